This design comes from an exercise in tuning for small area, a short achievable clock period and few clock cycles per item on the open sky130 flow, not from production work. RTL that was checked went through simulation tests only; none was proved equivalent to the original. Runs are listed by start time; runs that overlapped did not see each other's results, and the first one shown may already differ from the original design. The series may have gaps, and a smaller design here may also do less where the tests do not look. Only the layout flow was run in runs 2 to 19, 22, 23 and 26; the RTL was not checked for function there. Power is estimated from default activity; no workload was simulated.

File: design/flow/design.v
module gift128(input  wire clk,
               input  wire [127:0] P,
               input  wire [127:0] K,
	           input  wire ld, 
               output wire [127:0] C,
               output wire done);
	localparam [0:40*6-1] GIFT_RC = {
     6'h01,6'h03,6'h07,6'h0F,6'h1F,6'h3E,6'h3D,6'h3B,6'h37,6'h2F,
     6'h1E,6'h3C,6'h39,6'h33,6'h27,6'h0E,6'h1D,6'h3A,6'h35,6'h2B,
     6'h16,6'h2C,6'h18,6'h30,6'h21,6'h02,6'h05,6'h0B,6'h17,6'h2E,
     6'h1C,6'h38,6'h31,6'h23,6'h06,6'h0D,6'h1B,6'h36,6'h2D,6'h1A};
	reg  [127:0] state;
	reg  [127:0] roundkey;
    reg  [5:0]   round;
    wire [127:0] round_out;
    wire [127:0] roundkey_out;
    wire  [127:0] next_state;
    wire  [127:0] next_roundkey;
    wire  [5:0]   next_round;
    wire [127:0] sub_1, sub_2, sub_3;
    assign sub_1[(128- 32)-1 -: 32] =  state[(128- 32)-1 -: 32] ^ (state[(128    )-1 -: 32] & state[(128- 64)-1 -: 32]);
    assign sub_1[(128    )-1 -: 32] =  state[(128    )-1 -: 32] ^ (sub_1[(128- 32)-1 -: 32] & state[(128- 96)-1 -: 32]);
    assign sub_1[(128- 64)-1 -: 32] =  state[(128- 64)-1 -: 32] ^ (sub_1[(128    )-1 -: 32] | sub_1[(128- 32)-1 -: 32]);
    assign sub_1[(128- 96)-1 -: 32] =  state[(128- 96)-1 -: 32] ^ sub_1[(128- 64)-1 -: 32];
    assign sub_2[(128- 32)-1 -: 32] =  sub_1[(128- 32)-1 -: 32] ^ sub_1[(128- 96)-1 -: 32];
    assign sub_2[(128- 96)-1 -: 32] = ~sub_1[(128- 96)-1 -: 32];
    assign sub_2[(128- 64)-1 -: 32] =  sub_1[(128- 64)-1 -: 32] ^ (sub_1[(128    )-1 -: 32] & sub_2[(128- 32)-1 -: 32]);
    assign sub_2[(128    )-1 -: 32] =  sub_1[(128    )-1 -: 32];
    assign sub_3[(128    )-1 -: 32] =  sub_2[(128- 96)-1 -: 32];
    assign sub_3[(128- 32)-1 -: 32] =  sub_2[(128- 32)-1 -: 32];
    assign sub_3[(128- 64)-1 -: 32] =  sub_2[(128- 64)-1 -: 32];
    assign sub_3[(128- 96)-1 -: 32] =  sub_2[(128    )-1 -: 32];
    wire [31:0] pq0, pq1, pq2, pq3;
    wire [31:0] pi0, pi1, pi2, pi3;
    assign pi0 = sub_3[(128    )-1 -: 32];
    assign pi1 = sub_3[(128- 32)-1 -: 32];
    assign pi2 = sub_3[(128- 64)-1 -: 32];
    assign pi3 = sub_3[(128- 96)-1 -: 32];
    assign {pq0[15], pq0[23], pq0[31], pq0[ 7], pq0[14], pq0[22], pq0[30], pq0[ 6], 
            pq0[13], pq0[21], pq0[29], pq0[ 5], pq0[12], pq0[20], pq0[28], pq0[ 4], 
            pq0[11], pq0[19], pq0[27], pq0[ 3], pq0[10], pq0[18], pq0[26], pq0[ 2], 
            pq0[ 9], pq0[17], pq0[25], pq0[ 1], pq0[ 8], pq0[16], pq0[24], pq0[ 0]} = pi0;
    assign {pq1[23], pq1[31], pq1[ 7], pq1[15], pq1[22], pq1[30], pq1[ 6], pq1[14], 
            pq1[21], pq1[29], pq1[ 5], pq1[13], pq1[20], pq1[28], pq1[ 4], pq1[12], 
            pq1[19], pq1[27], pq1[ 3], pq1[11], pq1[18], pq1[26], pq1[ 2], pq1[10], 
            pq1[17], pq1[25], pq1[ 1], pq1[ 9], pq1[16], pq1[24], pq1[ 0], pq1[ 8]} = pi1;
    assign {pq2[31], pq2[ 7], pq2[15], pq2[23], pq2[30], pq2[ 6], pq2[14], pq2[22], 
            pq2[29], pq2[ 5], pq2[13], pq2[21], pq2[28], pq2[ 4], pq2[12], pq2[20], 
            pq2[27], pq2[ 3], pq2[11], pq2[19], pq2[26], pq2[ 2], pq2[10], pq2[18], 
            pq2[25], pq2[ 1], pq2[ 9], pq2[17], pq2[24], pq2[ 0], pq2[ 8], pq2[16]} = pi2;
    assign {pq3[ 7], pq3[15], pq3[23], pq3[31], pq3[ 6], pq3[14], pq3[22], pq3[30], 
            pq3[ 5], pq3[13], pq3[21], pq3[29], pq3[ 4], pq3[12], pq3[20], pq3[28], 
            pq3[ 3], pq3[11], pq3[19], pq3[27], pq3[ 2], pq3[10], pq3[18], pq3[26], 
            pq3[ 1], pq3[ 9], pq3[17], pq3[25], pq3[ 0], pq3[ 8], pq3[16], pq3[24]} = pi3;
	wire [31:0] ark0, ark1, ark2, ark3;
	assign ark0 = pq0;
	assign ark1 = {roundkey[(128- 96)-1 -: 16], roundkey[(128-112)-1 -: 16]} ^ pq1;
	assign ark2 = {roundkey[(128- 32)-1 -: 16], roundkey[(128- 48)-1 -: 16]} ^ pq2;
	assign ark3 = ((round < 6'd40) ? GIFT_RC[6*round +: 6] : 6'h00) ^ pq3 ^ 32'h80000000;
    wire [127:0] ark_out;
	assign ark_out = {ark0, ark1, ark2, ark3};
	wire [15:0] rw0, rw1, rw2, rw3, rw4, rw5, rw6, rw7;
	assign {rw0, rw1, rw2, rw3, rw4, rw5, rw6, rw7} = roundkey;
	assign roundkey_out = {{rw6[2-1:0], rw6[15:2]}, {rw7[12-1:0], rw7[15:12]},
							rw0, rw1, rw2, rw3, rw4, rw5};
    assign round_out = ark_out;
    assign next_state = (ld) ? P : round_out;
    assign next_roundkey = (ld)   ? K : roundkey_out;
    assign next_round    = (ld)   ? 4'h0 : 
                           (done) ? 4'h0 : round + 4'h1;
    always @(posedge clk)
    begin
      state    <= next_state;
      roundkey <= next_roundkey; 
      round    <= next_round;
    end
    assign C = ark_out;
    assign done = (round == 6'd39);
endmodule
File: design/flow/run.sh
#!/bin/bash
# synth_recipe.tcl (not shown) runs the flow's synth.tcl, then flattens the netlist and writes it again
# the make line also repeats each setting of config.mk as NAME=value (left out here)
make -C /OpenROAD-flow-scripts/flow DESIGN_CONFIG=/design/flow/config.mk WORK_HOME=/design/flow/orfs CLKGATE_MAP_FILE= SYNTH_SCRIPT=/design/flow/synth_recipe.tcl finish
File: design/flow/config.mk
export PLATFORM = sky130hd
export DESIGN_NAME = gift128
export DESIGN_NICKNAME = gift128
export VERILOG_FILES = /design/flow/design.v
export SDC_FILE = /design/flow/constraint.sdc
export NUM_CORES = 4
export LEC_CHECK = 0
export CAP_MARGIN = 20
export CORE_MARGIN = 2
export CORE_UTILIZATION = 40
export SLEW_MARGIN = 20
File: design/flow/constraint.sdc
create_clock -name core_clock -period 10.0 [get_ports {clk}]
set_input_delay 2.0000 -clock core_clock [delete_from_list [all_inputs] [get_ports {clk}]]
set_output_delay 2.0000 -clock core_clock [all_outputs]
set_load 0.01 [all_outputs]
==> results.json, run 1 <==
{
  "synth_warnings": 1,
  "route.antenna.remaining_nets": 0,
  "ys_types": 75,
  "core.rowCount": 68,
  "cts_tree": "built",
  "yosysTopAreaCell": "dfxtp_1",
  "die_width_um": 190,
  "cts_max_path_buffers": 3,
  "initial_core_util_pct": 40.3,
  "area_growth_pct": 38.4,
  "clkPwrFrac_pct": 14.8,
  "tns_ns": 0,
  "syn_inst": 1424,
  "synth_area_um2": 13800,
  "die_h_um": 190,
  "root_buffer": "clkbuf_16",
  "utilization_pct": 55.8,
  "tightest_slew_ns": 1.06,
  "min_path_type": "flip-flop to flip-flop",
  "finalWirelength_um": 50900,
  "yosysTopAreaCellShare_pct": 37.9,
  "grt-ovfl-total": 0,
  "hold_viol_final": 0,
  "drive_above_1_share_pct": 18.5,
  "crit_path_frequent_cell": "ha_1",
  "first_pass_iters": 5,
  "first_iter_violations": 823,
  "insertion_delay_ns": 0.57,
  "num_vias": 11750,
  "dp_hpwl_um": 39700,
  "cts_buffers": 30,
  "antenna_found_initial": 10,
  "finalWorstSetupSlack_ns": 2.67,
  "portBuffers": 386,
  "comb_power_share_pct": 59.8,
  "power.switching_mw": 3.10,
  "wire_per_inst_um": 22.3,
  "cellInternalPower_mw": 4.35,
  "core_um2": 34300,
  "drc": 0,
  "syn_avg_cell_area_um2": 9.71,
  "powerDensity_nw_per_um2": 389,
  "max_freq_ghz": 0.136,
  "cts-resized-gates": 0,
  "clock_sinks": 262,
  "vdd_drop_max_v": 0.000249,
  "rsz0062_at_grt": "no",
  "postCtsSetupBuffers": 0,
  "crit_fanout": 19,
  "fin_nets": 2058,
  "synth_edf_count": 0,
  "crit_arrival_ns": 5.33,
  "htreeDepth": 1,
  "max_slew_margin_pct": 29.3,
  "p_leak_nw": 7.17,
  "grt_max_degree": 87,
  "fin_skew_ns": 0.00943,
  "fin_crit_ns": 7.33,
  "grt.total_usage_pct": 27.2,
  "ys_seq_area_share_pct": 37.9,
  "ys_ff_latch": 262,
  "dpl_worst_slack_ns": 3.19,
  "startpoint_type": "flip-flop",
  "synth_area_leaders": "dfxtp_1 38%, mux2_2 21%, xnor2_1 11%",
  "finalMaxSlewViolations": 0,
  "pin_count": 387,
  "end_kind": "primary output",
  "async_flop_share_pct": 0,
  "gp_congestion": 0.909,
  "clk_pin_slew_ns": 0.06,
  "path_cells": "ha_1, fa_1, ha_1, xor3_1, nor2_1, a21oi_1, o211ai_1, o2111ai_1, a221oi_1, a211oi_1, o31ai_1, xor2_1, clkdlybuf4s50_1",
  "placed_area_um2": 18100,
  "crit_type": "flip-flop to primary output",
  "holdBufCountCts": 0,
  "outcome": "timing/DRC/antenna clean",
  "switching_share_pct": 41.6,
  "finalCritPeriodShare_pct": 73.3,
  "setup_viol": 0,
  "grt_pass1_vias": 11467,
  "synth_top_flop_cell": "dfxtp_1",
  "syn_nets": 1691,
  "p_seq_share_pct": 25.3,
  "required_ns": 8.00,
  "cp_slowest_stage_delay_ns": 0.65,
  "die-area_um2": 36100,
  "grt_pass1_wl_um": 72800,
  "cpMaxStageDelayCell": "clkdlybuf4s50_1",
  "max_cap_violations": 0,
  "design_area_um2": 19100,
  "viasPerCell": 5.16
}
registers in the layout, summed over array words and instances, names as in the netlist:
register	cells
roundkey	128
state	128
round	6
worst max-delay path, delay by kind of cell (launching register included):
kind	cells	cell delay, ns
buf+inv	1	0.65
flops	1	0.34
fa+ha+maj	3	1.10
simple gates	1	0.49
xor+xnor	2	0.92
compound gates	6	1.24
cells in the mapped netlist (8+ instances only):
library cell and instances:
xnor2_1 172, nand2b_1 38, clkbuf_1 47, xor2_1 38
nor2_1 74, a31oi_1 10, a21oi_1 122, mux2_2 254
nand2_1 97, nand3b_1 28, dfxtp_1 262, ha_1 8
inv_1 9, o21ai_0 90, nand3_1 40
per-layer routing:
layer | GRT usage [%] | routed length (um)
met5 | 0 | 23
met4 | 11.2 | 2000
met3 | 6.51 | 3730
met2 | 45.8 | 23800
met1 | 33.3 | 21300
per-stage QoR:
stage	std cells	hold WS, ns	total power, mW
floorplan	1424	0.434	4.05
global placement	2214	0.437	6.33
detailed placement	2214	0.441	6.34
CTS	2269	0.455	7.49
global route	2276	0.461	7.88
finish	2277	0.454	7.45
worst paths after layout:
| kind | from | to | slack [ns] | depth (start not counted) |
|---|---|---|---|---|
| worst max-delay path | round[1]$_SDFF_PP0_ | C[5] | 2.67 | 13 |
| worst max register to register | round[1]$_SDFF_PP0_ | state[2]$_DFF_P_ | 5.46 | 12 |
| worst min register to register | roundkey[48]$_DFF_P_ | roundkey[16]$_DFF_P_ | 0.45 | 1 |
| worst min-delay path | roundkey[48]$_DFF_P_ | roundkey[16]$_DFF_P_ | 0.45 | 1 |
layout make-up:
cell class | instances | area [um^2]
inverters | 10 | 42.5
clock buffers | 44 | 903
repair buffers | 394 | 3930
multi-input cells | 1093 | 8340
flip-flops and latches | 262 | 5250
clock inverters | 11 | 100
diodes | 8 | 20.0
fillers | 3082 | 15100
well taps | 455 | 569
cell families (layout without fill, tap and decap cells):
| kind of cell | count (synthesis) | after routing | synth area share (%) |
|---|---|---|---|
| mux | 261 | 261 | 21.2 |
| xor+xnor | 216 | 216 | 14.1 |
| simple gates | 310 | 310 | 11.0 |
| compound gates | 297 | 297 | 12.9 |
| flops | 262 | 262 | 37.9 |
| buf+inv | 69 | 459 | 1.96 |
| other cells | 0 | 8 | 0 |
| fa+ha+maj | 9 | 9 | 0.868 |
cell usage in the layout (no fill, tap or decap), drive strengths merged, types with 5 or more instances in the layout:
cell type        n
o21ai           93
nand2           98
a31oi           10
clkdlybuf4s50  385
a211oi           7
nand2b          38
a21o             6
ha               8
dfxtp          262
buf              9
mux2i            5
mux2           256
a22oi            5
nand3b          28
clkinv           8
clkbuf          44
nand3           41
o211ai           6
nor3             5
nor2            75
o32ai            5
diode            8
inv             10
or3              7
a21oi          123
xnor2          174
xor2            39
power by group through the flow:
stage	combinational (mW)	clock, mW	sequential [mW]
6_report	4.46	1.11	1.89
5_1_grt	4.77	1.17	1.95
4_1_cts	4.48	1.13	1.88
3_5_place_dp	4.45	0	1.90
3_3_place_gp	4.45	0	1.88
2_1_floorplan	2.30	0	1.75
Testbench counts, summed over its fixed seeds: cycles 15,368, items 384.
==> run 2, diff against run 1 <==
==> design/flow/design.v (replaced) <==
module gift128(input  wire clk,
               input  wire [127:0] P,
               input  wire [127:0] K,
               input  wire ld,
               output wire [127:0] C,
               output wire done);
    localparam R = 5;
    reg  [127:0] state;
    reg  [127:0] roundkey;
    reg  [5:0]   rc;       
    function [127:0] gift_round(input [127:0] s, input [127:0] w, input [5:0] c);
        reg [31:0] s0, s1, s2, s3, t, p0, p1, p2, p3;
        integer b;
        begin
            {s0, s1, s2, s3} = s;
            s1 = s1 ^ (s0 & s2);
            s0 = s0 ^ (s1 & s3);
            s2 = s2 ^ (s0 | s1);
            s3 = s3 ^ s2;
            s1 = s1 ^ s3;
            s3 = ~s3;
            s2 = s2 ^ (s0 & s1);
            t = s0; s0 = s3; s3 = t;
            for (b = 0; b < 8; b = b + 1) begin
                p0[b +  0] = s0[4*b+0]; p0[b + 24] = s0[4*b+1]; p0[b + 16] = s0[4*b+2]; p0[b +  8] = s0[4*b+3];
                p1[b +  8] = s1[4*b+0]; p1[b +  0] = s1[4*b+1]; p1[b + 24] = s1[4*b+2]; p1[b + 16] = s1[4*b+3];
                p2[b + 16] = s2[4*b+0]; p2[b +  8] = s2[4*b+1]; p2[b +  0] = s2[4*b+2]; p2[b + 24] = s2[4*b+3];
                p3[b + 24] = s3[4*b+0]; p3[b + 16] = s3[4*b+1]; p3[b +  8] = s3[4*b+2]; p3[b +  0] = s3[4*b+3];
            end
            p2 = p2 ^ w[95:64];
            p1 = p1 ^ w[31:0];
            p3 = p3 ^ {1'b1, 25'h0, c};
            gift_round = {p0, p1, p2, p3};
        end
    endfunction
    function [127:0] key_update(input [127:0] w);
        begin
            key_update = {w[17:16], w[31:18], w[11:0], w[15:12], w[127:32]};
        end
    endfunction
    function [5:0] rc_update(input [5:0] c);
        begin
            rc_update = {c[4:0], ~(c[5] ^ c[4])};
        end
    endfunction
    wire [127:0] st [0:R];
    wire [127:0] kw [0:R];
    wire [5:0]   cw [0:R];
    assign st[0] = state;
    assign kw[0] = roundkey;
    assign cw[0] = rc;
    genvar j;
    generate
        for (j = 0; j < R; j = j + 1) begin : rnd
            assign st[j+1] = gift_round(st[j], kw[j], cw[j]);
            assign kw[j+1] = key_update(kw[j]);
            assign cw[j+1] = rc_update(cw[j]);
        end
    endgenerate
    always @(posedge clk) begin
        state    <= ld ? P : st[R];
        roundkey <= ld ? K : kw[R];
        rc       <= ld ? 6'h01 : cw[R];
    end
    assign C    = state;
    assign done = (rc == 6'h34);    
endmodule
==> run 2 against run 1 <==
  * First-iteration DRC count rose to 4.9 times the previous value
  * Non-clock buffer count grew 27
  * Design area grew 100%
  * Utilization decreased by 7.9 points
  * Clock skew up 0.019 ns
  * Global-route usage grew 11 points
  * Final cell count up 140%
  * Critical path depth stayed put
  * Synthesized area grew 140%
  * Critical path type is now flip-flop to flip-flop
  * Critical endpoint is now state[28]$_DFF_P_
  * Highest routed layer unchanged
==> results.json, run 2 <==
{
  "max_slew_margin_pct": 11.1,
  "core.rowCount": 104,
  "crit_type": "flip-flop to flip-flop",
  "synth_most_common_cell": "xnor2_1",
  "fillers": 8046,
  "portBuffers": 386,
  "max_freq_ghz": 0.157,
  "drive_above_1_share_pct": 8.98,
  "first_pass_iters": 7,
  "regToRegEndpoint": "state[28]$_DFF_P_",
  "ys_ff_latch": 262,
  "setup_viol": 0,
  "initial_core_util_pct": 40.4,
  "synth_area_leaders": "dfxtp_1 16%, xnor2_1 15%, xor2_1 5.3%",
  "required_ns": 10.36,
  "final_cell_mix": "546 x xnor2_1, 385 x clkdlybuf4s50_1, 370 x nand2_1",
  "outcome": "timing/DRC/antenna clean",
  "fin_nets": 4719,
  "pin_count": 387,
  "async_flop_share_pct": 0,
  "tightest_slew_ns": 1.33,
  "ys_types": 125,
  "multi_input_area_um2": 26400,
  "hold_viol_final": 0,
  "syn_inst": 4167,
  "grt-ovfl-total": 0,
  "area_growth_pct": 18.7,
  "startpoint_type": "flip-flop",
  "cts-resized-gates": 0,
  "wire_per_inst_um": 30.2,
  "cp.buffers_inverters": 0,
  "dp_hpwl_um": 140000,
  "hold_start": "roundkey[119]$_DFF_P_",
  "crit_fanout": 8,
  "cts_buffers": 38,
  "grt_max_degree": 90,
  "holdPathStages": 1,
  "route.antenna.remaining_nets": 0,
  "cts_max_path_buffers": 3,
  "path_cells": "nand2b_1, a21oi_1, o31ai_2, nand2_1, or4_1, o211ai_1, a32oi_1, xnor2_1, mux2_2, a211oi_2, xor2_2, o311ai_0, o21ai_0",
  "cts_tree": "built",
  "grt_pass1_wl_um": 226000,
  "cpMaxStageDelayCell": "o21ai_0",
  "grt_pass1_vias": 30293,
  "crit_arrival_ns": 6.74,
  "yosysTopAreaCell": "dfxtp_1",
  "synth_warnings": 1,
  "cp_slowest_stage_delay_ns": 1.00,
  "reg2reg_depth": 13,
  "insertion_delay_ns": 0.58,
  "finalCritPeriodShare_pct": 63.8,
  "reg2reg_from": "state[93]$_DFF_P_",
  "core_um2": 80500,
  "rsz0062_at_grt": "no",
  "final_common_cell": "xnor2_1",
  "min_path_type": "flip-flop to flip-flop",
  "fin_crit_ns": 6.38,
  "holdBufCountCts": 0,
  "synth_top_flop_cell": "dfxtp_1",
  "fin_skew_ns": 0.0280,
  "syn_nets": 4428,
  "end_kind": "flip-flop",
  "ys_seq_area_share_pct": 16.1,
  "viasPerCell": 6.27,
  "synth_area_um2": 32500,
  "num_vias": 34761,
  "tns_ns": 0,
  "die_width_um": 289,
  "crit_family": "compound AO/OA/AOI/OAI gates",
  "die-area_um2": 83600,
  "finalWirelength_um": 167000,
  "finalMaxSlewViolations": 0,
  "synth_edf_count": 0,
  "min_delay_worst_endpoint": "roundkey[85]$_DFF_P_",
  "die_h_um": 289,
  "drc": 0,
  "clock_sinks": 262,
  "max_cap_violations": 0,
  "yosysTopAreaCellShare_pct": 16.1,
  "reg2reg_slack_ns": 3.62,
  "root_buffer": "clkbuf_16",
  "seqCellArea_um2": 5250,
  "yosys-top-cells-count": "547 x xnor2_1, 370 x nand2_1, 296 x nor2_1",
  "htreeDepth": 2,
  "antenna_found_initial": 15,
  "gp_congestion": 1.05,
  "clk_pin_slew_ns": 0.06,
  "syn_avg_cell_area_um2": 7.81,
  "postCtsSetupBuffers": 0,
  "first_iter_violations": 4032,
  "reg_top3": "roundkey (128), state (128), rc (6)",
  "grt.total_usage_pct": 38.5
}
run 2: cell count changes after synthesis, sizes merged, moves of 60 or more:
cell | before | now
o21ai | 93 | 279
nor3 | 5 | 103
a211oi | 7 | 67
a21oi | 123 | 210
xor2 | 39 | 208
nor2 | 75 | 296
and2 | 2 | 114
xnor2 | 174 | 563
nand3 | 41 | 129
nand2 | 98 | 374
mux2 | 256 | 154
and3 | 3 | 68
mux2i | 5 | 89
run 2: stage by stage:
stage                     setup slack, ns  utilization [%]  instances  hold WS, ns  area [um^2]
after floorplan                      5.69                -       4167        0.493        32500
after global placement               3.95             46.3       5477        0.617        37300
after detailed placement             4.08             46.3       5478        0.621        37300
after CTS                            4.03             47.9       5546        0.641        38600
after global routing                 3.67             47.9       5546        0.666        38600
final                                3.62             47.9       5548        0.665        38600
run 2: worst max-delay path by stage:
stage                            start           endpoint  cells past startpoint
floorplan             state[0]$_DFF_P_   state[3]$_DFF_P_                     16
global placement     state[89]$_DFF_P_  state[29]$_DFF_P_                     12
detailed placement   state[47]$_DFF_P_   state[1]$_DFF_P_                     15
CTS                  state[47]$_DFF_P_   state[1]$_DFF_P_                     15
global route        state[117]$_DFF_P_  state[92]$_DFF_P_                     14
finish               state[93]$_DFF_P_  state[28]$_DFF_P_                     13
run 2: layout make-up:
cell class | count | share of cell area (%)
diodes | 2 | 0.0130
clock buffers | 48 | 2.72
clock inverters | 20 | 0.674
inverters | 54 | 0.525
multi-input cells | 3681 | 68.3
flip-flops and latches | 262 | 13.6
well taps | 1060 | 3.44
repair buffers | 421 | 10.7
run 2: metal layers:
metal | part of all wire [%] | wire length [um] | GRT usage (%)
met1 | 40 | 67400 | 50.2
met2 | 42 | 70300 | 58.0
met3 | 9.8 | 16500 | 6.87
met4 | 7.9 | 13200 | 25.5
met5 | 0.023 | 38 | 0
run 2: cells by family after synthesis:
| kind of cell | synth area share [%] |
|---|---|
| buffers and inverters | 2.85 |
| XOR/XNOR | 24.3 |
| multiplexers | 8.08 |
| flip-flops | 16.1 |
| adder cells (fa/ha/maj) | 0.115 |
| AND/OR/NAND/NOR | 23.9 |
| AO/OA/AOI/OAI | 24.6 |
Power of run 2 is not shown: default switching activity piles up to over one toggle a cycle in this logic, so the estimate is an artifact.
==> run 3, diff against run 2 <==
--- a/design/flow/design.v
+++ b/design/flow/design.v
@@ -4,7 +4,7 @@
                input  wire ld,
                output wire [127:0] C,
                output wire done);
-    localparam R = 5;
+    localparam R = 4;
     reg  [127:0] state;
     reg  [127:0] roundkey;
     reg  [5:0]   rc;       
==> run 3 against run 2 <==
  * Still clean
  * Sequential share of layout area increased by 2.8 points
  * Final cell count is 20% lower
  * Routed wire length shrank 29%
  * Clock skew shrank 0.0093 ns
  * Utilization is 1.6 points higher
  * Hold slack worse by 0.15 ns
  * Count of clock-buffer cells in the layout decreased by 1
  * Critical path type unchanged
  * Critical endpoint is now state[50]$_DFF_P_
  * Highest routed layer unchanged
==> results.json, run 3 <==
{
  "grt_pass1_vias": 23353,
  "startpoint_type": "flip-flop",
  "setup_viol": 0,
  "reg_top3": "roundkey (128), state (128), rc (6)",
  "grt-ovfl-total": 0,
  "synth_most_common_cell": "xnor2_1",
  "htreeDepth": 2,
  "max_slew_margin_pct": 21.8,
  "crit_type": "flip-flop to flip-flop",
  "tightest_slew_ns": 1.16,
  "ys_types": 111,
  "max_freq_ghz": 0.195,
  "cts_max_path_buffers": 3,
  "yosysTopAreaCellShare_pct": 20.1,
  "async_flop_share_pct": 0,
  "yosys-top-cells-count": "457 x xnor2_1, 294 x nand2_1, 262 x dfxtp_1",
  "tns_ns": 0,
  "area_growth_pct": 22.3,
  "finalWorstSetupSlack_ns": 4.88,
  "drc": 0,
  "dpl_worst_slack_ns": 4.99,
  "synth_edf_count": 0,
  "synth_top_flop_cell": "dfxtp_1",
  "first_pass_iters": 6,
  "postCtsSetupBuffers": 0,
  "fin_skew_ns": 0.0187,
  "root_buffer": "clkbuf_16",
  "syn_inst": 3222,
  "clock_sinks": 262,
  "fillers": 6394,
  "first_iter_violations": 2963,
  "top_layer": "met5",
  "finalWirelength_um": 118000,
  "die-area_um2": 67300,
  "required_ns": 10.40,
  "final_cell_mix": "457 x xnor2_1, 385 x clkdlybuf4s50_1, 294 x nand2_1",
  "route.antenna.remaining_nets": 0,
  "dp_hpwl_um": 97500,
  "drive_above_1_share_pct": 9.07,
  "reg2reg_depth": 12,
  "final_common_cell": "xnor2_1",
  "path_cells": "nand2b_1, and3_1, or4_1, a31o_2, a211oi_1, xnor2_1, mux2_2, a211oi_1, xnor2_1, mux2i_1, a21boi_0, o31ai_1",
  "cts-resized-gates": 0,
  "core.rowCount": 93,
  "viasPerCell": 5.98,
  "end_kind": "flip-flop",
  "ys_seq_area_share_pct": 20.1,
  "finalMaxSlewViolations": 0,
  "clk_pin_slew_ns": 0.06,
  "cp_slowest_stage_delay_ns": 0.76,
  "synth_warnings": 1,
  "outcome": "timing/DRC/antenna clean",
  "insertion_delay_ns": 0.57,
  "cpMaxStageDelayCell": "a211oi_1",
  "ys_ff_latch": 262,
  "grt_max_degree": 96,
  "grt_pass1_wl_um": 164000,
  "synth_area_um2": 26100,
  "crit_end": "state[50]$_DFF_P_",
  "crit_fanout": 7,
  "syn_nets": 3482,
  "crit_arrival_ns": 5.51,
  "num_vias": 26539,
  "dr_wl_met2_um": 50900,
  "antenna_found_initial": 8,
  "regToRegEndpoint": "state[50]$_DFF_P_",
  "min_path_type": "flip-flop to flip-flop",
  "yosysTopAreaCell": "dfxtp_1",
  "holdBufCountCts": 0,
  "core_um2": 64500,
  "cp-startpoint": "state[62]$_DFF_P_",
  "max_cap_violations": 0,
  "met1Wirelength_um": 50100,
  "hold_viol_final": 0,
  "fin_nets": 3822,
  "fin_crit_ns": 5.12,
  "gp_congestion": 1.01,
  "rsz0062_at_grt": "no",
  "cts_tree": "built",
  "reg2reg_from": "state[62]$_DFF_P_",
  "pin_count": 387,
  "die_h_um": 259,
  "synth_area_leaders": "dfxtp_1 20%, xnor2_1 15%, mux2_2 7.0%",
  "wire_per_inst_um": 26.7,
  "die_width_um": 259,
  "initial_core_util_pct": 40.5,
  "syn_avg_cell_area_um2": 8.10,
  "finalCritPeriodShare_pct": 51.2,
  "grt.total_usage_pct": 33.8,
  "reg2reg_slack_ns": 4.88,
  "cts_buffers": 35,
  "portBuffers": 386,
  "wl_met3_um": 10600
}
## run 3: changes by cell type after synthesis, sizes merged, moves of 30 or more
cell	change
xnor2	-97
nand2	-79
nor2	-70
o21ai	-66
nor3	-61
a21oi	-53
xor2	-52
nand3	-50
buf	-39
and3	-33
and2	-32
clkbuf	-31
nand4	-30
## run 3: cells by family after synthesis
logic type	count (synthesis)	synth area share [%]
buf+inv	141	2.13
flops	262	20.1
fa+ha+maj	2	0.0959
compound gates	854	22.7
simple gates	1076	21.3
mux	236	9.84
xor+xnor	651	23.8
## run 3: layout make-up
type | count | area, um^2 | area share (%)
Antenna cell | 2 | 5.00 | 0.0157
Clock buffer | 47 | 1000 | 3.14
Clock inverter | 12 | 145 | 0.455
Inverter | 41 | 154 | 0.482
Multi-Input combinational cell | 2819 | 20300 | 63.6
Sequential cell | 262 | 5250 | 16.4
Tap cell | 855 | 1070 | 3.35
Timing Repair Buffer | 403 | 4000 | 12.5
## run 3: how the worst min path moves through the flow
stage	slack [ns]	endpoint	depth (start not counted)	start
after floorplan	0.48	roundkey[126]$_DFF_P_	2	roundkey[112]$_DFF_P_
after global placement	0.50	roundkey[58]$_DFF_P_	2	roundkey[60]$_DFF_P_
after detailed placement	0.51	roundkey[58]$_DFF_P_	2	roundkey[60]$_DFF_P_
after CTS	0.52	roundkey[58]$_DFF_P_	2	roundkey[60]$_DFF_P_
after global routing	0.56	roundkey[58]$_DFF_P_	2	roundkey[60]$_DFF_P_
final	0.51	roundkey[58]$_DFF_P_	2	roundkey[60]$_DFF_P_
## run 3: worst max-delay path: cells and delay by family, from the launching register on
family                    cells  cell delay (ns)
AOI/OAI and AO/OA             5             1.97
DFF                           1             0.67
xor gates and xnor gates      2             0.70
and+or+nand+nor               3             0.90
muxes                         2             0.69
## run 3: metal layers
metal	vias to the layer above	GRT usage, %
met3	214	5.80
met1	12683	45.6
met2	1162	51.6
met4	6	17.5
li1	12474	-
met5	-	0
## run 3: through the flow
stage | std cells | utilization [%] | instance area, um^2 | hold WS (ns)
2_1_floorplan | 3222 | - | 26100 | 0.476
3_3_place_gp | 4380 | 47.7 | 30800 | 0.500
4_1_cts | 4439 | 49.5 | 31900 | 0.516
6_report | 4441 | 49.5 | 31900 | 0.514
3_5_place_dp | 4380 | 47.7 | 30800 | 0.507
5_1_grt | 4439 | 49.5 | 31900 | 0.562
Power of run 3 is left out for the same reason.
==> run 4, diff against run 3 <==
--- a/design/flow/design.v
+++ b/design/flow/design.v
@@ -4,13 +4,13 @@
                input  wire ld,
                output wire [127:0] C,
                output wire done);
-    localparam R = 4;
+    localparam R = 4;     
+    localparam M = 4;     
     reg  [127:0] state;
     reg  [127:0] roundkey;
-    reg  [5:0]   rc;       
-    function [127:0] gift_round(input [127:0] s, input [127:0] w, input [5:0] c);
-        reg [31:0] s0, s1, s2, s3, t, p0, p1, p2, p3;
-        integer b;
+    reg  [5:0]   rc;        
+    function [127:0] sub_cells(input [127:0] s);
+        reg [31:0] s0, s1, s2, s3;
         begin
             {s0, s1, s2, s3} = s;
             s1 = s1 ^ (s0 & s2);
@@ -20,7 +20,14 @@
             s1 = s1 ^ s3;
             s3 = ~s3;
             s2 = s2 ^ (s0 & s1);
-            t = s0; s0 = s3; s3 = t;
+            sub_cells = {s3, s1, s2, s0};
+        end
+    endfunction
+    function [127:0] perm_ark(input [127:0] s, input [127:0] w, input [5:0] c);
+        reg [31:0] s0, s1, s2, s3, p0, p1, p2, p3;
+        integer b;
+        begin
+            {s0, s1, s2, s3} = s;
             for (b = 0; b < 8; b = b + 1) begin
                 p0[b +  0] = s0[4*b+0]; p0[b + 24] = s0[4*b+1]; p0[b + 16] = s0[4*b+2]; p0[b +  8] = s0[4*b+3];
                 p1[b +  8] = s1[4*b+0]; p1[b +  0] = s1[4*b+1]; p1[b + 24] = s1[4*b+2]; p1[b + 16] = s1[4*b+3];
@@ -30,7 +37,7 @@
             p2 = p2 ^ w[95:64];
             p1 = p1 ^ w[31:0];
             p3 = p3 ^ {1'b1, 25'h0, c};
-            gift_round = {p0, p1, p2, p3};
+            perm_ark = {p0, p1, p2, p3};
         end
     endfunction
     function [127:0] key_update(input [127:0] w);
@@ -46,15 +53,27 @@
     wire [127:0] st [0:R];
     wire [127:0] kw [0:R];
     wire [5:0]   cw [0:R];
+    wire [127:0] st_in [0:R-1];
+    wire [127:0] kw_in [0:R-1];
+    wire [5:0]   cw_in [0:R-1];
     assign st[0] = state;
     assign kw[0] = roundkey;
     assign cw[0] = rc;
     genvar j;
     generate
         for (j = 0; j < R; j = j + 1) begin : rnd
-            assign st[j+1] = gift_round(st[j], kw[j], cw[j]);
-            assign kw[j+1] = key_update(kw[j]);
-            assign cw[j+1] = rc_update(cw[j]);
+            if (j == M) begin : mx
+                assign st_in[j] = ld ? P : st[j];
+                assign kw_in[j] = ld ? K : kw[j];
+                assign cw_in[j] = ld ? 6'h01 : cw[j];
+            end else begin : nomx
+                assign st_in[j] = st[j];
+                assign kw_in[j] = kw[j];
+                assign cw_in[j] = cw[j];
+            end
+            assign st[j+1] = perm_ark(sub_cells(st_in[j]), kw_in[j], cw_in[j]);
+            assign kw[j+1] = key_update(kw_in[j]);
+            assign cw[j+1] = rc_update(cw_in[j]);
         end
     endgenerate
     always @(posedge clk) begin
--- a/design/flow/config.mk
+++ b/design/flow/config.mk
@@ -8,4 +8,5 @@
 export CAP_MARGIN = 20
 export CORE_MARGIN = 2
 export CORE_UTILIZATION = 40
+export SETUP_SLACK_MARGIN = 5
 export SLEW_MARGIN = 20
==> run 4 against run 3 <==
  * Die area unchanged
  * Synthesized area unchanged
  * Global-route usage increased by 0.11 points
  * Routed wire length increased by 0.43%
  * Critical path type unchanged
  * Critical endpoint is now state[13]$_DFF_P_
==> results.json, run 4 <==
{
  "max_slew_margin_pct": 24.8,
  "reg_top3": "roundkey (128), state (128), rc (6)",
  "fin_crit_ns": 4.99,
  "pin_count": 387,
  "die_width_um": 259,
  "yosysTopAreaCell": "dfxtp_1",
  "synth_area_um2": 26100,
  "synth_edf_count": 0,
  "path_cells": "and3b_1, or4_1, a21o_1, and4_1, o31ai_1, and2_4, o211ai_2, xor2_1, and3_1, o21bai_1, xnor2_1, o21ai_0",
  "grt_pass1_wl_um": 165000,
  "grt.total_usage_pct": 33.9,
  "initial_core_util_pct": 40.5,
  "required_ns": 10.37,
  "max_freq_ghz": 0.200,
  "fin_skew_ns": 0.0244,
  "insertion_delay_ns": 0.58,
  "crit_arrival_ns": 5.37,
  "route.antenna.remaining_nets": 0,
  "viasPerCell": 6.01,
  "rsz0062_at_grt": "yes",
  "syn_nets": 3482,
  "die_h_um": 259,
  "crit_type": "flip-flop to flip-flop",
  "grt-ovfl-total": 0,
  "cts_max_path_buffers": 3,
  "finalCritPeriodShare_pct": 49.9,
  "multi_input_area_um2": 20300,
  "die-area_um2": 67300,
  "cts_buffers": 36,
  "final_cell_mix": "455 x xnor2_1, 385 x clkdlybuf4s50_1, 294 x nand2_1",
  "synth_warnings": 1,
  "end_kind": "flip-flop",
  "root_buffer": "clkbuf_16",
  "core.rowCount": 93,
  "synth_top_flop_cell": "dfxtp_1",
  "grt_pass1_vias": 23026,
  "hold_viol_final": 0,
  "first_pass_iters": 8,
  "fillers": 6293,
  "tns_ns": 0,
  "crit_fanout": 10,
  "htreeDepth": 2,
  "dp_hpwl_um": 97600,
  "first_iter_violations": 2967,
  "num_vias": 26703,
  "fin_nets": 3817,
  "core_um2": 64500,
  "postCtsSetupBuffers": 0,
  "outcome": "timing/DRC/antenna clean",
  "utilization_pct": 49.6,
  "gp_congestion": 1.02,
  "finalWirelength_um": 119000,
  "portBuffers": 386,
  "final_common_cell": "xnor2_1",
  "finalMaxSlewViolations": 0,
  "synth_most_common_cell": "xnor2_1",
  "max_cap_violations": 0,
  "min_path_type": "flip-flop to flip-flop",
  "setup_viol": 0,
  "ys_seq_area_share_pct": 20.1,
  "clock_sinks": 262,
  "area_growth_pct": 22.5,
  "cts_tree": "built",
  "seqCellArea_um2": 5250,
  "drive_above_1_share_pct": 9.24,
  "syn_avg_cell_area_um2": 8.10,
  "drc": 0,
  "async_flop_share_pct": 0,
  "ys_types": 111,
  "yosysTopAreaCellShare_pct": 20.1,
  "tightest_slew_ns": 1.12,
  "cpMaxStageDelayCell": "o31ai_1",
  "cp_slowest_stage_delay_ns": 0.79,
  "startpoint_type": "flip-flop",
  "syn_inst": 3222,
  "wire_per_inst_um": 26.8,
  "clk_pin_slew_ns": 0.06,
  "grt_max_degree": 181,
  "antenna_found_initial": 4,
  "yosys-top-cells-count": "457 x xnor2_1, 294 x nand2_1, 262 x dfxtp_1",
  "ys_ff_latch": 262,
  "synth_area_leaders": "dfxtp_1 20%, xnor2_1 15%, mux2_2 7.0%"
}
-- run 4: layout make-up --
class | instances | area share, %
clock inverters | 19 | 0.657
flip-flops and latches | 262 | 16.4
multi-input cells | 2819 | 63.6
inverters | 41 | 0.481
well taps | 855 | 3.34
repair buffers | 397 | 12.4
diodes | 4 | 0.0313
clock buffers | 46 | 3.13
-- run 4: worst paths after layout --
path / startpoint / endpoint / slack [ns] / depth (start not counted)
worst min-delay path: roundkey[48]$_DFF_P_ / roundkey[62]$_DFF_P_ / 0.54 / 2
worst max register to register: state[79]$_DFF_P_ / state[13]$_DFF_P_ / 5.01 / 12
worst min register to register: roundkey[48]$_DFF_P_ / roundkey[62]$_DFF_P_ / 0.54 / 2
worst max-delay path: state[79]$_DFF_P_ / state[13]$_DFF_P_ / 5.01 / 12
-- run 4: timing repair --
action,4_1_cts,5_1_grt
gates cloned,0,0
gates resized for setup,2,3
hold buffers,0,0
setup endpoints to repair,1,3
-- run 4: logic make-up (layout without fill, tap and decap cells) --
group / count (synthesis) / count (layout) / synth area share (%)
buffers and inverters: 141 / 503 / 2.13
other: 0 / 4 / 0
muxes: 236 / 236 / 9.84
AOI/OAI and AO/OA: 854 / 854 / 22.7
and+or+nand+nor: 1076 / 1076 / 21.3
adders and majority gates: 2 / 2 / 0.0959
DFF: 262 / 262 / 20.1
xor gates and xnor gates: 651 / 651 / 23.8
-- run 4: routing by layer --
layer | wire length [um] | track usage [%]
met5 | 13 | 0
met4 | 6470 | 15.6
met3 | 12400 | 6.63
met2 | 50800 | 51.3
met1 | 49300 | 46.3
-- run 4: critical path, delay by kind of cell, from the launching register on --
kind            cells  cell delay [ns]
flops               1             0.51
xor+xnor            2             0.66
simple gates        5             1.63
compound gates      5             1.99
-- run 4: metrics by stage --
| step | worst slack [ns] | hold WS, ns | std cells | instance area, um^2 |
|---|---|---|---|---|
| 2_1_floorplan | 6.27 | 0.476 | 3222 | 26100 |
| 3_3_place_gp | 4.65 | 0.539 | 4374 | 30700 |
| 3_5_place_dp | 4.65 | 0.547 | 4374 | 30700 |
| 4_1_cts | 5.16 | 0.550 | 4439 | 32000 |
| 5_1_grt | 4.97 | 0.589 | 4439 | 32000 |
| 6_report | 5.01 | 0.542 | 4443 | 32000 |
Power of run 4 is left out for the same reason.
==> run 5, diff against run 4 <==
--- a/design/flow/design.v
+++ b/design/flow/design.v
@@ -4,8 +4,8 @@
                input  wire ld,
                output wire [127:0] C,
                output wire done);
-    localparam R = 4;     
-    localparam M = 4;     
+    localparam R = 3;     
+    localparam M = 2;     
     reg  [127:0] state;
     reg  [127:0] roundkey;
     reg  [5:0]   rc;        
@@ -77,9 +77,9 @@
         end
     endgenerate
     always @(posedge clk) begin
-        state    <= ld ? P : st[R];
-        roundkey <= ld ? K : kw[R];
-        rc       <= ld ? 6'h01 : cw[R];
+        state    <= st[R];
+        roundkey <= kw[R];
+        rc       <= cw[R];
     end
     assign C    = state;
     assign done = (rc == 6'h34);    
==> design/flow/flow/run.sh (new file) <==
#!/bin/bash
# Standard ORFS layout, with timing repair aimed at a tighter period than the
# constraint (setup margin) and small port buffers. Logs: flow_std.log here,
# ORFS's own per-step logs under orfs/logs.
set -euo pipefail
MARGIN=$(cat flow/margin.txt 2>/dev/null || echo 7)
bash standard.sh SETUP_SLACK_MARGIN=$MARGIN "BUFFER_PORTS_ARGS=-buffer_cell sky130_fd_sc_hd__buf_1" finish > flow_std.log 2>&1
==> design/flow/flow/margin.txt (new file) <==
7
==> design/flow/standard.sh (new file) <==
#!/bin/bash
# synth_recipe.tcl (not shown) runs the flow's synth.tcl, then flattens the netlist and writes it again
# the make line also repeats each setting of config.mk as NAME=value (left out here)
make -C /OpenROAD-flow-scripts/flow DESIGN_CONFIG=/design/flow/config.mk WORK_HOME=/design/flow/orfs CLKGATE_MAP_FILE= SYNTH_SCRIPT=/design/flow/synth_recipe.tcl "${@:-finish}"
--- a/design/flow/config.mk
+++ b/design/flow/config.mk
@@ -8,5 +8,4 @@
 export CAP_MARGIN = 20
 export CORE_MARGIN = 2
 export CORE_UTILIZATION = 40
-export SETUP_SLACK_MARGIN = 5
 export SLEW_MARGIN = 20
removed: design/flow/run.sh
==> run 5 against run 4 <==
  * Still clean on timing, DRC and antenna
  * Utilization up 14 points
  * Count of clock-buffer cells in the layout down 3
  * Die area is 17% lower
  * First-iteration DRC count decreased by 9.5%
  * Sequential cell count is the same
  * Via count down 7.4%
  * Synthesized cell count decreased by 22%
==> results.json, run 5 <==
{
  "outcome": "timing/DRC/antenna clean",
  "min_delay_worst_endpoint": "roundkey[2]$_DFF_P_",
  "tns_ns": 0,
  "gp_congestion": 0.940,
  "ys_types": 119,
  "htreeDepth": 2,
  "grt.total_usage_pct": 39.0,
  "synth_most_common_cell": "xnor2_1",
  "min_path_type": "flip-flop to flip-flop",
  "max_cap_violations": 0,
  "drc": 0,
  "syn_inst": 2512,
  "pin_count": 387,
  "wire_per_inst_um": 29.3,
  "finalWirelength_um": 117000,
  "cts_tree": "built",
  "finalCritPeriodShare_pct": 34.9,
  "final_common_cell": "buf_4",
  "reg_top3": "roundkey (128), state (128), rc (6)",
  "async_flop_share_pct": 0,
  "worst_hold_slack_ns": 0.508,
  "ys_seq_area_share_pct": 24.3,
  "area_growth_pct": 57.2,
  "portBuffers": 386,
  "seqCellArea_um2": 5740,
  "core.rowCount": 85,
  "clk_pin_slew_ns": 0.06,
  "cts_max_path_buffers": 3,
  "first_pass_iters": 8,
  "final_cell_mix": "276 x buf_4, 261 x xnor2_1, 256 x buf_1",
  "reg2reg_from": "state[65]$_DFF_P_",
  "synth_top_flop_cell": "dfxtp_1",
  "rsz0062_at_grt": "yes",
  "fin_crit_ns": 3.49,
  "core_um2": 53600,
  "synth_edf_count": 0,
  "multi_input_area_um2": 18900,
  "required_ns": 10.47,
  "yosysTopAreaCellShare_pct": 24.3,
  "hold_viol_final": 0,
  "fin_nets": 3534,
  "die_width_um": 236,
  "finalWorstSetupSlack_ns": 6.51,
  "hold_start": "roundkey[98]$_DFF_P_",
  "drive_above_1_share_pct": 42.3,
  "holdPathStages": 1,
  "syn_avg_cell_area_um2": 8.58,
  "reg2reg_depth": 11,
  "antenna_found_initial": 4,
  "setup_viol": 0,
  "placed_area_um2": 24400,
  "crit_type": "input pin to flip-flop",
  "root_buffer": "clkbuf_16",
  "startpoint_type": "input pin",
  "crit_fanout": 17,
  "tightest_slew_ns": 1.01,
  "clock_sinks": 262,
  "cts_buffers": 34,
  "dp_hpwl_um": 76500,
  "grt-ovfl-total": 0,
  "design_area_um2": 33900,
  "insertion_delay_ns": 0.58,
  "yosys-top-cells-count": "325 x xnor2_1, 262 x dfxtp_1, 214 x nand2_1",
  "grt_pass1_wl_um": 157000,
  "max_freq_ghz": 0.287,
  "viasPerCell": 6.19,
  "synth_area_leaders": "dfxtp_1 24%, xnor2_1 13%, mux2_2 8.3%",
  "crit_arrival_ns": 3.95,
  "fin_skew_ns": 0.0296,
  "num_vias": 24715,
  "grt_max_degree": 38,
  "regToRegEndpoint": "state[38]$_DFF_P_",
  "synth_warnings": 1,
  "finalMaxSlewViolations": 0,
  "end_kind": "flip-flop",
  "ys_ff_latch": 262,
  "initial_core_util_pct": 40.2,
  "max_slew_margin_pct": 31.9,
  "first_iter_violations": 2684,
  "syn_nets": 2771,
  "fillers": 4252,
  "reg2reg_slack_ns": 6.63,
  "die-area_um2": 55800,
  "route.antenna.remaining_nets": 0,
  "synth_area_um2": 21600,
  "cp-startpoint": "ld",
  "grt_pass1_vias": 22588,
  "dpl_worst_slack_ns": 4.66,
  "yosysTopAreaCell": "dfxtp_1",
  "die_h_um": 236
}
[run 5: worst max-delay path: stages]
cell,delay [ns]
clkbuf_16,0.13
buf_16,0.14
buf_12,0.14
buf_16,0.17
o41ai_4,0.60
inv_1,0.10
o31ai_1,0.42
xor2_1,0.22
[run 5: logic make-up (layout without fill, tap and decap cells)]
logic type	count (synthesis)	after routing	synth area share, %
AND/OR/NAND/NOR	810	810	19.3
AO/OA/AOI/OAI	628	628	21.0
XOR/XNOR	475	475	21.7
flip-flops	262	262	24.3
multiplexers	225	225	11.5
buffers and inverters	111	896	2.08
adder cells (fa/ha/maj)	1	1	0.0580
other	0	1	0
[run 5: stage by stage]
| stage | utilization (%) | std cells |
|---|---|---|
| global route | 63.2 | 3993 |
| global placement | 45.4 | 3519 |
| CTS | 59.3 | 3899 |
| detailed placement | 45.4 | 3519 |
| finish | 63.2 | 3994 |
| floorplan | - | 2512 |
[run 5: final cells by class]
cell class | instances | share of cell area [%]
flip-flops and latches | 262 | 16.9
repair buffers | 800 | 20.3
multi-input cells | 2139 | 55.9
clock buffers | 43 | 2.79
diodes | 1 | 0.00738
repair inverters | 8 | 0.613
inverters | 30 | 0.417
clock inverters | 15 | 0.450
well taps | 696 | 2.57
[run 5: routing by layer]
metal,share of wire [%],global-route usage [%]
met3,10,8.75
met1,38,49.6
met2,43,58.5
met5,0.010,0
met4,8.6,27.4
[run 5: worst max path at each step]
stage	cells after the start	slack, ns	end
2_1_floorplan	8	6.46	state[57]$_DFF_P_
3_3_place_gp	9	4.72	state[32]$_DFF_P_
3_5_place_dp	11	4.66	state[38]$_DFF_P_
4_1_cts	3	6.58	done
5_1_grt	8	6.46	state[38]$_DFF_P_
6_report	8	6.51	state[38]$_DFF_P_
[run 5: repair_timing]
item,in CTS,in global routing
pin swaps,137,168
setup endpoints to repair,374,255
setup buffers,293,91
resized for setup,884,272
hold buffers,0,0
cloned,29,3
Power of run 5 is left out for the same reason.
==> run 6, diff against run 5 <==
--- a/design/flow/design.v
+++ b/design/flow/design.v
@@ -9,6 +9,7 @@
     reg  [127:0] state;
     reg  [127:0] roundkey;
     reg  [5:0]   rc;        
+    reg          done_r;    
     function [127:0] sub_cells(input [127:0] s);
         reg [31:0] s0, s1, s2, s3;
         begin
@@ -76,11 +77,13 @@
             assign cw[j+1] = rc_update(cw_in[j]);
         end
     endgenerate
+    wire [5:0] rc_next = cw[R];
     always @(posedge clk) begin
+        done_r <= (rc_next == 6'h34);    
         state    <= st[R];
         roundkey <= kw[R];
-        rc       <= cw[R];
+        rc       <= rc_next;
     end
     assign C    = state;
-    assign done = (rc == 6'h34);    
+    assign done = done_r;
 endmodule
==> design/flow/flow/run.sh (replaced) <==
#!/bin/bash
# The standard ORFS layout, with 1x port buffers instead of the default
# (clkdlybuf4s50_1) and, if flow/margin.txt exists, timing repair aimed that
# many ns below the clock period (setup margin). The make output goes to
# flow_std.log here; ORFS's per-step logs are under orfs/logs.
set -euo pipefail
ARGS=("BUFFER_PORTS_ARGS=-buffer_cell sky130_fd_sc_hd__buf_1")
if [[ -f flow/margin.txt ]]; then ARGS+=("SETUP_SLACK_MARGIN=$(cat flow/margin.txt)"); fi
bash standard.sh "${ARGS[@]}" finish > flow_std.log 2>&1
removed: design/flow/flow/margin.txt
==> run 6 against run 5 <==
  * Final cell count down 11%
  * Hold slack worse by 0.0023 ns
  * Routed wire length down 22%
  * Synthesized cell count down 0.92%
  * Non-clock buffer count down 407
  * Design area down 27%
  * Register-to-register slack worse by 0.47 ns
  * Clock skew down 0.012 ns
  * Fmax down 27%
==> results.json, run 6 <==
{
  "portBuffers": 386,
  "finalWirelength_um": 91000,
  "syn_avg_cell_area_um2": 8.58,
  "syn_nets": 2747,
  "end_kind": "flip-flop",
  "clk_pin_slew_ns": 0.06,
  "synth_top_flop_cell": "dfxtp_1",
  "final_common_cell": "buf_1",
  "fin_crit_ns": 4.79,
  "tightest_slew_ns": 1.18,
  "area_growth_pct": 15.3,
  "synth_warnings": 1,
  "max_slew_margin_pct": 20.9,
  "pin_count": 387,
  "gp_congestion": 0.937,
  "hold_viol_final": 0,
  "die_h_um": 235,
  "initial_core_util_pct": 40.5,
  "grt_pass1_vias": 19038,
  "grt_pass1_wl_um": 128000,
  "rsz0062_at_grt": "no",
  "synth_edf_count": 0,
  "reg_top3": "roundkey (128), state (128), rc (6)",
  "core.rowCount": 84,
  "yosysTopAreaCell": "dfxtp_1",
  "first_iter_violations": 1861,
  "setup_viol": 0,
  "drive_above_1_share_pct": 10.5,
  "dpl_worst_slack_ns": 4.72,
  "core_um2": 52700,
  "grt_max_degree": 166,
  "finalMaxSlewViolations": 0,
  "cp_slowest_stage_delay_ns": 0.69,
  "dp_hpwl_um": 74400,
  "max_cap_violations": 0,
  "synth_area_um2": 21300,
  "finalWorstSetupSlack_ns": 5.21,
  "synth_most_common_cell": "xnor2_1",
  "postCtsSetupBuffers": 0,
  "route.antenna.remaining_nets": 0,
  "fin_nets": 3108,
  "first_pass_iters": 5,
  "yosys-top-cells-count": "324 x xnor2_1, 263 x dfxtp_1, 219 x nand2_1",
  "ys_seq_area_share_pct": 24.7,
  "cpMaxStageDelayCell": "buf_4",
  "insertion_delay_ns": 0.55,
  "root_buffer": "clkbuf_16",
  "cts-resized-gates": 0,
  "required_ns": 10.44,
  "die-area_um2": 55200,
  "min_path_type": "flip-flop to flip-flop",
  "crit_arrival_ns": 5.23,
  "grt-ovfl-total": 0,
  "ys_types": 115,
  "synth_area_leaders": "dfxtp_1 25%, xnor2_1 13%, mux2_2 8.2%",
  "finalCritPeriodShare_pct": 47.9,
  "outcome": "timing/DRC/antenna clean",
  "cts_buffers": 35,
  "grt.total_usage_pct": 31.4,
  "ys_ff_latch": 263,
  "antenna_found_initial": 0,
  "path_cells": "clkbuf_4, buf_4, buf_12, nor2_1, nand2_1, mux2i_1, a311o_1, or3_1, and3_1, xnor2_1",
  "crit_fanout": 165,
  "syn_inst": 2489,
  "yosysTopAreaCellShare_pct": 24.7,
  "htreeDepth": 2,
  "fillers": 5196,
  "fin_skew_ns": 0.0173,
  "cts_max_path_buffers": 3,
  "cts_tree": "built",
  "startpoint_type": "input pin",
  "tns_ns": 0,
  "final_cell_mix": "385 x buf_1, 324 x xnor2_1, 263 x dfxtp_1",
  "crit_type": "input pin to flip-flop",
  "holdBufCountCts": 0,
  "viasPerCell": 5.80,
  "die_width_um": 235,
  "max_freq_ghz": 0.209,
  "drc": 0,
  "async_flop_share_pct": 0,
  "num_vias": 20666,
  "wire_per_inst_um": 25.5,
  "clock_sinks": 263
}
[run 6: changes by cell type after synthesis, moves of 7 or more]
cell      delta
a211oi_1     -9
o21ai_1     -15
and2_1       +7
nand2b_1    +10
o31a_1       -9
nor3_1      -16
o211ai_1     -7
o21ai_0     +13
clkbuf_1    -18
nor2b_1      +8
mux2i_1     +14
[run 6: worst paths after layout]
path / slack (ns) / endpoint / cells after the start / startpoint
max: 5.21 / state[50]$_DFF_P_ / 10 / ld
min reg2reg: 0.51 / roundkey[10]$_DFF_P_ / 1 / roundkey[106]$_DFF_P_
max reg2reg: 6.16 / state[35]$_DFF_P_ / 10 / state[7]$_DFF_P_
min: 0.51 / roundkey[10]$_DFF_P_ / 1 / roundkey[106]$_DFF_P_
[run 6: worst max-delay path, delay by kind of cell]
| family | cells | cell delay (ns) |
|---|---|---|
| and+or+nand+nor | 4 | 0.86 |
| xor gates and xnor gates | 1 | 0.11 |
| muxes | 1 | 0.07 |
| AOI/OAI and AO/OA | 1 | 0.48 |
| buffers and inverters | 3 | 1.34 |
[run 6: cell families after synthesis]
group | count (synthesis) | share of synthesized area, %
and+or+nand+nor | 819 | 19.7
AOI/OAI and AO/OA | 586 | 19.1
xor gates and xnor gates | 478 | 22.1
DFF | 263 | 24.7
muxes | 238 | 12.4
buffers and inverters | 105 | 2.09
[run 6: metrics by stage]
stage               instance area, um^2  hold slack (ns)  instances  util [%]
detailed placement                23400            0.492       3501      44.5
floorplan                         21300            0.449       2489         -
CTS                               24600            0.504       3563      46.7
global placement                  23400            0.489       3501      44.5
finish                            24600            0.506       3565      46.7
global route                      24600            0.523       3563      46.7
[run 6: area by class of cell]
cell class | instances | area [um^2] | share of cell area, %
sequential | 263 | 5270 | 21.4
inverter | 36 | 138 | 0.559
timing repair buffer | 393 | 1520 | 6.17
clock inverter | 15 | 189 | 0.768
multi-input combinational | 2121 | 15600 | 63.5
antenna | 2 | 5.00 | 0.0203
clock buffer | 47 | 993 | 4.04
tap | 688 | 861 | 3.50
[run 6: routing by layer]
layer  GRT usage, %  share of wire, %  wire (um)
met1           44.2                46      41400
met2           49.0                44      39900
met3           4.26               6.9       6290
met4           11.1               3.6       3310
met5              0                 0          0
Power of run 6 is left out for the same reason.
==> run 7, diff against run 6 <==
--- a/design/flow/design.v
+++ b/design/flow/design.v
@@ -4,7 +4,7 @@
                input  wire ld,
                output wire [127:0] C,
                output wire done);
-    localparam R = 3;     
+    localparam R = 2;     
     localparam M = 2;     
     reg  [127:0] state;
     reg  [127:0] roundkey;
@@ -77,11 +77,11 @@
             assign cw[j+1] = rc_update(cw_in[j]);
         end
     endgenerate
-    wire [5:0] rc_next = cw[R];
+    wire [5:0] rc_next = ld ? 6'h01 : cw[R];
     always @(posedge clk) begin
         done_r <= (rc_next == 6'h34);    
-        state    <= st[R];
-        roundkey <= kw[R];
+        state    <= ld ? P : st[R];
+        roundkey <= ld ? K : kw[R];
         rc       <= rc_next;
     end
     assign C    = state;
==> run 7 against run 6 <==
  * Highest routed layer is now met5
  * Non-clock buffer count is 3 lower
  * Critical path depth shrank 7
  * Synthesized cell count fell by 27%
  * Via count fell by 29%
  * Largest cell class unchanged
  * Routed wire length fell by 35%
  * Clock skew decreased by 0.0056 ns
  * Register-to-register slack better by 0.95 ns
  * Die area is 24% lower
  * Synthesized area is 24% lower
  * Still clean
==> results.json, run 7 <==
{
  "htreeDepth": 1,
  "synth_compound_area_share_pct": 16.8,
  "synth_area_um2": 16200,
  "antenna_found_initial": 3,
  "path_cells": "clkbuf_4, buf_4, mux2_2",
  "cts-resized-gates": 0,
  "fin_crit_ns": 3.80,
  "portBuffers": 386,
  "die-area_um2": 42000,
  "dp_hpwl_um": 48100,
  "hold_viol_final": 0,
  "rsz0062_at_grt": "no",
  "setup_viol": 0,
  "synth_top_flop_cell": "dfxtp_1",
  "crit_arrival_ns": 4.25,
  "yosysTopAreaCell": "dfxtp_1",
  "first_iter_violations": 944,
  "crit_family": "buffers and inverters",
  "yosys-top-cells-count": "263 x dfxtp_1, 259 x xnor2_1, 179 x nand2_1",
  "wire_per_inst_um": 21.6,
  "fin_skew_ns": 0.0117,
  "critical_path_depth": 3,
  "grt_max_degree": 97,
  "num_vias": 14678,
  "postCtsSetupBuffers": 0,
  "clock_sinks": 263,
  "max_freq_ghz": 0.263,
  "synthMuxAreaShare_pct": 13.7,
  "crit_end": "roundkey[91]$_DFF_P_",
  "syn_avg_cell_area_um2": 8.90,
  "drc": 0,
  "cp-startpoint": "ld",
  "ys_types": 71,
  "cpMaxStageDelayCell": "buf_4",
  "route.antenna.remaining_nets": 0,
  "core.rowCount": 73,
  "area_growth_pct": 18.1,
  "final_common_cell": "buf_1",
  "max_slew_margin_pct": 29.3,
  "finalCritPeriodShare_pct": 38.0,
  "reg_top3": "roundkey (128), state (128), rc (6)",
  "regToRegEndpoint": "state[32]$_DFF_P_",
  "drive_above_1_share_pct": 10.7,
  "async_flop_share_pct": 0,
  "synth_area_leaders": "dfxtp_1 33%, xnor2_1 14%, mux2_2 11%",
  "cts_buffers": 30,
  "tns_ns": 0,
  "synth-xor-area-share_pct": 18.0,
  "root_buffer": "clkbuf_16",
  "ys_ff_latch": 263,
  "finalWirelength_um": 59000,
  "max_cap_violations": 0,
  "ys_seq_area_share_pct": 32.6,
  "grt_pass1_vias": 13620,
  "cp_slowest_stage_delay_ns": 0.87,
  "syn_nets": 2074,
  "syn_inst": 1816,
  "placed_area_um2": 18100,
  "clk_pin_slew_ns": 0.06,
  "grt-ovfl-total": 0,
  "insertion_delay_ns": 0.57,
  "crit_fanout": 96,
  "cp.buffers_inverters": 2,
  "finalMaxSlewViolations": 0,
  "final_cell_mix": "385 x buf_1, 263 x dfxtp_1, 259 x xnor2_1",
  "crit_type": "input pin to flip-flop",
  "synth_edf_count": 0,
  "die_h_um": 205,
  "synth_fa_ha_area_share_pct": 0,
  "outcome": "timing/DRC/antenna clean",
  "startpoint_type": "input pin",
  "first_pass_iters": 5,
  "reg2reg_depth": 7,
  "min_path_type": "flip-flop to flip-flop",
  "required_ns": 10.46,
  "yosysTopAreaCellShare_pct": 32.6,
  "tightest_slew_ns": 1.06,
  "synth_most_common_cell": "dfxtp_1",
  "cts_tree": "built",
  "viasPerCell": 5.37,
  "synth_warnings": 1,
  "design_area_um2": 19100,
  "grt_pass1_wl_um": 85200,
  "synth_top_family_by_area": "XOR/XNOR gates",
  "grt.total_usage_pct": 27.4,
  "pin_count": 387,
  "synthSimpleGateAreaFrac_pct": 17.1,
  "reg2reg_from": "state[43]$_DFF_P_",
  "fin_nets": 2441,
  "holdBufCountCts": 0,
  "end_kind": "flip-flop",
  "core_um2": 39800,
  "initial_core_util_pct": 40.6,
  "die_width_um": 205,
  "fillers": 3942,
  "gp_congestion": 0.883,
  "reg2reg_slack_ns": 7.11,
  "cts_max_path_buffers": 3
}
[run 7: cell type report]
class	count	area, um^2	area share [%]
tap	525	657	3.44
inverter	16	60.1	0.315
multi-input combinational	1482	10600	55.5
timing repair buffer	390	1480	7.77
clock inverter	10	109	0.570
sequential	263	5270	27.6
antenna	1	2.50	0.0131
clock buffer	44	915	4.79
[run 7: worst register-to-register path, stage by stage, from the launching register on]
cell      delay, ns
dfxtp_1        0.52
and4b_1        0.25
a211oi_2       0.25
xor2_2         0.35
mux2_1         0.37
a211oi_1       0.74
xor2_1         0.20
o21ai_1        0.07
[run 7: cell families after synthesis]
kind of cell    after synthesis
compound gates              413
xor+xnor                    322
buf+inv                      71
flops                       263
mux                         201
simple gates                546
[run 7: routing by layer]
metal / vias up / share of wire, % / track usage, %
met1: 6968 / 45 / 37.8
met4: 4 / 1.5 / 4.34
li1: 7154 / - / -
met5: - / 0.053 / 0
met3: 51 / 7.0 / 3.88
met2: 501 / 47 / 46.0
[run 7: metrics by stage]
step	hold WS (ns)	utilization [%]	setup WS (ns)	instances
floorplan	0.473	-	6.55	1816
global placement	0.485	45.4	5.75	2676
detailed placement	0.494	45.4	5.68	2676
CTS	0.507	47.9	6.26	2730
global route	0.526	47.9	6.09	2730
finish	0.503	47.9	6.20	2731
[run 7: worst min path at each step]
| stage | start | depth (start not counted) | to |
|---|---|---|---|
| final | roundkey[80]$_DFF_P_ | 1 | roundkey[16]$_DFF_P_ |
| after global routing | roundkey[80]$_DFF_P_ | 1 | roundkey[16]$_DFF_P_ |
| after CTS | roundkey[80]$_DFF_P_ | 1 | roundkey[16]$_DFF_P_ |
| after detailed placement | roundkey[80]$_DFF_P_ | 1 | roundkey[16]$_DFF_P_ |
| after global placement | roundkey[101]$_DFF_P_ | 1 | roundkey[37]$_DFF_P_ |
| after floorplan | roundkey[74]$_DFF_P_ | 1 | roundkey[10]$_DFF_P_ |
Power of run 7 is not shown: the default activity estimate is doubtful for this run.
==> run 8, diff against run 7 <==
==> design/flow/flow/margin.txt (new file) <==
6.5
==> run 8 against run 7 <==
  * Setup slack gained 0.33 ns
  * Sequential cell count is the same
  * Via count grew 0.50%
  * Clock skew grew 0.0022 ns
  * Sequential share of layout area is essentially flat
  * Global-route usage is essentially flat
  * Critical endpoint is now C[30]
==> results.json, run 8 <==
{
  "finalMaxSlewViolations": 0,
  "core_um2": 39800,
  "reg_top3": "roundkey (128), state (128), rc (6)",
  "syn_nets": 2074,
  "tns_ns": 0,
  "yosysTopAreaCellShare_pct": 32.6,
  "finalWirelength_um": 59100,
  "dp_hpwl_um": 48100,
  "portBuffers": 386,
  "grt_pass1_wl_um": 85300,
  "synthSimpleGateAreaFrac_pct": 17.1,
  "first_pass_iters": 5,
  "finalCritPeriodShare_pct": 34.7,
  "antenna_found_initial": 3,
  "die_width_um": 205,
  "synth_area_leaders": "dfxtp_1 33%, xnor2_1 14%, mux2_2 11%",
  "async_flop_share_pct": 0,
  "die-area_um2": 42000,
  "max_cap_violations": 0,
  "synth_warnings": 1,
  "rsz0062_at_grt": "no",
  "synth_fa_ha_area_share_pct": 0,
  "area_growth_pct": 18.2,
  "ys_types": 71,
  "ys_seq_area_share_pct": 32.6,
  "yosysTopAreaCell": "dfxtp_1",
  "synth_top_family_by_area": "XOR/XNOR gates",
  "drc": 0,
  "postCtsSetupBuffers": 0,
  "yosys-top-cells-count": "263 x dfxtp_1, 259 x xnor2_1, 179 x nand2_1",
  "setup_viol": 0,
  "end_kind": "primary output",
  "max_slew_margin_pct": 39.7,
  "initial_core_util_pct": 40.6,
  "grt_max_degree": 97,
  "grt-ovfl-total": 0,
  "hold_viol_final": 0,
  "crit_fanout": 9,
  "gp_congestion": 0.883,
  "fin_skew_ns": 0.0139,
  "min_path_type": "flip-flop to flip-flop",
  "viasPerCell": 5.40,
  "synth_most_common_cell": "dfxtp_1",
  "wire_per_inst_um": 21.7,
  "root_buffer": "clkbuf_16",
  "fin_nets": 2441,
  "clk_pin_slew_ns": 0.06,
  "synth_area_um2": 16200,
  "final_cell_mix": "385 x buf_1, 262 x dfxtp_1, 259 x xnor2_1",
  "synth-xor-area-share_pct": 18.0,
  "holdPathStages": 1,
  "cts_max_path_buffers": 3,
  "grt.total_usage_pct": 27.4,
  "cp_slowest_stage_delay_ns": 0.65,
  "pin_count": 387,
  "fin_crit_ns": 3.47,
  "route.antenna.remaining_nets": 0,
  "startpoint_type": "flip-flop",
  "crit_type": "flip-flop to primary output",
  "syn_avg_cell_area_um2": 8.90,
  "num_vias": 14752,
  "required_ns": 8.00,
  "htreeDepth": 1,
  "holdBufCountCts": 0,
  "cts_buffers": 30,
  "insertion_delay_ns": 0.58,
  "drive_above_1_share_pct": 10.8,
  "cts_tree": "built",
  "reg2reg_depth": 7,
  "synth_top_flop_cell": "dfxtp_1",
  "crit_family": "flip-flops",
  "cpMaxStageDelayCell": "dfxtp_1",
  "synth_edf_count": 0,
  "tightest_slew_ns": 0.898,
  "core.rowCount": 73,
  "outcome": "timing/DRC/antenna clean",
  "max_freq_ghz": 0.288,
  "synthMuxAreaShare_pct": 13.7,
  "grt_pass1_vias": 13610,
  "cp.buffers_inverters": 1,
  "synth_compound_area_share_pct": 16.8,
  "die_h_um": 205,
  "final_common_cell": "buf_1",
  "cts-resized-gates": 4,
  "fillers": 3936,
  "crit_arrival_ns": 1.47,
  "critical_path_depth": 1,
  "path_cells": "buf_1",
  "ys_ff_latch": 263,
  "first_iter_violations": 932,
  "clock_sinks": 263,
  "syn_inst": 1816
}
[run 8: cell count changes in the layout (fill, tap and decap cells not counted)]
cell      previous run  this run
clkbuf_4             1         0
buf_6                0         2
dfxtp_1            263       262
dfxtp_2              0         1
clkbuf_8             9        10
buf_4                4         2
[run 8: path summary, 6_finish.rpt]
path / slack (ns) / endpoint / startpoint
worst min-delay path: 0.50 / roundkey[16]$_DFF_P_ / roundkey[80]$_DFF_P_
worst max-delay path: 6.53 / C[30] / state[30]$_DFF_P_
worst min register to register: 0.50 / roundkey[16]$_DFF_P_ / roundkey[80]$_DFF_P_
worst max register to register: 7.09 / state[32]$_DFF_P_ / state[43]$_DFF_P_
[run 8: logic make-up (layout without fill, tap and decap cells)]
| kind of cell | count (synthesis) | in the layout |
|---|---|---|
| buf+inv | 71 | 460 |
| mux | 201 | 201 |
| xor+xnor | 322 | 322 |
| compound gates | 413 | 413 |
| other cells | 0 | 1 |
| simple gates | 546 | 546 |
| flops | 263 | 263 |
[run 8: per-layer routing]
layer / up-vias / GRT usage (%) / part of all wire [%]
met2: 496 / 46.0 / 47
met5: - / 0 / 0.052
li1: 7163 / - / -
met4: 4 / 4.32 / 1.5
met3: 55 / 3.90 / 6.3
met1: 7034 / 37.8 / 45
[run 8: layout make-up]
cell class                 count  area [um^2]  area share (%)
antenna                        1         2.50          0.0131
clock buffer                  44          915            4.79
clock inverter                10          109           0.570
inverter                      16         60.1           0.314
multi-input combinational   1482        10600            55.5
sequential                   263         5270            27.6
tap                          525          657            3.44
timing repair buffer         390         1500            7.83
[run 8: per-stage QoR]
step | hold WS, ns | utilization (%) | instance area, um^2 | setup slack [ns] | cells
6_report | 0.501 | 48.0 | 19100 | 6.53 | 2731
5_1_grt | 0.526 | 48.0 | 19100 | 6.51 | 2730
4_1_cts | 0.507 | 48.0 | 19100 | 6.52 | 2730
3_5_place_dp | 0.494 | 45.4 | 18100 | 5.68 | 2676
3_3_place_gp | 0.485 | 45.4 | 18100 | 5.75 | 2676
2_1_floorplan | 0.473 | - | 16200 | 6.55 | 1816
Power of run 8 is not shown: the default activity estimate is doubtful for this run.
==> run 9, diff against run 8 <==
==> design/flow/flow/margin.txt (replaced) <==
6.8
==> run 9 against run 8 <==
  * Still clean
  * Register-to-register slack improved by 0.02 ns
  * Via count rose by 0.93%
  * Sequential cell count stayed put
  * Utilization rose by 1.9 points
  * Non-clock buffer count grew 16
  * Critical path type unchanged
  * Critical endpoint is now C[27]
==> results.json, run 9 <==
{
  "syn_inst": 1816,
  "max_cap_violations": 0,
  "cts_tree": "built",
  "hold_viol_final": 0,
  "finalMaxSlewViolations": 0,
  "clock_sinks": 263,
  "route.antenna.remaining_nets": 0,
  "finalCritPeriodShare_pct": 31.7,
  "drc": 0,
  "required_ns": 8.00,
  "portBuffers": 386,
  "first_pass_iters": 6,
  "yosysTopAreaCell": "dfxtp_1",
  "hold_start": "roundkey[101]$_DFF_P_",
  "final_cell_mix": "319 x buf_1, 259 x xnor2_1, 179 x nand2_1",
  "synth_most_common_cell": "dfxtp_1",
  "clk_pin_slew_ns": 0.06,
  "grt-ovfl-total": 0,
  "grt.total_usage_pct": 28.0,
  "yosys-top-cells-count": "263 x dfxtp_1, 259 x xnor2_1, 179 x nand2_1",
  "crit_fanout": 7,
  "path_cells": "buf_1",
  "yosysTopAreaCellShare_pct": 32.6,
  "insertion_delay_ns": 0.58,
  "initial_core_util_pct": 40.6,
  "fillers": 3934,
  "cts_buffers": 31,
  "grt_max_degree": 110,
  "pin_count": 387,
  "tns_ns": 0,
  "cts_max_path_buffers": 3,
  "critical_path_depth": 1,
  "diodes": 0,
  "reg2reg_from": "state[11]$_DFF_P_",
  "crit_type": "flip-flop to primary output",
  "max_slew_margin_pct": 37.0,
  "reg_top3": "roundkey (128), state (128), rc (6)",
  "cp-startpoint": "state[27]$_DFF_P_",
  "crit_arrival_ns": 1.17,
  "utilization_pct": 49.8,
  "ys_ff_latch": 263,
  "finalWirelength_um": 60700,
  "rsz0062_at_grt": "yes",
  "root_buffer": "clkbuf_16",
  "final_common_cell": "buf_1",
  "max_freq_ghz": 0.315,
  "startpoint_type": "flip-flop",
  "drive_above_1_share_pct": 20.3,
  "area_growth_pct": 22.8,
  "gp_congestion": 0.891,
  "syn_avg_cell_area_um2": 8.90,
  "cp_slowest_stage_delay_ns": 0.43,
  "outcome": "timing/DRC/antenna clean",
  "synth_warnings": 1,
  "async_flop_share_pct": 0,
  "end_kind": "primary output",
  "num_vias": 14889,
  "grt_pass1_wl_um": 86400,
  "antenna_found_initial": 4,
  "synth_area_leaders": "dfxtp_1 33%, xnor2_1 14%, mux2_2 11%",
  "dp_hpwl_um": 47700,
  "tightest_slew_ns": 0.939,
  "cp.buffers_inverters": 1,
  "grt_pass1_vias": 13824,
  "core.rowCount": 73,
  "syn_nets": 2074,
  "setup_viol": 0,
  "core_um2": 39800,
  "viasPerCell": 5.42,
  "min_path_type": "flip-flop to flip-flop",
  "synth_edf_count": 0,
  "wire_per_inst_um": 22.1,
  "fin_skew_ns": 0.0136,
  "htreeDepth": 1,
  "synth_area_um2": 16200,
  "ys_seq_area_share_pct": 32.6,
  "fin_crit_ns": 3.17,
  "reg2reg_depth": 8,
  "cpMaxStageDelayCell": "dfxtp_4",
  "die_width_um": 205,
  "die-area_um2": 42000,
  "synth_top_flop_cell": "dfxtp_1",
  "fin_nets": 2458,
  "crit_family": "flip-flops",
  "ys_types": 71,
  "holdPathStages": 1,
  "first_iter_violations": 1079,
  "die_h_um": 205
}
-- run 9: cell counts after synthesis --
Identical to the previous run, type by type.
-- run 9: kinds of logic after synthesis --
family	Yosys count	synth area share [%]
buffers and inverters	71	1.87
muxes	201	13.7
AOI/OAI and AO/OA	413	16.8
DFF	263	32.6
and+or+nand+nor	546	17.1
xor gates and xnor gates	322	18.0
-- run 9: final timing paths --
| check | to | slack [ns] |
|---|---|---|
| worst max-delay path | C[27] | 6.83 |
| worst min-delay path | roundkey[37]$_DFF_P_ | 0.51 |
| worst max register to register | state[32]$_DFF_P_ | 7.11 |
| worst min register to register | roundkey[37]$_DFF_P_ | 0.51 |
-- run 9: area by class of cell --
cell class              instances  area (um^2)  share of cell area [%]
clock buffers                  39          856                    4.31
well taps                     525          657                    3.31
flip-flops and latches        263         5630                    28.4
clock inverters                18          282                    1.42
repair buffers                406         1770                    8.93
multi-input cells            1482        10600                    53.4
inverters                      16         60.1                   0.303
-- run 9: timing repair --
| item | in CTS | in global routing |
|---|---|---|
| gates cloned | 2 | 0 |
| hold buffers | 0 | 0 |
| endpoints found under the setup margin | 340 | 85 |
| buffers inserted | 6 | 10 |
| resized for setup | 216 | 64 |
-- run 9: metal layers --
metal	global-route usage (%)	vias to the layer above	wire [um]
li1	-	7197	-
met4	6.96	4	1560
met5	0.357	-	27
met3	5.90	83	4470
met1	37.2	7073	26700
met2	46.2	532	28000
-- run 9: per-stage QoR --
stage | worst slack [ns] | hold WS (ns) | cells | cell area, um^2
after CTS | 6.80 | 0.508 | 2739 | 19700
after floorplan | 6.71 | 0.473 | 1816 | 16200
after detailed placement | 5.46 | 0.495 | 2674 | 18100
final | 6.83 | 0.507 | 2749 | 19900
after global placement | 5.45 | 0.484 | 2674 | 18100
after global routing | 6.79 | 0.514 | 2749 | 19900
Power of run 9 is not shown: the default activity estimate is doubtful for this run.
==> run 10, diff against run 9 <==
==> design/flow/flow/margin.txt (replaced) <==
7.1
==> run 10 against run 9 <==
  * Sequential cell count unchanged
  * Critical path depth unchanged
  * Utilization up 4.8 points
  * Routed wire length up 4.5%
  * Design area up 9.6%
  * Synthesized area unchanged
  * Count of clock-buffer cells in the layout up 7
  * Synthesized cell count unchanged
  * Non-clock buffer count up 126
  * Clock skew down 0.0041 ns
  * Hold slack better by 0.0034 ns
  * Critical endpoint is now C[28]
  * Largest cell class unchanged
  * Highest routed layer unchanged
==> results.json, run 10 <==
{
  "die-area_um2": 42000,
  "cts_max_path_buffers": 3,
  "fin_crit_ns": 3.12,
  "crit_arrival_ns": 1.12,
  "finalMaxSlewViolations": 0,
  "synth_edf_count": 0,
  "synth_area_leaders": "dfxtp_1 33%, xnor2_1 14%, mux2_2 11%",
  "fillers": 3704,
  "htreeDepth": 1,
  "gp_congestion": 0.898,
  "finalWirelength_um": 63500,
  "cts_tree": "built",
  "ys_seq_area_share_pct": 32.6,
  "tns_ns": 0,
  "viasPerCell": 5.43,
  "yosys-top-cells-count": "263 x dfxtp_1, 259 x xnor2_1, 179 x nand2_1",
  "final_cell_mix": "259 x xnor2_1, 256 x buf_1, 179 x nand2_1",
  "die_width_um": 205,
  "cp_slowest_stage_delay_ns": 0.41,
  "wl_met3_um": 4460,
  "yosysTopAreaCell": "dfxtp_1",
  "grt_max_degree": 114,
  "syn_inst": 1816,
  "dp_hpwl_um": 47600,
  "pin_count": 387,
  "first_iter_violations": 1005,
  "first_pass_iters": 5,
  "reg2reg_depth": 9,
  "initial_core_util_pct": 40.6,
  "crit_type": "flip-flop to primary output",
  "synth_area_um2": 16200,
  "finalCritPeriodShare_pct": 31.2,
  "required_ns": 8.00,
  "max_freq_ghz": 0.321,
  "insertion_delay_ns": 0.58,
  "route.antenna.remaining_nets": 0,
  "reg2reg_from": "state[46]$_DFF_P_",
  "drc": 0,
  "final_common_cell": "xnor2_1",
  "holdPathStages": 1,
  "synth_top_flop_cell": "dfxtp_1",
  "max_slew_margin_pct": 42.3,
  "fin_nets": 2583,
  "rsz0062_at_grt": "yes",
  "grt_pass1_wl_um": 91300,
  "wire_per_inst_um": 22.1,
  "grt_pass1_vias": 14824,
  "syn_avg_cell_area_um2": 8.90,
  "cts_buffers": 30,
  "syn_nets": 2074,
  "cp.buffers_inverters": 1,
  "reg2reg_slack_ns": 7.23,
  "grt-ovfl-total": 0,
  "portBuffers": 386,
  "yosysTopAreaCellShare_pct": 32.6,
  "hold_start": "roundkey[103]$_DFF_P_",
  "holdBufCountCts": 0,
  "drive_above_1_share_pct": 27.3,
  "async_flop_share_pct": 0,
  "die_h_um": 205,
  "outcome": "timing/DRC/antenna clean",
  "dr_wl_met2_um": 29700,
  "top_layer": "met5",
  "synth_most_common_cell": "dfxtp_1",
  "ys_ff_latch": 263,
  "crit_family": "flip-flops",
  "regToRegEndpoint": "state[0]$_DFF_P_",
  "num_vias": 15609,
  "ys_types": 71,
  "clock_sinks": 263,
  "root_buffer": "clkbuf_16",
  "synth_warnings": 1,
  "fin_skew_ns": 0.00948,
  "hold_viol_final": 0,
  "met1Wirelength_um": 27300,
  "reg_top3": "roundkey (128), state (128), rc (6)",
  "startpoint_type": "flip-flop",
  "core.rowCount": 73,
  "min_delay_worst_endpoint": "roundkey[39]$_DFF_P_",
  "min_path_type": "flip-flop to flip-flop",
  "max_cap_violations": 0,
  "core_um2": 39800,
  "path_cells": "buf_6",
  "clk_pin_slew_ns": 0.06,
  "crit_fanout": 2,
  "antenna_found_initial": 3,
  "setup_viol": 0,
  "end_kind": "primary output",
  "area_growth_pct": 34.6,
  "cpMaxStageDelayCell": "dfxtp_4",
  "tightest_slew_ns": 0.866,
  "grt.total_usage_pct": 29.4
}
[run 10: cell families (layout without fill, tap and decap cells)]
family	Yosys count	count (layout)	share of synthesized area (%)
mux	201	201	13.7
buf+inv	71	604	1.87
flops	263	263	32.6
compound gates	413	413	16.8
simple gates	546	546	17.1
other cells	0	2	0
xor+xnor	322	322	18.0
[run 10: final cells by class]
cell class              instances  area (um^2)  area share [%]
clock inverters                10          128           0.587
inverters                      16         60.1           0.276
flip-flops and latches        263         5750            26.4
repair buffers                532         3600            16.6
clock buffers                  46          942            4.33
multi-input cells            1482        10600            48.8
diodes                          2         5.00          0.0230
well taps                     525          657            3.02
[run 10: how the worst max path moves through the flow]
stage / startpoint / to / slack (ns) / depth (start not counted)
floorplan: ld / state[1]$_DFF_P_ / 7.06 / 4
global placement: ld / roundkey[44]$_DFF_P_ / 5.93 / 3
detailed placement: ld / roundkey[108]$_DFF_P_ / 5.88 / 3
CTS: state[28]$_DFF_P_ / C[28] / 6.85 / 1
global route: state[28]$_DFF_P_ / C[28] / 6.87 / 1
finish: state[28]$_DFF_P_ / C[28] / 6.88 / 1
[run 10: timing repair]
| item | 4_1_cts | 5_1_grt |
|---|---|---|
| setup buffers | 137 | 5 |
| gates cloned | 2 | 0 |
| setup endpoints to repair | 352 | 159 |
| resized for setup | 538 | 5 |
[run 10: metal layers]
layer  global-route usage, %  up-vias
li1                        -     7458
met1                    38.7     7488
met2                    49.4      561
met3                    4.60      100
met4                    8.94        2
met5                       0        -
[run 10: per-stage QoR]
step | worst slack (ns) | area, um^2 | hold slack (ns) | utilization [%] | instances
after floorplan | 7.06 | 16300 | 0.472 | - | 1816
after global placement | 5.93 | 18100 | 0.489 | 45.4 | 2674
after detailed placement | 5.88 | 18100 | 0.490 | 45.4 | 2674
after CTS | 6.85 | 21700 | 0.509 | 54.5 | 2869
after global routing | 6.87 | 21700 | 0.530 | 54.6 | 2875
final | 6.88 | 21800 | 0.511 | 54.6 | 2876
Power of run 10 is not shown: the default activity estimate is doubtful for this run.
==> run 11, diff against run 10 <==
--- a/design/flow/design.v
+++ b/design/flow/design.v
@@ -4,7 +4,7 @@
                input  wire ld,
                output wire [127:0] C,
                output wire done);
-    localparam R = 2;     
+    localparam R = 3;     
     localparam M = 2;     
     reg  [127:0] state;
     reg  [127:0] roundkey;
@@ -77,11 +77,11 @@
             assign cw[j+1] = rc_update(cw_in[j]);
         end
     endgenerate
-    wire [5:0] rc_next = ld ? 6'h01 : cw[R];
+    wire [5:0] rc_next = cw[R];
     always @(posedge clk) begin
         done_r <= (rc_next == 6'h34);    
-        state    <= ld ? P : st[R];
-        roundkey <= ld ? K : kw[R];
+        state    <= st[R];
+        roundkey <= kw[R];
         rc       <= rc_next;
     end
     assign C    = state;
==> design/flow/flow/margin.txt (replaced) <==
6.4
==> run 11 against run 10 <==
  * Still clean on timing, DRC and antenna
  * Fmax decreased by 13%
  * Sequential share of layout area decreased by 5.5 points
  * Utilization decreased by 6.8 points
  * Routed wire length increased by 48%
  * Critical path depth increased by 7
  * Via count increased by 34%
  * Clock skew increased by 0.013 ns
  * First-iteration DRC count increased by 110%
  * Setup slack got worse by 0.45 ns
  * Final cell count increased by 24%
  * Hold slack improved by 0.00051 ns
  * Design area increased by 16%
  * Critical path type is now input pin to flip-flop
  * Critical endpoint is now state[37]$_DFF_P_
==> results.json, run 11 <==
{
  "crit_fanout": 56,
  "fin_skew_ns": 0.0225,
  "gp_congestion": 0.942,
  "max_freq_ghz": 0.280,
  "wire_per_inst_um": 26.2,
  "syn_nets": 2747,
  "ys_types": 115,
  "outcome": "timing/DRC/antenna clean",
  "grt-ovfl-total": 0,
  "clock_sinks": 263,
  "ys_seq_area_share_pct": 24.7,
  "initial_core_util_pct": 40.5,
  "first_pass_iters": 6,
  "route.antenna.remaining_nets": 0,
  "crit_family": "buffers and inverters",
  "tns_ns": 0,
  "fin_nets": 3115,
  "root_buffer": "clkbuf_16",
  "grt.total_usage_pct": 32.1,
  "pin_count": 387,
  "cts_max_path_buffers": 3,
  "dp_hpwl_um": 74000,
  "async_flop_share_pct": 0,
  "insertion_delay_ns": 0.57,
  "finalMaxSlewViolations": 0,
  "yosys-top-cells-count": "324 x xnor2_1, 263 x dfxtp_1, 219 x nand2_1",
  "area_growth_pct": 18.0,
  "fin_crit_ns": 3.57,
  "path_cells": "clkbuf_16, buf_12, buf_16, nor3_1, a221o_2, xnor2_1, a211oi_1, xnor2_1",
  "die_width_um": 235,
  "finalCritPeriodShare_pct": 35.7,
  "ys_ff_latch": 263,
  "final_cell_mix": "385 x buf_1, 321 x xnor2_1, 262 x dfxtp_1",
  "syn_avg_cell_area_um2": 8.58,
  "synth_warnings": 1,
  "min_path_type": "flip-flop to flip-flop",
  "num_vias": 20859,
  "die_h_um": 235,
  "viasPerCell": 5.84,
  "startpoint_type": "input pin",
  "drive_above_1_share_pct": 12.0,
  "synth_top_flop_cell": "dfxtp_1",
  "portBuffers": 386,
  "max_slew_margin_pct": 35.6,
  "worst_hold_slack_ns": 0.511,
  "syn_inst": 2489,
  "setup_viol": 0,
  "design_area_um2": 25200,
  "yosysTopAreaCell": "dfxtp_1",
  "cp_slowest_stage_delay_ns": 0.51,
  "max_cap_violations": 0,
  "crit_arrival_ns": 4.05,
  "antenna_found_initial": 5,
  "grt_max_degree": 72,
  "tightest_slew_ns": 0.957,
  "reg_top3": "roundkey (128), state (128), rc (6)",
  "synth_most_common_cell": "xnor2_1",
  "cts_tree": "built",
  "crit_path_frequent_cell": "xnor2_1",
  "grt_pass1_wl_um": 131000,
  "required_ns": 10.48,
  "finalWirelength_um": 93700,
  "yosysTopAreaCellShare_pct": 24.7,
  "crit_type": "input pin to flip-flop",
  "grt_pass1_vias": 19351,
  "die-area_um2": 55200,
  "first_iter_violations": 2152,
  "synth_area_um2": 21300,
  "synth_edf_count": 0,
  "placed_area_um2": 23500,
  "cpMaxStageDelayCell": "a221o_2",
  "clk_pin_slew_ns": 0.06,
  "drc": 0,
  "synth_area_leaders": "dfxtp_1 25%, xnor2_1 13%, mux2_2 8.2%",
  "htreeDepth": 2,
  "end_kind": "flip-flop",
  "cp.buffers_inverters": 3,
  "core_um2": 52700,
  "holdBufCountCts": 0,
  "cts_buffers": 35,
  "hold_viol_final": 0,
  "final_common_cell": "buf_1",
  "core.rowCount": 84,
  "rsz0062_at_grt": "yes"
}
-- run 11: cell families (layout without fill, tap and decap cells) --
| logic type | after synthesis | count (layout) | synth area share (%) |
|---|---|---|---|
| AOI/OAI and AO/OA | 586 | 586 | 19.1 |
| xor gates and xnor gates | 478 | 478 | 22.1 |
| buffers and inverters | 105 | 499 | 2.09 |
| DFF | 263 | 263 | 24.7 |
| muxes | 238 | 238 | 12.4 |
| other | 0 | 1 | 0 |
| and+or+nand+nor | 819 | 819 | 19.7 |
-- run 11: area by class of cell --
class                      count  area (um^2)
fill                        5132        27500
multi-input combinational   2121        15900
sequential                   263         5270
timing repair buffer         399         1750
clock buffer                  48          996
tap                          688          861
clock inverter                15          240
inverter                      36          151
timing repair inverter         1         8.76
antenna                        1         2.50
-- run 11: worst register-to-register path: cells and delay by family, from the launching register on --
kind | cells | cell delay, ns
AO/OA/AOI/OAI | 4 | 1.44
XOR/XNOR | 2 | 0.79
flip-flops | 1 | 0.61
multiplexers | 1 | 0.39
AND/OR/NAND/NOR | 1 | 0.15
-- run 11: layer usage --
layer  up-vias  track usage, %  part of all wire, %
met5         -               0                0.027
met4         4            14.3                  4.8
met3       181            5.73                  8.1
met2       924            50.2                   44
met1     10060            43.1                   43
li1       9690               -                    -
-- run 11: path summary, 6_finish.rpt --
| check | slack [ns] | from | to | cells past startpoint |
|---|---|---|---|---|
| worst min register to register | 0.51 | roundkey[103]$_DFF_P_ | roundkey[7]$_DFF_P_ | 1 |
| worst min-delay path | 0.51 | roundkey[103]$_DFF_P_ | roundkey[7]$_DFF_P_ | 1 |
| worst max-delay path | 6.43 | ld | state[37]$_DFF_P_ | 8 |
| worst max register to register | 6.46 | state[120]$_DFF_P_ | state[7]$_DFF_P_ | 8 |
-- run 11: stage by stage --
stage                     worst slack [ns]  cells  util (%)
after global placement                4.77   3498      44.6
final                                 6.43   3572      47.9
after global routing                  6.36   3571      47.8
after floorplan                       6.34   2489         -
after CTS                             6.38   3565      47.5
after detailed placement              4.71   3498      44.6
-- run 11: timing repair --
item | in CTS | in global routing
gates resized for setup | 35 | 14
buffers inserted | 0 | 3
pin swaps | 1 | 2
setup endpoints to repair | 156 | 34
endpoints found under the hold margin | 0 | 0
gates cloned | 4 | 3
Power of run 11 is not shown: default switching activity piles up to over one toggle a cycle in this logic, so the estimate is an artifact.
==> run 12, diff against run 11 <==
--- a/design/flow/design.v
+++ b/design/flow/design.v
@@ -4,7 +4,7 @@
                input  wire ld,
                output wire [127:0] C,
                output wire done);
-    localparam R = 3;     
+    localparam R = 2;     
     localparam M = 2;     
     reg  [127:0] state;
     reg  [127:0] roundkey;
@@ -77,11 +77,11 @@
             assign cw[j+1] = rc_update(cw_in[j]);
         end
     endgenerate
-    wire [5:0] rc_next = cw[R];
+    wire [5:0] rc_next = ld ? 6'h01 : cw[R];
     always @(posedge clk) begin
         done_r <= (rc_next == 6'h34);    
-        state    <= st[R];
-        roundkey <= kw[R];
+        state    <= ld ? P : st[R];
+        roundkey <= ld ? K : kw[R];
         rc       <= rc_next;
     end
     assign C    = state;
==> design/flow/flow/margin.txt (replaced) <==
6.8
--- a/design/flow/config.mk
+++ b/design/flow/config.mk
@@ -8,4 +8,6 @@
 export CAP_MARGIN = 20
 export CORE_MARGIN = 2
 export CORE_UTILIZATION = 40
+export CTS_CLUSTER_DIAMETER = 120
+export CTS_CLUSTER_SIZE = 24
 export SLEW_MARGIN = 20
==> run 12 against run 11 <==
  * Non-clock buffer count down 3
  * Die area decreased by 24%
  * Count of clock-buffer cells in the layout decreased by 32
  * Synthesized cell count fell by 27%
  * Critical path depth shrank 7
  * Setup slack improved by 0.40 ns
==> results.json, run 12 <==
{
  "finalMaxSlewViolations": 0,
  "cpMaxStageDelayCell": "dfxtp_4",
  "reg_top3": "roundkey (128), state (128), rc (6)",
  "ys_seq_area_share_pct": 32.6,
  "synth_area_um2": 16200,
  "crit_family": "flip-flops",
  "insertion_delay_ns": 0.52,
  "antenna_found_initial": 5,
  "max_slew_margin_pct": 35.6,
  "finalWirelength_um": 60100,
  "crit_type": "flip-flop to primary output",
  "cts_max_path_buffers": 3,
  "pin_count": 387,
  "htreeDepth": 1,
  "drc": 0,
  "holdBufCountCts": 0,
  "route.antenna.remaining_nets": 0,
  "core.rowCount": 73,
  "wire_per_inst_um": 22.3,
  "rsz0062_at_grt": "no",
  "outcome": "timing/DRC/antenna clean",
  "first_pass_iters": 5,
  "required_ns": 8.00,
  "root_buffer": "clkbuf_16",
  "grt.total_usage_pct": 27.7,
  "synth_area_leaders": "dfxtp_1 33%, xnor2_1 14%, mux2_2 11%",
  "fin_nets": 2431,
  "core_um2": 39800,
  "grt_max_degree": 110,
  "syn_avg_cell_area_um2": 8.90,
  "synth_top_flop_cell": "dfxtp_1",
  "yosysTopAreaCellShare_pct": 32.6,
  "yosys-top-cells-count": "263 x dfxtp_1, 259 x xnor2_1, 179 x nand2_1",
  "crit_arrival_ns": 1.17,
  "drive_above_1_share_pct": 15.9,
  "cp_slowest_stage_delay_ns": 0.46,
  "tightest_slew_ns": 0.960,
  "initial_core_util_pct": 40.6,
  "setup_viol": 0,
  "gp_congestion": 0.891,
  "clk_pin_slew_ns": 0.10,
  "yosysTopAreaCell": "dfxtp_1",
  "portBuffers": 386,
  "die_h_um": 205,
  "async_flop_share_pct": 0,
  "diodes": 0,
  "area_growth_pct": 16.5,
  "path_cells": "buf_2",
  "final_cell_mix": "375 x buf_1, 259 x xnor2_1, 179 x nand2_1",
  "crit_fanout": 7,
  "finalCritPeriodShare_pct": 31.7,
  "dp_hpwl_um": 47700,
  "ys_ff_latch": 263,
  "num_vias": 14589,
  "die-area_um2": 42000,
  "syn_inst": 1816,
  "cts_buffers": 14,
  "ys_types": 71,
  "grt-ovfl-total": 0,
  "die_width_um": 205,
  "cts_tree": "built",
  "synth_most_common_cell": "dfxtp_1",
  "final_common_cell": "buf_1",
  "max_cap_violations": 0,
  "cp.buffers_inverters": 1,
  "first_iter_violations": 1000,
  "syn_nets": 2074,
  "min_path_type": "flip-flop to flip-flop",
  "fin_crit_ns": 3.17,
  "startpoint_type": "flip-flop",
  "viasPerCell": 5.41,
  "clock_sinks": 263,
  "reg2reg_slack_ns": 7.15,
  "grt_pass1_vias": 13560,
  "fin_skew_ns": 0.0141,
  "max_freq_ghz": 0.316,
  "hold_viol_final": 0,
  "grt_pass1_wl_um": 85300,
  "synth_edf_count": 0,
  "tns_ns": 0,
  "fillers": 4037,
  "synth_warnings": 1,
  "end_kind": "primary output"
}
-- run 12: cell families (layout without fill, tap and decap cells) --
kind of cell,Yosys count,after routing,share of synthesized area [%]
DFF,263,263,32.6
buffers and inverters,71,428,1.87
and+or+nand+nor,546,546,17.1
AOI/OAI and AO/OA,413,413,16.8
xor gates and xnor gates,322,322,18.0
muxes,201,201,13.7
-- run 12: path summary, 6_finish.rpt --
| kind | depth (start not counted) | startpoint | to |
|---|---|---|---|
| hold / removal | 1 | roundkey[102]$_DFF_P_ | roundkey[38]$_DFF_P_ |
| setup / recovery | 1 | state[28]$_DFF_P_ | C[28] |
| hold reg to reg | 1 | roundkey[102]$_DFF_P_ | roundkey[38]$_DFF_P_ |
| setup reg to reg | 7 | state[43]$_DFF_P_ | state[32]$_DFF_P_ |
-- run 12: area by class of cell --
cell class              count  area [um^2]  share of cell area, %
multi-input cells        1482        10600                   56.3
flip-flops and latches    263         5500                   29.2
repair buffers            396         1630                   8.64
well taps                 525          657                   3.49
clock buffers              16          379                   2.01
inverters                  16         60.1                  0.319
-- run 12: stage by stage --
stage	cells	area (um^2)	util, %	worst slack [ns]	hold slack (ns)
6_report	2698	18800	47.3	6.83	0.511
5_1_grt	2698	18800	47.3	6.80	0.519
4_1_cts	2692	18700	47.0	6.77	0.505
2_1_floorplan	1816	16200	-	6.71	0.473
3_5_place_dp	2674	18100	45.3	5.46	0.495
3_3_place_gp	2674	18100	45.3	5.45	0.484
-- run 12: repair_timing --
action                     4_1_cts  5_1_grt
gates cloned                     2        0
resized for setup              135       39
buffers inserted                 0        6
setup endpoints to repair      321       83
-- run 12: routing by layer --
layer  vias to the layer above  GRT usage, %  part of all wire (%)
li1                       7110             -                     -
met2                       435          45.7                    46
met5                         -             0                 0.067
met3                        61          6.19                   7.0
met1                      6977          36.7                    45
met4                         6          6.29                   2.2
Power of run 12 is not shown: the default activity estimate is doubtful for this run.
==> run 13, diff against run 12 <==
--- a/design/flow/design.v
+++ b/design/flow/design.v
@@ -4,7 +4,7 @@
                input  wire ld,
                output wire [127:0] C,
                output wire done);
-    localparam R = 2;     
+    localparam R = 3;     
     localparam M = 2;     
     reg  [127:0] state;
     reg  [127:0] roundkey;
@@ -77,11 +77,11 @@
             assign cw[j+1] = rc_update(cw_in[j]);
         end
     endgenerate
-    wire [5:0] rc_next = ld ? 6'h01 : cw[R];
+    wire [5:0] rc_next = cw[R];
     always @(posedge clk) begin
         done_r <= (rc_next == 6'h34);    
-        state    <= ld ? P : st[R];
-        roundkey <= ld ? K : kw[R];
+        state    <= st[R];
+        roundkey <= kw[R];
         rc       <= rc_next;
     end
     assign C    = state;
==> design/flow/flow/margin.txt (replaced) <==
6.7
--- a/design/flow/config.mk
+++ b/design/flow/config.mk
@@ -8,6 +8,4 @@
 export CAP_MARGIN = 20
 export CORE_MARGIN = 2
 export CORE_UTILIZATION = 40
-export CTS_CLUSTER_DIAMETER = 120
-export CTS_CLUSTER_SIZE = 24
 export SLEW_MARGIN = 20
==> run 13 against run 12 <==
  * Clock skew is 0.0056 ns higher
  * Register-to-register slack worse by 0.45 ns
  * Via count is 46% higher
  * Hold slack worse by 0.0043 ns
  * Utilization is 2.9 points higher
  * Fmax is 8.1% lower
  * Critical endpoint is now state[62]$_DFF_P_
==> results.json, run 13 <==
{
  "outcome": "timing/DRC/antenna clean",
  "portBuffers": 386,
  "synthMuxAreaShare_pct": 12.4,
  "clk_pin_slew_ns": 0.07,
  "grt_pass1_vias": 19625,
  "clock_sinks": 263,
  "hold_viol_final": 0,
  "first_pass_iters": 5,
  "syn_nets": 2747,
  "reg2reg_slack_ns": 6.70,
  "num_vias": 21315,
  "route.antenna.remaining_nets": 0,
  "async_flop_share_pct": 0,
  "pin_count": 387,
  "rsz0062_at_grt": "yes",
  "antenna_found_initial": 6,
  "startpoint_type": "input pin",
  "synth_compound_area_share_pct": 19.1,
  "gp_congestion": 0.949,
  "tns_ns": 0,
  "end_kind": "flip-flop",
  "syn_inst": 2489,
  "ys_ff_latch": 263,
  "grt_pass1_wl_um": 132000,
  "crit_family": "buffers and inverters",
  "grt.total_usage_pct": 32.4,
  "yosysTopAreaCell": "dfxtp_1",
  "cts_tree": "built",
  "synth_warnings": 1,
  "max_cap_violations": 0,
  "cp_slowest_stage_delay_ns": 0.47,
  "synth_edf_count": 0,
  "drc": 0,
  "crit_type": "input pin to flip-flop",
  "viasPerCell": 5.91,
  "yosysTopAreaCellShare_pct": 24.7,
  "dp_hpwl_um": 73600,
  "grt-ovfl-total": 0,
  "tightest_slew_ns": 1.02,
  "synth_area_leaders": "dfxtp_1 25%, xnor2_1 13%, mux2_2 8.2%",
  "fin_skew_ns": 0.0197,
  "wire_per_inst_um": 26.5,
  "core.rowCount": 84,
  "die-area_um2": 55200,
  "final_common_cell": "buf_1",
  "finalCritPeriodShare_pct": 34.4,
  "cp.buffers_inverters": 2,
  "die_width_um": 235,
  "reg_top3": "roundkey (128), state (128), rc (6)",
  "required_ns": 10.44,
  "initial_core_util_pct": 40.5,
  "synth_fa_ha_area_share_pct": 0,
  "path_cells": "clkbuf_16, inv_8, mux2i_4, nor2_1, a21oi_1, o221ai_2, xor2_1",
  "die_h_um": 235,
  "cts_max_path_buffers": 3,
  "synth_area_um2": 21300,
  "fin_nets": 3144,
  "root_buffer": "clkbuf_16",
  "max_slew_margin_pct": 29.9,
  "core_um2": 52700,
  "syn_avg_cell_area_um2": 8.58,
  "drive_above_1_share_pct": 19.3,
  "htreeDepth": 2,
  "min_path_type": "flip-flop to flip-flop",
  "ys_seq_area_share_pct": 24.7,
  "insertion_delay_ns": 0.56,
  "synth_top_family_by_area": "XOR/XNOR gates",
  "ys_types": 115,
  "fin_crit_ns": 3.44,
  "synth-xor-area-share_pct": 22.1,
  "setup_viol": 0,
  "synth_top_flop_cell": "dfxtp_1",
  "finalMaxSlewViolations": 0,
  "yosys-top-cells-count": "324 x xnor2_1, 263 x dfxtp_1, 219 x nand2_1",
  "cts_buffers": 35,
  "cpMaxStageDelayCell": "inv_8",
  "crit_arrival_ns": 3.88,
  "synth_most_common_cell": "xnor2_1",
  "first_iter_violations": 2204,
  "finalWirelength_um": 95400,
  "max_freq_ghz": 0.290,
  "crit_fanout": 54,
  "grt_max_degree": 55,
  "synthSimpleGateAreaFrac_pct": 19.7,
  "area_growth_pct": 23.7,
  "final_cell_mix": "376 x buf_1, 308 x xnor2_1, 217 x nand2_1"
}
-- run 13: cell families after synthesis --
family / after synthesis
AO/OA/AOI/OAI: 586
XOR/XNOR: 478
buffers and inverters: 105
flip-flops: 263
multiplexers: 238
AND/OR/NAND/NOR: 819
-- run 13: path summary, 6_finish.rpt --
check | from | endpoint | depth (start not counted)
hold reg to reg | roundkey[98]$_DFF_P_ | roundkey[2]$_DFF_P_ | 1
hold / removal | roundkey[98]$_DFF_P_ | roundkey[2]$_DFF_P_ | 1
setup / recovery | ld | state[62]$_DFF_P_ | 7
setup reg to reg | state[54]$_DFF_P_ | state[42]$_DFF_P_ | 10
-- run 13: through the flow --
stage | util, % | instances | hold slack (ns) | area, um^2 | setup slack (ns)
final | 50.1 | 3604 | 0.507 | 26400 | 6.56
after global routing | 50.1 | 3600 | 0.535 | 26400 | 6.54
after CTS | 48.9 | 3575 | 0.505 | 25800 | 6.57
after detailed placement | 45.2 | 3499 | 0.492 | 23800 | 4.82
after global placement | 45.2 | 3499 | 0.489 | 23800 | 4.86
after floorplan | - | 2489 | 0.449 | 22100 | 6.34
-- run 13: worst register-to-register path: stages (launching register included) --
cell      delay (ns)
dfxtp_1         0.57
nor2b_1         0.12
o21ba_2         0.22
or4_1           0.51
and2_1          0.25
o211ai_2        0.19
xnor2_1         0.23
o21ai_2         0.35
and3b_1         0.21
a221o_1         0.30
xor2_1          0.25
-- run 13: repair_timing --
item / in CTS / in global routing
buffers inserted: 5 / 20
pin swaps: 6 / 9
setup endpoints to repair: 210 / 85
hold buffers: 0 / 0
resized for setup: 138 / 83
cloned: 8 / 5
-- run 13: final cells by class --
cell class,count,area (um^2)
clock inverter,16,253
clock buffer,47,1030
inverter,36,161
tap,688,861
timing repair buffer,426,2100
multi-input combinational,2121,16600
antenna,4,10.0
timing repair inverter,3,33.8
fill,5019,26300
sequential,263,5380
-- run 13: layer usage --
metal	share of wire, %	GRT usage [%]	up-vias
met1	42	42.9	10285
met3	8.2	6.16	224
met2	44	51.1	1041
li1	-	-	9759
met5	0.042	0	-
met4	5.3	14.6	6
Power of run 13 is not shown: default switching activity piles up to over one toggle a cycle in this logic, so the estimate is an artifact.
==> run 14, diff against run 13 <==
==> design/flow/flow/margin.txt (replaced) <==
6.4
--- a/design/flow/config.mk
+++ b/design/flow/config.mk
@@ -8,4 +8,6 @@
 export CAP_MARGIN = 20
 export CORE_MARGIN = 2
 export CORE_UTILIZATION = 40
+export CTS_CLUSTER_DIAMETER = 120
+export CTS_CLUSTER_SIZE = 24
 export SLEW_MARGIN = 20
==> run 14 against run 13 <==
  * Fmax shrank 5.2%
  * Die area is the same
  * First-iteration DRC count shrank 8.6%
==> results.json, run 14 <==
{
  "outcome": "timing/DRC/antenna clean",
  "fin_crit_ns": 3.63,
  "drive_above_1_share_pct": 10.9,
  "synth_edf_count": 0,
  "initial_core_util_pct": 40.5,
  "drc": 0,
  "end_kind": "flip-flop",
  "ys_types": 115,
  "yosysTopAreaCellShare_pct": 24.7,
  "finalWirelength_um": 92300,
  "crit_arrival_ns": 4.03,
  "core_um2": 52700,
  "worst_hold_slack_ns": 0.512,
  "min_path_type": "flip-flop to flip-flop",
  "num_vias": 20806,
  "startpoint_type": "flip-flop",
  "fin_skew_ns": 0.0559,
  "finalMaxSlewViolations": 0,
  "max_slew_margin_pct": 37.4,
  "viasPerCell": 5.89,
  "grt_pass1_wl_um": 130000,
  "syn_inst": 2489,
  "setup_viol": 0,
  "die_h_um": 235,
  "cp_slowest_stage_delay_ns": 0.69,
  "path_cells": "mux2_2, a22oi_1, xor2_1, xnor2_1, o21ai_0, nand2_1, o21ai_0, a21oi_1",
  "grt.total_usage_pct": 31.7,
  "reg_top3": "roundkey (128), state (128), rc (6)",
  "gp_congestion": 0.942,
  "cts_buffers": 16,
  "clk_pin_slew_ns": 0.11,
  "area_growth_pct": 14.3,
  "required_ns": 10.39,
  "cpMaxStageDelayCell": "xnor2_1",
  "grt-ovfl-total": 0,
  "finalCritPeriodShare_pct": 36.3,
  "grt_pass1_vias": 19077,
  "die_width_um": 235,
  "synth_area_um2": 21300,
  "crit_fanout": 8,
  "tightest_slew_ns": 0.932,
  "ys_ff_latch": 263,
  "die-area_um2": 55200,
  "crit_family": "compound AO/OA/AOI/OAI gates",
  "portBuffers": 386,
  "syn_nets": 2747,
  "tns_ns": 0,
  "cts_max_path_buffers": 3,
  "antenna_found_initial": 3,
  "route.antenna.remaining_nets": 0,
  "grt_max_degree": 72,
  "yosysTopAreaCell": "dfxtp_1",
  "root_buffer": "clkbuf_16",
  "synth_top_flop_cell": "dfxtp_1",
  "synth_area_leaders": "dfxtp_1 25%, xnor2_1 13%, mux2_2 8.2%",
  "final_cell_mix": "385 x buf_1, 323 x xnor2_1, 261 x dfxtp_1",
  "core.rowCount": 84,
  "cts_tree": "built",
  "yosys-top-cells-count": "324 x xnor2_1, 263 x dfxtp_1, 219 x nand2_1",
  "ys_seq_area_share_pct": 24.7,
  "wire_per_inst_um": 26.1,
  "max_cap_violations": 0,
  "synth_most_common_cell": "xnor2_1",
  "dp_hpwl_um": 74000,
  "pin_count": 387,
  "insertion_delay_ns": 0.58,
  "fin_nets": 3093,
  "synth_warnings": 1,
  "htreeDepth": 1,
  "async_flop_share_pct": 0,
  "hold_viol_final": 0,
  "cp.buffers_inverters": 0,
  "first_pass_iters": 5,
  "holdBufCountCts": 0,
  "crit_path_frequent_cell": "o21ai_0",
  "crit_type": "flip-flop to flip-flop",
  "max_freq_ghz": 0.275,
  "syn_avg_cell_area_um2": 8.58,
  "first_iter_violations": 2014,
  "final_common_cell": "buf_1",
  "rsz0062_at_grt": "yes",
  "clock_sinks": 263
}
[run 14: logic make-up after synthesis]
family                 share of synthesized area [%]
AND/OR/NAND/NOR                                 19.7
AO/OA/AOI/OAI                                   19.1
XOR/XNOR                                        22.1
flip-flops                                      24.7
multiplexers                                    12.4
buffers and inverters                           2.09
[run 14: final timing paths]
path	from	endpoint	slack, ns	cells past startpoint
worst max-delay path	state[120]$_DFF_P_	state[7]$_DFF_P_	6.37	8
worst min-delay path	roundkey[104]$_DFF_P_	roundkey[8]$_DFF_P_	0.51	2
worst max register to register	state[120]$_DFF_P_	state[7]$_DFF_P_	6.37	8
worst min register to register	roundkey[104]$_DFF_P_	roundkey[8]$_DFF_P_	0.51	2
[run 14: repair_timing]
action / in CTS / in global routing
pin swaps: 0 / 0
setup buffers: 0 / 1
endpoints found under the setup margin: 156 / 29
gates cloned: 5 / 1
gates resized for setup: 30 / 12
[run 14: cell type report]
cell class	count	area, um^2
antenna	3	7.51
clock buffer	17	404
clock inverter	8	129
fill	5207	28300
inverter	36	151
multi-input combinational	2121	15900
sequential	263	5270
tap	688	861
timing repair buffer	396	1720
timing repair inverter	1	8.76
[run 14: per-layer routing]
metal  track usage (%)  vias up  part of all wire, %
li1                  -     9638                    -
met1              43.6    10045                   44
met2              50.4      965                   45
met3              4.10      158                  6.9
met4              12.3        0                  4.4
met5                 0        -                    0
[run 14: tightest hold or removal path: stages, from the launching register on]
cell and delay, ns:
dfxtp_1 0.32, nand2_1 0.10, nand2_1 0.05
[run 14: through the flow]
stage               util [%]  cell area [um^2]  setup WS, ns  std cells
floorplan                  -             21600          6.34       2489
global placement        44.6             23500          4.77       3498
detailed placement      44.6             23500          4.71       3498
CTS                     46.1             24300          6.40       3528
global route            46.3             24400          6.33       3530
finish                  46.3             24400          6.37       3533
Power of run 14 is left out for the same reason.
==> run 15, diff against run 14 <==
--- a/design/flow/design.v
+++ b/design/flow/design.v
@@ -4,26 +4,12 @@
                input  wire ld,
                output wire [127:0] C,
                output wire done);
-    localparam R = 3;     
+    localparam R = 2;     
     localparam M = 2;     
     reg  [127:0] state;
     reg  [127:0] roundkey;
     reg  [5:0]   rc;        
     reg          done_r;    
-    function [127:0] sub_cells(input [127:0] s);
-        reg [31:0] s0, s1, s2, s3;
-        begin
-            {s0, s1, s2, s3} = s;
-            s1 = s1 ^ (s0 & s2);
-            s0 = s0 ^ (s1 & s3);
-            s2 = s2 ^ (s0 | s1);
-            s3 = s3 ^ s2;
-            s1 = s1 ^ s3;
-            s3 = ~s3;
-            s2 = s2 ^ (s0 & s1);
-            sub_cells = {s3, s1, s2, s0};
-        end
-    endfunction
     function [127:0] perm_ark(input [127:0] s, input [127:0] w, input [5:0] c);
         reg [31:0] s0, s1, s2, s3, p0, p1, p2, p3;
         integer b;
@@ -72,18 +58,42 @@
                 assign kw_in[j] = kw[j];
                 assign cw_in[j] = cw[j];
             end
-            assign st[j+1] = perm_ark(sub_cells(st_in[j]), kw_in[j], cw_in[j]);
+            wire [127:0] sb;
+            gift_sbox_layer sbox (.a(st_in[j]), .y(sb));
+            assign st[j+1] = perm_ark(sb, kw_in[j], cw_in[j]);
             assign kw[j+1] = key_update(kw_in[j]);
             assign cw[j+1] = rc_update(cw_in[j]);
         end
     endgenerate
-    wire [5:0] rc_next = cw[R];
+    wire [5:0] rc_next = ld ? 6'h01 : cw[R];
     always @(posedge clk) begin
         done_r <= (rc_next == 6'h34);    
-        state    <= st[R];
-        roundkey <= kw[R];
+        state    <= ld ? P : st[R];
+        roundkey <= ld ? K : kw[R];
         rc       <= rc_next;
     end
     assign C    = state;
     assign done = done_r;
 endmodule
+module gift_sbox_layer(input wire [127:0] a, output wire [127:0] y);
+    genvar i;
+    generate
+        for (i = 0; i < 32; i = i + 1) begin : nib
+            gift_sbox sb (.s0(a[96+i]), .s1(a[64+i]), .s2(a[32+i]), .s3(a[i]),
+                          .y0(y[96+i]), .y1(y[64+i]), .y2(y[32+i]), .y3(y[i]));
+        end
+    endgenerate
+endmodule
+module gift_sbox(input wire s0, input wire s1, input wire s2, input wire s3,
+                 output wire y0, output wire y1, output wire y2, output wire y3);
+    wire t1 = s1 ^ (s0 & s2);
+    wire t0 = s0 ^ (t1 & s3);
+    wire t2 = s2 ^ (t0 | t1);
+    wire t3 = s3 ^ t2;
+    wire u1 = t1 ^ t3;
+    wire u2 = t2 ^ (t0 & u1);
+    assign y0 = ~t3;
+    assign y1 = u1;
+    assign y2 = u2;
+    assign y3 = t0;
+endmodule
==> design/flow/flow/margin.txt (replaced) <==
6.8
--- a/design/flow/config.mk
+++ b/design/flow/config.mk
@@ -11,3 +11,4 @@
 export CTS_CLUSTER_DIAMETER = 120
 export CTS_CLUSTER_SIZE = 24
 export SLEW_MARGIN = 20
+export SYNTH_HIERARCHICAL = 1
==> run 15 against run 14 <==
  * Non-clock buffer count shrank 3
  * Synthesized area shrank 23%
  * Hold slack gained 0.0025 ns
  * Routed wire length shrank 39%
  * Die area shrank 22%
  * First-iteration DRC count shrank 60%
  * Utilization shrank 0.52 points
  * Via count shrank 35%
  * Sequential share of layout area grew 7.9 points
  * Final cell count shrank 27%
  * Critical path depth shrank 7
  * Clock skew shrank 0.040 ns
  * Still clean on timing, DRC and antenna
==> results.json, run 15 <==
{
  "yosysTopAreaCellShare_pct": 31.9,
  "syn_avg_cell_area_um2": 9.50,
  "grt_pass1_wl_um": 80200,
  "route.antenna.remaining_nets": 0,
  "startpoint_type": "flip-flop",
  "finalCritPeriodShare_pct": 31.7,
  "end_kind": "primary output",
  "synth_edf_count": 0,
  "ys_types": 22,
  "fin_nets": 2305,
  "synth_top_family_by_area": "multiplexers",
  "crit_arrival_ns": 1.17,
  "dp.cells": 2558,
  "first_pass_iters": 5,
  "drc": 0,
  "required_ns": 8.00,
  "synth_warnings": 7,
  "synthMuxAreaShare_pct": 23.7,
  "dp_hpwl_um": 45800,
  "max_freq_ghz": 0.315,
  "max_cap_violations": 0,
  "ys_seq_area_share_pct": 31.9,
  "synth_compound_area_share_pct": 10.9,
  "cpMaxStageDelayCell": "dfxtp_2",
  "crit_type": "flip-flop to primary output",
  "die_h_um": 207,
  "fin_skew_ns": 0.0163,
  "final_common_cell": "buf_1",
  "insertion_delay_ns": 0.52,
  "die-area_um2": 42900,
  "reg2reg_from": "state[11]$_DFF_P_",
  "finalNonFillerCells": 2587,
  "tightest_slew_ns": 0.831,
  "antenna_found_initial": 8,
  "portBuffers": 386,
  "grt-ovfl-total": 0,
  "crit_fanout": 8,
  "initial_core_util_pct": 40.4,
  "cp-startpoint": "state[82]$_DFF_P_",
  "regToRegEndpoint": "state[94]$_DFF_P_",
  "synth_area_um2": 16500,
  "rsz0062_at_grt": "no",
  "path_cells": "buf_1",
  "first_iter_violations": 803,
  "clk_pin_slew_ns": 0.10,
  "synth_top_flop_cell": "dfxtp_1",
  "async_flop_share_pct": 0,
  "finalMaxSlewViolations": 0,
  "grt_max_degree": 87,
  "drive_above_1_share_pct": 17.2,
  "syn_nets": 1996,
  "htreeDepth": 1,
  "outcome": "timing/DRC/antenna clean",
  "synthSimpleGateAreaFrac_pct": 11.2,
  "finalWirelength_um": 56600,
  "crit_end": "C[82]",
  "cts_max_path_buffers": 3,
  "synth_fa_ha_area_share_pct": 0,
  "synth-xor-area-share_pct": 17.7,
  "crit_family": "flip-flops",
  "final_cell_mix": "371 x buf_1, 263 x xnor2_1, 199 x nand2_1",
  "wire_per_inst_um": 21.9,
  "ys_ff_latch": 263,
  "grt_pass1_vias": 12532,
  "tns_ns": 0,
  "syn_inst": 1738,
  "reg2reg_slack_ns": 7.39,
  "critical_path_depth": 1,
  "cp_slowest_stage_delay_ns": 0.47,
  "yosys-top-cells-count": "263 x dfxtp_1, 263 x xnor2_1, 199 x nand2_1",
  "clock_sinks": 263,
  "max_slew_margin_pct": 44.6,
  "cts_buffers": 15,
  "setup_viol": 0,
  "viasPerCell": 5.20,
  "fin_crit_ns": 3.17,
  "hold_viol_final": 0,
  "area_growth_pct": 13.3,
  "yosysTopAreaCell": "dfxtp_1",
  "reg_top3": "roundkey (128), state (128), rc (6)",
  "utilization_pct": 45.8,
  "gp_congestion": 0.881,
  "cp.buffers_inverters": 1,
  "pin_count": 387,
  "core_um2": 40800,
  "num_vias": 13447,
  "reg2reg_depth": 7,
  "die_width_um": 207,
  "grt.total_usage_pct": 25.2,
  "core.rowCount": 74,
  "min_path_type": "flip-flop to flip-flop",
  "cts_tree": "built",
  "synth_area_leaders": "dfxtp_1 32%, xnor2_1 14%, mux2_4 13%",
  "root_buffer": "clkbuf_16"
}
## run 15: per-layer routing
layer | global-route usage [%] | vias up | share of wire, %
met3 | 3.18 | 78 | 5.0
met4 | 9.73 | 2 | 3.9
met5 | 0 | - | 0.023
met2 | 42.5 | 400 | 47
met1 | 32.7 | 6354 | 44
li1 | - | 6613 | -
## run 15: worst min path at each step
stage,start,endpoint,depth (start not counted)
finish,roundkey[25]$_DFF_P_,roundkey[87]$_DFF_P_,1
floorplan,roundkey[49]$_DFF_P_,roundkey[127]$_DFF_P_,1
global route,roundkey[51]$_DFF_P_,roundkey[113]$_DFF_P_,1
global placement,roundkey[92]$_DFF_P_,roundkey[28]$_DFF_P_,1
detailed placement,roundkey[25]$_DFF_P_,roundkey[87]$_DFF_P_,1
CTS,roundkey[25]$_DFF_P_,roundkey[87]$_DFF_P_,1
## run 15: timing repair
action | in CTS | in global routing
hold buffers | 0 | 0
setup buffers | 2 | 0
gates resized for setup | 139 | 45
setup endpoints to repair | 301 | 76
cloned | 2 | 0
## run 15: per-module statistics from Yosys (local to each module, per instance), excerpt
module / cells / copies in the design
gift128: 778 / 1
gift_sbox: 15 / 64
## run 15: layout make-up
| cell class | instances | area [um^2] |
|---|---|---|
| fill | 4068 | 22100 |
| multi-input combinational | 1373 | 10500 |
| sequential | 263 | 5510 |
| timing repair buffer | 393 | 1620 |
| tap | 532 | 666 |
| clock buffer | 16 | 379 |
| clock inverter | 5 | 45.0 |
| antenna | 4 | 10.0 |
| inverter | 1 | 3.75 |
## run 15: cells by family after synthesis
logic type,Yosys count
and+or+nand+nor,399
xor gates and xnor gates,334
AOI/OAI and AO/OA,327
muxes,313
DFF,263
buffers and inverters,102
## run 15: metrics by stage
step / setup slack, ns / area (um^2) / hold WS (ns)
after floorplan: 7.16 / 16500 / 0.480
after global placement: 5.34 / 17900 / 0.486
after detailed placement: 5.30 / 17900 / 0.491
after CTS: 6.80 / 18600 / 0.514
after global routing: 6.80 / 18700 / 0.530
final: 6.83 / 18700 / 0.515
Power of run 15 is left out for the same reason.
==> run 16, diff against run 15 <==
--- a/design/flow/design.v
+++ b/design/flow/design.v
@@ -4,7 +4,7 @@
                input  wire ld,
                output wire [127:0] C,
                output wire done);
-    localparam R = 2;     
+    localparam R = 3;     
     localparam M = 2;     
     reg  [127:0] state;
     reg  [127:0] roundkey;
@@ -65,11 +65,11 @@
             assign cw[j+1] = rc_update(cw_in[j]);
         end
     endgenerate
-    wire [5:0] rc_next = ld ? 6'h01 : cw[R];
+    wire [5:0] rc_next = cw[R];
     always @(posedge clk) begin
         done_r <= (rc_next == 6'h34);    
-        state    <= ld ? P : st[R];
-        roundkey <= ld ? K : kw[R];
+        state    <= st[R];
+        roundkey <= kw[R];
         rc       <= rc_next;
     end
     assign C    = state;
==> design/flow/flow/margin.txt (replaced) <==
6.4
==> run 16 against run 15 <==
  * Hold slack got worse by 0.0042 ns
  * First-iteration DRC count is 97% higher
  * Design area rose by 17%
  * Highest routed layer is now met4
==> results.json, run 16 <==
{
  "reg2reg_slack_ns": 6.46,
  "core.rowCount": 81,
  "placed_area_um2": 21100,
  "fillers": 5005,
  "setup_viol": 0,
  "tns_ns": 0,
  "yosysTopAreaCell": "dfxtp_1",
  "root_buffer": "clkbuf_16",
  "dp_hpwl_um": 66000,
  "die_width_um": 227,
  "final_cell_mix": "385 x buf_1, 354 x xnor2_1, 264 x nand2_1",
  "path_cells": "clkbuf_16, buf_16, buf_12, mux2_2, nand2_1, o21ai_0, xnor2_1, xor2_1",
  "synth_area_um2": 19900,
  "required_ns": 10.45,
  "grt-ovfl-total": 0,
  "finalMaxSlewViolations": 0,
  "syn_avg_cell_area_um2": 8.66,
  "die-area_um2": 51500,
  "grt_pass1_wl_um": 108000,
  "startpoint_type": "input pin",
  "holdBufCountCts": 0,
  "tightest_slew_ns": 0.975,
  "cp_slowest_stage_delay_ns": 0.42,
  "crit_fanout": 61,
  "final_common_cell": "buf_1",
  "finalWirelength_um": 79500,
  "yosysTopAreaCellShare_pct": 26.5,
  "cts_buffers": 15,
  "first_iter_violations": 1579,
  "ys_ff_latch": 263,
  "initial_core_util_pct": 40.6,
  "rsz0062_at_grt": "yes",
  "route.antenna.remaining_nets": 0,
  "portBuffers": 386,
  "wire_per_inst_um": 24.6,
  "drive_above_1_share_pct": 9.18,
  "fin_nets": 2828,
  "fin_crit_ns": 3.56,
  "reg_top3": "roundkey (128), state (128), rc (6)",
  "gp_congestion": 0.956,
  "viasPerCell": 5.52,
  "hold_viol_final": 0,
  "syn_nets": 2552,
  "cp.buffers_inverters": 3,
  "synth_edf_count": 0,
  "synth_top_flop_cell": "dfxtp_1",
  "outcome": "timing/DRC/antenna clean",
  "reg2reg_from": "state[3]$_DFF_P_",
  "grt_pass1_vias": 16121,
  "clock_sinks": 263,
  "synth_warnings": 7,
  "regToRegEndpoint": "state[91]$_DFF_P_",
  "htreeDepth": 1,
  "drc": 0,
  "holdPathStages": 1,
  "crit_family": "buffers and inverters",
  "async_flop_share_pct": 0,
  "first_pass_iters": 5,
  "reg2reg_depth": 11,
  "design_area_um2": 21800,
  "cts_max_path_buffers": 3,
  "min_delay_worst_endpoint": "roundkey[18]$_DFF_P_",
  "clk_pin_slew_ns": 0.11,
  "max_freq_ghz": 0.281,
  "hold_start": "roundkey[114]$_DFF_P_",
  "area_growth_pct": 9.86,
  "grt_max_degree": 65,
  "num_vias": 17863,
  "max_cap_violations": 0,
  "min_path_type": "flip-flop to flip-flop",
  "core_um2": 49000,
  "yosys-top-cells-count": "359 x xnor2_1, 264 x nand2_1, 263 x dfxtp_1",
  "max_slew_margin_pct": 35.0,
  "syn_inst": 2294,
  "crit_arrival_ns": 4.01,
  "pin_count": 387,
  "antenna_found_initial": 2,
  "finalCritPeriodShare_pct": 35.6,
  "insertion_delay_ns": 0.54,
  "cts_tree": "built",
  "ys_types": 23,
  "crit_type": "input pin to flip-flop",
  "die_h_um": 227,
  "fin_skew_ns": 0.0366,
  "ys_seq_area_share_pct": 26.5,
  "cpMaxStageDelayCell": "mux2_2",
  "synth_area_leaders": "dfxtp_1 27%, xnor2_1 16%, mux2_2 10%",
  "synth_most_common_cell": "xnor2_1",
  "end_kind": "flip-flop",
  "grt.total_usage_pct": 29.3,
  "cp-startpoint": "ld",
  "postCtsSetupBuffers": 0
}
run 16: cell count changes in the layout (fill, tap and decap cells not counted), moves of 44 or more:
cell / before / now
o21ai_1: 1 / 45
dfxtp_2: 88 / 0
nand2_1: 199 / 264
a21oi_1: 128 / 189
xnor2_1: 263 / 354
mux2i_1: 128 / 192
mux2_2: 41 / 185
mux2_4: 144 / 0
xor2_1: 71 / 132
dfxtp_1: 138 / 263
run 16: modules after synthesis (local to each module, per instance), excerpt:
module / cells inside / cell area (um^2)
gift_sbox: 15 / 100
gift128: 854 / 10300
run 16: how the worst max path moves through the flow:
| stage | end | slack (ns) | cells after the start |
|---|---|---|---|
| after floorplan | state[64]$_DFF_P_ | 6.49 | 7 |
| after global placement | state[48]$_DFF_P_ | 4.87 | 7 |
| after detailed placement | state[65]$_DFF_P_ | 4.75 | 8 |
| after CTS | state[95]$_DFF_P_ | 6.41 | 8 |
| after global routing | state[35]$_DFF_P_ | 6.22 | 12 |
| final | state[95]$_DFF_P_ | 6.44 | 8 |
run 16: area by class of cell:
cell class | count | area, um^2 | area share (%)
clock inverter | 3 | 35.0 | 0.161
multi-input combinational | 1894 | 13700 | 62.6
inverter | 3 | 11.3 | 0.0516
sequential | 263 | 5270 | 24.1
tap | 664 | 831 | 3.81
antenna | 1 | 2.50 | 0.0115
timing repair buffer | 393 | 1640 | 7.50
clock buffer | 15 | 375 | 1.72
run 16: metrics by stage:
stage / instances / worst slack (ns) / util [%] / hold slack (ns)
global placement: 3215 / 4.87 / 43.2 / 0.484
detailed placement: 3215 / 4.75 / 43.2 / 0.492
finish: 3236 / 6.44 / 44.6 / 0.511
floorplan: 2294 / 6.49 / - / 0.480
global route: 3235 / 6.22 / 44.6 / 0.529
CTS: 3233 / 6.41 / 44.2 / 0.516
run 16: logic make-up after synthesis:
| family | Yosys count | synth area share, % |
|---|---|---|
| and+or+nand+nor | 561 | 13.2 |
| xor gates and xnor gates | 501 | 22.1 |
| DFF | 263 | 26.5 |
| buffers and inverters | 137 | 5.40 |
| AOI/OAI and AO/OA | 455 | 12.7 |
| muxes | 377 | 20.2 |
run 16: worst register-to-register path: cells and delay by family (launching register included):
family,cells,cell delay [ns]
AOI/OAI and AO/OA,4,1.00
muxes,1,0.14
DFF,1,0.57
and+or+nand+nor,1,0.17
xor gates and xnor gates,5,1.59
run 16: timing repair:
action	in CTS	in global routing
endpoints found under the setup margin	152	74
pin swaps	0	1
gates resized for setup	26	64
endpoints found under the hold margin	0	0
gates cloned	0	2
run 16: metal layers:
metal / wire length [um] / vias to the layer above / GRT usage, %
met2: 37600 / 729 / 50.2
met1: 33900 / 8547 / 38.0
met5: 0 / - / 0
li1: - / 8485 / -
met4: 2900 / 0 / 9.91
met3: 5140 / 102 / 3.64
Power of run 16 is left out for the same reason.
==> run 17, diff against run 16 <==
--- a/design/flow/design.v
+++ b/design/flow/design.v
@@ -4,8 +4,8 @@
                input  wire ld,
                output wire [127:0] C,
                output wire done);
-    localparam R = 3;     
-    localparam M = 2;     
+    localparam R = 4;     
+    localparam M = 4;     
     reg  [127:0] state;
     reg  [127:0] roundkey;
     reg  [5:0]   rc;        
@@ -65,11 +65,11 @@
             assign cw[j+1] = rc_update(cw_in[j]);
         end
     endgenerate
-    wire [5:0] rc_next = cw[R];
+    wire [5:0] rc_next = ld ? 6'h01 : cw[R];
     always @(posedge clk) begin
         done_r <= (rc_next == 6'h34);    
-        state    <= st[R];
-        roundkey <= kw[R];
+        state    <= ld ? P : st[R];
+        roundkey <= ld ? K : kw[R];
         rc       <= rc_next;
     end
     assign C    = state;
==> design/flow/flow/margin.txt (replaced) <==
6.0
==> run 17 against run 16 <==
  * Non-clock buffer count increased by 127
  * Setup slack got worse by 0.40 ns
  * Register-to-register slack got worse by 0.42 ns
  * Critical path type is now flip-flop to flip-flop
  * Fmax down 10%
==> results.json, run 17 <==
{
  "outcome": "timing/DRC/antenna clean",
  "crit_type": "flip-flop to flip-flop",
  "area_growth_pct": 22.1,
  "ys_seq_area_share_pct": 21.9,
  "finalWirelength_um": 96800,
  "htreeDepth": 1,
  "fin_skew_ns": 0.0433,
  "async_flop_share_pct": 0,
  "insertion_delay_ns": 0.57,
  "reg_top3": "roundkey (128), state (128), rc (6)",
  "placed_area_um2": 25200,
  "drc": 0,
  "grt_max_degree": 161,
  "design_area_um2": 29400,
  "clk_pin_slew_ns": 0.11,
  "required_ns": 10.39,
  "dp_hpwl_um": 76800,
  "syn_nets": 3105,
  "num_vias": 22360,
  "grt_pass1_vias": 19012,
  "first_iter_violations": 2538,
  "synth_most_common_cell": "xnor2_1",
  "synth_top_flop_cell": "dfxtp_1",
  "end_kind": "flip-flop",
  "rsz0062_at_grt": "yes",
  "finalNonFillerCells": 3996,
  "cp-startpoint": "state[56]$_DFF_P_",
  "die_h_um": 249,
  "yosys-top-cells-count": "454 x xnor2_1, 327 x nand2_1, 263 x dfxtp_1",
  "reg2reg_from": "state[56]$_DFF_P_",
  "hold_viol_final": 0,
  "synth_area_um2": 24100,
  "yosysTopAreaCellShare_pct": 21.9,
  "fin_crit_ns": 3.96,
  "drive_above_1_share_pct": 24.3,
  "yosysTopAreaCell": "dfxtp_1",
  "synth_warnings": 7,
  "viasPerCell": 5.60,
  "portBuffers": 386,
  "ys_ff_latch": 263,
  "final_cell_mix": "385 x buf_1, 357 x xnor2_1, 327 x nand2_1",
  "gp_congestion": 0.976,
  "fillers": 5630,
  "cts_buffers": 16,
  "die_width_um": 249,
  "tns_ns": 0,
  "grt-ovfl-total": 0,
  "cts_tree": "built",
  "core.rowCount": 89,
  "crit_arrival_ns": 4.35,
  "cts_max_path_buffers": 3,
  "setup_viol": 0,
  "fin_nets": 3473,
  "dp.cells": 3838,
  "grt.total_usage_pct": 29.3,
  "synth_area_leaders": "dfxtp_1 22%, xnor2_1 17%, mux2i_1 11%",
  "syn_avg_cell_area_um2": 8.45,
  "syn_inst": 2847,
  "hold_start": "roundkey[127]$_DFF_P_",
  "ys_types": 24,
  "first_pass_iters": 8,
  "grt_pass1_wl_um": 133000,
  "holdBufCountCts": 0,
  "min_path_type": "flip-flop to flip-flop",
  "route.antenna.remaining_nets": 0,
  "startpoint_type": "flip-flop",
  "max_freq_ghz": 0.253,
  "core_um2": 59200,
  "clock_sinks": 263,
  "max_slew_margin_pct": 32.6,
  "initial_core_util_pct": 40.6,
  "wire_per_inst_um": 24.2,
  "pin_count": 387,
  "max_cap_violations": 0,
  "crit_fanout": 7,
  "die-area_um2": 62100,
  "utilization_pct": 49.6,
  "antenna_found_initial": 8,
  "finalMaxSlewViolations": 0,
  "final_common_cell": "buf_1",
  "tightest_slew_ns": 1.01,
  "synth_edf_count": 0,
  "root_buffer": "clkbuf_16",
  "finalCritPeriodShare_pct": 39.6
}
-- run 17: final timing paths --
check	end	slack (ns)	depth (start not counted)
setup reg to reg	state[94]$_DFF_P_	6.04	13
hold / removal	roundkey[125]$_DFF_P_	0.62	1
setup / recovery	state[94]$_DFF_P_	6.04	13
hold reg to reg	roundkey[125]$_DFF_P_	0.62	1
-- run 17: final cells by class --
type	count	area, um^2	share of cell area (%)
multi-input cells	2411	20000	68.2
flip-flops and latches	263	5370	18.3
well taps	773	967	3.29
inverters	3	11.3	0.0383
repair buffers	520	2480	8.45
clock inverters	7	90.1	0.307
diodes	2	5.00	0.0170
clock buffers	17	425	1.45
-- run 17: modules after synthesis (local to each module, per instance), excerpt --
module	flip-flops and latches	cells inside	copies in the design
gift_sbox	0	15	128
gift128	263	927	1
-- run 17: logic make-up (layout without fill, tap and decap cells) --
group | Yosys count | count (layout) | synth area share (%)
xor+xnor | 668 | 668 | 24.5
buf+inv | 173 | 547 | 5.30
simple gates | 719 | 719 | 14.0
compound gates | 583 | 583 | 13.5
other cells | 0 | 2 | 0
flops | 263 | 263 | 21.9
mux | 441 | 441 | 20.9
-- run 17: routing by layer --
layer | wire (um) | vias to the layer above | global-route usage, %
li1 | - | 10425 | -
met1 | 39900 | 10613 | 40.6
met2 | 41600 | 1126 | 44.9
met3 | 9880 | 184 | 4.76
met4 | 5210 | 12 | 12.4
met5 | 78 | - | 0
-- run 17: critical path: stages (launching register included) --
cell	delay (ns)
dfxtp_1	0.52
o21ai_0	0.17
xnor2_1	0.32
xor2_2	0.33
nand2_1	0.12
mux2i_1	0.27
a21oi_4	0.17
mux2i_1	0.17
o211ai_1	0.47
xor2_2	0.36
o21ai_0	0.22
xnor2_2	0.36
xnor2_1	0.22
o21ai_0	0.11
-- run 17: metrics by stage --
step / setup slack [ns] / hold slack [ns]
after floorplan: 6.79 / 0.500
after global placement: 5.43 / 0.567
after detailed placement: 5.45 / 0.562
after CTS: 5.91 / 0.583
after global routing: 5.87 / 0.653
final: 6.04 / 0.616
-- run 17: repair_timing --
| item | in CTS | in global routing |
|---|---|---|
| endpoints found under the setup margin | 118 | 126 |
| gates resized for setup | 214 | 243 |
| buffers inserted | 7 | 125 |
| pin swaps | 18 | 99 |
| endpoints found under the hold margin | 0 | 0 |
Power of run 17 is left out for the same reason.
==> run 18, diff against run 17 <==
--- a/design/flow/design.v
+++ b/design/flow/design.v
@@ -4,8 +4,8 @@
                input  wire ld,
                output wire [127:0] C,
                output wire done);
-    localparam R = 4;     
-    localparam M = 4;     
+    localparam R = 3;     
+    localparam M = 2;     
     reg  [127:0] state;
     reg  [127:0] roundkey;
     reg  [5:0]   rc;        
@@ -65,11 +65,11 @@
             assign cw[j+1] = rc_update(cw_in[j]);
         end
     endgenerate
-    wire [5:0] rc_next = ld ? 6'h01 : cw[R];
+    wire [5:0] rc_next = cw[R];
     always @(posedge clk) begin
         done_r <= (rc_next == 6'h34);    
-        state    <= ld ? P : st[R];
-        roundkey <= ld ? K : kw[R];
+        state    <= st[R];
+        roundkey <= kw[R];
         rc       <= rc_next;
     end
     assign C    = state;
==> design/flow/flow/margin.txt (replaced) <==
6.6
--- a/design/flow/config.mk
+++ b/design/flow/config.mk
@@ -7,7 +7,7 @@
 export LEC_CHECK = 0
 export CAP_MARGIN = 20
 export CORE_MARGIN = 2
-export CORE_UTILIZATION = 40
+export CORE_UTILIZATION = 55
 export CTS_CLUSTER_DIAMETER = 120
 export CTS_CLUSTER_SIZE = 24
 export SLEW_MARGIN = 20
==> run 18 against run 17 <==
  * Synthesized area is 17% lower
  * Critical path depth is 12 lower
  * Synthesized cell count is 19% lower
  * Largest cell class unchanged
  * Register-to-register slack better by 0.63 ns
==> results.json, run 18 <==
{
  "min_path_type": "flip-flop to flip-flop",
  "hold_viol_final": 0,
  "portBuffers": 386,
  "root_buffer": "clkbuf_16",
  "cts_tree": "built",
  "grt-ovfl-total": 0,
  "die_h_um": 194,
  "grt_max_degree": 68,
  "yosysTopAreaCellShare_pct": 26.5,
  "antenna_found_initial": 0,
  "grt_pass1_wl_um": 101000,
  "path_cells": "buf_1",
  "grt.total_usage_pct": 36.0,
  "tns_ns": 0,
  "crit_type": "flip-flop to primary output",
  "final_common_cell": "buf_1",
  "reg_top3": "roundkey (128), state (128), rc (6)",
  "hold_start": "roundkey[119]$_DFF_P_",
  "first_pass_iters": 6,
  "ys_ff_latch": 263,
  "grt_pass1_vias": 15828,
  "syn_inst": 2294,
  "yosysTopAreaCell": "dfxtp_1",
  "first_iter_violations": 1660,
  "cts_max_path_buffers": 3,
  "rsz0062_at_grt": "no",
  "diodes": 0,
  "drc": 0,
  "reg2reg_depth": 12,
  "max_cap_violations": 0,
  "reg2reg_from": "state[52]$_DFF_P_",
  "dp_hpwl_um": 58300,
  "crit_arrival_ns": 1.35,
  "die-area_um2": 37700,
  "yosys-top-cells-count": "359 x xnor2_1, 264 x nand2_1, 263 x dfxtp_1",
  "holdPathStages": 1,
  "viasPerCell": 5.89,
  "max_slew_margin_pct": 38.2,
  "cp-startpoint": "state[22]$_DFF_P_",
  "ys_types": 23,
  "fin_nets": 2829,
  "crit_fanout": 8,
  "cpMaxStageDelayCell": "dfxtp_1",
  "end_kind": "primary output",
  "syn_nets": 2552,
  "fin_skew_ns": 0.0162,
  "final_cell_mix": "385 x buf_1, 343 x xnor2_1, 264 x nand2_1",
  "initial_core_util_pct": 55.9,
  "clock_sinks": 263,
  "synth_area_um2": 19900,
  "ys_seq_area_share_pct": 26.5,
  "min_delay_worst_endpoint": "roundkey[23]$_DFF_P_",
  "async_flop_share_pct": 0,
  "synth_top_flop_cell": "dfxtp_1",
  "die_width_um": 194,
  "area_growth_pct": 9.84,
  "outcome": "timing/DRC/antenna clean",
  "core.rowCount": 69,
  "route.antenna.remaining_nets": 0,
  "critical_path_depth": 1,
  "clk_pin_slew_ns": 0.10,
  "core_um2": 35600,
  "synth_warnings": 7,
  "synth_edf_count": 0,
  "crit_family": "flip-flops",
  "regToRegEndpoint": "state[0]$_DFF_P_",
  "finalWirelength_um": 72300,
  "tightest_slew_ns": 0.920,
  "htreeDepth": 1,
  "gp_congestion": 0.918,
  "cp_slowest_stage_delay_ns": 0.63,
  "cp.buffers_inverters": 1,
  "setup_viol": 0,
  "reg2reg_slack_ns": 6.67,
  "syn_avg_cell_area_um2": 8.66,
  "max_freq_ghz": 0.298,
  "pin_count": 387,
  "finalCritPeriodShare_pct": 33.5,
  "finalMaxSlewViolations": 0,
  "cts_buffers": 14,
  "num_vias": 17859,
  "drive_above_1_share_pct": 10.9,
  "wire_per_inst_um": 23.8,
  "synth_most_common_cell": "xnor2_1",
  "startpoint_type": "flip-flop",
  "insertion_delay_ns": 0.52,
  "required_ns": 8.00,
  "synth_area_leaders": "dfxtp_1 27%, xnor2_1 16%, mux2_2 10%",
  "fin_crit_ns": 3.35
}
run 18: changes by cell type after synthesis, moves of 63 or more:
cell     change
mux2i_1     -64
nand2_1     -63
mux2_2     +101
mux2_4     -100
a21oi_1     -64
xor2_1      -69
xnor2_1     -95
run 18: logic make-up (layout without fill, tap and decap cells):
logic type	count (synthesis)	count (layout)	share of synthesized area (%)
DFF	263	263	26.5
and+or+nand+nor	561	561	13.2
AOI/OAI and AO/OA	455	455	12.7
buffers and inverters	137	414	5.40
xor gates and xnor gates	501	501	22.1
muxes	377	377	20.2
run 18: how the worst max path moves through the flow:
stage	slack [ns]	endpoint
global placement	5.37	state[92]$_DFF_P_
detailed placement	5.37	state[92]$_DFF_P_
floorplan	6.51	state[64]$_DFF_P_
global route	6.56	state[94]$_DFF_P_
finish	6.65	C[22]
CTS	6.61	state[0]$_DFF_P_
run 18: layout make-up:
cell class / count / area (um^2)
well taps: 461 / 577
flip-flops and latches: 263 / 5270
inverters: 3 / 11.3
repair buffers: 395 / 1660
fillers: 3245 / 13700
clock buffers: 16 / 379
multi-input cells: 1894 / 13900
run 18: per-module statistics from Yosys (local to each module, per instance), excerpt:
module	times used	area, um^2	cells inside
gift128	1	10300	854
gift_sbox	96	100	15
run 18: metrics by stage:
step / setup slack, ns / utilization (%) / instances / area [um^2] / hold slack (ns)
3_3_place_gp: 5.37 / 58.7 / 3012 / 20900 / 0.487
6_report: 6.65 / 61.4 / 3032 / 21800 / 0.518
5_1_grt: 6.56 / 61.4 / 3032 / 21800 / 0.537
3_5_place_dp: 5.37 / 58.7 / 3012 / 20900 / 0.497
2_1_floorplan: 6.51 / - / 2294 / 19900 / 0.480
4_1_cts: 6.61 / 60.3 / 3030 / 21400 / 0.521
run 18: timing repair:
action	in CTS	in global routing
endpoints found under the hold margin	0	0
pin swaps	1	4
setup buffers	0	0
hold buffers	0	0
endpoints found under the setup margin	142	65
cloned	2	2
resized for setup	31	67
run 18: per-layer routing:
metal	share of wire [%]	global-route usage, %
met3	7.7	4.89
met5	0	0
met4	4.4	14.6
met2	47	60.0
met1	41	46.8
Power of run 18 is left out for the same reason.
==> run 19, diff against run 18 <==
==> design/flow/flow/margin.txt (replaced) <==
6.8
==> run 19 against run 18 <==
  * Non-clock buffer count is 16 higher
  * Synthesized area stayed put
  * Critical path depth is 5 higher
  * Count of clock-buffer cells in the layout is 1 lower
  * Final cell count is 0.66% higher
  * Setup slack better by 0.16 ns
  * First-iteration DRC count is 6.3% lower
  * Highest routed layer is now met5
  * Still clean
  * Hold slack worse by 0.026 ns
  * Design area is 4.6% higher
  * Clock skew is 0.0084 ns higher
  * Utilization is 2.8 points higher
==> results.json, run 19 <==
{
  "outcome": "timing/DRC/antenna clean",
  "die-area_um2": 37700,
  "htreeDepth": 1,
  "max_cap_violations": 0,
  "cts_tree": "built",
  "top_usage_layer": "met2",
  "grt_pass1_wl_um": 104000,
  "synth_edf_count": 0,
  "area_growth_pct": 14.9,
  "die_h_um": 194,
  "cts_buffers": 15,
  "die_width_um": 194,
  "clk_pin_slew_ns": 0.10,
  "max_slew_margin_pct": 40.1,
  "reg_top3": "roundkey (128), state (128), rc (6)",
  "viasPerCell": 5.90,
  "cpMaxStageDelayCell": "o21ai_1",
  "dp_hpwl_um": 57900,
  "core_um2": 35600,
  "finalCritPeriodShare_pct": 31.9,
  "synth_warnings": 7,
  "final_cell_mix": "373 x buf_1, 336 x xnor2_1, 264 x nand2_1",
  "crit_type": "input pin to flip-flop",
  "path_cells": "clkbuf_16, bufbuf_16, o21ai_1, o21ai_0, xnor2_2, xor2_1",
  "ys_ff_latch": 263,
  "rsz0062_at_grt": "yes",
  "max_freq_ghz": 0.313,
  "grt.total_usage_pct": 36.9,
  "insertion_delay_ns": 0.53,
  "root_buffer": "clkbuf_16",
  "yosysTopAreaCellShare_pct": 26.5,
  "fin_crit_ns": 3.19,
  "grt_use_met3_pct": 5.72,
  "ys_seq_area_share_pct": 26.5,
  "ys_types": 23,
  "syn_inst": 2294,
  "setup_viol": 0,
  "yosys-top-cells-count": "359 x xnor2_1, 264 x nand2_1, 263 x dfxtp_1",
  "finalWorstSetupSlack_ns": 6.81,
  "grt-ovfl-total": 0,
  "use_met1_pct": 47.7,
  "route.antenna.remaining_nets": 0,
  "pin_count": 387,
  "yosysTopAreaCell": "dfxtp_1",
  "syn_avg_cell_area_um2": 8.66,
  "synth_top_flop_cell": "dfxtp_1",
  "grtUsageMet2_pct": 61.3,
  "worst_hold_slack_ns": 0.492,
  "gp_congestion": 0.923,
  "drc": 0,
  "first_pass_iters": 5,
  "initial_core_util_pct": 55.9,
  "tightest_slew_ns": 0.898,
  "crit_fanout": 16,
  "fin_nets": 2846,
  "end_kind": "flip-flop",
  "num_vias": 18006,
  "syn_nets": 2552,
  "wire_per_inst_um": 24.3,
  "grt_pass1_vias": 15910,
  "hold_viol_final": 0,
  "drive_above_1_share_pct": 18.8,
  "async_flop_share_pct": 0,
  "clock_sinks": 263,
  "antenna_found_initial": 4,
  "core.rowCount": 69,
  "grt_max_degree": 89,
  "required_ns": 10.45,
  "tns_ns": 0,
  "holdBufCountCts": 0,
  "crit_arrival_ns": 3.64,
  "portBuffers": 386,
  "cp_slowest_stage_delay_ns": 0.38,
  "finalWirelength_um": 74200,
  "fin_skew_ns": 0.0245,
  "finalMaxSlewViolations": 0,
  "min_path_type": "flip-flop to flip-flop",
  "final_common_cell": "buf_1",
  "startpoint_type": "input pin",
  "first_iter_violations": 1555,
  "dpl_worst_slack_ns": 4.72,
  "synth_area_leaders": "dfxtp_1 27%, xnor2_1 16%, mux2_2 10%",
  "synth_most_common_cell": "xnor2_1",
  "cts_max_path_buffers": 3,
  "synth_area_um2": 19900
}
run 19: layout make-up:
cell class / instances / area (um^2)
antenna: 2 / 5.00
sequential: 263 / 5460
fill: 3186 / 12700
clock inverter: 3 / 80.1
inverter: 3 / 11.3
timing repair buffer: 411 / 1920
tap: 461 / 577
clock buffer: 15 / 375
multi-input combinational: 1894 / 14400
run 19: Yosys stat by module (local to each module, per instance), a selection:
| module | flops+latches | times used |
|---|---|---|
| gift128 | 263 | 1 |
| gift_sbox | 0 | 96 |
run 19: repair_timing:
item,in CTS,in global routing
setup buffers,0,12
pin swaps,2,13
resized for setup,160,105
gates cloned,7,3
setup endpoints to repair,339,112
run 19: path summary, 6_finish.rpt:
check,start,end,slack (ns),cells past startpoint
max,ld,state[95]$_DFF_P_,6.81,6
max reg2reg,state[75]$_DFF_P_,state[73]$_DFF_P_,6.91,11
min,roundkey[106]$_DFF_P_,roundkey[10]$_DFF_P_,0.49,1
min reg2reg,roundkey[106]$_DFF_P_,roundkey[10]$_DFF_P_,0.49,1
run 19: cells by family after synthesis:
family / count (synthesis) / share of synthesized area, %
buffers and inverters: 137 / 5.40
AOI/OAI and AO/OA: 455 / 12.7
xor gates and xnor gates: 501 / 22.1
DFF: 263 / 26.5
muxes: 377 / 20.2
and+or+nand+nor: 561 / 13.2
run 19: layer usage:
metal / routed length [um] / up-vias
li1: - / 8517
met4: 3900 / 2
met5: 9 / -
met1: 29800 / 8504
met2: 34000 / 829
met3: 6410 / 154
run 19: per-stage QoR:
step,instance area (um^2),std cells,utilization (%)
3_3_place_gp,21100,3010,59.4
2_1_floorplan,20300,2294,-
5_1_grt,22800,3050,64.2
4_1_cts,22200,3035,62.4
6_report,22800,3052,64.2
3_5_place_dp,21100,3010,59.4
run 19: critical path, delay by kind of cell:
| kind | cells | cell delay [ns] |
|---|---|---|
| buffers and inverters | 2 | 0.51 |
| AO/OA/AOI/OAI | 2 | 0.62 |
| XOR/XNOR | 2 | 0.49 |
Power of run 19 is left out for the same reason.
==> run 20, diff against run 19 <==
==> design/flow/design.v (replaced) <==
module gift128(input  wire clk,
               input  wire [127:0] P,
               input  wire [127:0] K,
               input  wire ld,
               output wire [127:0] C,
               output wire done);
    localparam R = 3;     
    localparam M = 2;     
    reg  [127:0] state;
    reg  [127:0] roundkey;
    reg  [5:0]   rc;        
    reg          done_r;    
    function [127:0] key_update(input [127:0] w);
        begin
            key_update = {w[17:16], w[31:18], w[11:0], w[15:12], w[127:32]};
        end
    endfunction
    function [5:0] rc_update(input [5:0] c);
        begin
            rc_update = {c[4:0], ~(c[5] ^ c[4])};
        end
    endfunction
    wire [127:0] st [0:R];
    wire [127:0] kw [0:R];
    wire [5:0]   cw [0:R];
    wire [127:0] st_in [0:R-1];
    wire [127:0] kw_in [0:R-1];
    wire [5:0]   cw_in [0:R-1];
    assign st[0] = state;
    assign kw[0] = roundkey;
    assign cw[0] = rc;
    genvar j;
    generate
        for (j = 0; j < R; j = j + 1) begin : rnd
            if (j == M) begin : mx
                assign st_in[j] = ld ? P : st[j];
                assign kw_in[j] = ld ? K : kw[j];
                assign cw_in[j] = ld ? 6'h01 : cw[j];
            end else begin : nomx
                assign st_in[j] = st[j];
                assign kw_in[j] = kw[j];
                assign cw_in[j] = cw[j];
            end
            gift_round round (.s(st_in[j]), .k1(kw_in[j][31:0]), .k2(kw_in[j][95:64]),
                              .c(cw_in[j]), .y(st[j+1]));
            assign kw[j+1] = key_update(kw_in[j]);
            assign cw[j+1] = rc_update(cw_in[j]);
        end
    endgenerate
    wire [5:0] rc_next = cw[R];
    always @(posedge clk) begin
        done_r   <= (rc_next == 6'h34);    
        state    <= st[R];
        roundkey <= kw[R];
        rc       <= rc_next;
    end
    assign C    = state;
    assign done = done_r;
endmodule
module gift_round(input wire [127:0] s, input wire [31:0] k1, input wire [31:0] k2,
                  input wire [5:0] c, output wire [127:0] y);
    reg [31:0] s0, s1, s2, s3, t, p0, p1, p2, p3;
    integer b;
    always @(*) begin
        {s0, s1, s2, s3} = s;
        s1 = s1 ^ (s0 & s2);
        s0 = s0 ^ (s1 & s3);
        s2 = s2 ^ (s0 | s1);
        s3 = s3 ^ s2;
        s1 = s1 ^ s3;
        s3 = ~s3;
        s2 = s2 ^ (s0 & s1);
        t = s0; s0 = s3; s3 = t;
        for (b = 0; b < 8; b = b + 1) begin
            p0[b +  0] = s0[4*b+0]; p0[b + 24] = s0[4*b+1]; p0[b + 16] = s0[4*b+2]; p0[b +  8] = s0[4*b+3];
            p1[b +  8] = s1[4*b+0]; p1[b +  0] = s1[4*b+1]; p1[b + 24] = s1[4*b+2]; p1[b + 16] = s1[4*b+3];
            p2[b + 16] = s2[4*b+0]; p2[b +  8] = s2[4*b+1]; p2[b +  0] = s2[4*b+2]; p2[b + 24] = s2[4*b+3];
            p3[b + 24] = s3[4*b+0]; p3[b + 16] = s3[4*b+1]; p3[b +  8] = s3[4*b+2]; p3[b +  0] = s3[4*b+3];
        end
        p1 = p1 ^ k1;
        p2 = p2 ^ k2;
        p3 = p3 ^ {1'b1, 25'h0, c};
    end
    assign y = {p0, p1, p2, p3};
endmodule
==> design/flow/flow/margin.txt (replaced) <==
6.6
==> run 20 against run 19 <==
  * Register-to-register slack got worse by 0.19 ns
  * Non-clock buffer count down 18
  * Sequential cell count is the same
  * Global-route usage rose by 0.26 points
  * Hold slack better by 0.032 ns
  * Final cell count decreased by 3.3%
  * Critical endpoint is now C[4]
  * Clock skew down 0.0034 ns
  * Via count down 7.1%
  * Critical path type is now flip-flop to primary output
  * Count of clock-buffer cells in the layout up 1
  * Routed wire length fell by 3.9%
  * Die area fell by 2.0%
==> results.json, run 20 <==
{
  "cts_max_path_buffers": 3,
  "hold_viol_final": 0,
  "htreeDepth": 1,
  "reg2reg_from": "state[95]$_DFF_P_",
  "num_vias": 16728,
  "viasPerCell": 5.67,
  "hold_start": "roundkey[111]$_DFF_P_",
  "clock_sinks": 263,
  "route.antenna.remaining_nets": 0,
  "cts_buffers": 14,
  "path_cells": "buf_1",
  "tightest_slew_ns": 0.883,
  "postCtsSetupBuffers": 0,
  "async_flop_share_pct": 0,
  "setup_viol": 0,
  "max_freq_ghz": 0.299,
  "end_kind": "primary output",
  "core.rowCount": 68,
  "dp_hpwl_um": 58400,
  "crit_type": "flip-flop to primary output",
  "yosysTopAreaCell": "dfxtp_1",
  "area_growth_pct": 12.5,
  "finalMaxSlewViolations": 0,
  "reg2reg_slack_ns": 6.72,
  "reg2reg_depth": 11,
  "final_common_cell": "xnor2_1",
  "gp_congestion": 0.960,
  "ys_ff_latch": 263,
  "drc": 0,
  "die-area_um2": 36900,
  "pin_count": 387,
  "max_cap_violations": 0,
  "reg_top3": "roundkey (128), state (128), rc (6)",
  "root_buffer": "clkbuf_16",
  "yosysTopAreaCellShare_pct": 27.1,
  "syn_nets": 2393,
  "finalCritPeriodShare_pct": 33.5,
  "startpoint_type": "flip-flop",
  "portBuffers": 386,
  "grt_pass1_wl_um": 98700,
  "rsz0062_at_grt": "no",
  "required_ns": 8.00,
  "ys_seq_area_share_pct": 27.1,
  "grt_pass1_vias": 15232,
  "syn_avg_cell_area_um2": 9.11,
  "die_h_um": 192,
  "min_delay_worst_endpoint": "roundkey[15]$_DFF_P_",
  "cp_slowest_stage_delay_ns": 0.63,
  "ys_types": 21,
  "crit_fanout": 7,
  "die_width_um": 192,
  "antenna_found_initial": 1,
  "synth_warnings": 8,
  "clk_pin_slew_ns": 0.10,
  "outcome": "timing/DRC/antenna clean",
  "cp.buffers_inverters": 1,
  "initial_core_util_pct": 56.0,
  "crit_arrival_ns": 1.35,
  "synth_most_common_cell": "xnor2_1",
  "insertion_delay_ns": 0.52,
  "grt_max_degree": 74,
  "max_slew_margin_pct": 40.7,
  "fin_nets": 2752,
  "fin_crit_ns": 3.35,
  "synth_area_leaders": "dfxtp_1 27%, xnor2_1 20%, mux2_2 15%",
  "tns_ns": 0,
  "grt.total_usage_pct": 37.2,
  "syn_inst": 2135,
  "crit_family": "flip-flops",
  "first_pass_iters": 5,
  "first_iter_violations": 1416,
  "cts_tree": "built",
  "core_um2": 34700,
  "yosys-top-cells-count": "442 x xnor2_1, 267 x mux2_2, 263 x dfxtp_1",
  "regToRegEndpoint": "state[40]$_DFF_P_",
  "min_path_type": "flip-flop to flip-flop",
  "final_cell_mix": "432 x xnor2_1, 385 x buf_1, 267 x mux2_2",
  "fin_skew_ns": 0.0211,
  "synth_area_um2": 19500,
  "synth_top_flop_cell": "dfxtp_1",
  "grt-ovfl-total": 0,
  "finalWirelength_um": 71300,
  "holdPathStages": 1,
  "holdBufCountCts": 0,
  "cpMaxStageDelayCell": "dfxtp_1",
  "wire_per_inst_um": 24.2,
  "synth_edf_count": 0,
  "drive_above_1_share_pct": 15.0
}
[run 20: per-stage QoR]
stage	utilization, %	hold slack, ns	area [um^2]	std cells	setup WS (ns)
3_3_place_gp	61.0	0.490	21200	2929	5.05
3_5_place_dp	61.0	0.499	21200	2929	5.01
2_1_floorplan	-	0.478	19500	2135	6.62
6_report	63.0	0.524	21900	2950	6.65
5_1_grt	63.0	0.537	21900	2949	6.60
4_1_cts	62.5	0.524	21700	2947	6.60
[run 20: layout make-up]
| class | count | area [um^2] |
|---|---|---|
| Timing Repair Buffer | 393 | 1650 |
| Multi-Input combinational cell | 1822 | 14000 |
| Antenna cell | 1 | 2.50 |
| Fill cell | 3133 | 12800 |
| Clock buffer | 16 | 379 |
| Sequential cell | 263 | 5270 |
| Tap cell | 455 | 569 |
[run 20: per-module statistics from Yosys (local to each module, per instance)]
| module | flip-flops and latches | cells inside |
|---|---|---|
| gift_round | 0 | 525 |
| gift128 | 263 | 560 |
[run 20: timing repair]
item                       in CTS  in global routing
gates resized for setup        15                 20
gates cloned                    2                  2
setup endpoints to repair     223                 33
pin swaps                       0                  0
[run 20: worst max path at each step]
stage	endpoint	start	slack, ns	cells past startpoint
after floorplan	state[63]$_DFF_P_	ld	6.62	8
after global placement	state[34]$_DFF_P_	ld	5.05	7
after detailed placement	state[2]$_DFF_P_	ld	5.01	6
after CTS	state[54]$_DFF_P_	ld	6.60	7
after global routing	state[40]$_DFF_P_	state[95]$_DFF_P_	6.60	11
final	C[4]	state[4]$_DFF_P_	6.65	1
[run 20: logic make-up (layout without fill, tap and decap cells)]
group / after synthesis / after routing / synth area share, %
multiplexers: 334 / 334 / 20.5
AND/OR/NAND/NOR: 576 / 576 / 14.1
XOR/XNOR: 594 / 594 / 26.7
AO/OA/AOI/OAI: 318 / 318 / 9.90
flip-flops: 263 / 263 / 27.1
buffers and inverters: 50 / 409 / 1.64
other: 0 / 1 / 0
[run 20: layer usage]
layer	vias to the layer above	part of all wire [%]	wire length (um)	global-route usage, %
li1	7942	-	-	-
met1	7939	43	30400	49.8
met2	717	44	31600	59.7
met3	128	8.2	5860	6.03
met4	2	4.8	3400	15.1
met5	-	0.018	13	0
Testbench counts for the RTL of run 20, summed over its fixed seeds: cycles 5,384, items 384.
Power of run 20 is left out for the same reason.
==> run 21, diff against run 20 <==
==> design/flow/flow/margin.txt (replaced) <==
6.8
--- a/design/flow/config.mk
+++ b/design/flow/config.mk
@@ -7,7 +7,7 @@
 export LEC_CHECK = 0
 export CAP_MARGIN = 20
 export CORE_MARGIN = 2
-export CORE_UTILIZATION = 55
+export CORE_UTILIZATION = 65
 export CTS_CLUSTER_DIAMETER = 120
 export CTS_CLUSTER_SIZE = 24
 export SLEW_MARGIN = 20
==> run 21 against run 20 <==
  * Register-to-register slack improved by 0.13 ns
  * Count of clock-buffer cells in the layout did not move
  * Routed wire length fell by 1.0%
  * Utilization rose by 13 points
  * Die area fell by 15%
  * Final cell count fell by 1.7%
  * Critical endpoint is now state[83]$_DFF_P_
==> results.json, run 21 <==
{
  "synth_warnings": 8,
  "crit_type": "input pin to flip-flop",
  "first_iter_violations": 1897,
  "synth_area_um2": 19500,
  "seqCellArea_um2": 5410,
  "num_vias": 17473,
  "finalMaxSlewViolations": 0,
  "final_cell_mix": "428 x xnor2_1, 376 x buf_1, 233 x mux2_2",
  "gp_congestion": 0.999,
  "ys_types": 21,
  "clk_pin_slew_ns": 0.10,
  "fin_crit_ns": 3.23,
  "yosysTopAreaCell": "dfxtp_1",
  "cp.buffers_inverters": 2,
  "path_cells": "clkbuf_16, buf_16, mux2_2, xor2_1, xnor2_1",
  "syn_avg_cell_area_um2": 9.11,
  "pin_count": 387,
  "synth_most_common_cell": "xnor2_1",
  "hold_viol_final": 0,
  "max_cap_violations": 0,
  "grt_pass1_vias": 15731,
  "synth_edf_count": 0,
  "drive_above_1_share_pct": 21.1,
  "viasPerCell": 6.03,
  "max_slew_margin_pct": 43.5,
  "cts_buffers": 14,
  "crit_family": "XOR/XNOR gates",
  "htreeDepth": 1,
  "tightest_slew_ns": 0.842,
  "dp.cells": 2863,
  "required_ns": 10.37,
  "reg2reg_from": "state[39]$_DFF_P_",
  "final_common_cell": "xnor2_1",
  "finalCritPeriodShare_pct": 32.3,
  "worst_hold_slack_ns": 0.512,
  "crit_arrival_ns": 3.60,
  "crit_fanout": 37,
  "yosysTopAreaCellShare_pct": 27.1,
  "outcome": "timing/DRC/antenna clean",
  "placed_area_um2": 21300,
  "cpMaxStageDelayCell": "mux2_2",
  "finalWirelength_um": 70500,
  "portBuffers": 386,
  "route.antenna.remaining_nets": 0,
  "area_growth_pct": 14.9,
  "clock_sinks": 263,
  "yosys-top-cells-count": "442 x xnor2_1, 267 x mux2_2, 263 x dfxtp_1",
  "syn_nets": 2393,
  "hold_start": "roundkey[56]$_DFF_P_",
  "synth_area_leaders": "dfxtp_1 27%, xnor2_1 20%, mux2_2 15%",
  "cp-startpoint": "ld",
  "ys_ff_latch": 263,
  "fin_nets": 2765,
  "design_area_um2": 22400,
  "tns_ns": 0,
  "drc": 0,
  "reg_top3": "roundkey (128), state (128), rc (6)",
  "root_buffer": "clkbuf_16",
  "die_h_um": 177,
  "fin_skew_ns": 0.0282,
  "wire_per_inst_um": 24.3,
  "finalNonFillerCells": 2899,
  "core.rowCount": 63,
  "fillers": 2265,
  "initial_core_util_pct": 65.8,
  "cts_tree": "built",
  "holdBufCountCts": 0,
  "die_width_um": 177,
  "synth_top_flop_cell": "dfxtp_1",
  "antenna_found_initial": 4,
  "grt_pass1_wl_um": 98100,
  "cp_slowest_stage_delay_ns": 0.40,
  "cts_max_path_buffers": 3,
  "core_um2": 29600,
  "max_freq_ghz": 0.310,
  "dp_hpwl_um": 55600,
  "die-area_um2": 31300,
  "end_kind": "flip-flop",
  "grt_max_degree": 75,
  "ys_seq_area_share_pct": 27.1,
  "startpoint_type": "input pin",
  "grt.total_usage_pct": 42.9,
  "first_pass_iters": 6,
  "multi_input_area_um2": 14300,
  "syn_inst": 2135,
  "async_flop_share_pct": 0,
  "grt-ovfl-total": 0,
  "rsz0062_at_grt": "yes",
  "min_path_type": "flip-flop to flip-flop",
  "insertion_delay_ns": 0.52,
  "setup_viol": 0
}
## run 21: cell counts after synthesis
No cell type changed its count.
## run 21: stage by stage
step	worst slack [ns]	util, %
global route	6.76	75.6
global placement	5.35	72.0
finish	6.77	75.6
floorplan	6.65	-
CTS	6.80	74.5
detailed placement	5.29	72.0
## run 21: cell type report
class	count	share of cell area (%)
multi-input cells	1822	64.0
repair buffers	406	7.95
flip-flops and latches	263	24.2
well taps	390	2.18
clock buffers	16	1.70
diodes	2	0.0224
## run 21: logic make-up after synthesis
kind of cell	count (synthesis)	share of synthesized area [%]
buf+inv	50	1.64
mux	334	20.5
simple gates	576	14.1
xor+xnor	594	26.7
flops	263	27.1
compound gates	318	9.90
## run 21: worst paths after layout
check,endpoint,slack (ns),cells after the start
setup / recovery,state[83]$_DFF_P_,6.77,5
hold / removal,roundkey[86]$_DFF_P_,0.51,1
setup reg to reg,state[35]$_DFF_P_,6.85,14
hold reg to reg,roundkey[86]$_DFF_P_,0.51,1
## run 21: repair_timing
item | 4_1_cts | 5_1_grt
gates resized for setup | 93 | 69
gates cloned | 4 | 2
setup endpoints to repair | 296 | 94
pin swaps | 1 | 6
buffers inserted | 3 | 9
## run 21: routing by layer
metal / track usage [%] / vias to the layer above / wire (um)
met5: 0 / - / 27
met4: 24.8 / 4 / 5310
met3: 7.67 / 224 / 7150
met2: 68.3 / 987 / 30800
met1: 54.5 / 8295 / 27200
li1: - / 7963 / -
## run 21: Yosys stat by module, one instance, submodules excluded
module | cells inside | copies in the design | cell area [um^2]
gift128 | 560 | 1 | 8670
gift_round | 525 | 3 | 3590
Power of run 21 is left out for the same reason.
==> run 22, diff against run 21 <==
--- a/design/flow/design.v
+++ b/design/flow/design.v
@@ -59,27 +59,110 @@
 endmodule
 module gift_round(input wire [127:0] s, input wire [31:0] k1, input wire [31:0] k2,
                   input wire [5:0] c, output wire [127:0] y);
-    reg [31:0] s0, s1, s2, s3, t, p0, p1, p2, p3;
-    integer b;
-    always @(*) begin
-        {s0, s1, s2, s3} = s;
-        s1 = s1 ^ (s0 & s2);
-        s0 = s0 ^ (s1 & s3);
-        s2 = s2 ^ (s0 | s1);
-        s3 = s3 ^ s2;
-        s1 = s1 ^ s3;
-        s3 = ~s3;
-        s2 = s2 ^ (s0 & s1);
-        t = s0; s0 = s3; s3 = t;
-        for (b = 0; b < 8; b = b + 1) begin
-            p0[b +  0] = s0[4*b+0]; p0[b + 24] = s0[4*b+1]; p0[b + 16] = s0[4*b+2]; p0[b +  8] = s0[4*b+3];
-            p1[b +  8] = s1[4*b+0]; p1[b +  0] = s1[4*b+1]; p1[b + 24] = s1[4*b+2]; p1[b + 16] = s1[4*b+3];
-            p2[b + 16] = s2[4*b+0]; p2[b +  8] = s2[4*b+1]; p2[b +  0] = s2[4*b+2]; p2[b + 24] = s2[4*b+3];
-            p3[b + 24] = s3[4*b+0]; p3[b + 16] = s3[4*b+1]; p3[b +  8] = s3[4*b+2]; p3[b +  0] = s3[4*b+3];
-        end
-        p1 = p1 ^ k1;
-        p2 = p2 ^ k2;
-        p3 = p3 ^ {1'b1, 25'h0, c};
-    end
-    assign y = {p0, p1, p2, p3};
+    gift_sbox_k sb0 (.s0(s[96]), .s1(s[64]), .s2(s[32]), .s3(s[0]), .k1(k1[8]), .k2(k2[16]),
+        .y0(y[96]), .y1(y[72]), .y2(y[48]), .y3(y[24]));
+    gift_sbox_k sb1 (.s0(s[97]), .s1(s[65]), .s2(s[33]), .s3(s[1]), .k1(k1[0]), .k2(k2[8]),
+        .y0(y[120]), .y1(y[64]), .y2(y[40]), .y3(y[16]));
+    gift_sbox_k sb2 (.s0(s[98]), .s1(s[66]), .s2(s[34]), .s3(s[2]), .k1(k1[24]), .k2(k2[0]),
+        .y0(y[112]), .y1(y[88]), .y2(y[32]), .y3(y[8]));
+    gift_sbox_kc sb3 (.s0(s[99]), .s1(s[67]), .s2(s[35]), .s3(s[3]), .k1(k1[16]), .k2(k2[24]), .k3(c[0]),
+        .y0(y[104]), .y1(y[80]), .y2(y[56]), .y3(y[0]));
+    gift_sbox_k sb4 (.s0(s[100]), .s1(s[68]), .s2(s[36]), .s3(s[4]), .k1(k1[9]), .k2(k2[17]),
+        .y0(y[97]), .y1(y[73]), .y2(y[49]), .y3(y[25]));
+    gift_sbox_k sb5 (.s0(s[101]), .s1(s[69]), .s2(s[37]), .s3(s[5]), .k1(k1[1]), .k2(k2[9]),
+        .y0(y[121]), .y1(y[65]), .y2(y[41]), .y3(y[17]));
+    gift_sbox_k sb6 (.s0(s[102]), .s1(s[70]), .s2(s[38]), .s3(s[6]), .k1(k1[25]), .k2(k2[1]),
+        .y0(y[113]), .y1(y[89]), .y2(y[33]), .y3(y[9]));
+    gift_sbox_kc sb7 (.s0(s[103]), .s1(s[71]), .s2(s[39]), .s3(s[7]), .k1(k1[17]), .k2(k2[25]), .k3(c[1]),
+        .y0(y[105]), .y1(y[81]), .y2(y[57]), .y3(y[1]));
+    gift_sbox_k sb8 (.s0(s[104]), .s1(s[72]), .s2(s[40]), .s3(s[8]), .k1(k1[10]), .k2(k2[18]),
+        .y0(y[98]), .y1(y[74]), .y2(y[50]), .y3(y[26]));
+    gift_sbox_k sb9 (.s0(s[105]), .s1(s[73]), .s2(s[41]), .s3(s[9]), .k1(k1[2]), .k2(k2[10]),
+        .y0(y[122]), .y1(y[66]), .y2(y[42]), .y3(y[18]));
+    gift_sbox_k sb10 (.s0(s[106]), .s1(s[74]), .s2(s[42]), .s3(s[10]), .k1(k1[26]), .k2(k2[2]),
+        .y0(y[114]), .y1(y[90]), .y2(y[34]), .y3(y[10]));
+    gift_sbox_kc sb11 (.s0(s[107]), .s1(s[75]), .s2(s[43]), .s3(s[11]), .k1(k1[18]), .k2(k2[26]), .k3(c[2]),
+        .y0(y[106]), .y1(y[82]), .y2(y[58]), .y3(y[2]));
+    gift_sbox_k sb12 (.s0(s[108]), .s1(s[76]), .s2(s[44]), .s3(s[12]), .k1(k1[11]), .k2(k2[19]),
+        .y0(y[99]), .y1(y[75]), .y2(y[51]), .y3(y[27]));
+    gift_sbox_k sb13 (.s0(s[109]), .s1(s[77]), .s2(s[45]), .s3(s[13]), .k1(k1[3]), .k2(k2[11]),
+        .y0(y[123]), .y1(y[67]), .y2(y[43]), .y3(y[19]));
+    gift_sbox_k sb14 (.s0(s[110]), .s1(s[78]), .s2(s[46]), .s3(s[14]), .k1(k1[27]), .k2(k2[3]),
+        .y0(y[115]), .y1(y[91]), .y2(y[35]), .y3(y[11]));
+    gift_sbox_kc sb15 (.s0(s[111]), .s1(s[79]), .s2(s[47]), .s3(s[15]), .k1(k1[19]), .k2(k2[27]), .k3(c[3]),
+        .y0(y[107]), .y1(y[83]), .y2(y[59]), .y3(y[3]));
+    gift_sbox_k sb16 (.s0(s[112]), .s1(s[80]), .s2(s[48]), .s3(s[16]), .k1(k1[12]), .k2(k2[20]),
+        .y0(y[100]), .y1(y[76]), .y2(y[52]), .y3(y[28]));
+    gift_sbox_k sb17 (.s0(s[113]), .s1(s[81]), .s2(s[49]), .s3(s[17]), .k1(k1[4]), .k2(k2[12]),
+        .y0(y[124]), .y1(y[68]), .y2(y[44]), .y3(y[20]));
+    gift_sbox_k sb18 (.s0(s[114]), .s1(s[82]), .s2(s[50]), .s3(s[18]), .k1(k1[28]), .k2(k2[4]),
+        .y0(y[116]), .y1(y[92]), .y2(y[36]), .y3(y[12]));
+    gift_sbox_kc sb19 (.s0(s[115]), .s1(s[83]), .s2(s[51]), .s3(s[19]), .k1(k1[20]), .k2(k2[28]), .k3(c[4]),
+        .y0(y[108]), .y1(y[84]), .y2(y[60]), .y3(y[4]));
+    gift_sbox_k sb20 (.s0(s[116]), .s1(s[84]), .s2(s[52]), .s3(s[20]), .k1(k1[13]), .k2(k2[21]),
+        .y0(y[101]), .y1(y[77]), .y2(y[53]), .y3(y[29]));
+    gift_sbox_k sb21 (.s0(s[117]), .s1(s[85]), .s2(s[53]), .s3(s[21]), .k1(k1[5]), .k2(k2[13]),
+        .y0(y[125]), .y1(y[69]), .y2(y[45]), .y3(y[21]));
+    gift_sbox_k sb22 (.s0(s[118]), .s1(s[86]), .s2(s[54]), .s3(s[22]), .k1(k1[29]), .k2(k2[5]),
+        .y0(y[117]), .y1(y[93]), .y2(y[37]), .y3(y[13]));
+    gift_sbox_kc sb23 (.s0(s[119]), .s1(s[87]), .s2(s[55]), .s3(s[23]), .k1(k1[21]), .k2(k2[29]), .k3(c[5]),
+        .y0(y[109]), .y1(y[85]), .y2(y[61]), .y3(y[5]));
+    gift_sbox_k sb24 (.s0(s[120]), .s1(s[88]), .s2(s[56]), .s3(s[24]), .k1(k1[14]), .k2(k2[22]),
+        .y0(y[102]), .y1(y[78]), .y2(y[54]), .y3(y[30]));
+    gift_sbox_k sb25 (.s0(s[121]), .s1(s[89]), .s2(s[57]), .s3(s[25]), .k1(k1[6]), .k2(k2[14]),
+        .y0(y[126]), .y1(y[70]), .y2(y[46]), .y3(y[22]));
+    gift_sbox_k sb26 (.s0(s[122]), .s1(s[90]), .s2(s[58]), .s3(s[26]), .k1(k1[30]), .k2(k2[6]),
+        .y0(y[118]), .y1(y[94]), .y2(y[38]), .y3(y[14]));
+    gift_sbox_k sb27 (.s0(s[123]), .s1(s[91]), .s2(s[59]), .s3(s[27]), .k1(k1[22]), .k2(k2[30]),
+        .y0(y[110]), .y1(y[86]), .y2(y[62]), .y3(y[6]));
+    gift_sbox_kn sb28 (.s0(s[124]), .s1(s[92]), .s2(s[60]), .s3(s[28]), .k1(k1[15]), .k2(k2[23]),
+        .y0(y[103]), .y1(y[79]), .y2(y[55]), .y3(y[31]));
+    gift_sbox_k sb29 (.s0(s[125]), .s1(s[93]), .s2(s[61]), .s3(s[29]), .k1(k1[7]), .k2(k2[15]),
+        .y0(y[127]), .y1(y[71]), .y2(y[47]), .y3(y[23]));
+    gift_sbox_k sb30 (.s0(s[126]), .s1(s[94]), .s2(s[62]), .s3(s[30]), .k1(k1[31]), .k2(k2[7]),
+        .y0(y[119]), .y1(y[95]), .y2(y[39]), .y3(y[15]));
+    gift_sbox_k sb31 (.s0(s[127]), .s1(s[95]), .s2(s[63]), .s3(s[31]), .k1(k1[23]), .k2(k2[31]),
+        .y0(y[111]), .y1(y[87]), .y2(y[63]), .y3(y[7]));
 endmodule
+module gift_sbox_k(input wire s0, input wire s1, input wire s2, input wire s3,
+                   input wire k1, input wire k2,
+                   output wire y0, output wire y1, output wire y2, output wire y3);
+    wire t1 = s1 ^ (s0 & s2);
+    wire t0 = s0 ^ (t1 & s3);
+    wire t2 = s2 ^ (t0 | t1);
+    wire t3 = s3 ^ t2;
+    wire u1 = t1 ^ t3;
+    wire u2 = t2 ^ (t0 & u1);
+    assign y0 = ~t3;
+    assign y1 = u1 ^ k1;
+    assign y2 = u2 ^ k2;
+    assign y3 = t0;
+endmodule
+module gift_sbox_kn(input wire s0, input wire s1, input wire s2, input wire s3,
+                    input wire k1, input wire k2,
+                    output wire y0, output wire y1, output wire y2, output wire y3);
+    wire t1 = s1 ^ (s0 & s2);
+    wire t0 = s0 ^ (t1 & s3);
+    wire t2 = s2 ^ (t0 | t1);
+    wire t3 = s3 ^ t2;
+    wire u1 = t1 ^ t3;
+    wire u2 = t2 ^ (t0 & u1);
+    assign y0 = ~t3;
+    assign y1 = u1 ^ k1;
+    assign y2 = u2 ^ k2;
+    assign y3 = ~t0;
+endmodule
+module gift_sbox_kc(input wire s0, input wire s1, input wire s2, input wire s3,
+                    input wire k1, input wire k2, input wire k3,
+                    output wire y0, output wire y1, output wire y2, output wire y3);
+    wire t1 = s1 ^ (s0 & s2);
+    wire t0 = s0 ^ (t1 & s3);
+    wire t2 = s2 ^ (t0 | t1);
+    wire t3 = s3 ^ t2;
+    wire u1 = t1 ^ t3;
+    wire u2 = t2 ^ (t0 & u1);
+    assign y0 = ~t3;
+    assign y1 = u1 ^ k1;
+    assign y2 = u2 ^ k2;
+    assign y3 = t0 ^ k3;
+endmodule
--- a/design/flow/config.mk
+++ b/design/flow/config.mk
@@ -7,7 +7,7 @@
 export LEC_CHECK = 0
 export CAP_MARGIN = 20
 export CORE_MARGIN = 2
-export CORE_UTILIZATION = 65
+export CORE_UTILIZATION = 55
 export CTS_CLUSTER_DIAMETER = 120
 export CTS_CLUSTER_SIZE = 24
 export SLEW_MARGIN = 20
==> run 22 against run 21 <==
  * Highest routed layer unchanged
  * Synthesized area increased by 9.4%
  * Via count grew 1.6%
  * Routed wire length is 9.1% higher
  * Die area is 29% higher
  * Fmax up 1.0%
  * Non-clock buffer count shrank 6
  * Global-route usage shrank 6.5 points
  * Utilization fell by 15 points
==> results.json, run 22 <==
{
  "tightest_slew_ns": 0.936,
  "first_iter_violations": 1468,
  "fin_crit_ns": 3.19,
  "yosysTopAreaCell": "dfxtp_1",
  "finalNonFillerCells": 3021,
  "max_cap_violations": 0,
  "num_vias": 17746,
  "synth_area_leaders": "dfxtp_1 25%, xnor2_1 13%, mux2_2 10%",
  "setup_viol": 0,
  "fin_nets": 2759,
  "hold_viol_final": 0,
  "synth_area_um2": 21300,
  "synth_edf_count": 0,
  "synth_warnings": 7,
  "holdPathStages": 1,
  "viasPerCell": 5.87,
  "crit_type": "input pin to flip-flop",
  "gp_congestion": 0.937,
  "yosysTopAreaCellShare_pct": 24.7,
  "die-area_um2": 40300,
  "syn_inst": 2228,
  "synth_fa_ha_area_share_pct": 0,
  "min_path_type": "flip-flop to flip-flop",
  "grt_pass1_wl_um": 107000,
  "grt_max_degree": 63,
  "wire_per_inst_um": 25.5,
  "grt.total_usage_pct": 36.3,
  "synth_top_flop_cell": "dfxtp_1",
  "outcome": "timing/DRC/antenna clean",
  "end_kind": "flip-flop",
  "root_buffer": "clkbuf_16",
  "initial_core_util_pct": 55.4,
  "htreeDepth": 1,
  "max_slew_margin_pct": 37.1,
  "reg_top3": "roundkey (128), state (128), rc (6)",
  "antenna_found_initial": 5,
  "grt_pass1_vias": 15917,
  "async_flop_share_pct": 0,
  "rsz0062_at_grt": "yes",
  "synth_compound_area_share_pct": 15.5,
  "cts_max_path_buffers": 3,
  "tns_ns": 0,
  "synth-xor-area-share_pct": 20.6,
  "ys_types": 24,
  "finalCritPeriodShare_pct": 31.9,
  "syn_nets": 2486,
  "clk_pin_slew_ns": 0.11,
  "dp_hpwl_um": 61900,
  "required_ns": 10.37,
  "route.antenna.remaining_nets": 0,
  "portBuffers": 386,
  "clock_sinks": 263,
  "cts_tree": "built",
  "final_common_cell": "buf_1",
  "finalMaxSlewViolations": 0,
  "max_freq_ghz": 0.313,
  "synth_top_family_by_area": "XOR/XNOR gates",
  "core_um2": 38400,
  "drc": 0,
  "core.rowCount": 72,
  "pin_count": 387,
  "syn_avg_cell_area_um2": 9.55,
  "die_width_um": 201,
  "holdBufCountCts": 0,
  "reg2reg_depth": 10,
  "crit_arrival_ns": 3.56,
  "ys_seq_area_share_pct": 24.7,
  "fin_skew_ns": 0.0188,
  "startpoint_type": "input pin",
  "grt-ovfl-total": 0,
  "crit_fanout": 31,
  "area_growth_pct": 8.77,
  "dp.cells": 2992,
  "ys_ff_latch": 263,
  "first_pass_iters": 6,
  "finalWirelength_um": 76900,
  "die_h_um": 201,
  "drive_above_1_share_pct": 23.6,
  "synth_most_common_cell": "xnor2_1",
  "cts_buffers": 14,
  "synthMuxAreaShare_pct": 20.5,
  "final_cell_mix": "366 x buf_1, 301 x xnor2_1, 185 x xor2_1",
  "insertion_delay_ns": 0.52,
  "yosys-top-cells-count": "307 x xnor2_1, 263 x dfxtp_1, 194 x xor2_1",
  "synthSimpleGateAreaFrac_pct": 11.7
}
-- run 22: cell types whose count changed after synthesis, moves of 78 or more --
cell      delta
a21oi_1    +123
and2_1      +78
buf_6      +111
mux2i_1     +93
nand2_1     -93
nand3_1     +96
nor2_1      -96
nor2b_1     -93
o221ai_2    +78
xnor2_1    -135
-- run 22: worst paths after layout --
check                                     startpoint                    to  slack, ns
worst min-delay path            roundkey[38]$_DFF_P_  roundkey[74]$_DFF_P_       0.52
worst max register to register     state[86]$_DFF_P_      state[2]$_DFF_P_       6.84
worst max-delay path                              ld    state[104]$_DFF_P_       6.81
worst min register to register  roundkey[38]$_DFF_P_  roundkey[74]$_DFF_P_       0.52
-- run 22: routing by layer --
layer	up-vias	global-route usage (%)	routed length (um)
li1	8306	-	-
met1	8615	48.9	33100
met2	725	61.1	35800
met3	98	4.35	5280
met4	2	10.8	2680
met5	-	0	13
-- run 22: cells by family after synthesis --
| family | after synthesis |
|---|---|
| AOI/OAI and AO/OA | 462 |
| xor gates and xnor gates | 501 |
| muxes | 370 |
| and+or+nand+nor | 489 |
| buffers and inverters | 143 |
| DFF | 263 |
-- run 22: per-stage QoR --
| stage | hold WS [ns] | utilization, % | instance area (um^2) | setup slack (ns) |
|---|---|---|---|---|
| 2_1_floorplan | 0.478 | - | 21600 | 6.73 |
| 3_3_place_gp | 0.487 | 57.6 | 22100 | 4.97 |
| 3_5_place_dp | 0.492 | 57.6 | 22100 | 4.88 |
| 4_1_cts | 0.517 | 59.8 | 22900 | 6.80 |
| 5_1_grt | 0.527 | 60.3 | 23100 | 6.77 |
| 6_report | 0.516 | 60.3 | 23100 | 6.81 |
-- run 22: what timing repair did --
item	4_1_cts	5_1_grt
endpoints found under the setup margin	327	70
gates resized for setup	127	64
buffers inserted	4	0
gates cloned	5	2
-- run 22: cell type report --
cell class | instances | area, um^2
Antenna cell | 2 | 5.00
Sequential cell | 263 | 5450
Timing Repair Buffer | 400 | 1800
Clock buffer | 16 | 379
Tap cell | 518 | 648
Multi-Input combinational cell | 1822 | 14900
Fill cell | 3515 | 15200
-- run 22: worst max-delay path, stage by stage --
cell,delay (ns)
clkbuf_16,0.21
bufbuf_16,0.42
mux2_4,0.38
xnor2_1,0.15
xnor2_1,0.37
-- run 22: modules after synthesis, one instance, submodules excluded, a selection --
module        copies in the design  cell area [um^2]  flip-flops and latches
gift_sbox_kn                     3               128                       0
gift_sbox_kc                    18               158                       0
gift128                          1              8670                     263
gift_sbox_k                     75               125                       0
Power of run 22 is left out for the same reason.
==> run 23, diff against run 22 <==
==> design/flow/design.v (replaced) <==
module gift128(input  wire clk,
               input  wire [127:0] P,
               input  wire [127:0] K,
               input  wire ld,
               output wire [127:0] C,
               output wire done);
    localparam R = 3;     
    localparam M = 2;     
    reg  [127:0] state;
    reg  [127:0] roundkey;
    reg  [5:0]   rc;        
    reg          done_r;    
    function [127:0] key_update(input [127:0] w);
        begin
            key_update = {w[17:16], w[31:18], w[11:0], w[15:12], w[127:32]};
        end
    endfunction
    function [5:0] rc_update(input [5:0] c);
        begin
            rc_update = {c[4:0], ~(c[5] ^ c[4])};
        end
    endfunction
    wire [127:0] st [0:R];
    wire [127:0] kw [0:R];
    wire [5:0]   cw [0:R];
    wire [127:0] st_in [0:R-1];
    wire [127:0] kw_in [0:R-1];
    wire [5:0]   cw_in [0:R-1];
    assign st[0] = state;
    assign kw[0] = roundkey;
    assign cw[0] = rc;
    genvar j;
    generate
        for (j = 0; j < R; j = j + 1) begin : rnd
            if (j == M) begin : mx
                assign st_in[j] = st[j];    
                assign kw_in[j] = ld ? K : kw[j];
                assign cw_in[j] = ld ? 6'h01 : cw[j];
            end else begin : nomx
                assign st_in[j] = st[j];
                assign kw_in[j] = kw[j];
                assign cw_in[j] = cw[j];
            end
            if (j == M) begin : ldr
                gift_round_ld round (.x(st[j]), .p(P), .ld(ld), .k1(kw_in[j][31:0]),
                                     .k2(kw_in[j][95:64]), .c(cw_in[j]), .y(st[j+1]));
            end else begin : r
                gift_round round (.s(st_in[j]), .k1(kw_in[j][31:0]), .k2(kw_in[j][95:64]),
                                  .c(cw_in[j]), .y(st[j+1]));
            end
            assign kw[j+1] = key_update(kw_in[j]);
            assign cw[j+1] = rc_update(cw_in[j]);
        end
    endgenerate
    wire [5:0] rc_next = cw[R];
    always @(posedge clk) begin
        done_r   <= (rc_next == 6'h34);    
        state    <= st[R];
        roundkey <= kw[R];
        rc       <= rc_next;
    end
    assign C    = state;
    assign done = done_r;
endmodule
module gift_round(input wire [127:0] s, input wire [31:0] k1, input wire [31:0] k2,
                  input wire [5:0] c, output wire [127:0] y);
    reg [31:0] s0, s1, s2, s3, t, p0, p1, p2, p3;
    integer b;
    always @(*) begin
        {s0, s1, s2, s3} = s;
        s1 = s1 ^ (s0 & s2);
        s0 = s0 ^ (s1 & s3);
        s2 = s2 ^ (s0 | s1);
        s3 = s3 ^ s2;
        s1 = s1 ^ s3;
        s3 = ~s3;
        s2 = s2 ^ (s0 & s1);
        t = s0; s0 = s3; s3 = t;
        for (b = 0; b < 8; b = b + 1) begin
            p0[b +  0] = s0[4*b+0]; p0[b + 24] = s0[4*b+1]; p0[b + 16] = s0[4*b+2]; p0[b +  8] = s0[4*b+3];
            p1[b +  8] = s1[4*b+0]; p1[b +  0] = s1[4*b+1]; p1[b + 24] = s1[4*b+2]; p1[b + 16] = s1[4*b+3];
            p2[b + 16] = s2[4*b+0]; p2[b +  8] = s2[4*b+1]; p2[b +  0] = s2[4*b+2]; p2[b + 24] = s2[4*b+3];
            p3[b + 24] = s3[4*b+0]; p3[b + 16] = s3[4*b+1]; p3[b +  8] = s3[4*b+2]; p3[b +  0] = s3[4*b+3];
        end
        p1 = p1 ^ k1;
        p2 = p2 ^ k2;
        p3 = p3 ^ {1'b1, 25'h0, c};
    end
    assign y = {p0, p1, p2, p3};
endmodule
module gift_round_ld(input wire [127:0] x, input wire [127:0] p, input wire ld,
                     input wire [31:0] k1, input wire [31:0] k2,
                     input wire [5:0] c, output wire [127:0] y);
    reg [31:0] s0, s1, s2, s3, t, p0, p1, p2, p3;
    integer b;
    always @(*) begin
        {s0, s1, s2, s3} = ld ? p : x;
        s1 = s1 ^ (s0 & s2);
        s0 = s0 ^ (s1 & s3);
        s2 = s2 ^ (s0 | s1);
        s3 = s3 ^ s2;
        s1 = s1 ^ s3;
        s3 = ~s3;
        s2 = s2 ^ (s0 & s1);
        t = s0; s0 = s3; s3 = t;
        for (b = 0; b < 8; b = b + 1) begin
            p0[b +  0] = s0[4*b+0]; p0[b + 24] = s0[4*b+1]; p0[b + 16] = s0[4*b+2]; p0[b +  8] = s0[4*b+3];
            p1[b +  8] = s1[4*b+0]; p1[b +  0] = s1[4*b+1]; p1[b + 24] = s1[4*b+2]; p1[b + 16] = s1[4*b+3];
            p2[b + 16] = s2[4*b+0]; p2[b +  8] = s2[4*b+1]; p2[b +  0] = s2[4*b+2]; p2[b + 24] = s2[4*b+3];
            p3[b + 24] = s3[4*b+0]; p3[b + 16] = s3[4*b+1]; p3[b +  8] = s3[4*b+2]; p3[b +  0] = s3[4*b+3];
        end
        p1 = p1 ^ k1;
        p2 = p2 ^ k2;
        p3 = p3 ^ {1'b1, 25'h0, c};
    end
    assign y = {p0, p1, p2, p3};
endmodule
==> run 23 against run 22 <==
  * Via count hardly changed
  * Die area fell by 2.6%
  * Design area up 6.7%
  * Still clean
  * Non-clock buffer count rose by 49
  * First-iteration DRC count fell by 12%
  * Global-route usage grew 1.3 points
  * Clock skew fell by 0.0016 ns
  * Largest cell class unchanged
==> results.json, run 23 <==
{
  "viasPerCell": 5.77,
  "hold_start": "roundkey[108]$_DFF_P_",
  "synth_area_leaders": "dfxtp_1 25%, xnor2_1 19%, mux2_2 9.8%",
  "drive_above_1_share_pct": 24.6,
  "synth_warnings": 9,
  "gp_congestion": 0.947,
  "portBuffers": 386,
  "core_um2": 37400,
  "initial_core_util_pct": 55.4,
  "min_delay_worst_endpoint": "roundkey[12]$_DFF_P_",
  "outcome": "timing/DRC/antenna clean",
  "root_buffer": "clkbuf_16",
  "antenna_found_initial": 2,
  "cts_tree": "built",
  "path_cells": "clkbuf_16, buf_16, buf_12, buf_12, mux2i_4, mux2i_1, a211oi_2, xnor2_1",
  "fin_crit_ns": 3.20,
  "ys_types": 39,
  "area_growth_pct": 19.3,
  "required_ns": 10.44,
  "grtUsageMet2_pct": 63.1,
  "crit_family": "buffers and inverters",
  "syn_avg_cell_area_um2": 9.66,
  "pin_count": 387,
  "fin_nets": 2818,
  "final_common_cell": "xnor2_1",
  "startpoint_type": "input pin",
  "reg2reg_depth": 11,
  "grt-ovfl-total": 0,
  "grt_use_met3_pct": 4.58,
  "yosysTopAreaCellShare_pct": 25.4,
  "async_flop_share_pct": 0,
  "core.rowCount": 71,
  "tightest_slew_ns": 0.791,
  "min_path_type": "flip-flop to flip-flop",
  "grt_pass1_vias": 15872,
  "max_slew_margin_pct": 46.9,
  "grt_max_degree": 59,
  "cp.buffers_inverters": 4,
  "cts_buffers": 14,
  "finalCritPeriodShare_pct": 32.0,
  "holdPathStages": 1,
  "fin_skew_ns": 0.0172,
  "cp-startpoint": "ld",
  "clk_pin_slew_ns": 0.10,
  "grt.total_usage_pct": 37.6,
  "reg2reg_slack_ns": 6.87,
  "grt_pass1_wl_um": 106000,
  "holdBufCountCts": 0,
  "tns_ns": 0,
  "cp_slowest_stage_delay_ns": 0.41,
  "die-area_um2": 39200,
  "cpMaxStageDelayCell": "a211oi_2",
  "synth_top_flop_cell": "dfxtp_1",
  "final_cell_mix": "432 x xnor2_1, 373 x buf_1, 182 x nand2_1",
  "synth_most_common_cell": "xnor2_1",
  "end_kind": "flip-flop",
  "first_pass_iters": 5,
  "setup_viol": 0,
  "num_vias": 17742,
  "clock_sinks": 263,
  "route.antenna.remaining_nets": 0,
  "top_usage_layer": "met2",
  "crit_arrival_ns": 3.64,
  "syn_inst": 2143,
  "synth_area_um2": 20700,
  "rsz0062_at_grt": "yes",
  "cts_max_path_buffers": 3,
  "synth_edf_count": 0,
  "syn_nets": 2401,
  "yosysTopAreaCell": "dfxtp_1",
  "regToRegEndpoint": "state[18]$_DFF_P_",
  "ys_seq_area_share_pct": 25.4,
  "htreeDepth": 1,
  "insertion_delay_ns": 0.52,
  "yosys-top-cells-count": "447 x xnor2_1, 263 x dfxtp_1, 182 x nand2_1",
  "dp_hpwl_um": 60900,
  "ys_ff_latch": 263,
  "wire_per_inst_um": 24.9,
  "crit_fanout": 8,
  "finalMaxSlewViolations": 0,
  "crit_path_frequent_cell": "buf_12",
  "max_cap_violations": 0,
  "first_iter_violations": 1287,
  "fillers": 3146,
  "die_h_um": 198,
  "hold_viol_final": 0,
  "die_width_um": 198,
  "finalWirelength_um": 76600,
  "drc": 0,
  "reg2reg_from": "state[55]$_DFF_P_",
  "crit_type": "input pin to flip-flop",
  "use_met1_pct": 49.7,
  "reg_top3": "roundkey (128), state (128), rc (6)",
  "max_freq_ghz": 0.312
}
## run 23: repair_timing
item                                   CTS  global route
resized for setup                      158            72
cloned                                   8             1
buffers inserted                         9            40
setup endpoints to repair              301            82
pin swaps                                2            12
endpoints found under the hold margin    0             0
## run 23: layer usage
layer | vias to the layer above | wire [um] | share of wire [%]
met4 | 0 | 3040 | 4.0
li1 | 8349 | - | -
met2 | 686 | 36000 | 47
met3 | 117 | 5610 | 7.3
met1 | 8590 | 31900 | 42
met5 | - | 0 | 0
## run 23: cell type report
| cell class | count | area (um^2) | share of cell area [%] |
|---|---|---|---|
| diodes | 2 | 5.00 | 0.0203 |
| clock buffers | 16 | 379 | 1.53 |
| multi-input cells | 1832 | 15900 | 64.3 |
| flip-flops and latches | 263 | 5450 | 22.1 |
| well taps | 511 | 639 | 2.59 |
| repair buffers | 449 | 2340 | 9.49 |
## run 23: per-module statistics from Yosys, one instance, submodules excluded
module	cell area, um^2	flops+latches	copies in the design
gift128	7080	263	1
gift_round	3590	0	2
gift_round_ld	6440	0	1
## run 23: metrics by stage
| stage | util (%) | hold WS (ns) | worst slack, ns | instance area [um^2] | std cells |
|---|---|---|---|---|---|
| 3_3_place_gp | 61.1 | 0.490 | 4.78 | 22900 | 2997 |
| 2_1_floorplan | - | 0.478 | 6.69 | 21200 | 2143 |
| 3_5_place_dp | 61.1 | 0.497 | 4.71 | 22900 | 2997 |
| 6_report | 66.0 | 0.523 | 6.80 | 24700 | 3073 |
| 4_1_cts | 64.4 | 0.524 | 6.79 | 24100 | 3030 |
| 5_1_grt | 66.0 | 0.535 | 6.79 | 24700 | 3071 |
## run 23: cell families (layout without fill, tap and decap cells)
logic type	count (synthesis)	in the layout	share of synthesized area, %
xor+xnor	563	563	23.8
simple gates	513	513	11.6
mux	386	386	24.8
compound gates	370	370	12.4
flops	263	263	25.4
buf+inv	48	465	1.92
other cells	0	2	0
## run 23: worst reg2reg max path, stage by stage (launching register included)
cell,delay (ns)
dfxtp_1,0.43
nand2b_1,0.15
nor2_1,0.05
a211oi_1,0.43
xor2_2,0.49
nand2_1,0.14
xnor2_1,0.18
nor2_1,0.09
xnor2_2,0.40
mux2_2,0.30
nor2_1,0.06
o32ai_1,0.29
## run 23: how the worst max path moves through the flow
stage	to	depth (start not counted)	slack, ns
after floorplan	state[2]$_DFF_P_	7	6.69
after global placement	state[53]$_DFF_P_	7	4.78
after detailed placement	state[53]$_DFF_P_	7	4.71
after CTS	state[46]$_DFF_P_	8	6.79
after global routing	state[49]$_DFF_P_	7	6.79
final	state[33]$_DFF_P_	8	6.80
Power of run 23 is left out for the same reason.
==> run 24, diff against run 23 <==
--- a/design/flow/design.v
+++ b/design/flow/design.v
@@ -33,7 +33,7 @@
     generate
         for (j = 0; j < R; j = j + 1) begin : rnd
             if (j == M) begin : mx
-                assign st_in[j] = st[j];    
+                assign st_in[j] = ld ? P : st[j];
                 assign kw_in[j] = ld ? K : kw[j];
                 assign cw_in[j] = ld ? 6'h01 : cw[j];
             end else begin : nomx
@@ -41,13 +41,8 @@
                 assign kw_in[j] = kw[j];
                 assign cw_in[j] = cw[j];
             end
-            if (j == M) begin : ldr
-                gift_round_ld round (.x(st[j]), .p(P), .ld(ld), .k1(kw_in[j][31:0]),
-                                     .k2(kw_in[j][95:64]), .c(cw_in[j]), .y(st[j+1]));
-            end else begin : r
-                gift_round round (.s(st_in[j]), .k1(kw_in[j][31:0]), .k2(kw_in[j][95:64]),
-                                  .c(cw_in[j]), .y(st[j+1]));
-            end
+            gift_round round (.s(st_in[j]), .k1(kw_in[j][31:0]), .k2(kw_in[j][95:64]),
+                              .c(cw_in[j]), .y(st[j+1]));
             assign kw[j+1] = key_update(kw_in[j]);
             assign cw[j+1] = rc_update(cw_in[j]);
         end
@@ -88,30 +83,3 @@
     end
     assign y = {p0, p1, p2, p3};
 endmodule
-module gift_round_ld(input wire [127:0] x, input wire [127:0] p, input wire ld,
-                     input wire [31:0] k1, input wire [31:0] k2,
-                     input wire [5:0] c, output wire [127:0] y);
-    reg [31:0] s0, s1, s2, s3, t, p0, p1, p2, p3;
-    integer b;
-    always @(*) begin
-        {s0, s1, s2, s3} = ld ? p : x;
-        s1 = s1 ^ (s0 & s2);
-        s0 = s0 ^ (s1 & s3);
-        s2 = s2 ^ (s0 | s1);
-        s3 = s3 ^ s2;
-        s1 = s1 ^ s3;
-        s3 = ~s3;
-        s2 = s2 ^ (s0 & s1);
-        t = s0; s0 = s3; s3 = t;
-        for (b = 0; b < 8; b = b + 1) begin
-            p0[b +  0] = s0[4*b+0]; p0[b + 24] = s0[4*b+1]; p0[b + 16] = s0[4*b+2]; p0[b +  8] = s0[4*b+3];
-            p1[b +  8] = s1[4*b+0]; p1[b +  0] = s1[4*b+1]; p1[b + 24] = s1[4*b+2]; p1[b + 16] = s1[4*b+3];
-            p2[b + 16] = s2[4*b+0]; p2[b +  8] = s2[4*b+1]; p2[b +  0] = s2[4*b+2]; p2[b + 24] = s2[4*b+3];
-            p3[b + 24] = s3[4*b+0]; p3[b + 16] = s3[4*b+1]; p3[b +  8] = s3[4*b+2]; p3[b +  0] = s3[4*b+3];
-        end
-        p1 = p1 ^ k1;
-        p2 = p2 ^ k2;
-        p3 = p3 ^ {1'b1, 25'h0, c};
-    end
-    assign y = {p0, p1, p2, p3};
-endmodule
==> design/flow/flow/margin.txt (replaced) <==
7.0
==> run 24 against run 23 <==
  * Synthesized area down 6.1%
  * Non-clock buffer count grew 146
  * Routed wire length rose by 2.7%
  * Critical path type is now flip-flop to primary output
  * Clock skew grew 0.00091 ns
  * Count of clock-buffer cells in the layout unchanged
  * Die area is 5.9% lower
  * Global-route usage up 2.5 points
  * Critical path depth shrank 7
  * Fmax rose by 4.8%
  * Largest cell class unchanged
  * Sequential share of layout area is 0.089 points lower
  * Synthesized cell count down 0.37%
  * First-iteration DRC count increased by 31%
==> results.json, run 24 <==
{
  "drc": 0,
  "fillers": 2582,
  "syn_nets": 2393,
  "portBuffers": 386,
  "synth_area_um2": 19500,
  "drive_above_1_share_pct": 35.5,
  "final_common_cell": "xnor2_1",
  "first_pass_iters": 6,
  "tns_ns": 0,
  "critical_path_depth": 1,
  "clk_pin_slew_ns": 0.10,
  "dp_hpwl_um": 58200,
  "viasPerCell": 5.83,
  "clock_sinks": 263,
  "gp_congestion": 0.976,
  "cpMaxStageDelayCell": "dfxtp_4",
  "root_buffer": "clkbuf_16",
  "initial_core_util_pct": 56.0,
  "grt.total_usage_pct": 40.1,
  "max_slew_margin_pct": 45.1,
  "syn_inst": 2135,
  "reg2reg_from": "state[87]$_DFF_P_",
  "crit_type": "flip-flop to primary output",
  "outcome": "timing/DRC/antenna clean",
  "grt_pass1_wl_um": 107000,
  "cts_tree": "built",
  "wire_per_inst_um": 25.0,
  "tightest_slew_ns": 0.815,
  "ys_types": 21,
  "min_path_type": "flip-flop to flip-flop",
  "fin_crit_ns": 3.05,
  "grt-ovfl-total": 0,
  "cp_slowest_stage_delay_ns": 0.42,
  "finalCritPeriodShare_pct": 30.5,
  "reg2reg_depth": 14,
  "max_cap_violations": 0,
  "ys_seq_area_share_pct": 27.1,
  "finalWirelength_um": 78700,
  "fin_skew_ns": 0.0181,
  "die_h_um": 192,
  "startpoint_type": "flip-flop",
  "async_flop_share_pct": 0,
  "cp.buffers_inverters": 1,
  "path_cells": "buf_6",
  "crit_family": "flip-flops",
  "first_iter_violations": 1692,
  "synth_most_common_cell": "xnor2_1",
  "final_cell_mix": "375 x xnor2_1, 256 x buf_1, 186 x buf_4",
  "ys_ff_latch": 263,
  "synth_edf_count": 0,
  "end_kind": "primary output",
  "diodes": 0,
  "synth_warnings": 8,
  "rsz0062_at_grt": "yes",
  "crit_fanout": 2,
  "synth_area_leaders": "dfxtp_1 27%, xnor2_1 20%, mux2_2 15%",
  "htreeDepth": 1,
  "insertion_delay_ns": 0.52,
  "grt_max_degree": 43,
  "route.antenna.remaining_nets": 0,
  "yosysTopAreaCellShare_pct": 27.1,
  "holdBufCountCts": 0,
  "grt_pass1_vias": 16485,
  "finalMaxSlewViolations": 0,
  "reg2reg_slack_ns": 7.03,
  "syn_avg_cell_area_um2": 9.11,
  "area_growth_pct": 34.4,
  "cts_buffers": 14,
  "hold_viol_final": 0,
  "cp-startpoint": "state[30]$_DFF_P_",
  "core.rowCount": 68,
  "regToRegEndpoint": "state[42]$_DFF_P_",
  "setup_viol": 0,
  "core_um2": 34700,
  "synth_top_flop_cell": "dfxtp_1",
  "die-area_um2": 36900,
  "fin_nets": 2954,
  "required_ns": 8.00,
  "reg_top3": "roundkey (128), state (128), rc (6)",
  "max_freq_ghz": 0.327,
  "yosysTopAreaCell": "dfxtp_1",
  "num_vias": 18363,
  "cts_max_path_buffers": 3,
  "crit_arrival_ns": 1.05,
  "yosys-top-cells-count": "442 x xnor2_1, 267 x mux2_2, 263 x dfxtp_1",
  "pin_count": 387,
  "die_width_um": 192,
  "antenna_found_initial": 5,
  "crit_end": "C[30]"
}
run 24: stage by stage:
step,hold slack [ns],worst slack (ns),area [um^2],cells,utilization (%)
detailed placement,0.492,5.23,21500,2930,62.0
global placement,0.485,5.25,21500,2930,62.0
CTS,0.519,6.94,24900,3100,71.8
global route,0.532,6.88,26100,3151,75.3
floorplan,0.478,6.65,19900,2135,-
finish,0.517,6.95,26100,3151,75.3
run 24: worst min-delay path by stage:
stage,start,endpoint,slack [ns],depth (start not counted)
floorplan,roundkey[49]$_DFF_P_,roundkey[95]$_DFF_P_,0.48,1
global placement,roundkey[106]$_DFF_P_,roundkey[10]$_DFF_P_,0.49,1
detailed placement,roundkey[104]$_DFF_P_,roundkey[8]$_DFF_P_,0.49,1
CTS,roundkey[32]$_DFF_P_,roundkey[68]$_DFF_P_,0.52,1
global route,roundkey[35]$_DFF_P_,roundkey[71]$_DFF_P_,0.53,1
finish,roundkey[32]$_DFF_P_,roundkey[68]$_DFF_P_,0.52,1
run 24: logic make-up after synthesis:
group | share of synthesized area (%)
AOI/OAI and AO/OA | 9.90
xor gates and xnor gates | 26.7
buffers and inverters | 1.64
DFF | 27.1
muxes | 20.5
and+or+nand+nor | 14.1
run 24: final cells by class:
class / instances / area, um^2 / share of cell area, %
clock buffer: 16 / 379 / 1.45
multi-input combinational: 1822 / 15100 / 57.7
sequential: 263 / 5750 / 22.0
tap: 455 / 569 / 2.18
timing repair buffer: 595 / 4370 / 16.7
run 24: modules after synthesis (local to each module, per instance):
module      flip-flops and latches  cells
gift128                        263    560
gift_round                       0    525
run 24: timing repair:
| action | CTS | global route |
|---|---|---|
| endpoints found under the setup margin | 368 | 172 |
| gates resized for setup | 581 | 152 |
| cloned | 10 | 3 |
| pin swaps | 3 | 38 |
| buffers inserted | 144 | 48 |
run 24: metal layers:
layer  track usage [%]  share of wire [%]  up-vias
li1                  -                  -     8350
met1              53.3                 41     8867
met2              63.4                 44      941
met3              7.00                9.5      197
met4              18.5                5.2        8
met5                 0              0.060        -
Testbench counts for the RTL of run 24, summed over its fixed seeds: cycles 5,384, items 384.
Power of run 24 is left out for the same reason.
==> run 25, diff against run 24 <==
==> design/flow/flow/margin.txt (replaced) <==
6.8
==> run 25 against run 24 <==
  * Synthesized area stayed put
  * Critical path depth is 4 higher
  * Clock skew is 0.012 ns higher
  * Final cell count is 5.6% lower
  * Sequential share of layout area is 1.9 points higher
  * First-iteration DRC count is 24% lower
  * Via count is 7.1% lower
  * Design area is 13% lower
  * Setup slack worse by 0.14 ns
  * Utilization is 10 points lower
  * Fmax is 4.4% lower
  * Routed wire length is 7.5% lower
  * Highest routed layer is now met4
==> results.json, run 25 <==
{
  "synthMuxAreaShare_pct": 20.5,
  "regToRegEndpoint": "state[35]$_DFF_P_",
  "syn_inst": 2135,
  "async_flop_share_pct": 0,
  "root_buffer": "clkbuf_16",
  "first_iter_violations": 1283,
  "core_um2": 34700,
  "synth_compound_area_share_pct": 9.90,
  "reg2reg_depth": 13,
  "crit_arrival_ns": 3.55,
  "grt.total_usage_pct": 38.1,
  "cts_max_path_buffers": 3,
  "fin_skew_ns": 0.0304,
  "yosysTopAreaCell": "dfxtp_1",
  "htreeDepth": 1,
  "min_delay_worst_endpoint": "roundkey[10]$_DFF_P_",
  "die-area_um2": 36900,
  "startpoint_type": "input pin",
  "first_pass_iters": 6,
  "gp_congestion": 0.961,
  "finalCritPeriodShare_pct": 31.9,
  "clock_sinks": 263,
  "hold_start": "roundkey[106]$_DFF_P_",
  "min_path_type": "flip-flop to flip-flop",
  "ys_ff_latch": 263,
  "reg2reg_slack_ns": 6.84,
  "die_width_um": 192,
  "viasPerCell": 5.74,
  "synth_top_family_by_area": "XOR/XNOR gates",
  "fin_nets": 2776,
  "final_common_cell": "xnor2_1",
  "area_growth_pct": 16.6,
  "insertion_delay_ns": 0.52,
  "holdPathStages": 1,
  "synth_most_common_cell": "xnor2_1",
  "num_vias": 17060,
  "clk_pin_slew_ns": 0.10,
  "cp_slowest_stage_delay_ns": 0.45,
  "antenna_found_initial": 2,
  "grt-ovfl-total": 0,
  "synth_area_um2": 19500,
  "grt_max_degree": 52,
  "end_kind": "flip-flop",
  "crit_path_frequent_cell": "xnor2_1",
  "synthSimpleGateAreaFrac_pct": 14.1,
  "dp_hpwl_um": 58500,
  "die_h_um": 192,
  "initial_core_util_pct": 56.0,
  "tightest_slew_ns": 0.912,
  "synth_area_leaders": "dfxtp_1 27%, xnor2_1 20%, mux2_2 15%",
  "fin_crit_ns": 3.19,
  "synth_top_flop_cell": "dfxtp_1",
  "crit_type": "input pin to flip-flop",
  "synth_edf_count": 0,
  "drc": 0,
  "pin_count": 387,
  "core.rowCount": 68,
  "route.antenna.remaining_nets": 0,
  "path_cells": "clkbuf_16, buf_12, mux2_2, xnor2_1, xnor2_1",
  "max_cap_violations": 0,
  "cpMaxStageDelayCell": "mux2_2",
  "yosys-top-cells-count": "442 x xnor2_1, 267 x mux2_2, 263 x dfxtp_1",
  "reg2reg_from": "state[39]$_DFF_P_",
  "setup_viol": 0,
  "utilization_pct": 65.4,
  "outcome": "timing/DRC/antenna clean",
  "crit_fanout": 51,
  "diodes": 0,
  "max_slew_margin_pct": 38.8,
  "max_freq_ghz": 0.313,
  "hold_viol_final": 0,
  "drive_above_1_share_pct": 22.0,
  "cts_buffers": 14,
  "grt_pass1_vias": 15305,
  "portBuffers": 386,
  "syn_avg_cell_area_um2": 9.11,
  "rsz0062_at_grt": "yes",
  "synth_warnings": 8,
  "reg_top3": "roundkey (128), state (128), rc (6)",
  "synth-xor-area-share_pct": 26.7,
  "ys_types": 21,
  "yosysTopAreaCellShare_pct": 27.1,
  "finalWirelength_um": 72800,
  "finalMaxSlewViolations": 0,
  "final_cell_mix": "425 x xnor2_1, 374 x buf_1, 232 x mux2_2",
  "synth_fa_ha_area_share_pct": 0,
  "tns_ns": 0,
  "cts_tree": "built",
  "grt_pass1_wl_um": 100000,
  "syn_nets": 2393,
  "required_ns": 10.36,
  "wire_per_inst_um": 24.5,
  "ys_seq_area_share_pct": 27.1
}
==> run 25: logic make-up (layout without fill, tap and decap cells) <==
| logic type | after synthesis | after routing |
|---|---|---|
| multiplexers | 334 | 334 |
| AO/OA/AOI/OAI | 318 | 318 |
| XOR/XNOR | 594 | 594 |
| buffers and inverters | 50 | 433 |
| flip-flops | 263 | 263 |
| AND/OR/NAND/NOR | 576 | 576 |
==> run 25: stage by stage <==
step | instances | instance area (um^2) | worst slack, ns | hold WS [ns]
after global placement | 2931 | 21400 | 4.96 | 0.487
after CTS | 2956 | 22300 | 6.80 | 0.517
after detailed placement | 2931 | 21400 | 4.96 | 0.492
after global routing | 2973 | 22700 | 6.69 | 0.528
after floorplan | 2135 | 19700 | 6.65 | 0.478
final | 2973 | 22700 | 6.81 | 0.516
==> run 25: critical path, delay by kind of cell <==
kind      cells  cell delay, ns
xor+xnor      2            0.58
buf+inv       2            0.47
mux           1            0.45
==> run 25: modules after synthesis (local to each module, per instance) <==
module	area, um^2	cells inside	flops+latches
gift128	8670	560	263
gift_round	3590	525	0
==> run 25: area by class of cell <==
type | count | area (um^2)
well taps | 455 | 569
fillers | 2999 | 12000
repair buffers | 417 | 1990
multi-input cells | 1822 | 14300
flip-flops and latches | 263 | 5410
clock buffers | 16 | 379
==> run 25: metal layers <==
layer | up-vias | wire (um) | track usage (%)
met1 | 8190 | 30400 | 50.9
met2 | 753 | 33000 | 61.9
met5 | - | 0 | 0
met3 | 128 | 5950 | 4.82
met4 | 0 | 3450 | 15.9
li1 | 7989 | - | -
==> run 25: repair_timing <==
item | in CTS | in global routing
endpoints found under the setup margin | 273 | 94
resized for setup | 113 | 78
buffers inserted | 1 | 17
hold buffers | 0 | 0
cloned | 8 | 0
pin swaps | 1 | 5
==> run 25: worst max-delay path by stage <==
stage | startpoint | to | cells after the start
final | ld | state[124]$_DFF_P_ | 5
after global routing | state[35]$_DFF_P_ | state[52]$_DFF_P_ | 13
after CTS | ld | state[56]$_DFF_P_ | 8
after detailed placement | ld | state[1]$_DFF_P_ | 7
after global placement | ld | state[1]$_DFF_P_ | 7
after floorplan | ld | state[63]$_DFF_P_ | 8
Power of run 25 is left out for the same reason.
==> run 26, diff against run 25 <==
--- a/design/flow/design.v
+++ b/design/flow/design.v
@@ -4,8 +4,8 @@
                input  wire ld,
                output wire [127:0] C,
                output wire done);
-    localparam R = 3;     
-    localparam M = 2;     
+    localparam R = 4;     
+    localparam M = 4;     
     reg  [127:0] state;
     reg  [127:0] roundkey;
     reg  [5:0]   rc;        
@@ -47,11 +47,11 @@
             assign cw[j+1] = rc_update(cw_in[j]);
         end
     endgenerate
-    wire [5:0] rc_next = cw[R];
+    wire [5:0] rc_next = ld ? 6'h01 : cw[R];
     always @(posedge clk) begin
         done_r   <= (rc_next == 6'h34);    
-        state    <= st[R];
-        roundkey <= kw[R];
+        state    <= ld ? P : st[R];
+        roundkey <= ld ? K : kw[R];
         rc       <= rc_next;
     end
     assign C    = state;
==> design/flow/flow/margin.txt (replaced) <==
6.2
==> run 26 against run 25 <==
  * Routed wire length rose by 27%
  * Critical endpoint is now state[18]$_DFF_P_
  * Non-clock buffer count up 137
  * Fmax decreased by 15%
  * Setup slack got worse by 0.57 ns
  * Die area is 21% higher
  * Sequential cell count unchanged
  * Sequential share of layout area down 5.4 points
  * Clock skew up 0.0070 ns
  * Count of clock-buffer cells in the layout unchanged
==> results.json, run 26 <==
{
  "viasPerCell": 5.83,
  "final_common_cell": "xnor2_1",
  "diodes": 0,
  "reg2reg_from": "state[24]$_DFF_P_",
  "finalWirelength_um": 92200,
  "num_vias": 21632,
  "first_pass_iters": 8,
  "antenna_found_initial": 2,
  "required_ns": 10.42,
  "cpMaxStageDelayCell": "dfxtp_1",
  "setup_viol": 0,
  "synth_most_common_cell": "xnor2_1",
  "grt_pass1_vias": 19284,
  "ys_ff_latch": 263,
  "yosysTopAreaCellShare_pct": 22.4,
  "outcome": "timing/DRC/antenna clean",
  "first_iter_violations": 1876,
  "core_um2": 42100,
  "fillers": 3430,
  "drc": 0,
  "drive_above_1_share_pct": 31.1,
  "die-area_um2": 44500,
  "crit_arrival_ns": 4.19,
  "cp_slowest_stage_delay_ns": 0.49,
  "seqCellArea_um2": 5420,
  "cts_buffers": 14,
  "crit_fanout": 7,
  "synth_warnings": 8,
  "rsz0062_at_grt": "yes",
  "fin_nets": 3431,
  "portBuffers": 386,
  "reg_top3": "roundkey (128), state (128), rc (6)",
  "reg2reg_slack_ns": 6.23,
  "syn_inst": 2660,
  "tns_ns": 0,
  "path_cells": "nand2_1, xnor2_1, nor2_1, xnor2_2, buf_4, nor2b_1, xnor2_1, nor2_2, xnor2_2, nor2b_1, xnor2_1, nor2_1, xnor2_2, buf_4, mux2_2, a22o_1, mux2_2",
  "htreeDepth": 1,
  "startpoint_type": "flip-flop",
  "ys_types": 21,
  "crit_type": "flip-flop to flip-flop",
  "clock_sinks": 263,
  "crit_family": "simple AND/OR/NAND/NOR gates",
  "grt.total_usage_pct": 39.3,
  "async_flop_share_pct": 0,
  "max_cap_violations": 0,
  "initial_core_util_pct": 55.9,
  "pin_count": 387,
  "finalMaxSlewViolations": 0,
  "holdPathStages": 1,
  "core.rowCount": 75,
  "hold_start": "roundkey[39]$_DFF_P_",
  "clk_pin_slew_ns": 0.11,
  "cts_tree": "built",
  "grt_pass1_wl_um": 127000,
  "min_path_type": "flip-flop to flip-flop",
  "yosys-top-cells-count": "591 x xnor2_1, 263 x dfxtp_1, 256 x nor2_1, 256 x o21ai_0, 252 x nand2_1",
  "yosysTopAreaCell": "dfxtp_1",
  "grt_max_degree": 74,
  "fin_skew_ns": 0.0374,
  "synth_edf_count": 0,
  "worst_hold_slack_ns": 0.595,
  "max_freq_ghz": 0.265,
  "synth_top_flop_cell": "dfxtp_1",
  "regToRegEndpoint": "state[18]$_DFF_P_",
  "final_cell_mix": "391 x xnor2_1, 385 x buf_1, 250 x nand2_1",
  "area_growth_pct": 24.9,
  "syn_nets": 2918,
  "ys_seq_area_share_pct": 22.4,
  "dp_hpwl_um": 73200,
  "wire_per_inst_um": 24.8,
  "cts_max_path_buffers": 3,
  "reg2reg_depth": 17,
  "tightest_slew_ns": 1.04,
  "syn_avg_cell_area_um2": 8.85,
  "multi_input_area_um2": 20100,
  "min_delay_worst_endpoint": "roundkey[43]$_DFF_P_",
  "die_width_um": 211,
  "insertion_delay_ns": 0.54,
  "route.antenna.remaining_nets": 0,
  "end_kind": "flip-flop",
  "cp.buffers_inverters": 2,
  "max_slew_margin_pct": 30.0,
  "die_h_um": 211,
  "root_buffer": "clkbuf_16",
  "gp_congestion": 0.975,
  "hold_viol_final": 0,
  "grt-ovfl-total": 0,
  "finalCritPeriodShare_pct": 37.7,
  "synth_area_um2": 23500,
  "synth_area_leaders": "dfxtp_1 22%, xnor2_1 22%, mux2_4 11%",
  "fin_crit_ns": 3.77
}
run 26: cell types whose count changed in the layout (fill, tap and decap cells not counted), sizes merged, moves of 6 or more:
cell    delta
xnor2    +149
buf      +148
nor2      +64
o21ai     +64
nand2     +63
xor2      +49
nor2b     +31
mux2      +25
a22o      +24
nor3b     +24
a21oi     +10
a211oi     +6
bufbuf     -6
nand2b     +6
run 26: area by class of cell:
class / instances / share of cell area (%)
well taps: 539 / 2.29
repair buffers: 554 / 9.49
flip-flops and latches: 263 / 18.4
multi-input cells: 2340 / 68.5
clock buffers: 16 / 1.29
run 26: cells by family after synthesis:
| kind of cell | count (synthesis) | synth area share (%) |
|---|---|---|
| xor gates and xnor gates | 792 | 29.5 |
| and+or+nand+nor | 764 | 15.4 |
| AOI/OAI and AO/OA | 424 | 10.9 |
| muxes | 360 | 20.0 |
| DFF | 263 | 22.4 |
| buffers and inverters | 57 | 1.88 |
run 26: through the flow:
stage | std cells | util (%) | setup slack (ns) | cell area [um^2]
after global routing | 3712 | 69.8 | 6.08 | 29400
after floorplan | 2660 | - | 6.57 | 23500
after detailed placement | 3531 | 60.0 | 5.41 | 25300
after global placement | 3531 | 60.0 | 5.46 | 25300
after CTS | 3605 | 64.9 | 6.12 | 27400
final | 3712 | 69.8 | 6.23 | 29400
run 26: timing repair:
action | CTS | global route
pin swaps | 31 | 99
resized for setup | 219 | 294
hold buffers | 0 | 0
gates cloned | 1 | 0
buffers inserted | 57 | 107
setup endpoints to repair | 222 | 122
run 26: worst max-delay path by stage:
stage / cells past startpoint / slack, ns / startpoint / endpoint
6_report: 17 / 6.23 / state[24]$_DFF_P_ / state[18]$_DFF_P_
5_1_grt: 17 / 6.08 / state[60]$_DFF_P_ / state[40]$_DFF_P_
4_1_cts: 16 / 6.12 / state[87]$_DFF_P_ / state[34]$_DFF_P_
3_5_place_dp: 12 / 5.41 / state[87]$_DFF_P_ / state[39]$_DFF_P_
3_3_place_gp: 12 / 5.46 / state[87]$_DFF_P_ / state[39]$_DFF_P_
2_1_floorplan: 18 / 6.57 / state[15]$_DFF_P_ / state[57]$_DFF_P_
run 26: per-layer routing:
layer,GRT usage (%),up-vias,part of all wire [%]
li1,-,10010,-
met1,51.9,10492,40
met2,65.4,951,46
met3,4.83,179,8.4
met4,15.1,0,4.9
met5,0,-,0
run 26: modules after synthesis (local to each module, per instance):
module | cells inside | flip-flops and latches
gift128 | 560 | 263
gift_round | 525 | 0
Power of run 26 is left out for the same reason.

[separate check: timing with driven ports]
No port has a modelled driver above. Below, the same layouts with a new extraction and two added sets of constraints. Step 1: set_driving_cell puts a clkbuf_16 on clk and a buf_2 on each other input, an assumption about the parent block. Step 2 moves the port delays by t, midway between the first and last clock arrival at a register: inputs arrive t later, outputs are due t later. That takes back most of the time a late clock gives input paths. a / b / c = ideal ports / drivers / drivers and shift; a / b = the first two.
run | t (ns) | setup WS [ns] | worst hold slack (ns)
run 1 | 0.618 | 2.672 / 2.614 / 3.232 | 0.454 / 0.454 / 0.454
run 2 | 0.640 | 3.623 / 3.623 / 3.623 | 0.665 / 0.665 / 0.665
run 3 | 0.629 | 4.883 / 4.883 / 4.883 | 0.514 / 0.514 / 0.514
run 4 | 0.631 | 5.007 / 5.007 / 5.007 | 0.542 / 0.542 / 0.542
run 5 | 0.629 | 6.513 / 6.444 / 5.816 | 0.508 / 0.508 / 0.508
run 6 | 0.597 | 5.214 / 5.247 / 4.650 | 0.506 / 0.506 / 0.506
run 7 | 0.619 | 6.205 / 6.234 / 5.615 | 0.503 / 0.503 / 0.503
run 8 | 0.620 | 6.531 / 6.479 / 6.150 | 0.501 / 0.501 / 0.501
run 9 | 0.627 | 6.826 / 6.774 / 6.241 | 0.507 / 0.507 / 0.507
run 10 | 0.629 | 6.884 / 6.832 / 6.517 | 0.511 / 0.511 / 0.511
run 11 | 0.621 | 6.434 / 6.326 / 5.705 | 0.511 / 0.511 / 0.511
run 12 | 0.566 | 6.835 / 6.779 / 6.335 | 0.511 / 0.511 / 0.511
run 13 | 0.616 | 6.555 / 6.423 / 5.807 | 0.507 / 0.507 / 0.507
run 14 | 0.614 | 6.367 / 6.289 / 5.675 | 0.512 / 0.512 / 0.512
run 15 | 0.566 | 6.827 / 6.772 / 6.325 | 0.515 / 0.515 / 0.515
run 16 | 0.581 | 6.443 / 6.447 / 5.866 | 0.511 / 0.511 / 0.511
run 17 | 0.607 | 6.042 / 6.042 / 6.008 | 0.616 / 0.616 / 0.616
run 18 | 0.569 | 6.649 / 6.589 / 6.020 | 0.518 / 0.518 / 0.518
run 19 | 0.573 | 6.809 / 6.756 / 6.201 | 0.492 / 0.492 / 0.492
run 20 | 0.559 | 6.651 / 6.596 / 6.117 | 0.524 / 0.524 / 0.524
run 21 | 0.561 | 6.775 / 6.670 / 6.108 | 0.512 / 0.512 / 0.512
run 22 | 0.569 | 6.808 / 6.715 / 6.146 | 0.516 / 0.516 / 0.516
run 23 | 0.569 | 6.799 / 6.705 / 6.137 | 0.523 / 0.523 / 0.523
run 24 | 0.567 | 6.945 / 6.801 / 6.235 | 0.517 / 0.517 / 0.517
run 25 | 0.564 | 6.806 / 6.698 / 6.135 | 0.516 / 0.516 / 0.516
run 26 | 0.581 | 6.233 / 6.233 / 5.842 | 0.595 / 0.595 / 0.595
After both steps every run listed still meets setup and hold. For run 13, which loses most, drivers alone change the setup slack by -0.132 ns; drivers and shift together by -0.748 ns.
